This design comes from an exercise in tuning for small area and a short achievable clock period on the open sky130 flow, not from production work. In this exercise RTL edits were held to simulation tests only and were not proved equivalent to the original. Runs are listed by start time; runs that overlapped did not see each other's results, and the first one shown may already differ from the original design. Not every run is shown, and edits may drop behaviour that the tests do not exercise. In runs 19 to 30 the design's own scripts or RTL, not TritonCTS, make the clock network. The flow treats the clock pin as an ideal source. Dropping or thinning the clock tree relies on that and would not hold on a real chip.

==> flow/config.mk <==
export PLATFORM = sky130hd
export DESIGN_NAME = top_module
export DESIGN_NICKNAME = top_module
export VERILOG_FILES = /design/flow/design.v
export SDC_FILE = /design/flow/constraint.sdc
export NUM_CORES = 4
export LEC_CHECK = 0
export CAP_MARGIN = 20
export CORE_MARGIN = 2
export CORE_UTILIZATION = 40
export SLEW_MARGIN = 20
==> flow/run.sh <==
#!/bin/bash
# synth_recipe.tcl (not shown) runs the flow's synth.tcl, then flattens the netlist and writes it again
# the make line also repeats each setting of config.mk as NAME=value (left out here)
make -C /OpenROAD-flow-scripts/flow DESIGN_CONFIG=/design/flow/config.mk WORK_HOME=/design/flow/orfs CLKGATE_MAP_FILE= SYNTH_SCRIPT=/design/flow/synth_recipe.tcl finish
==> flow/design.v <==
module top_module(
    input clk,
    input load,
    input [255:0] data,
    output reg [255:0] q ); 
    integer i, j, x, y, w, h;
    reg [15:0] next_q [15:0];
    reg [3:0] counter [0:15][0:15];
    always@(*) begin
        for(i=0; i<16; i=i+1) begin
            next_q[i] = q[i*16 +: 16];
            for(j=0; j<16; j=j+1) begin
                counter[i][j] = 0;
            end
        end
        for(i=0; i<16; i=i+1) begin
            for(j=0; j<16; j=j+1) begin
                x = (16+(i-1))%16;
                y = (16+(j-1))%16;
                w = (16+(i+1))%16;
                h = (16+(j+1))%16;
                counter[i][j] = 
                	next_q[x][y] + next_q[x][j] + next_q[x][h] + 
                    next_q[i][y] +                next_q[i][h] + 
                    next_q[w][y] + next_q[w][j] + next_q[w][h];
            end
        end
        for(i=0; i<16; i=i+1) begin
            for(j=0; j<16; j=j+1) begin
                if(counter[i][j] <= 4'd1)
                    next_q[i][j] = 0;
                else if(counter[i][j] == 4'd3)
                    next_q[i][j] = 1;
                else if(counter[i][j] >= 4'd4)
                    next_q[i][j] = 0;
            end
        end
    end
    always@(posedge clk) begin
        if(load)
            q <= data;
        else begin
            for(i=0; i<16; i=i+1) begin
                for(j=0; j<16; j=j+1) begin
                    q[i*16 + j] <= next_q[i][j]; 
                end
            end
        end
    end
endmodule
==> flow/constraint.sdc <==
create_clock -name core_clock -period 5.0 [get_ports {clk}]
set_input_delay 1.0000 -clock core_clock [delete_from_list [all_inputs] [get_ports {clk}]]
set_output_delay 1.0000 -clock core_clock [all_outputs]
set_load 0.01 [all_outputs]
==> impl_metrics.csv, run 1 <==
group,metric,value,unit
setup_path,r2r_slack,0.98,ns
placed_design,port-buffer-count,513,
clock_network,ctsResizeCount,0,
drt,num_vias,39640,
drt,drc,0,
worst_hold_path,hold_depth,2,
status,outcome,"complete, no violations",
synth,ys_types,22,
die,initial_utilization,0.4014,
setup_path,endpoint_kind,"flop",
timing,slew_violations,0,
timing,finalHoldViolations,0,
timing,tns,0,ns
clock_network,cts_root_buf,"clkbuf_16",
finish,final_cell_mix,"1335 x inv_1, 1023 x fa_1, 768 x ha_1",
drt,first_iter_violations,2039,
finish,layout_commonest_cell,"inv_1",
grt,grt_pass1_vias,41580,
finish,area_growth,14.96,%
setup_path,r2r_start,"q[156]",
run,maxCapViolCount,0,
clock_network,cts_tree,"built",
clock_network,cts-hold-fix-buffers,0,
clock_network,clk_pin_slew,0.06,ns
timing,setup_viol,0,
die,die_w,374.8,µm
timing,max_freq,248.7,MHz
drt,drt-met1-wl,67760,µm
clock_network,max-clock-path-buffers,3,
setup_path,cp_common_cell,"fa_1",
clock_network,cts_buffers,45,
clock_network,clock_latency,0.64,ns
grt,overflow,0,
clock_network,cts.sinks,256,
die,ios,514,
grt,grt_max_degree,115,
drt,viasPerCell,5.076,
synth,synth_nets,7546,
grt,antenna_found_initial,5,
setup_path,ff2ff_path_depth,11,
synth,syn-instance-count,5497,
clock_network,h-tree-depth,2,
drt,wl_met2,71910,µm
setup_path,slowest_delay,0.52,ns
synth,ys_seq_area_frac,0.1398,
die,rows,136,
timing,finClkSkew,0.02324,ns
placed_design,gp_congestion,0.8808,
drt,postRouteWirelength,153300,µm
synth,ys_ff_latch,256,
setup_path,critical_path_peak_fanout,6,
drt,drtPass1Iterations,5,
timing,maxSlewHeadroom,0.4367,
finish,largest_reg_flops,256,
synth,synth_top_area_frac,0.3725,
timing,fin_crit_sh,0.8041,
die,dieArea,140400,µm²
setup_path,critPathRequiredTime,5.37,ns
timing,period_minus_slack,4.020,ns
finish,drive_gt1_frac,0.01380,
setup_path,rr_endpoint,"q[172]",
timing,rsz0062_at_grt,"false",
setup_path,cp_cell_sequence,"inv_1 > fa_1 > fa_1 > fa_1 > inv_1 > ha_1 > inv_1 > fa_1 > nor3b_1 > a21oi_1 > or4_1",
drt,top_layer_used,"met5",
drt,routed-wl-met3,8847,µm
setup_path,critPathLaunchType,"flop",
setup_path,crit_type,"reg2reg",
setup_path,critical-path-slowest-cell,"fa_1",
die,die_y,374.8,µm
synth,avgSynthCellArea,10.00,µm²
placed_design,dpl.hpwl,129700,µm
synth,netlist_area,54980,µm²
worst_hold_path,hold_path_end,"q[147]",
finish,nets,8035,
timing,tightestPinTransition,0.8450,ns
worst_hold_path,hp-class,"reg2reg",
grt,grt_pass1_wl,240600,µm
clock_network,postCtsSetupRepairBufs,0,
synth,yosysTopAreaCell,"fa_1",
grt,grt_use_total,0.2242,
synth,synth_area_leaders,"fa_1 37%, ha_1 17%, edfxtp_1 14%, inv_1 9.1%, a21oi_1 4.2%",
synth,ys_warn_count,3,
drt,ant_nets,0,
finish,reg_top3,"q (256)",
finish,largest-register,"q",
drt,wl_per_cell,19.63,µm
die,core_area,137000,µm²
worst_hold_path,hp-start,"q[132]",
setup_path,crit_arrival,4.39,ns
## Yosys cell counts, drive strengths merged
master / number
a21oi: 457
inv: 1335
nand2: 516
mux2i: 5
edfxtp: 256
nor2b: 23
nor2: 260
o21ai: 11
nor3b: 1
o41ai: 18
fa: 1023
and2: 228
or4: 28
a211oi: 5
o31ai: 227
buf: 85
nand3b: 1
a31oi: 22
or4b: 228
ha: 768
## critical path: cells and delay by family (launching register included)
kind / cells / cell delay, ns
AND/OR/NAND/NOR: 2 / 0.66
adder cells (fa/ha/maj): 5 / 1.98
AO/OA/AOI/OAI: 1 / 0.12
flip-flops: 1 / 0.47
buffers and inverters: 3 / 0.53
## per-layer routing
| layer | vias up | global-route usage |
|---|---|---|
| met1 | 19810 | 0.3032 |
| li1 | 18770 | - |
| met3 | 193 | 0.04040 |
| met4 | 6 | 0.06216 |
| met5 | - | 0 |
| met2 | 851 | 0.3687 |
## worst max path at each step
stage	from	slack [ns]	end
after floorplan	q[144]	1.29	q[145]
after global placement	q[165]	1.07	q[166]
after detailed placement	q[219]	1.03	q[220]
after CTS	q[219]	1.02	q[220]
after global routing	q[156]	0.74	q[172]
final	q[156]	0.98	q[172]
## kinds of logic (layout without fill, tap and decap cells)
family | Yosys count | in the layout | synth area share
AOI/OAI and AO/OA | 740 | 740 | 0.08210
adders and majority gates | 1791 | 1791 | 0.5472
buffers and inverters | 1420 | 1937 | 0.1028
DFF | 256 | 256 | 0.1398
muxes | 5 | 5 | 0.0009103
other | 0 | 1 | 0
and+or+nand+nor | 1285 | 1285 | 0.1271
## stage by stage
step / util / worst slack [ns] / instances / hold slack, ns / cell area [µm²]
finish: 0.4615 / 0.9797 / 7809 / 0.8313 / 63210
global route: 0.4614 / 0.7416 / 7808 / 0.8874 / 63210
CTS: 0.4614 / 1.019 / 7808 / 0.8380 / 63210
detailed placement: 0.4518 / 1.028 / 7733 / 0.8200 / 61890
global placement: 0.4518 / 1.072 / 7733 / 0.8186 / 61890
floorplan: - / 1.288 / 5497 / 0.8135 / 54980
## layout make-up
cell class	instances	area [µm²]
fill	12820	73770
clock buffer	61	1229
timing repair buffer	527	5308
sequential	256	7687
inverter	1335	5011
tap	1794	2245
multi-input combinational	3821	41640
clock inverter	14	85.08
antenna	1	2.502
Power of run 1 is left out: the tool's default activity adds up to more than one toggle a clock period on the data nets, which glitch-free logic cannot reach.
==> inputs of run 2 (changes only) <==
==> flow/design.v (replaced) <==
module lf_fa(input a, input b, input c, output s, output co);
    assign s  = a ^ b ^ c;
    assign co = (a & b) | (a & c) | (b & c);
endmodule
module lf_next(input z0, input z1, input x0, input d, input self,
               input load, input data, output n);
    wire c0 = x0 ^ d;
    wire y  = x0 & d;
    assign n = load ? data : (~z1 & (z0 ^ y) & (c0 | self));
endmodule
module top_module(
    input clk,
    input load,
    input [255:0] data,
    output reg [255:0] q );
    wire [255:0] v0, v1, nxt;
    genvar i, j;
    generate
        for (i = 0; i < 16; i = i + 1) begin : row
            for (j = 0; j < 16; j = j + 1) begin : col
                lf_fa uv (.a(q[((i+15)%16)*16+j]), .b(q[i*16+j]), .c(q[((i+1)%16)*16+j]),
                          .s(v0[i*16+j]), .co(v1[i*16+j]));
            end
            for (j = 0; j < 16; j = j + 1) begin : cl
                localparam M = i*16+j;
                localparam L = i*16+((j+15)%16);
                localparam R = i*16+((j+1)%16);
                wire x0, x1, z0, z1;
                lf_fa ux (.a(v0[L]), .b(v0[R]), .c(q[((i+15)%16)*16+j]), .s(x0), .co(x1));
                lf_fa uz (.a(v1[L]), .b(v1[R]), .c(x1), .s(z0), .co(z1));
                lf_next un (.z0(z0), .z1(z1), .x0(x0), .d(q[((i+1)%16)*16+j]), .self(q[M]),
                            .load(load), .data(data[M]), .n(nxt[M]));
            end
        end
    endgenerate
    always @(posedge clk)
        q <= nxt;
endmodule
==> run 2 against run 1 <==
  * Area after synthesis is 37% lower
  * Wire length decreased by 32%
  * Core utilization up 0.53 points
  * Worst setup slack better by 0.99 ns
  * Non-clock buffer count decreased by 7
  * Count of clock-buffer cells in the layout did not move
==> impl_metrics.csv, run 2 <==
group,metric,value,unit
die,die_y,298.5,µm
placed_design,gp_congestion,0.8705,
synth,synth_most_common_cell,"fa_1",
die,ios,514,
placed_design,placed_area,38980,µm²
timing,period_minus_slack,3.030,ns
timing,maxSlewHeadroom,0.4585,
synth,synth_flop_cell,"dfxtp_1",
timing,max_freq,330.0,MHz
clock_network,cts-hold-fix-buffers,0,
finish,final_cell_mix,"768 x fa_1, 584 x inv_1, 512 x clkdlybuf4s50_1",
synth,synth_nets,4483,
finish,stdcell_area,40300,µm²
synth,ys_types,16,
worst_hold_path,hp-class,"reg2reg",
die,die_w,298.5,µm
drt,viasPerCell,4.916,
timing,holdWs,0.6824,ns
synth,netlist_area,34700,µm²
timing,slew_violations,0,
drt,ant_nets,0,
drt,num_vias,22780,
finish,n_fill_cell,7994,
grt,grt_use_total,0.2395,
die,rows,108,
setup_path,crit_arrival,2.03,ns
die,initial_utilization,0.4018,
setup_path,cp_cell_sequence,"clkdlybuf4s50_1",
finish,fin_util,0.4668,
setup_path,critical-path-slowest-cell,"clkdlybuf4s50_1",
die,dieArea,89120,µm²
finish,nets,4731,
synth,syn-instance-count,3201,
setup_path,slowest_delay,0.83,ns
synth,synth_area_leaders,"fa_1 44%, dfxtp_1 15%, ha_1 9.2%, inv_1 6.3%, xor2_1 6.2%",
clock_network,cts_tree,"built",
timing,tightestPinTransition,0.8123,ns
timing,finalHoldViolations,0,
setup_path,crit_type,"reg2out",
synth,async_reset_ff_frac,0,
run,maxCapViolCount,0,
setup_path,critPathRequiredTime,4.00,ns
synth,synthTopCellsByCount,"768 x fa_1, 584 x inv_1",
setup_path,critPathLaunchType,"flop",
synth,yosysTopAreaCell,"fa_1",
clock_network,max-clock-path-buffers,3,
finish,layout_commonest_cell,"fa_1",
clock_network,postCtsSetupRepairBufs,0,
timing,setup_viol,0,
status,outcome,"complete, no violations",
drt,drtPass1Iterations,7,
setup_path,crit_buf_inv,1,
grt,overflow,0,
timing,fin_crit_sh,0.6061,
clock_network,cts.sinks,256,
drt,drc,0,
finish,ff_latch_area,5125,µm²
setup_path,crit_family,"buffers and inverters",
timing,rsz0062_at_grt,"false",
setup_path,endpoint_kind,"output pin",
finish,reg_top3,"q (256)",
clock_network,ctsResizeCount,0,
clock_network,h-tree-depth,2,
finish,multi_input_area,24980,µm²
drt,postRouteWirelength,103900,µm
grt,antenna_found_initial,3,
synth,synth_top_area_frac,0.4431,
placed_design,port-buffer-count,513,
synth,ys_warn_count,1,
clock_network,clk_pin_slew,0.06,ns
timing,finClkSkew,0.02967,ns
synth,avgSynthCellArea,10.84,µm²
grt,grt_pass1_wl,159500,µm
clock_network,clock_latency,0.57,ns
drt,wl_per_cell,22.43,µm
finish,largest-register,"q",
drt,first_iter_violations,1167,
clock_network,cts_root_buf,"clkbuf_16",
synth,synth_edf_count,0,
grt,grt_max_degree,115,
timing,tns,0,ns
grt,grt_pass1_vias,24470,
setup_path,critical_path_peak_fanout,7,
die,core_area,86350,µm²
finish,area_growth,16.16,%
placed_design,dpl.hpwl,88150,µm
finish,drive_gt1_frac,0.01842,
clock_network,cts_buffers,39,
finish,largest_reg_flops,256,
synth,ys_ff_latch,256,
synth,ys_seq_area_frac,0.1477,
## run 2: changes by cell type in the layout (fill, tap and decap cells not counted), moves of 228 or more
cell / before / now
o21ai_0: 11 / 244
fa_1: 1023 / 768
and2_1: 228 / 0
xor2_1: 0 / 244
a21oi_1: 457 / 0
nand2_1: 516 / 256
edfxtp_1: 256 / 0
ha_1: 768 / 256
or4b_1: 228 / 0
inv_1: 1335 / 584
dfxtp_1: 0 / 256
nor2_1: 260 / 12
## run 2: layer usage
metal  part of all wire  track usage
met1               0.43       0.3212
met3              0.059      0.04311
met5            0.00013            0
met2               0.49       0.4006
met4              0.028      0.06281
## run 2: final cells by class
cell class / count / area share
diodes: 3 / 0.0001863
clock buffers: 61 / 0.02955
clock inverters: 6 / 0.003229
inverters: 584 / 0.05439
multi-input cells: 2048 / 0.6199
flip-flops and latches: 256 / 0.1272
well taps: 1155 / 0.03586
repair buffers: 520 / 0.1298
## run 2: worst paths after layout
check	start	endpoint	slack (ns)	cells after the start
worst min-delay path	q[153]	q[153]	0.68	2
worst min register to register	q[153]	q[153]	0.68	2
worst max-delay path	q[200]	q[200]	1.97	1
worst max register to register	q[5]	q[246]	2.20	7
## run 2: kinds of logic (layout without fill, tap and decap cells)
family	count (synthesis)	count (layout)	share of synthesized area
fa+ha+maj	1024	1024	0.5354
buf+inv	897	1171	0.1323
compound gates	500	500	0.09101
simple gates	268	268	0.02899
xor+xnor	256	256	0.06462
flops	256	256	0.1477
other cells	0	3	0
## run 2: through the flow
step	instances	setup WS [ns]
after detailed placement	4563	2.209
after global placement	4563	2.279
after CTS	4630	1.886
after floorplan	3201	2.459
after global routing	4632	1.811
final	4633	1.970
Power of run 2 is left out for the same reason.
==> inputs of run 3 (changes only) <==
--- a/flow/config.mk
+++ b/flow/config.mk
@@ -11 +11,3 @@
 export SLEW_MARGIN = 20
+export SYNTH_HIERARCHICAL = 1
+export SYNTH_MINIMUM_KEEP_SIZE = 0
==> run 3 against run 2 <==
  * Still clean
  * Via count shrank 5.9%
  * Synthesized cell count shrank 28%
  * Worst hold slack gained 0.042 ns
  * Final cell count shrank 15%
==> impl_metrics.csv, run 3 <==
group,metric,value,unit
status,outcome,"complete, no violations",
die,core_area,79130,µm²
clock_network,cts-hold-fix-buffers,0,
finish,nets,4150,
synth,avgSynthCellArea,13.90,µm²
clock_network,cts_buffers,39,
clock_network,ctsResizeCount,0,
die,initial_utilization,0.4048,
setup_path,crit_arrival,1.97,ns
synth,ys_seq_area_frac,0.1600,
timing,slew_violations,0,
clock_network,cts_root_buf,"clkbuf_16",
placed_design,gp_congestion,0.9226,
placed_design,port-buffer-count,513,
finish,final_cell_mix,"768 x fa_1, 512 x clkdlybuf4s50_1",
timing,rsz0062_at_grt,"false",
timing,fin_crit_sh,0.5940,
grt,antenna_found_initial,2,
setup_path,critPathRequiredTime,4.00,ns
drt,drtPass1Iterations,4,
drt,postRouteWirelength,103100,µm
die,ios,514,
timing,setup_viol,0,
synth,synth_nets,3586,
clock_network,clock_latency,0.57,ns
clock_network,clk_pin_slew,0.06,ns
clock_network,h-tree-depth,2,
drt,wl_per_cell,26.16,µm
timing,maxSlewHeadroom,0.3934,
die,die_w,287.0,µm
clock_network,cts_tree,"built",
timing,period_minus_slack,2.970,ns
die,die_y,287.0,µm
die,rows,103,
grt,grt_max_degree,95,
timing,finalHoldViolations,0,
clock_network,postCtsSetupRepairBufs,0,
synth,synth_edf_count,0,
finish,largest-register,"q",
setup_path,slowest_delay,0.71,ns
grt,grt_pass1_wl,158700,µm
grt,grt_use_total,0.2588,
finish,layout_commonest_cell,"fa_1",
synth,async_reset_ff_frac,0,
finish,reg_top3,"q (256)",
setup_path,cp_cell_sequence,"clkdlybuf4s50_1",
setup_path,endpoint_kind,"output pin",
finish,largest_reg_flops,256,
synth,synth_flop_cell,"dfxtp_1",
die,dieArea,82360,µm²
worst_hold_path,hp-class,"reg2reg",
drt,num_vias,21440,
synth,syn-instance-count,2304,
timing,max_freq,336.7,MHz
synth,yosysTopAreaCell,"fa_1",
setup_path,crit_family,"buffers and inverters",
synth,synth_most_common_cell,"fa_1",
drt,viasPerCell,5.439,
setup_path,critPathLaunchType,"flop",
finish,area_growth,24.17,%
grt,overflow,0,
drt,drc,0,
synth,netlist_area,32030,µm²
timing,tightestPinTransition,0.9099,ns
setup_path,crit_type,"reg2out",
synth,synth_area_leaders,"fa_1 48%, dfxtp_1 16%, o41ai_2 13%, ha_1 10%, xnor2_1 7.0%",
setup_path,crit_buf_inv,1,
synth,ys_ff_latch,256,
clock_network,cts.sinks,256,
synth,ys_warn_count,7,
drt,first_iter_violations,928,
grt,grt_pass1_vias,25200,
finish,drive_gt1_frac,0.1097,
run,maxCapViolCount,0,
placed_design,dpl.hpwl,87600,µm
setup_path,critical-path-slowest-cell,"clkdlybuf4s50_1",
synth,synth_top_area_frac,0.4800,
timing,finClkSkew,0.01339,ns
synth,ys_types,7,
clock_network,max-clock-path-buffers,3,
drt,ant_nets,0,
setup_path,critical_path_peak_fanout,7,
timing,tns,0,ns
## run 3: worst paths after layout
path              startpoint      to  slack (ns)  cells after the start
setup / recovery      q[188]  q[188]        2.03                      1
hold / removal          q[6]    q[6]        0.72                      2
setup reg to reg       q[42]   q[27]        2.21                      5
hold reg to reg         q[6]    q[6]        0.72                      2
## run 3: stage by stage
stage | std cells | setup slack [ns] | area, µm² | util | hold WS [ns]
after CTS | 3941 | 2.007 | 39770 | 0.5026 | 0.7313
after global routing | 3942 | 1.974 | 39770 | 0.5026 | 0.7586
after detailed placement | 3877 | 2.262 | 38620 | 0.4881 | 0.7185
after floorplan | 2304 | 2.580 | 32030 | - | 0.6652
after global placement | 3877 | 2.307 | 38620 | 0.4881 | 0.6954
final | 3942 | 2.030 | 39770 | 0.5026 | 0.7247
## run 3: logic make-up (layout without fill, tap and decap cells)
kind of cell / after synthesis / in the layout / synth area share
compound gates: 256 / 256 / 0.1300
buf+inv: 0 / 587 / 0
fa+ha+maj: 1024 / 1024 / 0.5800
simple gates: 512 / 512 / 0.06000
flops: 256 / 256 / 0.1600
other cells: 0 / 1 / 0
xor+xnor: 256 / 256 / 0.07000
## run 3: per-module statistics from Yosys (local to each module, per instance)
module | cells | flops+latches | cell area [µm²]
lf_fa | 1 | 0 | 20.02
lf_next | 5 | 0 | 45.04
top_module | 256 | 256 | 5125
## run 3: per-layer routing
metal / global-route usage / routed length [µm] / vias to the layer above
met4: 0.09180 / 3939 / 2
li1: - / - / 9224
met5: 0 / 10 / -
met1: 0.3345 / 42530 / 11450
met2: 0.4361 / 51340 / 599
met3: 0.04714 / 5286 / 166
## run 3: layout make-up
class | instances | area [µm²]
flip-flops and latches | 256 | 5125
fillers | 6918 | 39360
diodes | 1 | 2.502
repair buffers | 523 | 5278
multi-input cells | 2048 | 26910
clock inverters | 5 | 36.28
clock buffers | 59 | 1111
well taps | 1050 | 1314
Power of run 3 is left out for the same reason.
==> inputs of run 4 (changes only) <==
==> flow/flow/run.sh (new file) <==
#!/bin/bash
# Layout flow: the standard ORFS flow (standard.sh), with
#  - port buffers made from $PORT_BUF instead of the default delay buffer,
#  - after floorplan, cells resized by flow/resize.tcl (flip-flops to a
#    stronger drive, oversized logic gates back to size 1).
# Each tool's output goes to the logs under orfs/logs and to standard.log here.
set -euo pipefail
here=$(pwd)
source "$here/flow/opts.sh"
{
  echo "export BUFFER_PORTS_ARGS = -buffer_cell $PORT_BUF"
  echo "export POST_FLOORPLAN_TCL = $here/flow/resize.tcl"
  echo "export FF_CELL = $FF_CELL"
} >> "$FLOW_CONFIG"
bash standard.sh > standard.log 2>&1
==> flow/flow/opts.sh (new file) <==
PORT_BUF=sky130_fd_sc_hd__buf_1
FF_CELL=sky130_fd_sc_hd__dfxtp_2
==> flow/flow/resize.tcl (new file) <==
# Resize cells after floorplan: flip-flops to $FF_CELL, and the
# "_2" sizes that synthesis picked for single logic gates back to "_1".
set ff [get_lib_cell $::env(FF_CELL)]
set n_ff 0
set n_dn 0
foreach inst [get_cells *] {
  set m [get_property [get_property $inst lib_cell] name]
  if {$m eq "sky130_fd_sc_hd__dfxtp_1" && $m ne $::env(FF_CELL)} {
    replace_cell $inst $ff
    incr n_ff
  } elseif {[regexp {^(sky130_fd_sc_hd__(o41ai|o31ai|a31oi|nor4bb|o21ai|a21oi|nand2|nor2|xnor2|xor2))_2$} $m -> base]} {
    replace_cell $inst [get_lib_cell ${base}_1]
    incr n_dn
  }
}
puts "resize.tcl: $n_ff flip-flops to $::env(FF_CELL), $n_dn gates to size 1"
==> flow/standard.sh (new file) <==
#!/bin/bash
# synth_recipe.tcl (not shown) runs the flow's synth.tcl, then flattens the netlist and writes it again
# the make line also repeats each setting of config.mk as NAME=value (left out here)
make -C /OpenROAD-flow-scripts/flow DESIGN_CONFIG=/design/flow/config.mk WORK_HOME=/design/flow/orfs CLKGATE_MAP_FILE= SYNTH_SCRIPT=/design/flow/synth_recipe.tcl "${@:-finish}"
--- a/flow/config.mk
+++ b/flow/config.mk
@@ -13 +13,4 @@
 export SYNTH_MINIMUM_KEEP_SIZE = 0
+export BUFFER_PORTS_ARGS = -buffer_cell sky130_fd_sc_hd__buf_1
+export POST_FLOORPLAN_TCL = /design/flow/flow/resize.tcl
+export FF_CELL = sky130_fd_sc_hd__dfxtp_2
removed: flow/run.sh
==> run 4 against run 3 <==
  * Synthesized cell count unchanged
  * The run now fails in floorplan
  * Area after synthesis unchanged
==> impl_metrics.csv, run 4 <==
group,metric,value,unit
synth,async_reset_ff_frac,0,
status,tool.error,"Error: floorplan.tcl, 161 instance objects do not have a lib_cell property.",
synth,synth_top_area_frac,0.4800,
synth,avgSynthCellArea,13.90,µm²
synth,yosysTopAreaCell,"fa_1",
die,initial_utilization,0.4048,
synth,synth_area_leaders,"fa_1 48%, dfxtp_1 16%, o41ai_2 13%, ha_1 10%, xnor2_1 7.0%",
die,die_w,287.0,µm
die,rows,103,
synth,ys_warn_count,7,
synth,ys_types,7,
synth,syn-instance-count,2304,
synth,synth_edf_count,0,
die,die_y,287.0,µm
synth,netlist_area,32030,µm²
synth,synth_most_common_cell,"fa_1",
synth,synth_flop_cell,"dfxtp_1",
status,outcome,"did not finish",
synth,synth_nets,3586,
synth,ys_seq_area_frac,0.1600,
status,last-stage-reached,"floorplan",
synth,ys_ff_latch,256,
## run 4: cell families after synthesis
| group | share of synthesized area |
|---|---|
| AOI/OAI and AO/OA | 0.1300 |
| xor gates and xnor gates | 0.07000 |
| DFF | 0.1600 |
| and+or+nand+nor | 0.06000 |
| adders and majority gates | 0.5800 |
## run 4: per-module statistics from Yosys, one instance, submodules excluded
module	flops+latches	area (µm²)	times used
lf_fa	0	20.02	768
top_module	256	5125	1
lf_next	0	45.04	256
==> inputs of run 5 (changes only) <==
==> flow/flow/opts.sh (replaced) <==
PORT_BUF=sky130_fd_sc_hd__buf_1
FF_CELL=sky130_fd_sc_hd__dfxtp_4
--- a/flow/config.mk
+++ b/flow/config.mk
@@ -10,2 +10,3 @@
 export CORE_UTILIZATION = 40
+export CTS_CLUSTER_SIZE = 32
 export SLEW_MARGIN = 20
@@ -15,2 +16,2 @@
 export POST_FLOORPLAN_TCL = /design/flow/flow/resize.tcl
-export FF_CELL = sky130_fd_sc_hd__dfxtp_2
+export FF_CELL = sky130_fd_sc_hd__dfxtp_4
==> run 5 against run 4 <==
  * The flow again stops in floorplan
  * Area after synthesis stayed put
  * Synthesized cell count stayed put
==> impl_metrics.csv, run 5 <==
group,metric,value,unit
status,outcome,"did not finish",
status,last-stage-reached,"floorplan",
status,tool.error,"Error: floorplan.tcl, 161 instance objects do not have a lib_cell property.",
synth,async_reset_ff_frac,0,
synth,ys_warn_count,7,
synth,synth_flop_cell,"dfxtp_1",
synth,synth_compound_area_frac,0.1300,
die,rows,103,
synth,ys_seq_area_frac,0.1600,
synth,synth_most_common_cell,"fa_1",
die,die_w,287.0,µm
die,initial_utilization,0.4048,
synth,ys_types,7,
synth,synth_area_leaders,"fa_1 48%, dfxtp_1 16%, o41ai_2 13%, ha_1 10%, xnor2_1 7.0%",
synth,synthSimpleGateAreaFrac,0.06000,
synth,synth_top_area_frac,0.4800,
synth,synthMuxAreaShare,0,
synth,synth_adder_area_share,0.5800,
synth,netlist_area,32030,µm²
synth,yosysTopAreaCell,"fa_1",
synth,synth-xor-area-share,0.07000,
synth,avgSynthCellArea,13.90,µm²
synth,synth_nets,3586,
synth,synth_edf_count,0,
synth,synth_top_family_by_area,"adder cells",
synth,syn-instance-count,2304,
die,die_y,287.0,µm
synth,ys_ff_latch,256,
run 5: cell families after synthesis:
logic type               after synthesis
adder cells (fa/ha/maj)             1024
AND/OR/NAND/NOR                      512
AO/OA/AOI/OAI                        256
XOR/XNOR                             256
flip-flops                           256
run 5: Yosys stat by module, one instance, submodules excluded:
module,flops+latches,cells,copies in the design
top_module,256,256,1
lf_next,0,5,256
lf_fa,0,1,768
==> inputs of run 6 (changes only) <==
==> flow/flow/resize.tcl (replaced) <==
# Resize cells after floorplan: flip-flops to $FF_CELL, and the
# "_2" sizes that synthesis picked for single logic gates back to "_1".
set n_ff 0
set n_dn 0
foreach inst [[ord::get_db_block] getInsts] {
  set m [[$inst getMaster] getName]
  set name [$inst getName]
  if {$m eq "sky130_fd_sc_hd__dfxtp_1" && $m ne $::env(FF_CELL)} {
    replace_cell [get_cells $name] [get_lib_cells $::env(FF_CELL)]
    incr n_ff
  } elseif {[regexp {^(sky130_fd_sc_hd__(o41ai|o31ai|a31oi|nor4bb|o21ai|a21oi|nand2|nor2|xnor2|xor2))_2$} $m -> base]} {
    replace_cell [get_cells $name] [get_lib_cells ${base}_1]
    incr n_dn
  }
}
puts "resize.tcl: $n_ff flip-flops to $::env(FF_CELL), $n_dn gates to size 1"
==> run 6 against run 5 <==
  * Area after synthesis unchanged
  * Synthesized cell count unchanged
  * The run now finishes clean
==> impl_metrics.csv, run 6 <==
group,metric,value,unit
timing,max_freq,392.4,MHz
timing,period_minus_slack,2.548,ns
synth,synth-xor-area-share,0.07000,
timing,finClkSkew,0.01112,ns
grt,grt_use_total,0.2504,
timing,setup_viol,0,
timing,tightestPinTransition,0.9554,ns
grt,grt_max_degree,138,
finish,area_growth,10.98,%
finish,final_cell_mix,"768 x fa_1, 512 x buf_1",
run,maxCapViolCount,0,
grt,overflow,0,
synth,synth_edf_count,0,
drt,drc,0,
drt,ant_nets,0,
synth,synth_area_leaders,"fa_1 48%, dfxtp_1 16%, o41ai_2 13%, ha_1 10%, xnor2_1 7.0%",
synth,netlist_area,32030,µm²
finish,nets,4149,
synth,ys_ff_latch,256,
timing,maxSlewHeadroom,0.3631,
synth,synth_compound_area_frac,0.1300,
clock_network,cts_root_buf,"clkbuf_16",
drt,wl_per_cell,25.45,µm
placed_design,gp_congestion,0.9036,
drt,postRouteWirelength,100600,µm
timing,slew_violations,0,
finish,drive_gt1_frac,0.1087,
synth,synth_top_area_frac,0.4800,
drt,num_vias,21540,
setup_path,critPathLaunchType,"flop",
synth,async_reset_ff_frac,0,
die,die_w,287.0,µm
die,ios,514,
synth,synth_adder_area_share,0.5800,
timing,fin_crit_sh,0.5096,
synth,synth_nets,3586,
timing,setup_ws,2.452,ns
grt,grt_pass1_vias,25290,
finish,largest_reg_flops,256,
drt,first_iter_violations,1033,
die,rows,103,
synth,ys_warn_count,7,
status,outcome,"complete, no violations",
synth,avgSynthCellArea,13.90,µm²
placed_design,dpl.hpwl,84960,µm
clock_network,cts_tree,"built",
clock_network,h-tree-depth,2,
timing,holdWs,0.5839,ns
die,initial_utilization,0.4048,
worst_hold_path,hp-class,"reg2reg",
clock_network,ctsResizeCount,0,
synth,ys_seq_area_frac,0.1600,
setup_path,crit_arrival,2.97,ns
synth,syn-instance-count,2304,
clock_network,clock_latency,0.56,ns
synth,ys_types,7,
placed_design,dp_slack,2.186,ns
clock_network,cts.sinks,256,
timing,tns,0,ns
clock_network,cts_buffers,39,
synth,synthMuxAreaShare,0,
placed_design,port-buffer-count,513,
finish,layout_commonest_cell,"fa_1",
clock_network,postCtsSetupRepairBufs,0,
setup_path,critPathRequiredTime,5.42,ns
drt,viasPerCell,5.453,
grt,antenna_found_initial,17,
drt,drtPass1Iterations,5,
die,core_area,79130,µm²
finish,fin_util,0.4493,
synth,synthSimpleGateAreaFrac,0.06000,
clock_network,max-clock-path-buffers,3,
setup_path,endpoint_kind,"flop",
synth,yosysTopAreaCell,"fa_1",
timing,finalHoldViolations,0,
setup_path,critical_path_peak_fanout,7,
clock_network,cts-hold-fix-buffers,0,
setup_path,crit_type,"reg2reg",
clock_network,clk_pin_slew,0.06,ns
grt,grt_pass1_wl,154200,µm
synth,synth_top_family_by_area,"adder cells",
finish,reg_top3,"q (256)",
synth,synth_flop_cell,"dfxtp_1",
die,dieArea,82360,µm²
timing,rsz0062_at_grt,"false",
synth,synth_most_common_cell,"fa_1",
die,die_y,287.0,µm
finish,largest-register,"q",
-- run 6: area by class of cell --
cell class / instances / area, µm²
clock buffers: 48 / 1010
multi-input cells: 2048 / 24980
clock inverters: 15 / 103.9
diodes: 12 / 30.03
fillers: 7312 / 43580
repair buffers: 522 / 2022
flip-flops and latches: 256 / 6086
well taps: 1050 / 1314
-- run 6: per-layer routing --
metal  GRT usage  up-vias  routed length, µm
met3     0.06706      223               7514
li1            -     9275                  -
met1      0.3079    11300              39250
met2      0.4178      732              49480
met4      0.1020       12               4229
met5           0        -                 71
-- run 6: critical path, cell delays in order, from the launching register on --
cell and delay, ns:
dfxtp_4 0.39, fa_1 0.56, fa_1 0.47, fa_1 0.46
xnor2_1 0.14, o41ai_1 0.39
-- run 6: cell families (layout without fill, tap and decap cells) --
family / Yosys count / after routing
other: 0 / 12
buffers and inverters: 0 / 585
DFF: 256 / 256
adders and majority gates: 1024 / 1024
and+or+nand+nor: 512 / 512
AOI/OAI and AO/OA: 256 / 256
xor gates and xnor gates: 256 / 256
-- run 6: per-module statistics from Yosys (local to each module, per instance) --
module	cells	area, µm²	times used	flops+latches
top_module	256	5125	1	256
lf_next	5	45.04	256	0
lf_fa	1	20.02	768	0
-- run 6: path summary, 6_finish.rpt --
kind / to / slack [ns] / start / cells past startpoint
worst max register to register: q[220] / 2.45 / q[203] / 5
worst min register to register: q[32] / 0.58 / q[32] / 2
worst max-delay path: q[220] / 2.45 / q[203] / 5
worst min-delay path: q[32] / 0.58 / q[32] / 2
-- run 6: per-stage QoR --
stage / cells / area, µm²
after floorplan: 2304 / 32030
after global placement: 3876 / 34410
after detailed placement: 3876 / 34410
after CTS: 3939 / 35520
after global routing: 3950 / 35550
final: 3951 / 35550
Power of run 6 is left out for the same reason.
==> inputs of run 7 (changes only) <==
==> flow/flow/opts.sh (replaced) <==
PORT_BUF=sky130_fd_sc_hd__buf_1
FF_CELL=sky130_fd_sc_hd__dfxtp_2
--- a/flow/config.mk
+++ b/flow/config.mk
@@ -10,3 +10,2 @@
 export CORE_UTILIZATION = 40
-export CTS_CLUSTER_SIZE = 32
 export SLEW_MARGIN = 20
@@ -16,2 +15,2 @@
 export POST_FLOORPLAN_TCL = /design/flow/flow/resize.tcl
-export FF_CELL = sky130_fd_sc_hd__dfxtp_4
+export FF_CELL = sky130_fd_sc_hd__dfxtp_2
==> run 7 against run 6 <==
  * Critical path depth unchanged
  * First-iteration DRC count increased by 0.87%
  * Count of clock-buffer cells in the layout increased by 8
  * Flip-flop and latch count unchanged
  * Die area unchanged
  * Global-route usage decreased by 1.5 points
  * Core utilization decreased by 0.67 points
  * Area after synthesis unchanged
  * Highest routed layer unchanged
==> impl_metrics.csv, run 7 <==
group,metric,value,unit
setup_path,critPathLaunchType,"flop",
clock_network,cts_buffers,38,
drt,drtPass1Iterations,5,
setup_path,critical_path_peak_fanout,7,
grt,overflow,0,
finish,n_fill_cell,7566,
timing,max_freq,384.4,MHz
drt,viasPerCell,5.251,
die,ios,514,
synth,synth_edf_count,0,
worst_hold_path,hold_path_end,"q[170]",
drt,drc,0,
setup_path,critPathRequiredTime,5.44,ns
grt,antenna_found_initial,6,
setup_path,r2r_start,"q[115]",
setup_path,r2r_slack,2.40,ns
finish,fin_util,0.4425,
setup_path,cp_common_cell,"fa_1",
synth,synth_top_area_frac,0.4800,
synth,ys_seq_area_frac,0.1600,
synth,ys_ff_latch,256,
drt,ant_nets,0,
clock_network,cts-hold-fix-buffers,0,
setup_path,crit_buf_inv,0,
setup_path,slowest_delay,0.56,ns
clock_network,postCtsSetupRepairBufs,0,
worst_hold_path,hp-start,"q[170]",
placed_design,port-buffer-count,513,
synth,syn-instance-count,2304,
drt,first_iter_violations,1042,
drt,postRouteWirelength,93730,µm
grt,grt_use_total,0.2357,
die,core_area,79130,µm²
synth,synth_area_leaders,"fa_1 48%, dfxtp_1 16%, o41ai_2 13%, ha_1 10%, xnor2_1 7.0%",
placed_design,gp_congestion,0.8530,
placed_design,dpl.hpwl,79580,µm
clock_network,clock_latency,0.56,ns
grt,grt_pass1_vias,23260,
clock_network,cts_root_buf,"clkbuf_16",
timing,period_minus_slack,2.601,ns
setup_path,endpoint_kind,"flop",
timing,tns,0,ns
die,dieArea,82360,µm²
synth,ys_warn_count,7,
finish,largest-register,"q",
timing,tightestPinTransition,0.9615,ns
timing,fin_crit_sh,0.5203,
timing,finalHoldViolations,0,
timing,rsz0062_at_grt,"false",
drt,wl_per_cell,23.75,µm
synth,synth_most_common_cell,"fa_1",
clock_network,cts.sinks,256,
setup_path,crit_arrival,3.04,ns
synth,netlist_area,32030,µm²
synth,synth_nets,3586,
grt,grt_max_degree,149,
finish,reg_top3,"q (256)",
setup_path,crit_family,"adder cells",
setup_path,cp_cell_sequence,"fa_1 > fa_1 > fa_1 > xnor2_1 > o41ai_1",
finish,drive_gt1_frac,0.1113,
finish,layout_commonest_cell,"fa_1",
clock_network,cts_tree,"built",
die,die_w,287.0,µm
finish,multi_input_area,24980,µm²
timing,slew_violations,0,
finish,ff_latch_area,5445,µm²
finish,largest_reg_flops,256,
setup_path,crit_type,"reg2reg",
die,die_y,287.0,µm
status,outcome,"complete, no violations",
setup_path,ff2ff_path_depth,5,
timing,holdWs,0.5903,ns
timing,finClkSkew,0.02212,ns
finish,nets,4148,
die,rows,103,
synth,ys_types,7,
synth,synth_flop_cell,"dfxtp_1",
timing,setup_viol,0,
synth,avgSynthCellArea,13.90,µm²
synth,async_reset_ff_frac,0,
clock_network,clk_pin_slew,0.06,ns
synth,yosysTopAreaCell,"fa_1",
run,maxCapViolCount,0,
finish,final_cell_mix,"768 x fa_1, 512 x buf_1",
worst_hold_path,hp-class,"reg2reg",
grt,grt_pass1_wl,144200,µm
worst_hold_path,hold_depth,2,
setup_path,rr_endpoint,"q[116]",
timing,maxSlewHeadroom,0.3590,
clock_network,h-tree-depth,2,
clock_network,ctsResizeCount,0,
finish,area_growth,9.324,%
clock_network,max-clock-path-buffers,3,
setup_path,critical-path-slowest-cell,"fa_1",
drt,num_vias,20720,
die,initial_utilization,0.4048,
-- run 7: changes by cell type in the layout (fill, tap and decap cells not counted) --
cell       before  now
clkbuf_8        0    7
clkinv_1        6    0
dfxtp_2         0  256
inv_6           3    2
bufinv_16       1    3
dfxtp_4       256    0
clkbuf_1        9   10
diode_2        12    4
-- run 7: cells by family after synthesis --
logic type	Yosys count	synth area share
compound gates	256	0.1300
fa+ha+maj	1024	0.5800
xor+xnor	256	0.07000
flops	256	0.1600
simple gates	512	0.06000
-- run 7: worst max path at each step --
stage                 from  cells past startpoint      to  slack [ns]
floorplan            q[31]                      5    q[0]        2.58
global placement      load                      3   q[42]        2.29
finish              q[115]                      5  q[116]        2.40
global route        q[131]                      5  q[116]        2.29
CTS                 q[131]                      5  q[116]        2.41
detailed placement    load                      4   q[33]        2.23
-- run 7: layout make-up --
class,count,share of cell area
Multi-Input combinational cell,2048,0.7135
Sequential cell,256,0.1555
Timing Repair Buffer,522,0.05774
Tap cell,1050,0.03752
Clock buffer,56,0.03169
Clock inverter,10,0.003787
Antenna cell,4,0.0002858
-- run 7: worst min-delay path, cell delays in order, from the launching register on --
cell and delay [ns]:
dfxtp_2 0.38, nor2_1 0.11, o41ai_1 0.06
-- run 7: Yosys stat by module, one instance, submodules excluded --
module      cells inside  flops+latches
top_module           256            256
lf_next                5              0
lf_fa                  1              0
-- run 7: per-layer routing --
| metal | vias up | wire, µm | global-route usage |
|---|---|---|---|
| li1 | 9212 | - | - |
| met1 | 10660 | 39690 | 0.3151 |
| met2 | 655 | 43900 | 0.3774 |
| met3 | 186 | 5897 | 0.04468 |
| met4 | 4 | 4232 | 0.09727 |
| met5 | - | 23 | 0 |
-- run 7: metrics by stage --
step | area [µm²] | worst slack (ns) | cells
6_report | 35020 | 2.399 | 3946
5_1_grt | 35020 | 2.291 | 3946
4_1_cts | 35010 | 2.412 | 3942
3_5_place_dp | 33760 | 2.230 | 3876
3_3_place_gp | 33760 | 2.289 | 3876
2_1_floorplan | 32030 | 2.580 | 2304
Power of run 7 is left out for the same reason.
==> inputs of run 8 (changes only) <==
==> flow/flow/opts.sh (replaced) <==
PORT_BUF=sky130_fd_sc_hd__buf_1
FF_CELL=sky130_fd_sc_hd__dfxtp_4
--- a/flow/config.mk
+++ b/flow/config.mk
@@ -9,3 +9,6 @@
 export CORE_MARGIN = 2
-export CORE_UTILIZATION = 40
+export CORE_UTILIZATION = 60
+export CTS_BUF_LIST = sky130_fd_sc_hd__clkbuf_8
+export CTS_CLUSTER_DIAMETER = 60
+export CTS_CLUSTER_SIZE = 30
 export SLEW_MARGIN = 20
@@ -15,2 +18,2 @@
 export POST_FLOORPLAN_TCL = /design/flow/flow/resize.tcl
-export FF_CELL = sky130_fd_sc_hd__dfxtp_2
+export FF_CELL = sky130_fd_sc_hd__dfxtp_4
==> run 8 against run 7 <==
  * First-iteration DRC count increased by 14%
  * Largest cell class unchanged
  * Count of clock-buffer cells in the layout is 15 lower
  * Global-route usage grew 11 points
  * Sequential share of layout area grew 2.0 points
  * Via count rose by 3.3%
==> impl_metrics.csv, run 8 <==
group,metric,value,unit
status,outcome,"complete, no violations",
clock_network,cts-hold-fix-buffers,0,
clock_network,clock_latency,0.63,ns
die,dieArea,55250,µm²
die,rows,84,
setup_path,critPathLaunchType,"flop",
clock_network,cts.sinks,256,
timing,period_minus_slack,2.532,ns
setup_path,endpoint_kind,"flop",
finish,area_growth,8.508,%
synth,synth_most_common_cell,"fa_1",
timing,finClkSkew,0.02307,ns
drt,drc,0,
synth,async_reset_ff_frac,0,
clock_network,cts_buffers,40,
finish,layout_commonest_cell,"fa_1",
placed_design,dpl.hpwl,78280,µm
clock_network,max-clock-path-buffers,3,
worst_hold_path,hp-class,"in2reg",
die,core_area,52660,µm²
drt,wl_per_cell,25.74,µm
setup_path,crit_type,"reg2reg",
synth,ys_seq_area_frac,0.1600,
setup_path,crit_arrival,3.03,ns
timing,rsz0062_at_grt,"false",
synth,synth_edf_count,0,
timing,max_freq,394.9,MHz
placed_design,port-buffer-count,513,
setup_path,r2r_slack,2.47,ns
timing,tns,0,ns
synth,syn-instance-count,2304,
grt,grt_use_total,0.3496,
grt,grt_max_degree,145,
synth,avgSynthCellArea,13.90,µm²
synth,ys_warn_count,7,
run,maxCapViolCount,0,
finish,largest_reg_flops,256,
timing,fin_crit_sh,0.5065,
finish,nets,4148,
die,die_y,235.1,µm
finish,largest-register,"q",
grt,antenna_found_initial,24,
die,ios,514,
clock_network,ctsResizeCount,0,
clock_network,postCtsSetupRepairBufs,0,
timing,maxSlewHeadroom,0.4520,
synth,ys_ff_latch,256,
clock_network,h-tree-depth,2,
die,initial_utilization,0.6083,
die,die_w,235.1,µm
grt,grt_pass1_wl,144600,µm
grt,overflow,0,
setup_path,critical_path_peak_fanout,7,
drt,first_iter_violations,1186,
drt,postRouteWirelength,92480,µm
grt,grt_pass1_vias,23670,
drt,viasPerCell,5.959,
setup_path,critPathRequiredTime,5.50,ns
timing,tightestPinTransition,0.8220,ns
finish,final_cell_mix,"768 x fa_1, 512 x buf_1",
synth,netlist_area,32030,µm²
placed_design,gp_congestion,0.9330,
finish,drive_gt1_frac,0.1096,
clock_network,cts_tree,"built",
synth,synth_flop_cell,"dfxtp_1",
timing,slew_violations,0,
clock_network,clk_pin_slew,0.07,ns
drt,num_vias,21410,
timing,finalHoldViolations,0,
clock_network,cts_root_buf,"clkbuf_8",
synth,ys_types,7,
drt,ant_nets,0,
synth,synth_area_leaders,"fa_1 48%, dfxtp_1 16%, o41ai_2 13%, ha_1 10%, xnor2_1 7.0%",
drt,drtPass1Iterations,5,
finish,reg_top3,"q (256)",
synth,yosysTopAreaCell,"fa_1",
synth,synth_top_area_frac,0.4800,
synth,synth_nets,3586,
timing,setup_viol,0,
run 8: cell counts after synthesis:
No cell type changed its count.
run 8: Yosys stat by module, one instance, submodules excluded:
module / cells inside / cell area (µm²) / flops+latches
top_module: 256 / 5125 / 256
lf_fa: 1 / 20.02 / 0
lf_next: 5 / 45.04 / 0
run 8: logic make-up (layout without fill, tap and decap cells):
group	after synthesis	count (layout)	synth area share
XOR/XNOR	256	256	0.07000
AO/OA/AOI/OAI	256	256	0.1300
buffers and inverters	0	588	0
adder cells (fa/ha/maj)	1024	1024	0.5800
AND/OR/NAND/NOR	512	512	0.06000
other	0	13	0
flip-flops	256	256	0.1600
run 8: worst paths after layout:
path	startpoint	to	cells past startpoint
max reg2reg	q[119]	q[136]	5
max	q[119]	q[136]	5
min reg2reg	q[29]	q[29]	2
min	data[48]	q[48]	3
run 8: critical path, stage by stage (launching register included):
cell and delay, ns:
dfxtp_4 0.40, fa_1 0.59, fa_1 0.47, fa_1 0.46
xnor2_1 0.14, o41ai_1 0.35
run 8: stage by stage:
step,worst slack [ns],cell area (µm²),hold WS (ns),utilization,cells
global placement,2.415,33940,0.5545,0.6445,3512
detailed placement,2.312,33940,0.5699,0.6445,3512
CTS,2.460,34720,0.4976,0.6594,3580
floorplan,2.580,32030,0.6652,-,2304
finish,2.468,34760,0.5472,0.6601,3593
global route,2.323,34750,0.5224,0.6600,3592
run 8: final cells by class:
cell class / count / area, µm²
antenna: 13 / 32.53
clock buffer: 41 / 564.3
clock inverter: 27 / 221.5
fill: 4115 / 17900
multi-input combinational: 2048 / 24980
sequential: 256 / 6086
tap: 688 / 860.8
timing repair buffer: 520 / 2007
run 8: metal layers:
| layer | global-route usage | share of wire | wire [µm] | vias to the layer above |
|---|---|---|---|---|
| li1 | - | - | - | 9248 |
| met1 | 0.4751 | 0.41 | 37850 | 11230 |
| met2 | 0.5527 | 0.48 | 44040 | 720 |
| met3 | 0.07695 | 0.072 | 6622 | 195 |
| met4 | 0.1373 | 0.042 | 3849 | 22 |
| met5 | 0 | 0.0012 | 114 | - |
Power of run 8 is left out for the same reason.
==> inputs of run 9 (changes only) <==
--- a/flow/config.mk
+++ b/flow/config.mk
@@ -9,6 +9,4 @@
 export CORE_MARGIN = 2
-export CORE_UTILIZATION = 60
-export CTS_BUF_LIST = sky130_fd_sc_hd__clkbuf_8
-export CTS_CLUSTER_DIAMETER = 60
-export CTS_CLUSTER_SIZE = 30
+export CORE_UTILIZATION = 70
+export CTS_BUF_LIST = sky130_fd_sc_hd__clkbuf_4 sky130_fd_sc_hd__clkbuf_8
 export SLEW_MARGIN = 20
==> run 9 against run 8 <==
  * Area after synthesis did not move
  * Global-route usage rose by 5.6 points
  * Cell area barely moved
  * Register-to-register slack got worse by 0.05 ns
  * Synthesized cell count did not move
  * Still clean on timing, DRC and antenna
  * Critical endpoint is now q[219]
  * Fmax fell by 1.8%
==> impl_metrics.csv, run 9 <==
group,metric,value,unit
drt,ant_nets,0,
clock_network,cts_buffers,52,
drt,postRouteWirelength,91520,µm
drt,first_iter_violations,1666,
synth,ys_seq_area_frac,0.1600,
grt,grt_max_degree,139,
setup_path,crit_type,"reg2reg",
setup_path,critical_path_peak_fanout,7,
setup_path,critical_path.startpoint,"q[202]",
die,die_y,217.9,µm
synth,avgSynthCellArea,13.90,µm²
timing,finClkSkew,0.02744,ns
finish,stdcell_area,34780,µm²
drt,num_vias,22150,
clock_network,clk_pin_slew,0.07,ns
grt,grt_pass1_wl,142700,µm
die,core_area,45280,µm²
clock_network,clock_latency,0.66,ns
placed_design,dpl.hpwl,76910,µm
setup_path,critPathRequiredTime,5.51,ns
synth,ys_warn_count,7,
finish,drive_gt1_frac,0.1157,
die,initial_utilization,0.7073,
setup_path,critPathLaunchType,"flop",
worst_hold_path,hp-start,"data[47]",
synth,synth_flop_cell,"dfxtp_1",
timing,finalHoldViolations,0,
clock_network,cts.sinks,256,
timing,holdWs,0.5338,ns
timing,tightestPinTransition,1.010,ns
synth,yosysTopAreaCell,"fa_1",
status,outcome,"complete, no violations",
synth,synth_most_common_cell,"fa_1",
setup_path,endpoint_kind,"flop",
finish,nets,4159,
run,maxCapViolCount,0,
grt,antenna_found_initial,21,
finish,final_cell_mix,"768 x fa_1, 512 x buf_1",
clock_network,max-clock-path-buffers,3,
timing,fin_crit_sh,0.5157,
timing,max_freq,387.8,MHz
synth,synth_edf_count,0,
finish,ff_latch_area,6086,µm²
grt,overflow,0,
clock_network,ctsResizeCount,0,
placed_design,placed_area,33830,µm²
finish,area_growth,8.598,%
synth,synth_top_area_frac,0.4800,
placed_design,port-buffer-count,513,
clock_network,cts-hold-fix-buffers,0,
synth,synth_area_leaders,"fa_1 48%, dfxtp_1 16%, o41ai_2 13%, ha_1 10%, xnor2_1 7.0%",
synth,syn-instance-count,2304,
clock_network,postCtsSetupRepairBufs,0,
finish,multi_input_area,24980,µm²
synth,async_reset_ff_frac,0,
synth,synth_nets,3586,
drt,drtPass1Iterations,5,
grt,grt_use_total,0.4060,
timing,rsz0062_at_grt,"false",
grt,grt_pass1_vias,24790,
timing,maxSlewHeadroom,0.3269,
setup_path,r2r_start,"q[202]",
finish,n_fill_cell,3069,
synth,ys_ff_latch,256,
finish,largest-register,"q",
die,ios,514,
synth,netlist_area,32030,µm²
finish,layout_commonest_cell,"fa_1",
worst_hold_path,hp-class,"in2reg",
timing,tns,0,ns
clock_network,h-tree-depth,2,
setup_path,crit_arrival,3.09,ns
clock_network,cts_tree,"built",
placed_design,gp_congestion,0.9525,
drt,wl_per_cell,25.98,µm
timing,slew_violations,0,
clock_network,cts_root_buf,"clkbuf_8",
die,rows,78,
synth,ys_types,7,
finish,largest_reg_flops,256,
timing,setup_viol,0,
drt,drc,0,
finish,reg_top3,"q (256)",
die,dieArea,47480,µm²
timing,period_minus_slack,2.578,ns
drt,viasPerCell,6.289,
die,die_w,217.9,µm
==> run 9: cell counts after synthesis <==
No cell type changed its count.
==> run 9: path summary, 6_finish.rpt <==
kind	endpoint	slack [ns]	cells after the start
worst max-delay path	q[219]	2.42	5
worst min-delay path	q[47]	0.53	3
worst min register to register	q[247]	0.58	2
worst max register to register	q[219]	2.42	5
==> run 9: cell families after synthesis <==
| kind of cell | share of synthesized area |
|---|---|
| xor+xnor | 0.07000 |
| simple gates | 0.06000 |
| compound gates | 0.1300 |
| fa+ha+maj | 0.5800 |
| flops | 0.1600 |
==> run 9: metal layers <==
layer  track usage  up-vias  share of wire
li1              -     9277              -
met1        0.5305    11610           0.38
met2        0.6553     1017           0.48
met3       0.08954      240          0.083
met4        0.1862       10          0.050
met5             0        -        0.00060
==> run 9: cell type report <==
type                       count  area share
clock inverter                 9    0.001007
tap                          600     0.02158
antenna                       18    0.001295
timing repair buffer         519     0.05784
clock buffer                  72     0.02507
multi-input combinational   2048      0.7182
sequential                   256      0.1750
==> run 9: modules after synthesis, one instance, submodules excluded <==
module	cells inside	times used
lf_fa	1	768
top_module	256	1
lf_next	5	256
==> run 9: per-stage QoR <==
stage,utilization,setup WS [ns],instances
2_1_floorplan,-,2.580,2304
3_3_place_gp,0.7471,2.281,3423
3_5_place_dp,0.7471,2.187,3423
4_1_cts,0.7672,2.429,3504
5_1_grt,0.7679,2.347,3517
6_report,0.7682,2.422,3522
==> run 9: worst max-delay path, cell delays in order (launching register included) <==
cell and delay, ns:
dfxtp_4 0.39, fa_1 0.57, fa_1 0.47, fa_1 0.48
xnor2_1 0.15, o41ai_1 0.38
Power of run 9 is left out for the same reason.
==> inputs of run 10 (changes only) <==
--- a/flow/design.v
+++ b/flow/design.v
@@ -4,7 +4,31 @@
 endmodule
-module lf_next(input z0, input z1, input x0, input d, input self,
-               input load, input data, output n);
-    wire c0 = x0 ^ d;
-    wire y  = x0 & d;
-    assign n = load ? data : (~z1 & (z0 ^ y) & (c0 | self));
+module lf_inv(input a, output y);
+    assign y = ~a;
+endmodule
+module lf_o21ai(input a1, input a2, input b1, output y);
+    assign y = ~((a1 | a2) & b1);
+endmodule
+module lf_a21oi(input a1, input a2, input b1, output y);
+    assign y = ~((a1 & a2) | b1);
+endmodule
+module lf_a31oi(input a1, input a2, input a3, input b1, output y);
+    assign y = ~((a1 & a2 & a3) | b1);
+endmodule
+module lf_a21o(input a1, input a2, input b1, output y);
+    assign y = (a1 & a2) | b1;
+endmodule
+module lf_nand2(input a, input b, output y);
+    assign y = ~(a & b);
+endmodule
+module lf_dec(input s0, input k, input t0, input t1, input self,
+              input load, input data, output n);
+    wire sn, a, b, c, e, h, dl;
+    lf_inv    g1 (.a(s0), .y(sn));
+    lf_o21ai  g2 (.a1(k), .a2(t0), .b1(t1), .y(a));            
+    lf_a21oi  g3 (.a1(k), .a2(t0), .b1(t1), .y(b));            
+    lf_a31oi  g4 (.a1(self), .a2(sn), .a3(a), .b1(b), .y(c));   
+    lf_o21ai  g5 (.a1(k), .a2(t0), .b1(s0), .y(e));            
+    lf_a21o   g6 (.a1(b), .a2(e), .b1(load), .y(h));           
+    lf_nand2  g7 (.a(data), .b(load), .y(dl));
+    lf_o21ai  g8 (.a1(c), .a2(h), .b1(dl), .y(n));
 endmodule
@@ -27,7 +51,7 @@
                 localparam R = i*16+((j+1)%16);
-                wire x0, x1, z0, z1;
-                lf_fa ux (.a(v0[L]), .b(v0[R]), .c(q[((i+15)%16)*16+j]), .s(x0), .co(x1));
-                lf_fa uz (.a(v1[L]), .b(v1[R]), .c(x1), .s(z0), .co(z1));
-                lf_next un (.z0(z0), .z1(z1), .x0(x0), .d(q[((i+1)%16)*16+j]), .self(q[M]),
-                            .load(load), .data(data[M]), .n(nxt[M]));
+                wire s0, k, t0, t1;
+                lf_fa ul (.a(v0[L]), .b(v0[M]), .c(v0[R]), .s(s0), .co(k));
+                lf_fa uh (.a(v1[L]), .b(v1[M]), .c(v1[R]), .s(t0), .co(t1));
+                lf_dec ud (.s0(s0), .k(k), .t0(t0), .t1(t1), .self(q[M]),
+                           .load(load), .data(data[M]), .n(nxt[M]));
             end
--- a/flow/config.mk
+++ b/flow/config.mk
@@ -9,4 +9,3 @@
 export CORE_MARGIN = 2
-export CORE_UTILIZATION = 70
-export CTS_BUF_LIST = sky130_fd_sc_hd__clkbuf_4 sky130_fd_sc_hd__clkbuf_8
+export CORE_UTILIZATION = 40
 export SLEW_MARGIN = 20
==> run 10 against run 9 <==
  * Worst setup slack better by 0.33 ns
  * Core utilization down 31 points
  * Synthesized cell count grew 33%
  * First-iteration DRC count grew 15%
  * Wire length rose by 10%
==> impl_metrics.csv, run 10 <==
group,metric,value,unit
finish,drive_gt1_frac,0.08518,
timing,tightestPinTransition,0.8529,ns
drt,wl_per_cell,21.34,µm
drt,num_vias,26120,
setup_path,endpoint_kind,"output pin",
setup_path,crit_path_end,"q[20]",
drt,ant_nets,0,
finish,n_fill_cell,7595,
setup_path,crit_arrival,1.25,ns
synth,yosysTopAreaCell,"fa_1",
clock_network,cts_buffers,39,
finish,largest_reg_flops,256,
setup_path,cp_num_cells,1,
drt,postRouteWirelength,100700,µm
clock_network,h-tree-depth,2,
setup_path,rr_endpoint,"q[152]",
die,initial_utilization,0.4048,
clock_network,clk_pin_slew,0.06,ns
timing,maxSlewHeadroom,0.4314,
grt,grt_max_degree,153,
setup_path,critPathLaunchType,"flop",
die,rows,103,
timing,rsz0062_at_grt,"false",
setup_path,critPathRequiredTime,4.00,ns
clock_network,clock_latency,0.58,ns
timing,max_freq,444.6,MHz
finish,largest-register,"q",
die,dieArea,82360,µm²
worst_hold_path,hp-class,"in2reg",
drt,first_iter_violations,1921,
synth,synth_top_area_frac,0.4800,
setup_path,crit_family,"flip-flops",
synth,async_reset_ff_frac,0,
finish,reg_top3,"q (256)",
clock_network,max-clock-path-buffers,3,
status,outcome,"complete, no violations",
die,die_y,287.0,µm
die,core_area,79130,µm²
timing,fin_crit_sh,0.4498,
timing,period_minus_slack,2.249,ns
drt,drtPass1Iterations,5,
setup_path,r2r_slack,2.94,ns
synth,synth_nets,4098,
timing,setup_ws,2.751,ns
clock_network,cts.sinks,256,
finish,fin_cells,4717,
drt,drc,0,
setup_path,ff2ff_path_depth,5,
setup_path,slowest_delay,0.41,ns
die,ios,514,
synth,ys_ff_latch,256,
synth,synth_flop_cell,"dfxtp_1",
setup_path,crit_buf_inv,1,
clock_network,cts_root_buf,"clkbuf_16",
placed_design,port-buffer-count,513,
finish,area_growth,14.16,%
drt,viasPerCell,5.537,
synth,syn-instance-count,3072,
finish,ff_latch_area,6086,µm²
placed_design,dp_slack,2.438,ns
setup_path,r2r_start,"q[135]",
finish,multi_input_area,24980,µm²
synth,ys_types,8,
synth,netlist_area,32030,µm²
setup_path,cp_cell_sequence,"buf_1",
placed_design,placed_cells,4641,
finish,final_cell_mix,"768 x o21ai_1, 768 x fa_1, 512 x buf_1",
setup_path,crit_type,"reg2out",
clock_network,ctsResizeCount,0,
synth,avgSynthCellArea,10.43,µm²
timing,setup_viol,0,
clock_network,cts_tree,"built",
run,maxCapViolCount,0,
timing,slew_violations,0,
grt,grt_pass1_wl,154800,µm
grt,overflow,0,
setup_path,critical_path.startpoint,"q[20]",
clock_network,postCtsSetupRepairBufs,0,
synth,synthTopCellsByCount,"768 x fa_1, 768 x o21ai_1",
timing,finClkSkew,0.02536,ns
placed_design,dpl.hpwl,84520,µm
synth,ys_warn_count,7,
clock_network,cts-hold-fix-buffers,0,
grt,antenna_found_initial,6,
placed_design,gp_congestion,0.8966,
timing,finalHoldViolations,0,
grt,grt_pass1_vias,26150,
finish,nets,4658,
setup_path,critical_path_peak_fanout,5,
setup_path,critical-path-slowest-cell,"dfxtp_4",
die,die_w,287.0,µm
timing,tns,0,ns
synth,ys_seq_area_frac,0.1600,
synth,synth_edf_count,0,
timing,holdWs,0.6162,ns
synth,synth_area_leaders,"fa_1 48%, dfxtp_1 16%, o21ai_1 12%, a21oi_2 7.0%, a21o_1 6.0%",
grt,grt_use_total,0.2473,
[run 10: Yosys stat by module (local to each module, per instance), a selection]
module / copies in the design / flops+latches
lf_a21oi: 256 / 0
lf_fa: 768 / 0
lf_inv: 256 / 0
lf_a31oi: 256 / 0
top_module: 1 / 256
lf_o21ai: 768 / 0
lf_a21o: 256 / 0
lf_nand2: 256 / 0
[run 10: stage by stage]
stage,instance area (µm²),util
after detailed placement,35360,0.4468
after global placement,35360,0.4468
after CTS,36560,0.4620
after floorplan,32030,-
after global routing,36560,0.4620
final,36570,0.4621
[run 10: how the worst min path moves through the flow]
| stage | start | end | slack [ns] | cells past startpoint |
|---|---|---|---|---|
| CTS | data[47] | q[47] | 0.58 | 3 |
| detailed placement | q[172] | q[172] | 0.61 | 2 |
| global placement | q[156] | q[156] | 0.61 | 2 |
| finish | data[29] | q[29] | 0.62 | 3 |
| global route | data[14] | q[14] | 0.60 | 3 |
| floorplan | q[0] | q[0] | 0.67 | 2 |
[run 10: cell families after synthesis]
| group | after synthesis | share of synthesized area |
|---|---|---|
| compound gates | 1536 | 0.3000 |
| fa+ha+maj | 768 | 0.4800 |
| buf+inv | 256 | 0.03000 |
| flops | 256 | 0.1600 |
| simple gates | 256 | 0.03000 |
[run 10: worst min-delay path, cell delays in order]
cell and delay, ns:
buf_1 0.07, nand2_1 0.05, o21ai_1 0.05
[run 10: routing by layer]
metal | vias to the layer above | GRT usage | wire length, µm
met5 | - | 0 | 22
met3 | 140 | 0.05143 | 7786
met2 | 952 | 0.4022 | 47880
met1 | 12860 | 0.3343 | 42220
li1 | 12160 | - | -
met4 | 4 | 0.07214 | 2747
[run 10: final cells by class]
class,instances,area share
Multi-Input combinational cell,2560,0.6833
Sequential cell,256,0.1664
Timing Repair Buffer,519,0.05502
Tap cell,1050,0.03593
Clock buffer,51,0.02792
Inverter,256,0.02628
Clock inverter,21,0.004859
Antenna cell,4,0.0002737
Power of run 10 is left out for the same reason.
==> inputs of run 11 (changes only) <==
--- a/flow/flow/run.sh
+++ b/flow/flow/run.sh
@@ -4,4 +4,9 @@
 #  - after floorplan, cells resized by flow/resize.tcl (flip-flops to a
-#    stronger drive, oversized logic gates back to size 1).
-# Each tool's output goes to the logs under orfs/logs and to standard.log here.
+#    stronger drive, oversized logic gates back to size 1),
+#  - after global placement, output port buffers resized to $OUT_BUF
+#    by flow/post_gp.tcl,
+#  - optionally, clock tree synthesis arguments of our own ($CTS_ARGS),
+#  - optionally, timing repair limited to the moves in $MOVES.
+# Settings are in flow/opts.sh. Each tool's output goes to its log under
+# orfs/logs, and make's output to standard.log here.
 set -euo pipefail
@@ -12,3 +17,11 @@
   echo "export POST_FLOORPLAN_TCL = $here/flow/resize.tcl"
+  echo "export POST_GLOBAL_PLACE_TCL = $here/flow/post_gp.tcl"
   echo "export FF_CELL = $FF_CELL"
+  echo "export OUT_BUF = $OUT_BUF"
+  if [[ -n "${CTS_ARGS:-}" ]]; then echo "export CTS_ARGS = $CTS_ARGS"; fi
+  if [[ -n "${MOVES:-}" ]]; then
+    echo "export SETUP_MOVE_SEQUENCE = $MOVES"
+    echo "export SKIP_GATE_CLONING = 1"
+    echo "export SKIP_LAST_GASP = 1"
+  fi
 } >> "$FLOW_CONFIG"
==> flow/flow/opts.sh (replaced) <==
PORT_BUF=sky130_fd_sc_hd__buf_1
FF_CELL=sky130_fd_sc_hd__dfxtp_4
OUT_BUF=sky130_fd_sc_hd__buf_2
CTS_ARGS="-sink_clustering_enable -repair_clock_nets -sink_buffer_max_cap_derate 0.05"
==> flow/flow/post_gp.tcl (new file) <==
# After global placement: output port buffers to $OUT_BUF.
set n 0
foreach inst [[ord::get_db_block] getInsts] {
  set m [[$inst getMaster] getName]
  if {$m eq "sky130_fd_sc_hd__buf_1" && [regexp {^output[0-9]+$} [$inst getName]]} {
    replace_cell [get_cells [$inst getName]] [get_lib_cells $::env(OUT_BUF)]
    incr n
  }
}
puts "post_gp.tcl: $n output buffers to $::env(OUT_BUF)"
--- a/flow/config.mk
+++ b/flow/config.mk
@@ -9,3 +9,3 @@
 export CORE_MARGIN = 2
-export CORE_UTILIZATION = 40
+export CORE_UTILIZATION = 60
 export SLEW_MARGIN = 20
@@ -15,2 +15,5 @@
 export POST_FLOORPLAN_TCL = /design/flow/flow/resize.tcl
+export POST_GLOBAL_PLACE_TCL = /design/flow/flow/post_gp.tcl
 export FF_CELL = sky130_fd_sc_hd__dfxtp_4
+export OUT_BUF = sky130_fd_sc_hd__buf_2
+export CTS_ARGS = -sink_clustering_enable -repair_clock_nets -sink_buffer_max_cap_derate 0.05
==> run 11 against run 10 <==
  * First-iteration DRC count grew 16%
  * Critical path depth did not move
  * Worst hold slack got worse by 0.30 ns
  * Synthesized cell count stayed put
==> impl_metrics.csv, run 11 <==
group,metric,value,unit
synth,ys_warn_count,7,
setup_path,r2r_start,"q[104]",
setup_path,slowest_delay,0.43,ns
setup_path,critical_path_peak_fanout,5,
clock_network,postCtsSetupRepairBufs,0,
synth,synth_nets,4098,
synth,synth_edf_count,0,
clock_network,h-tree-depth,2,
drt,num_vias,27680,
drt,ant_nets,0,
synth,synth_area_leaders,"fa_1 48%, dfxtp_1 16%, o21ai_1 12%, a21oi_2 7.0%, a21o_1 6.0%",
synth,synth_flop_cell,"dfxtp_1",
finish,final_cell_mix,"768 x o21ai_1, 768 x fa_1",
die,die_w,235.1,µm
setup_path,endpoint_kind,"output pin",
synth,netlist_area,32030,µm²
setup_path,critPathLaunchType,"flop",
setup_path,crit_arrival,1.50,ns
synth,yosysTopAreaCell,"fa_1",
synth,ys_seq_area_frac,0.1600,
setup_path,cp_num_cells,1,
timing,finalHoldViolations,0,
setup_path,critical-path-slowest-cell,"dfxtp_4",
timing,slew_violations,0,
drt,viasPerCell,6.322,
setup_path,r2r_slack,2.88,ns
synth,ys_types,8,
placed_design,port-buffer-count,513,
synth,synthTopCellsByCount,"768 x fa_1, 768 x o21ai_1",
grt,grt_max_degree,120,
timing,maxSlewHeadroom,0.4997,
die,die_y,235.1,µm
timing,setup_viol,0,
clock_network,cts.sinks,256,
timing,max_freq,399.6,MHz
setup_path,crit_path_end,"q[44]",
clock_network,cts_tree,"built",
clock_network,cts_root_buf,"clkbuf_4",
grt,antenna_found_initial,17,
setup_path,crit_family,"flip-flops",
worst_hold_path,hp-class,"in2reg",
placed_design,dpl.hpwl,84700,µm
grt,overflow,0,
setup_path,rr_endpoint,"q[121]",
finish,multi_input_area,24980,µm²
drt,postRouteWirelength,101400,µm
clock_network,cts_buffers,54,
setup_path,crit_type,"reg2out",
die,dieArea,55250,µm²
clock_network,cts-hold-fix-buffers,0,
clock_network,clock_latency,0.89,ns
grt,grt_pass1_wl,159100,µm
timing,tns,0,ns
setup_path,ff2ff_path_depth,5,
die,ios,514,
finish,nets,4672,
grt,grt_use_total,0.3719,
synth,syn-instance-count,3072,
synth,synth_top_area_frac,0.4800,
synth,async_reset_ff_frac,0,
timing,rsz0062_at_grt,"false",
timing,fin_crit_sh,0.5005,
synth,avgSynthCellArea,10.43,µm²
timing,finClkSkew,0.02429,ns
finish,ff_latch_area,6086,µm²
setup_path,cp_cell_sequence,"buf_2",
setup_path,critPathRequiredTime,4.00,ns
finish,largest-register,"q",
die,core_area,52660,µm²
finish,n_fill_cell,4039,
die,initial_utilization,0.6083,
setup_path,crit_buf_inv,1,
synth,ys_ff_latch,256,
finish,largest_reg_flops,256,
die,rows,84,
clock_network,ctsResizeCount,0,
run,maxCapViolCount,0,
drt,drc,0,
timing,period_minus_slack,2.502,ns
clock_network,clk_pin_slew,0.06,ns
grt,grt_pass1_vias,29220,
finish,drive_gt1_frac,0.1561,
drt,drtPass1Iterations,6,
finish,reg_top3,"q (256)",
status,outcome,"complete, no violations",
timing,tightestPinTransition,0.7505,ns
drt,first_iter_violations,2221,
drt,wl_per_cell,23.16,µm
finish,area_growth,12.81,%
setup_path,critical_path.startpoint,"q[44]",
clock_network,max-clock-path-buffers,3,
-- run 11: routing by layer --
metal  up-vias  GRT usage  wire (µm)
li1      12190          -          -
met1     13870     0.4738      38610
met2      1292     0.5986      47900
met3       296    0.09316       9264
met4        20     0.1791       5509
met5         -          0        114
-- run 11: area by class of cell --
type | count | share of cell area
Antenna cell | 7 | 0.0004848
Clock buffer | 79 | 0.02313
Clock inverter | 14 | 0.001454
Inverter | 256 | 0.02659
Multi-Input combinational cell | 2560 | 0.6914
Sequential cell | 256 | 0.1684
Tap cell | 688 | 0.02382
Timing Repair Buffer | 518 | 0.06468
-- run 11: cells by family after synthesis --
kind of cell,synth area share
AND/OR/NAND/NOR,0.03000
flip-flops,0.1600
AO/OA/AOI/OAI,0.3000
buffers and inverters,0.03000
adder cells (fa/ha/maj),0.4800
-- run 11: worst min-delay path by stage --
stage | slack, ns | startpoint | depth (start not counted) | to
after floorplan | 0.67 | q[0] | 2 | q[0]
after global placement | 0.60 | q[78] | 2 | q[78]
after detailed placement | 0.61 | q[116] | 2 | q[116]
after CTS | 0.24 | data[226] | 3 | q[226]
after global routing | 0.28 | data[194] | 3 | q[194]
final | 0.32 | data[226] | 3 | q[226]
-- run 11: per-module statistics from Yosys, one instance, submodules excluded, a selection --
module	copies in the design	cell area, µm²	cells	flip-flops and latches
lf_nand2	256	3.754	1	0
lf_a21oi	256	8.758	1	0
lf_a31oi	256	6.256	1	0
lf_inv	256	3.754	1	0
lf_o21ai	768	5.005	1	0
top_module	1	5125	256	256
-- run 11: through the flow --
stage / std cells / util / cell area, µm² / worst slack (ns) / hold WS, ns
4_1_cts: 4371 / 0.6859 / 36120 / 2.421 / 0.2391
3_3_place_gp: 4278 / 0.6630 / 34910 / 2.510 / 0.5952
2_1_floorplan: 3072 / - / 32030 / 3.044 / 0.6712
6_report: 4378 / 0.6862 / 36130 / 2.498 / 0.3164
3_5_place_dp: 4278 / 0.6690 / 35230 / 2.466 / 0.6095
5_1_grt: 4376 / 0.6862 / 36130 / 2.422 / 0.2781
Power of run 11 is left out for the same reason.
==> inputs of run 12 (changes only) <==
==> flow/flow/opts.sh (replaced) <==
PORT_BUF=sky130_fd_sc_hd__buf_1
FF_CELL=sky130_fd_sc_hd__dfxtp_4
OUT_BUF=sky130_fd_sc_hd__buf_2
MOVES=sizeup,swap
--- a/flow/config.mk
+++ b/flow/config.mk
@@ -10,2 +10,3 @@
 export CORE_UTILIZATION = 60
+export SETUP_SLACK_MARGIN = 3.0
 export SLEW_MARGIN = 20
@@ -18,2 +19,4 @@
 export OUT_BUF = sky130_fd_sc_hd__buf_2
-export CTS_ARGS = -sink_clustering_enable -repair_clock_nets -sink_buffer_max_cap_derate 0.05
+export SETUP_MOVE_SEQUENCE = sizeup,swap
+export SKIP_GATE_CLONING = 1
+export SKIP_LAST_GASP = 1
==> run 12 against run 11 <==
  * Worst hold slack gained 0.32 ns
  * Final cell count decreased by 0.71%
  * Die area stayed put
  * Worst setup slack improved by 0.35 ns
  * Wire length is 6.7% higher
  * Cell area rose by 9.8%
  * Critical path type unchanged
  * Critical endpoint is now q[41]
==> impl_metrics.csv, run 12 <==
group,metric,value,unit
setup_path,critical-path-slowest-cell,"dfxtp_4",
clock_network,cts_tree,"built",
grt,grt_max_degree,120,
clock_network,h-tree-depth,2,
setup_path,critical_path_peak_fanout,5,
clock_network,clk_pin_slew,0.06,ns
timing,fin_crit_sh,0.4311,
synth,ys_types,8,
finish,final_cell_mix,"740 x o21ai_1, 441 x fa_1, 327 x fa_2",
die,die_y,235.1,µm
grt,use_met1,0.4828,
drt,viasPerCell,6.530,
timing,tns,0,ns
setup_path,critPathLaunchType,"flop",
finish,n_fill_cell,3526,
run,maxCapViolCount,0,
finish,largest_reg_flops,256,
setup_path,crit_type,"reg2out",
timing,finClkSkew,0.01057,ns
synth,netlist_area,32030,µm²
synth,async_reset_ff_frac,0,
setup_path,endpoint_kind,"output pin",
die,ios,514,
setup_path,slowest_delay,0.45,ns
finish,reg_top3,"q (256)",
drt,num_vias,28390,
timing,period_minus_slack,2.155,ns
clock_network,postCtsSetupRepairBufs,0,
drt,drtPass1Iterations,5,
grt,met2_usage,0.6167,
grt,antenna_found_initial,15,
synth,avgSynthCellArea,10.43,µm²
clock_network,clock_latency,0.56,ns
synth,ys_warn_count,7,
finish,drive_gt1_frac,0.3131,
setup_path,cp_cell_sequence,"buf_6",
synth,synth_nets,4098,
timing,rsz0062_at_grt,"true",
die,rows,84,
finish,layout_commonest_cell,"o21ai_1",
setup_path,critPathRequiredTime,4.00,ns
drt,postRouteWirelength,108200,µm
grt,overflow,0,
finish,fin_util,0.7538,
setup_path,crit_family,"flip-flops",
grt,grt-busiest-layer,"met2",
die,core_area,52660,µm²
placed_design,dpl.hpwl,84700,µm
die,die_w,235.1,µm
clock_network,cts-hold-fix-buffers,0,
synth,ys_ff_latch,256,
synth,synth_edf_count,0,
finish,stdcell_area,39690,µm²
finish,nets,4655,
die,dieArea,55250,µm²
timing,max_freq,464.0,MHz
setup_path,crit_arrival,1.16,ns
status,outcome,"complete, no violations",
clock_network,cts_buffers,37,
synth,ys_seq_area_frac,0.1600,
drt,drc,0,
timing,finalHoldViolations,0,
synth,syn-instance-count,3072,
timing,setup_viol,0,
finish,largest-register,"q",
clock_network,max-clock-path-buffers,3,
timing,slew_violations,0,
grt,grt_use_total,0.3828,
grt,grt_pass1_vias,29840,
drt,first_iter_violations,2304,
placed_design,port-buffer-count,513,
synth,synthTopCellsByCount,"768 x fa_1, 768 x o21ai_1",
synth,yosysTopAreaCell,"fa_1",
setup_path,crit_buf_inv,1,
finish,area_growth,23.91,%
synth,synth_area_leaders,"fa_1 48%, dfxtp_1 16%, o21ai_1 12%, a21oi_2 7.0%, a21o_1 6.0%",
timing,tightestPinTransition,0.7025,ns
placed_design,placed_area,35230,µm²
grt,grt_pass1_wl,163600,µm
drt,ant_nets,0,
clock_network,cts_root_buf,"clkbuf_16",
grt,grt_use_met3,0.09164,
timing,maxSlewHeadroom,0.5317,
synth,synth_flop_cell,"dfxtp_1",
synth,synth_top_area_frac,0.4800,
drt,wl_per_cell,24.89,µm
die,initial_utilization,0.6083,
clock_network,cts.sinks,256,
worst_hold_path,hp-class,"reg2reg",
-- run 12: cell counts after synthesis --
No cell type changed its count.
-- run 12: worst paths after layout --
| path | from | endpoint | slack, ns | cells past startpoint |
|---|---|---|---|---|
| setup / recovery | q[41] | q[41] | 2.84 | 1 |
| setup reg to reg | q[164] | q[181] | 2.89 | 5 |
| hold reg to reg | q[134] | q[134] | 0.63 | 2 |
| hold / removal | q[134] | q[134] | 0.63 | 2 |
-- run 12: per-stage QoR --
step / setup slack [ns] / hold slack, ns / std cells
after detailed placement: 2.466 / 0.6095 / 4278
after global routing: 2.827 / 0.6360 / 4344
after floorplan: 3.044 / 0.6712 / 3072
after CTS: 2.832 / 0.6131 / 4339
final: 2.845 / 0.6333 / 4347
after global placement: 2.510 / 0.5952 / 4278
-- run 12: kinds of logic (layout without fill, tap and decap cells) --
family,Yosys count,count (layout),share of synthesized area
simple gates,256,256,0.03000
other cells,0,8,0
buf+inv,256,835,0.03000
compound gates,1536,1536,0.3000
flops,256,256,0.1600
fa+ha+maj,768,768,0.4800
-- run 12: what timing repair did --
action | in CTS | in global routing
endpoints found under the hold margin | 0 | 0
pin swaps | 2 | 441
cloned | 0 | 0
setup endpoints to repair | 448 | 509
resized for setup | 556 | 383
-- run 12: layout make-up --
type	instances	area, µm²	share of cell area
well taps	688	860.8	0.02169
multi-input cells	2560	26800	0.6753
clock buffers	49	970.9	0.02446
clock inverters	12	50.05	0.001261
diodes	8	20.02	0.0005044
repair buffers	518	3939	0.09924
inverters	256	960.9	0.02421
flip-flops and latches	256	6086	0.1533
-- run 12: per-layer routing --
layer / vias to the layer above / part of all wire
li1: 12140 / -
met1: 14500 / 0.37
met4: 18 / 0.060
met3: 347 / 0.087
met5: - / 0.00091
met2: 1385 / 0.48
-- run 12: modules after synthesis (local to each module, per instance), excerpt --
module | cells inside | flip-flops and latches | copies in the design
lf_a31oi | 1 | 0 | 256
top_module | 256 | 256 | 1
lf_o21ai | 1 | 0 | 768
lf_a21oi | 1 | 0 | 256
lf_a21o | 1 | 0 | 256
lf_inv | 1 | 0 | 256
lf_nand2 | 1 | 0 | 256
lf_fa | 1 | 0 | 768
-- run 12: worst register-to-register path, stage by stage (launching register included) --
cell and delay [ns]:
dfxtp_4 0.41, fa_1 0.61, fa_1 0.51, a21oi_1 0.25, a21o_1 0.15, o21ai_1 0.07
Power of run 12 is left out for the same reason.
==> inputs of run 13 (changes only) <==
==> flow/flow/opts.sh (replaced) <==
PORT_BUF=sky130_fd_sc_hd__buf_1
FF_CELL=sky130_fd_sc_hd__dfxtp_4
OUT_BUF=sky130_fd_sc_hd__buf_2
CTS_ARGS="-sink_clustering_enable -repair_clock_nets -sink_clustering_size 20 -sink_clustering_max_diameter 100 -buf_list sky130_fd_sc_hd__clkbuf_16 -root_buf sky130_fd_sc_hd__clkbuf_16"
--- a/flow/config.mk
+++ b/flow/config.mk
@@ -10,3 +10,2 @@
 export CORE_UTILIZATION = 60
-export SETUP_SLACK_MARGIN = 3.0
 export SLEW_MARGIN = 20
@@ -19,4 +18,2 @@
 export OUT_BUF = sky130_fd_sc_hd__buf_2
-export SETUP_MOVE_SEQUENCE = sizeup,swap
-export SKIP_GATE_CLONING = 1
-export SKIP_LAST_GASP = 1
+export CTS_ARGS = -sink_clustering_enable -repair_clock_nets -sink_clustering_size 20 -sink_clustering_max_diameter 100 -buf_list sky130_fd_sc_hd__clkbuf_16 -root_buf sky130_fd_sc_hd__clkbuf_16
==> run 13 against run 12 <==
  * Area after synthesis is the same
  * Highest routed layer unchanged
  * Wire length shrank 6.6%
  * Final cell count shrank 0.62%
  * Via count shrank 2.7%
  * Non-clock buffer count is the same
  * Count of clock-buffer cells in the layout shrank 28
  * Critical endpoint is now q[164]
  * Sequential share of layout area grew 1.6 points
  * Core utilization shrank 7.2 points
  * Die area is the same
==> impl_metrics.csv, run 13 <==
group,metric,value,unit
finish,nets,4638,
clock_network,postCtsSetupRepairBufs,0,
setup_path,critical_path_peak_fanout,5,
finish,final_cell_mix,"768 x o21ai_1, 768 x fa_1, 257 x inv_1",
clock_network,cts_root_buf,"clkbuf_16",
die,core_area,52660,µm²
clock_network,cts-hold-fix-buffers,0,
timing,setup_ws,2.803,ns
die,dieArea,55250,µm²
placed_design,dpl.hpwl,84700,µm
finish,stdcell_area,35920,µm²
synth,ys_types,8,
setup_path,endpoint_kind,"output pin",
timing,maxSlewHeadroom,0.5018,
finish,largest-register,"q",
clock_network,cts_buffers,20,
finish,area_growth,12.14,%
finish,drive_gt1_frac,0.1518,
die,initial_utilization,0.6083,
drt,postRouteWirelength,101100,µm
setup_path,rr_endpoint,"q[141]",
synth,netlist_area,32030,µm²
grt,overflow,0,
synth,synthTopCellsByCount,"768 x fa_1, 768 x o21ai_1",
setup_path,critical_path.startpoint,"q[164]",
grt,antenna_found_initial,13,
synth,ys_ff_latch,256,
synth,ys_warn_count,7,
clock_network,cts.sinks,256,
synth,syn-instance-count,3072,
timing,tightestPinTransition,0.7472,ns
grt,grt_pass1_wl,158300,µm
run,maxCapViolCount,0,
setup_path,crit_type,"reg2out",
setup_path,cp_cell_sequence,"buf_2",
drt,drc,0,
setup_path,crit_buf_inv,1,
setup_path,crit_family,"flip-flops",
worst_hold_path,hp-class,"reg2reg",
setup_path,cp_num_cells,1,
finish,reg_top3,"q (256)",
clock_network,clk_pin_slew,0.08,ns
setup_path,crit_path_end,"q[164]",
timing,setup_viol,0,
synth,synth_flop_cell,"dfxtp_1",
drt,ant_nets,0,
placed_design,placed_area,35230,µm²
synth,ys_seq_area_frac,0.1600,
die,die_y,235.1,µm
drt,wl_per_cell,23.40,µm
grt,grt_use_total,0.3690,
timing,slew_violations,0,
clock_network,ctsResizeCount,0,
drt,viasPerCell,6.396,
setup_path,slowest_delay,0.45,ns
drt,first_iter_violations,2364,
synth,synth_top_area_frac,0.4800,
timing,rsz0062_at_grt,"false",
placed_design,port-buffer-count,513,
synth,synth_edf_count,0,
setup_path,r2r_start,"q[125]",
setup_path,r2r_slack,2.84,ns
timing,finClkSkew,0.02357,ns
die,die_w,235.1,µm
clock_network,max-clock-path-buffers,3,
clock_network,cts_tree,"built",
synth,yosysTopAreaCell,"fa_1",
synth,synth_area_leaders,"fa_1 48%, dfxtp_1 16%, o21ai_1 12%, a21oi_2 7.0%, a21o_1 6.0%",
grt,grt_pass1_vias,28940,
finish,fin_cells,4320,
setup_path,crit_arrival,1.20,ns
synth,synth_nets,4098,
clock_network,h-tree-depth,1,
drt,drtPass1Iterations,6,
grt,grt_max_degree,120,
setup_path,ff2ff_path_depth,5,
timing,max_freq,455.2,MHz
die,ios,514,
timing,period_minus_slack,2.197,ns
setup_path,critical-path-slowest-cell,"dfxtp_4",
finish,n_fill_cell,4032,
timing,finalHoldViolations,0,
timing,tns,0,ns
clock_network,clock_latency,0.57,ns
die,rows,84,
placed_design,placed_cells,4278,
setup_path,critPathRequiredTime,4.00,ns
setup_path,critPathLaunchType,"flop",
timing,fin_crit_sh,0.4394,
placed_design,dp_slack,2.466,ns
status,outcome,"complete, no violations",
synth,avgSynthCellArea,10.43,µm²
finish,largest_reg_flops,256,
synth,async_reset_ff_frac,0,
drt,num_vias,27630,
==> run 13: cell counts after synthesis <==
No cell type changed its count.
==> run 13: final cells by class <==
class	count	area, µm²	share of cell area
sequential	256	6086	0.1694
tap	688	860.8	0.02397
antenna	8	20.02	0.0005574
clock buffer	21	525.5	0.01463
clock inverter	13	143.9	0.004006
multi-input combinational	2560	24980	0.6956
timing repair buffer	518	2337	0.06507
inverter	256	960.9	0.02675
==> run 13: worst min-delay path by stage <==
stage | start | to | slack [ns] | depth (start not counted)
2_1_floorplan | q[0] | q[0] | 0.67 | 2
3_3_place_gp | q[78] | q[78] | 0.60 | 2
3_5_place_dp | q[116] | q[116] | 0.61 | 2
4_1_cts | data[120] | q[120] | 0.60 | 3
5_1_grt | data[194] | q[194] | 0.63 | 3
6_report | q[63] | q[63] | 0.63 | 2
==> run 13: tightest hold or removal path, stage by stage, from the launching register on <==
cell	delay [ns]
dfxtp_4	0.40
a31oi_1	0.09
o21ai_1	0.10
==> run 13: cells by family after synthesis <==
family	share of synthesized area
AO/OA/AOI/OAI	0.3000
adder cells (fa/ha/maj)	0.4800
buffers and inverters	0.03000
flip-flops	0.1600
AND/OR/NAND/NOR	0.03000
==> run 13: metal layers <==
layer / global-route usage / wire length, µm
met1: 0.4807 / 38840
met2: 0.5999 / 47910
met3: 0.07307 / 8896
met4: 0.1715 / 5363
met5: 0 / 64
==> run 13: Yosys stat by module (local to each module, per instance), a selection <==
module | area, µm² | cells inside | flip-flops and latches | times used
lf_nand2 | 3.754 | 1 | 0 | 256
lf_inv | 3.754 | 1 | 0 | 256
lf_o21ai | 5.005 | 1 | 0 | 768
lf_a21oi | 8.758 | 1 | 0 | 256
lf_fa | 20.02 | 1 | 0 | 768
lf_a21o | 7.507 | 1 | 0 | 256
top_module | 5125 | 256 | 256 | 1
lf_a31oi | 6.256 | 1 | 0 | 256
==> run 13: metrics by stage <==
step	hold WS (ns)	utilization
after floorplan	0.6712	-
after global placement	0.5952	0.6630
after detailed placement	0.6095	0.6690
after CTS	0.6048	0.6818
after global routing	0.6303	0.6819
final	0.6253	0.6821
Power of run 13 is left out for the same reason.
==> inputs of run 14 (changes only) <==
--- a/flow/flow/run.sh
+++ b/flow/flow/run.sh
@@ -7,4 +7,3 @@
 #    by flow/post_gp.tcl,
-#  - optionally, clock tree synthesis arguments of our own ($CTS_ARGS),
-#  - optionally, timing repair limited to the moves in $MOVES.
+#  - optionally, clock tree synthesis arguments of our own ($CTS_ARGS).
 # Settings are in flow/opts.sh. Each tool's output goes to its log under
@@ -21,7 +20,2 @@
   if [[ -n "${CTS_ARGS:-}" ]]; then echo "export CTS_ARGS = $CTS_ARGS"; fi
-  if [[ -n "${MOVES:-}" ]]; then
-    echo "export SETUP_MOVE_SEQUENCE = $MOVES"
-    echo "export SKIP_GATE_CLONING = 1"
-    echo "export SKIP_LAST_GASP = 1"
-  fi
 } >> "$FLOW_CONFIG"
==> flow/flow/opts.sh (replaced) <==
PORT_BUF=sky130_fd_sc_hd__buf_1
FF_CELL=sky130_fd_sc_hd__dfxtp_4
OUT_BUF=sky130_fd_sc_hd__buf_2
--- a/flow/config.mk
+++ b/flow/config.mk
@@ -18,2 +18 @@
 export OUT_BUF = sky130_fd_sc_hd__buf_2
-export CTS_ARGS = -sink_clustering_enable -repair_clock_nets -sink_clustering_size 20 -sink_clustering_max_diameter 100 -buf_list sky130_fd_sc_hd__clkbuf_16 -root_buf sky130_fd_sc_hd__clkbuf_16
==> run 14 against run 13 <==
  * Critical path type unchanged
  * Synthesized cell count unchanged
  * Count of clock-buffer cells in the layout up 28
  * Final cell count up 0.63%
  * Still clean on timing, DRC and antenna
  * Fmax up 0.79%
  * Highest routed layer unchanged
  * Largest cell class unchanged
  * Sequential share of layout area down 0.16 points
  * Core utilization up 0.67 points
==> impl_metrics.csv, run 14 <==
group,metric,value,unit
status,outcome,"complete, no violations",
timing,maxSlewHeadroom,0.4971,
clock_network,cts_buffers,37,
die,die_w,235.1,µm
grt,grt_max_degree,120,
grt,antenna_found_initial,17,
finish,nets,4655,
placed_design,dpl.hpwl,84700,µm
setup_path,critPathRequiredTime,4.00,ns
setup_path,slowest_delay,0.44,ns
synth,yosysTopAreaCell,"fa_1",
synth,ys_warn_count,7,
clock_network,postCtsSetupRepairBufs,0,
synth,syn-instance-count,3072,
synth,ys_types,8,
clock_network,ctsResizeCount,0,
clock_network,cts-hold-fix-buffers,0,
synth,ys_ff_latch,256,
synth,netlist_area,32030,µm²
run,maxCapViolCount,0,
timing,max_freq,458.8,MHz
finish,area_growth,13.23,%
setup_path,crit_arrival,1.18,ns
drt,wl_per_cell,23.43,µm
clock_network,cts.sinks,256,
clock_network,clk_pin_slew,0.06,ns
synth,synth_area_leaders,"fa_1 48%, dfxtp_1 16%, o21ai_1 12%, a21oi_2 7.0%, a21o_1 6.0%",
setup_path,crit_buf_inv,1,
timing,tns,0,ns
timing,period_minus_slack,2.180,ns
synth,synth_edf_count,0,
grt,grt_pass1_vias,29150,
drt,drtPass1Iterations,6,
synth,ys_seq_area_frac,0.1600,
synth,synthTopCellsByCount,"768 x fa_1, 768 x o21ai_1",
synth,synth_nets,4098,
die,core_area,52660,µm²
synth,avgSynthCellArea,10.43,µm²
drt,viasPerCell,6.363,
clock_network,cts_tree,"built",
clock_network,h-tree-depth,2,
finish,largest_reg_flops,256,
setup_path,cp_cell_sequence,"buf_2",
placed_design,port-buffer-count,513,
timing,rsz0062_at_grt,"false",
grt,grt_pass1_wl,159600,µm
die,initial_utilization,0.6083,
setup_path,critPathLaunchType,"flop",
die,rows,84,
grt,grt_use_total,0.3736,
setup_path,critical_path_peak_fanout,5,
setup_path,endpoint_kind,"output pin",
setup_path,crit_family,"flip-flops",
finish,final_cell_mix,"768 x o21ai_1, 768 x fa_1",
clock_network,clock_latency,0.56,ns
clock_network,cts_root_buf,"clkbuf_16",
die,die_y,235.1,µm
drt,drc,0,
timing,tightestPinTransition,0.7544,ns
setup_path,crit_type,"reg2out",
clock_network,max-clock-path-buffers,3,
worst_hold_path,hp-class,"reg2reg",
finish,drive_gt1_frac,0.1531,
setup_path,critical-path-slowest-cell,"dfxtp_4",
timing,finalHoldViolations,0,
synth,synth_top_area_frac,0.4800,
grt,overflow,0,
synth,synth_flop_cell,"dfxtp_1",
finish,largest-register,"q",
die,ios,514,
drt,postRouteWirelength,101900,µm
timing,finClkSkew,0.01196,ns
finish,reg_top3,"q (256)",
drt,first_iter_violations,2416,
synth,async_reset_ff_frac,0,
timing,setup_viol,0,
drt,num_vias,27660,
die,dieArea,55250,µm²
drt,ant_nets,0,
timing,slew_violations,0,
finish,n_fill_cell,3986,
timing,fin_crit_sh,0.4359,
[run 14: cell counts after synthesis]
Identical to the previous run, type by type.
[run 14: per-layer routing]
metal  global-route usage  wire length, µm
met5                    0               99
met4               0.1866             5587
met3              0.09070             9267
met2               0.6013            48180
met1               0.4753            38730
[run 14: worst register-to-register path, stage by stage, from the launching register on]
cell and delay (ns):
dfxtp_4 0.40, fa_1 0.60, fa_1 0.50, a21oi_1 0.27
a21o_1 0.19, o21ai_1 0.07
[run 14: final timing paths]
| path | cells after the start | start | slack (ns) | end |
|---|---|---|---|---|
| min | 2 | q[63] | 0.62 | q[63] |
| max reg2reg | 5 | q[176] | 2.87 | q[193] |
| min reg2reg | 2 | q[63] | 0.62 | q[63] |
| max | 1 | q[164] | 2.82 | q[164] |
[run 14: area by class of cell]
type,count,area [µm²],share of cell area
multi-input cells,2560,24980,0.6888
clock inverters,12,50.05,0.001380
well taps,688,860.8,0.02373
clock buffers,49,970.9,0.02677
flip-flops and latches,256,6086,0.1678
repair buffers,518,2337,0.06444
diodes,8,20.02,0.0005520
inverters,256,960.9,0.02649
[run 14: cell families (layout without fill, tap and decap cells)]
kind of cell | after synthesis | after routing | synth area share
AOI/OAI and AO/OA | 1536 | 1536 | 0.3000
DFF | 256 | 256 | 0.1600
and+or+nand+nor | 256 | 256 | 0.03000
buffers and inverters | 256 | 835 | 0.03000
other | 0 | 8 | 0
adders and majority gates | 768 | 768 | 0.4800
[run 14: stage by stage]
stage	worst slack (ns)	util	hold slack [ns]	cell area [µm²]	std cells
2_1_floorplan	3.044	-	0.6712	32030	3072
3_3_place_gp	2.510	0.6630	0.5952	34910	4278
3_5_place_dp	2.466	0.6690	0.6095	35230	4278
4_1_cts	2.798	0.6884	0.6131	36250	4339
5_1_grt	2.776	0.6887	0.6358	36260	4344
6_report	2.820	0.6888	0.6220	36270	4347
[run 14: Yosys stat by module (local to each module, per instance), excerpt]
module,cells inside,flip-flops and latches,times used,cell area [µm²]
lf_nand2,1,0,256,3.754
top_module,256,256,1,5125
lf_a21oi,1,0,256,8.758
lf_fa,1,0,768,20.02
lf_o21ai,1,0,768,5.005
lf_a21o,1,0,256,7.507
lf_a31oi,1,0,256,6.256
lf_inv,1,0,256,3.754
Power of run 14 is left out for the same reason.
==> inputs of run 15 (changes only) <==
--- a/flow/flow/run.sh
+++ b/flow/flow/run.sh
@@ -7,3 +7,4 @@
 #    by flow/post_gp.tcl,
-#  - optionally, clock tree synthesis arguments of our own ($CTS_ARGS).
+#  - optionally, clock tree synthesis arguments of our own ($CTS_ARGS),
+#  - optionally, timing repair limited to the moves in $MOVES.
 # Settings are in flow/opts.sh. Each tool's output goes to its log under
@@ -20,2 +21,7 @@
   if [[ -n "${CTS_ARGS:-}" ]]; then echo "export CTS_ARGS = $CTS_ARGS"; fi
+  if [[ -n "${MOVES:-}" ]]; then
+    echo "export SETUP_MOVE_SEQUENCE = $MOVES"
+    echo "export SKIP_GATE_CLONING = 1"
+    echo "export SKIP_LAST_GASP = 1"
+  fi
 } >> "$FLOW_CONFIG"
--- a/flow/config.mk
+++ b/flow/config.mk
@@ -9,3 +9,3 @@
 export CORE_MARGIN = 2
-export CORE_UTILIZATION = 60
+export CORE_UTILIZATION = 75
 export SLEW_MARGIN = 20
==> run 15 against run 14 <==
  * Non-clock buffer count shrank 2
  * Sequential share of layout area is 0.097 points higher
  * Die area decreased by 20%
  * Register-to-register slack worse by 0.10 ns
  * Clock skew is 0.0017 ns lower
  * Critical path type is now reg2reg
  * Critical endpoint is now q[216]
==> impl_metrics.csv, run 15 <==
group,metric,value,unit
synth,syn-instance-count,3072,
placed_design,port-buffer-count,513,
synth,synth_top_area_frac,0.4800,
die,core_area,42040,µm²
grt,grt_pass1_vias,31580,
grt,grt_pass1_wl,167000,µm
finish,largest-register,"q",
status,outcome,"complete, no violations",
drt,num_vias,30200,
grt,grt_use_total,0.4963,
drt,ant_nets,0,
finish,final_cell_mix,"768 x o21ai_1, 768 x fa_1",
finish,drive_gt1_frac,0.1535,
drt,first_iter_violations,4096,
clock_network,h-tree-depth,2,
synth,avgSynthCellArea,10.43,µm²
timing,slew_violations,0,
worst_hold_path,hp-class,"in2reg",
die,ios,514,
finish,stdcell_area,36060,µm²
drt,drtPass1Iterations,6,
clock_network,cts_root_buf,"clkbuf_16",
synth,synth_edf_count,0,
timing,rsz0062_at_grt,"false",
setup_path,cp_cell_sequence,"fa_1 > fa_1 > a21oi_1 > a21o_1 > o21ai_1",
synth,ys_seq_area_frac,0.1600,
setup_path,critical-path-slowest-cell,"fa_1",
drt,drc,0,
placed_design,dpl.hpwl,85980,µm
timing,max_freq,447.7,MHz
setup_path,crit_family,"adder cells",
setup_path,critPathRequiredTime,5.45,ns
grt,grt_max_degree,189,
finish,fin_cells,4197,
grt,antenna_found_initial,13,
setup_path,cp_common_cell,"fa_1",
placed_design,placed_cells,4127,
finish,nets,4652,
synth,synth_top_family_by_area,"adder cells",
timing,finClkSkew,0.01026,ns
setup_path,crit_buf_inv,0,
finish,reg_top3,"q (256)",
synth,yosysTopAreaCell,"fa_1",
timing,maxSlewHeadroom,0.3117,
drt,viasPerCell,7.197,
timing,tightestPinTransition,1.033,ns
timing,fin_crit_sh,0.4467,
synth,ys_warn_count,7,
synth,synth_nets,4098,
clock_network,cts-hold-fix-buffers,0,
finish,largest_reg_flops,256,
synth,ys_ff_latch,256,
grt,overflow,0,
setup_path,slowest_delay,0.58,ns
placed_design,placed_area,35010,µm²
clock_network,cts.sinks,256,
synth,synth_compound_area_frac,0.3000,
clock_network,clock_latency,0.57,ns
timing,setup_viol,0,
die,initial_utilization,0.7619,
setup_path,crit_arrival,2.68,ns
die,dieArea,44380,µm²
die,die_w,210.7,µm
clock_network,clk_pin_slew,0.06,ns
timing,period_minus_slack,2.233,ns
synth,ys_types,8,
setup_path,endpoint_kind,"flop",
die,die_y,210.7,µm
synth,async_reset_ff_frac,0,
finish,area_growth,12.58,%
clock_network,postCtsSetupRepairBufs,0,
synth,synth-xor-area-share,0,
clock_network,cts_tree,"built",
synth,synth_flop_cell,"dfxtp_1",
timing,tns,0,ns
clock_network,max-clock-path-buffers,3,
synth,synth_area_leaders,"fa_1 48%, dfxtp_1 16%, o21ai_1 12%, a21oi_2 7.0%, a21o_1 6.0%",
synth,synthTopCellsByCount,"768 x fa_1, 768 x o21ai_1",
drt,postRouteWirelength,108100,µm
setup_path,critical_path_peak_fanout,5,
setup_path,critPathLaunchType,"flop",
run,maxCapViolCount,0,
drt,wl_per_cell,25.76,µm
synth,netlist_area,32030,µm²
synth,synthMuxAreaShare,0,
timing,finalHoldViolations,0,
synth,synth_adder_area_share,0.4800,
die,rows,75,
setup_path,crit_type,"reg2reg",
clock_network,ctsResizeCount,0,
synth,synthSimpleGateAreaFrac,0.03000,
clock_network,cts_buffers,36,
==> run 15: path summary, 6_finish.rpt <==
| path | from | endpoint | slack [ns] | cells after the start |
|---|---|---|---|---|
| max | q[199] | q[216] | 2.77 | 5 |
| min reg2reg | q[96] | q[96] | 0.63 | 2 |
| min | data[1] | q[1] | 0.63 | 3 |
| max reg2reg | q[199] | q[216] | 2.77 | 5 |
==> run 15: cells by family after synthesis <==
group | count (synthesis)
flops | 256
buf+inv | 256
fa+ha+maj | 768
simple gates | 256
compound gates | 1536
==> run 15: modules after synthesis, one instance, submodules excluded, a selection <==
module	cell area, µm²	copies in the design	cells inside	flops+latches
lf_a21oi	8.758	256	1	0
lf_a31oi	6.256	256	1	0
lf_fa	20.02	768	1	0
lf_inv	3.754	256	1	0
lf_nand2	3.754	256	1	0
lf_o21ai	5.005	768	1	0
top_module	5125	1	256	256
==> run 15: final cells by class <==
| type | count | area, µm² |
|---|---|---|
| antenna | 10 | 25.02 |
| tap | 539 | 674.4 |
| fill | 2199 | 5979 |
| timing repair buffer | 516 | 2310 |
| multi-input combinational | 2560 | 24980 |
| sequential | 256 | 6086 |
| inverter | 256 | 960.9 |
| clock inverter | 15 | 65.06 |
| clock buffer | 45 | 955.9 |
==> run 15: per-stage QoR <==
step / worst slack, ns / util / hold WS (ns)
after global placement: 2.826 / 0.8253 / 0.5927
after detailed placement: 2.771 / 0.8329 / 0.6098
final: 2.767 / 0.8578 / 0.6262
after CTS: 2.804 / 0.8572 / 0.6239
after floorplan: 3.044 / - / 0.6712
after global routing: 2.736 / 0.8575 / 0.6448
==> run 15: worst register-to-register path, cell delays in order, from the launching register on <==
cell,delay (ns)
dfxtp_4,0.38
fa_1,0.57
fa_1,0.58
a21oi_1,0.31
a21o_1,0.20
o21ai_1,0.08
==> run 15: routing by layer <==
metal	part of all wire	global-route usage	vias to the layer above
met4	0.094	0.3745	8
met2	0.46	0.7690	2792
met5	0.00044	0	-
met3	0.13	0.1459	806
met1	0.32	0.5933	14480
li1	-	-	12120
Power of run 15 is left out for the same reason.
==> inputs of run 16 (changes only) <==
==> flow/flow/opts.sh (replaced) <==
PORT_BUF=sky130_fd_sc_hd__buf_1
FF_CELL=sky130_fd_sc_hd__dfxtp_2
OUT_BUF=sky130_fd_sc_hd__buf_2
--- a/flow/config.mk
+++ b/flow/config.mk
@@ -9,3 +9,3 @@
 export CORE_MARGIN = 2
-export CORE_UTILIZATION = 75
+export CORE_UTILIZATION = 60
 export SLEW_MARGIN = 20
@@ -16,3 +16,3 @@
 export POST_GLOBAL_PLACE_TCL = /design/flow/flow/post_gp.tcl
-export FF_CELL = sky130_fd_sc_hd__dfxtp_4
+export FF_CELL = sky130_fd_sc_hd__dfxtp_2
 export OUT_BUF = sky130_fd_sc_hd__buf_2
==> run 16 against run 15 <==
  * Die area increased by 24%
  * First-iteration DRC count decreased by 43%
  * Synthesized cell count unchanged
  * Count of clock-buffer cells in the layout is 19 higher
  * Worst setup slack worse by 0.048 ns
  * Sequential share of layout area down 1.7 points
  * Area after synthesis stayed put
  * Critical endpoint is now q[108]
  * Flip-flop and latch count unchanged
  * Wire length down 5.5%
  * Critical path depth down 4
  * Via count fell by 8.4%
  * Register-to-register slack better by 0.06 ns
==> impl_metrics.csv, run 16 <==
group,metric,value,unit
timing,tightestPinTransition,0.8769,ns
drt,drc,0,
timing,slew_violations,0,
timing,finalHoldViolations,0,
drt,postRouteWirelength,102200,µm
synth,synthTopCellsByCount,"768 x fa_1, 768 x o21ai_1",
die,die_y,235.1,µm
clock_network,cts-hold-fix-buffers,0,
placed_design,dpl.hpwl,84970,µm
finish,largest_reg_flops,256,
finish,drive_gt1_frac,0.1592,
setup_path,critPathLaunchType,"flop",
clock_network,cts_buffers,38,
finish,final_cell_mix,"768 x o21ai_1, 768 x fa_1",
timing,maxSlewHeadroom,0.4154,
timing,setup_viol,0,
die,rows,84,
finish,largest-register,"q",
synth,synth_top_area_frac,0.4800,
die,core_area,52660,µm²
setup_path,critical_path_peak_fanout,5,
finish,n_fill_cell,4142,
drt,drtPass1Iterations,6,
setup_path,critPathRequiredTime,4.00,ns
grt,overflow,0,
die,initial_utilization,0.6083,
clock_network,cts_tree,"built",
timing,max_freq,438.2,MHz
grt,grt_pass1_vias,28630,
clock_network,ctsResizeCount,0,
timing,period_minus_slack,2.282,ns
clock_network,max-clock-path-buffers,3,
die,die_w,235.1,µm
synth,syn-instance-count,3072,
setup_path,crit_buf_inv,1,
setup_path,crit_type,"reg2out",
setup_path,slowest_delay,0.50,ns
clock_network,clk_pin_slew,0.06,ns
synth,ys_ff_latch,256,
synth,async_reset_ff_frac,0,
timing,fin_crit_sh,0.4564,
placed_design,port-buffer-count,513,
grt,grt_use_total,0.3713,
drt,first_iter_violations,2331,
setup_path,endpoint_kind,"output pin",
timing,rsz0062_at_grt,"false",
clock_network,postCtsSetupRepairBufs,0,
clock_network,h-tree-depth,2,
synth,netlist_area,32030,µm²
clock_network,clock_latency,0.59,ns
setup_path,critical-path-slowest-cell,"dfxtp_2",
synth,yosysTopAreaCell,"fa_1",
synth,ys_warn_count,7,
run,maxCapViolCount,0,
die,ios,514,
timing,finClkSkew,0.02553,ns
synth,synth_flop_cell,"dfxtp_1",
setup_path,cp_cell_sequence,"buf_2",
grt,grt_max_degree,112,
synth,ys_types,8,
timing,tns,0,ns
finish,reg_top3,"q (256)",
clock_network,cts.sinks,256,
drt,ant_nets,0,
setup_path,crit_family,"flip-flops",
status,outcome,"complete, no violations",
drt,num_vias,27670,
drt,wl_per_cell,23.43,µm
synth,synth_nets,4098,
grt,antenna_found_initial,16,
die,dieArea,55250,µm²
synth,avgSynthCellArea,10.43,µm²
drt,viasPerCell,6.343,
synth,synth_edf_count,0,
clock_network,cts_root_buf,"clkbuf_16",
grt,grt_pass1_wl,158500,µm
finish,area_growth,12.16,%
worst_hold_path,hp-class,"in2reg",
synth,synth_area_leaders,"fa_1 48%, dfxtp_1 16%, o21ai_1 12%, a21oi_2 7.0%, a21o_1 6.0%",
synth,ys_seq_area_frac,0.1600,
setup_path,crit_arrival,1.28,ns
finish,nets,4661,
[run 16: cell counts after synthesis]
No cell type changed its count.
[run 16: logic make-up after synthesis]
group,after synthesis,share of synthesized area
flip-flops,256,0.1600
AND/OR/NAND/NOR,256,0.03000
AO/OA/AOI/OAI,1536,0.3000
buffers and inverters,256,0.03000
adder cells (fa/ha/maj),768,0.4800
[run 16: per-stage QoR]
step	setup WS [ns]	cells	util	hold slack (ns)	cell area (µm²)
floorplan	3.044	3072	-	0.6712	32030
global placement	2.506	4283	0.6513	0.6213	34290
detailed placement	2.415	4283	0.6574	0.6258	34610
CTS	2.702	4351	0.6817	0.5887	35900
global route	2.703	4362	0.6822	0.6218	35920
finish	2.718	4363	0.6823	0.6040	35930
[run 16: final cells by class]
| type | instances | area, µm² | share of cell area |
|---|---|---|---|
| antenna | 12 | 30.03 | 0.0008359 |
| clock buffer | 64 | 1262 | 0.03514 |
| clock inverter | 4 | 20.02 | 0.0005572 |
| inverter | 256 | 960.9 | 0.02675 |
| multi-input combinational | 2560 | 24980 | 0.6954 |
| sequential | 256 | 5445 | 0.1516 |
| tap | 688 | 860.8 | 0.02396 |
| timing repair buffer | 523 | 2362 | 0.06575 |
[run 16: final timing paths]
| path | start | endpoint | slack, ns | cells after the start |
|---|---|---|---|---|
| setup / recovery | q[108] | q[108] | 2.72 | 1 |
| hold / removal | data[160] | q[160] | 0.60 | 3 |
| setup reg to reg | q[108] | q[93] | 2.83 | 5 |
| hold reg to reg | q[128] | q[128] | 0.63 | 2 |
[run 16: routing by layer]
layer	wire, µm	GRT usage
met3	9281	0.08435
met2	48940	0.5929
met4	5027	0.1824
met5	58	0
met1	38900	0.4820
[run 16: per-module statistics from Yosys, one instance, submodules excluded, excerpt]
module | cell area, µm² | copies in the design | cells inside
lf_a31oi | 6.256 | 256 | 1
lf_inv | 3.754 | 256 | 1
lf_o21ai | 5.005 | 768 | 1
lf_a21oi | 8.758 | 256 | 1
lf_fa | 20.02 | 768 | 1
lf_nand2 | 3.754 | 256 | 1
top_module | 5125 | 1 | 256
lf_a21o | 7.507 | 256 | 1
Power of run 16 is left out for the same reason.
==> inputs of run 17 (changes only) <==
==> flow/flow/opts.sh (replaced) <==
PORT_BUF=sky130_fd_sc_hd__buf_1
FF_CELL=sky130_fd_sc_hd__dfxtp_4
OUT_BUF=sky130_fd_sc_hd__buf_2
CTS_ARGS="-sink_clustering_enable -repair_clock_nets -sink_clustering_size 20 -sink_clustering_max_diameter 100 -buf_list sky130_fd_sc_hd__clkbuf_16 -root_buf sky130_fd_sc_hd__clkbuf_16 -dont_use_dummy_load"
--- a/flow/config.mk
+++ b/flow/config.mk
@@ -16,3 +16,4 @@
 export POST_GLOBAL_PLACE_TCL = /design/flow/flow/post_gp.tcl
-export FF_CELL = sky130_fd_sc_hd__dfxtp_2
+export FF_CELL = sky130_fd_sc_hd__dfxtp_4
 export OUT_BUF = sky130_fd_sc_hd__buf_2
+export CTS_ARGS = -sink_clustering_enable -repair_clock_nets -sink_clustering_size 20 -sink_clustering_max_diameter 100 -buf_list sky130_fd_sc_hd__clkbuf_16 -root_buf sky130_fd_sc_hd__clkbuf_16 -dont_use_dummy_load
==> run 17 against run 16 <==
  * Flip-flop and latch count unchanged
  * Global-route usage fell by 0.33 points
  * Critical path depth did not move
  * Fmax up 4.6%
  * First-iteration DRC count hardly changed
  * Synthesized cell count is the same
==> impl_metrics.csv, run 17 <==
group,metric,value,unit
status,outcome,"complete, no violations",
finish,drive_gt1_frac,0.1490,
grt,use_met1,0.4749,
synth,ys_warn_count,7,
grt,met2_usage,0.6006,
setup_path,rr_endpoint,"q[167]",
placed_design,dpl.hpwl,84700,µm
clock_network,cts-hold-fix-buffers,0,
synth,ys_ff_latch,256,
setup_path,critPathRequiredTime,4.00,ns
setup_path,r2r_slack,2.87,ns
grt,antenna_found_initial,17,
setup_path,cp_cell_sequence,"buf_2",
clock_network,cts_buffers,20,
die,die_w,235.1,µm
finish,n_fill_cell,4047,
setup_path,crit_buf_inv,1,
synth,synth_nets,4098,
finish,multi_input_area,24980,µm²
worst_hold_path,hold_depth,2,
grt,grt_use_met3,0.07895,
grt,grt-busiest-layer,"met2",
grt,grt_pass1_wl,158000,µm
timing,tightestPinTransition,0.7477,ns
timing,slew_violations,0,
synth,synth_edf_count,0,
timing,setup_viol,0,
setup_path,critPathLaunchType,"flop",
setup_path,crit_type,"reg2out",
drt,ant_nets,0,
die,core_area,52660,µm²
grt,grt_use_total,0.3680,
die,die_y,235.1,µm
finish,area_growth,11.60,%
drt,viasPerCell,6.400,
finish,ff_latch_area,6086,µm²
synth,synth_area_leaders,"fa_1 48%, dfxtp_1 16%, o21ai_1 12%, a21oi_2 7.0%, a21o_1 6.0%",
timing,finalHoldViolations,0,
clock_network,clock_latency,0.55,ns
timing,finClkSkew,0.03629,ns
synth,synth_flop_cell,"dfxtp_1",
finish,final_cell_mix,"768 x o21ai_1, 768 x fa_1",
setup_path,crit_arrival,1.18,ns
setup_path,slowest_delay,0.45,ns
clock_network,ctsResizeCount,0,
clock_network,postCtsSetupRepairBufs,0,
setup_path,crit_family,"flip-flops",
timing,fin_crit_sh,0.4363,
clock_network,cts.sinks,256,
timing,tns,0,ns
drt,num_vias,27550,
clock_network,cts_root_buf,"clkbuf_16",
clock_network,h-tree-depth,1,
finish,largest_reg_flops,256,
synth,avgSynthCellArea,10.43,µm²
drt,drtPass1Iterations,5,
placed_design,port-buffer-count,513,
setup_path,critical-path-slowest-cell,"dfxtp_4",
setup_path,critical_path_peak_fanout,5,
drt,postRouteWirelength,100700,µm
grt,grt_max_degree,120,
setup_path,r2r_start,"q[150]",
clock_network,max-clock-path-buffers,3,
die,rows,84,
synth,ys_types,8,
drt,wl_per_cell,23.40,µm
finish,largest-register,"q",
timing,max_freq,458.4,MHz
synth,syn-instance-count,3072,
grt,grt_pass1_vias,28860,
worst_hold_path,hold_path_end,"q[63]",
die,initial_utilization,0.6083,
timing,maxSlewHeadroom,0.5015,
synth,synth_top_area_frac,0.4800,
timing,rsz0062_at_grt,"false",
synth,synthTopCellsByCount,"768 x fa_1, 768 x o21ai_1",
synth,yosysTopAreaCell,"fa_1",
timing,period_minus_slack,2.182,ns
drt,drc,0,
synth,ys_seq_area_frac,0.1600,
finish,reg_top3,"q (256)",
synth,netlist_area,32030,µm²
die,ios,514,
grt,overflow,0,
clock_network,clk_pin_slew,0.07,ns
die,dieArea,55250,µm²
synth,async_reset_ff_frac,0,
run,maxCapViolCount,0,
worst_hold_path,hp-class,"reg2reg",
setup_path,endpoint_kind,"output pin",
clock_network,cts_tree,"built",
drt,first_iter_violations,2329,
setup_path,ff2ff_path_depth,5,
worst_hold_path,hp-start,"q[63]",
finish,nets,4638,
## run 17: cell counts after synthesis
No cell type changed its count.
## run 17: final cells by class
type / count / share of cell area
tap: 688 / 0.02408
timing repair buffer: 518 / 0.06538
multi-input combinational: 2560 / 0.6989
antenna: 7 / 0.0004900
clock buffer: 20 / 0.01400
sequential: 256 / 0.1702
inverter: 256 / 0.02688
## run 17: modules after synthesis, one instance, submodules excluded, excerpt
module / cells / cell area, µm² / flip-flops and latches / copies in the design
lf_a21o: 1 / 7.507 / 0 / 256
lf_a31oi: 1 / 6.256 / 0 / 256
lf_fa: 1 / 20.02 / 0 / 768
lf_inv: 1 / 3.754 / 0 / 256
lf_nand2: 1 / 3.754 / 0 / 256
lf_o21ai: 1 / 5.005 / 0 / 768
top_module: 256 / 5125 / 256 / 1
## run 17: through the flow
stage	hold slack (ns)	std cells	area, µm²	util	setup slack, ns
detailed placement	0.6095	4278	35230	0.6690	2.466
finish	0.6262	4305	35750	0.6789	2.818
floorplan	0.6712	3072	32030	-	3.044
CTS	0.6116	4298	35730	0.6785	2.796
global route	0.6470	4302	35740	0.6787	2.794
global placement	0.5952	4278	34910	0.6630	2.510
## run 17: cells by family (layout without fill, tap and decap cells)
logic type,Yosys count,count (layout),share of synthesized area
AND/OR/NAND/NOR,256,256,0.03000
flip-flops,256,256,0.1600
adder cells (fa/ha/maj),768,768,0.4800
buffers and inverters,256,794,0.03000
other,0,7,0
AO/OA/AOI/OAI,1536,1536,0.3000
## run 17: worst max-delay path by stage
stage | start | endpoint | depth (start not counted)
after floorplan | q[31] | q[0] | 5
after global placement | load | q[154] | 4
after detailed placement | load | q[121] | 4
after CTS | q[43] | q[43] | 1
after global routing | q[164] | q[164] | 1
final | q[164] | q[164] | 1
## run 17: worst register-to-register path: cells and delay by family, from the launching register on
family          cells  cell delay [ns]
compound gates      3             0.49
fa+ha+maj           2             1.11
flops               1             0.40
## run 17: routing by layer
| layer | share of wire | vias to the layer above |
|---|---|---|
| li1 | - | 12090 |
| met1 | 0.38 | 13900 |
| met2 | 0.48 | 1284 |
| met3 | 0.090 | 252 |
| met4 | 0.050 | 20 |
| met5 | 0.0011 | - |
Power of run 17 is left out for the same reason.
==> inputs of run 18 (changes only) <==
--- a/flow/flow/run.sh
+++ b/flow/flow/run.sh
@@ -20,2 +20,3 @@
   echo "export OUT_BUF = $OUT_BUF"
+  if [[ -n "${V_FA:-}" ]]; then echo "export V_FA = $V_FA"; fi
   if [[ -n "${CTS_ARGS:-}" ]]; then echo "export CTS_ARGS = $CTS_ARGS"; fi
--- a/flow/flow/opts.sh
+++ b/flow/flow/opts.sh
@@ -4 +4,2 @@
 CTS_ARGS="-sink_clustering_enable -repair_clock_nets -sink_clustering_size 20 -sink_clustering_max_diameter 100 -buf_list sky130_fd_sc_hd__clkbuf_16 -root_buf sky130_fd_sc_hd__clkbuf_16 -dont_use_dummy_load"
+V_FA=sky130_fd_sc_hd__fa_2
--- a/flow/flow/resize.tcl
+++ b/flow/flow/resize.tcl
@@ -1,5 +1,17 @@
-# Resize cells after floorplan: flip-flops to $FF_CELL, and the
-# "_2" sizes that synthesis picked for single logic gates back to "_1".
+# Resize cells after floorplan: flip-flops to $FF_CELL, the "_2" sizes that
+# synthesis picked for single logic gates back to "_1", and (if $V_FA is
+# set) the full adders fed straight from the flip-flops to $V_FA.
 set n_ff 0
 set n_dn 0
+set n_fa 0
+proc driver_master {iterm} {
+  set net [$iterm getNet]
+  if {$net eq "NULL"} { return "" }
+  foreach it [$net getITerms] {
+    if {[$it isOutputSignal]} { return [[[$it getInst] getMaster] getName] }
+  }
+  return ""
+}
+set vfa ""
+if {[info exists ::env(V_FA)]} { set vfa $::env(V_FA) }
 foreach inst [[ord::get_db_block] getInsts] {
@@ -13,4 +25,9 @@
     incr n_dn
+  } elseif {$m eq "sky130_fd_sc_hd__fa_1" && $vfa ne ""} {
+    if {[string match "sky130_fd_sc_hd__dfxtp*" [driver_master [$inst findITerm A]]]} {
+      replace_cell [get_cells $name] [get_lib_cells $vfa]
+      incr n_fa
+    }
   }
 }
-puts "resize.tcl: $n_ff flip-flops to $::env(FF_CELL), $n_dn gates to size 1"
+puts "resize.tcl: $n_ff flip-flops to $::env(FF_CELL), $n_dn gates to size 1, $n_fa adders to $vfa"
--- a/flow/config.mk
+++ b/flow/config.mk
@@ -18,2 +18,3 @@
 export OUT_BUF = sky130_fd_sc_hd__buf_2
+export V_FA = sky130_fd_sc_hd__fa_2
 export CTS_ARGS = -sink_clustering_enable -repair_clock_nets -sink_clustering_size 20 -sink_clustering_max_diameter 100 -buf_list sky130_fd_sc_hd__clkbuf_16 -root_buf sky130_fd_sc_hd__clkbuf_16 -dont_use_dummy_load
==> run 18 against run 17 <==
  * Critical path depth unchanged
  * Non-clock buffer count up 4
  * Synthesized cell count unchanged
  * Sequential share of layout area down 0.32 points
  * Via count up 0.24%
  * Still clean
  * Worst setup slack worse by 0.0077 ns
  * Clock skew up 0.0039 ns
  * Die area unchanged
  * Area after synthesis unchanged
  * Global-route usage up 0.80 points
  * Flip-flop and latch count unchanged
  * Register-to-register slack better by 0.06 ns
==> impl_metrics.csv, run 18 <==
group,metric,value,unit
status,outcome,"complete, no violations",
grt,grt_max_degree,151,
synth,netlist_area,32030,µm²
clock_network,clock_latency,0.57,ns
setup_path,crit_family,"flip-flops",
clock_network,cts-hold-fix-buffers,0,
synth,ys_ff_latch,256,
drt,first_iter_violations,2372,
setup_path,critPathLaunchType,"flop",
finish,final_cell_mix,"768 x o21ai_1, 512 x fa_1",
run,maxCapViolCount,0,
finish,layout_commonest_cell,"o21ai_1",
timing,tightestPinTransition,0.7417,ns
grt,antenna_found_initial,13,
setup_path,crit_arrival,1.19,ns
finish,multi_input_area,25620,µm²
finish,reg_top3,"q (256)",
placed_design,port-buffer-count,513,
setup_path,slowest_delay,0.43,ns
synth,ys_types,8,
setup_path,endpoint_kind,"output pin",
synth,ys_warn_count,7,
die,ios,514,
grt,grt_use_total,0.3760,
synth,yosysTopAreaCell,"fa_1",
timing,setup_viol,0,
clock_network,cts_tree,"built",
drt,ant_nets,0,
die,initial_utilization,0.6083,
setup_path,critPathRequiredTime,4.00,ns
drt,num_vias,27620,
clock_network,postCtsSetupRepairBufs,0,
synth,async_reset_ff_frac,0,
setup_path,critical-path-slowest-cell,"dfxtp_4",
finish,largest-register,"q",
clock_network,h-tree-depth,1,
worst_hold_path,hp-class,"in2reg",
die,rows,84,
timing,finalHoldViolations,0,
die,core_area,52660,µm²
finish,n_fill_cell,4034,
finish,fin_util,0.6920,
clock_network,cts_root_buf,"clkbuf_16",
drt,drtPass1Iterations,6,
clock_network,clk_pin_slew,0.10,ns
drt,viasPerCell,6.405,
timing,tns,0,ns
synth,synth_edf_count,0,
timing,holdWs,0.6310,ns
synth,avgSynthCellArea,10.43,µm²
timing,finClkSkew,0.04020,ns
synth,syn-instance-count,3072,
timing,slew_violations,0,
die,dieArea,55250,µm²
drt,postRouteWirelength,103300,µm
timing,max_freq,456.8,MHz
clock_network,cts_buffers,20,
clock_network,ctsResizeCount,0,
synth,synth_top_area_frac,0.4800,
finish,area_growth,13.76,%
timing,fin_crit_sh,0.4379,
setup_path,critical_path_peak_fanout,5,
die,die_y,235.1,µm
grt,grt_pass1_vias,28970,
drt,drc,0,
finish,ff_latch_area,6086,µm²
finish,fin_cells,4312,
setup_path,crit_type,"reg2out",
finish,drive_gt1_frac,0.2208,
placed_design,placed_cells,4282,
clock_network,cts.sinks,256,
synth,synthTopCellsByCount,"768 x fa_1, 768 x o21ai_1",
synth,synth_nets,4098,
drt,wl_per_cell,23.96,µm
die,die_w,235.1,µm
grt,grt_pass1_wl,161000,µm
finish,largest_reg_flops,256,
placed_design,dpl.hpwl,87270,µm
timing,rsz0062_at_grt,"false",
setup_path,crit_buf_inv,1,
grt,overflow,0,
finish,nets,4642,
timing,maxSlewHeadroom,0.5055,
synth,synth_area_leaders,"fa_1 48%, dfxtp_1 16%, o21ai_1 12%, a21oi_2 7.0%, a21o_1 6.0%",
synth,ys_seq_area_frac,0.1600,
timing,period_minus_slack,2.189,ns
setup_path,cp_cell_sequence,"buf_2",
clock_network,max-clock-path-buffers,3,
synth,synth_flop_cell,"dfxtp_1",
-- run 18: cell counts after synthesis --
No cell type changed its count.
-- run 18: cells by family (layout without fill, tap and decap cells) --
family | after synthesis | in the layout | synth area share
adder cells (fa/ha/maj) | 768 | 768 | 0.4800
buffers and inverters | 256 | 798 | 0.03000
AO/OA/AOI/OAI | 1536 | 1536 | 0.3000
flip-flops | 256 | 256 | 0.1600
AND/OR/NAND/NOR | 256 | 256 | 0.03000
other | 0 | 10 | 0
-- run 18: path summary, 6_finish.rpt --
kind             start  endpoint  slack, ns  depth (start not counted)
max             q[111]    q[111]       2.81                          1
min          data[172]    q[172]       0.63                          3
max reg2reg     q[150]    q[151]       2.93                          5
min reg2reg      q[19]     q[19]       0.63                          2
-- run 18: layer usage --
metal / wire length (µm) / global-route usage / vias to the layer above
li1: - / - / 12100
met1: 40790 / 0.5009 / 13960
met2: 50190 / 0.6157 / 1303
met3: 7758 / 0.05992 / 251
met4: 4530 / 0.1630 / 6
met5: 32 / 0 / -
-- run 18: layout make-up --
type / count / share of cell area
Antenna cell: 10 / 0.0006868
Clock buffer: 20 / 0.01374
Inverter: 256 / 0.02637
Multi-Input combinational cell: 2560 / 0.7032
Sequential cell: 256 / 0.1670
Timing Repair Buffer: 522 / 0.06531
Tap cell: 688 / 0.02362
-- run 18: through the flow --
stage,worst slack (ns),instance area (µm²)
2_1_floorplan,3.044,32030
3_3_place_gp,2.396,35590
3_5_place_dp,2.369,35910
4_1_cts,2.795,36410
5_1_grt,2.778,36430
6_report,2.811,36440
-- run 18: worst register-to-register path, stage by stage, from the launching register on --
cell	delay [ns]
dfxtp_4	0.45
fa_2	0.53
fa_1	0.50
a21oi_1	0.24
a21o_1	0.16
o21ai_1	0.08
-- run 18: Yosys stat by module, one instance, submodules excluded, a selection --
module	cell area, µm²	copies in the design	flip-flops and latches	cells inside
lf_a21oi	8.758	256	0	1
lf_o21ai	5.005	768	0	1
lf_inv	3.754	256	0	1
lf_a21o	7.507	256	0	1
lf_a31oi	6.256	256	0	1
lf_nand2	3.754	256	0	1
lf_fa	20.02	768	0	1
top_module	5125	1	256	256
Power of run 18 is left out for the same reason.
==> inputs of run 19 (changes only) <==
--- a/flow/flow/run.sh
+++ b/flow/flow/run.sh
@@ -8,3 +8,6 @@
 #  - optionally, clock tree synthesis arguments of our own ($CTS_ARGS),
-#  - optionally, timing repair limited to the moves in $MOVES.
+#  - optionally, timing repair limited to the moves in $MOVES,
+#  - optionally, a two-level clock tree of our own (flow/cts_tree.tcl)
+#    in place of TritonCTS ($CTS_GRID),
+#  - optionally, a buffer tree of our own for the load input ($LOAD_GRID).
 # Settings are in flow/opts.sh. Each tool's output goes to its log under
@@ -22,2 +25,13 @@
   if [[ -n "${CTS_ARGS:-}" ]]; then echo "export CTS_ARGS = $CTS_ARGS"; fi
+  if [[ -n "${CTS_GRID:-}" ]]; then
+    echo "export PRE_CTS_TCL = $here/flow/cts_tree.tcl"
+    echo "export CTS_GRID = $CTS_GRID"
+    echo "export CTS_LEAF = $CTS_LEAF"
+    echo "export CTS_ROOT = $CTS_ROOT"
+  fi
+  if [[ -n "${LOAD_GRID:-}" ]]; then
+    echo "export LOAD_GRID = $LOAD_GRID"
+    echo "export LOAD_LEAF = $LOAD_LEAF"
+    echo "export LOAD_ROOT = $LOAD_ROOT"
+  fi
   if [[ -n "${MOVES:-}" ]]; then
==> flow/flow/cts_tree.tcl (new file) <==
# PRE_CTS hook: clock_tree_synthesis replaced by a two-level tree of our
# own. One root buffer ($CTS_ROOT) on the clock port drives $CTS_GRID^2 leaf
# buffers ($CTS_LEAF), each at the centroid of an equal-size group of
# flip-flops formed by position (flow/tree.tcl). Every flip-flop sees the
# same two buffers.
source [file join [file dirname [info script]] tree.tcl]
rename clock_tree_synthesis orfs_clock_tree_synthesis
proc clock_tree_synthesis {args} {
  set block [ord::get_db_block]
  set clk [$block findNet clk]
  $clk setSigType CLOCK
  set root_net [insert_root $clk $::env(CTS_ROOT) clkbuf_root]
  split_net $root_net $::env(CTS_GRID) $::env(CTS_LEAF) clkbuf_leaf
}
==> flow/flow/opts.sh (replaced) <==
PORT_BUF=sky130_fd_sc_hd__buf_1
FF_CELL=sky130_fd_sc_hd__dfxtp_4
OUT_BUF=sky130_fd_sc_hd__buf_2
CTS_GRID=4
CTS_LEAF=sky130_fd_sc_hd__clkbuf_16
CTS_ROOT=sky130_fd_sc_hd__clkbuf_16
LOAD_GRID=4
LOAD_LEAF=sky130_fd_sc_hd__buf_4
LOAD_ROOT=sky130_fd_sc_hd__buf_8
--- a/flow/flow/post_gp.tcl
+++ b/flow/flow/post_gp.tcl
@@ -1,2 +1,3 @@
-# After global placement: output port buffers to $OUT_BUF.
+# After global placement: output port buffers to $OUT_BUF and, if
+# $LOAD_GRID is set, a buffer tree of our own for the load input.
 set n 0
@@ -10 +11,13 @@
 puts "post_gp.tcl: $n output buffers to $::env(OUT_BUF)"
+if {[info exists ::env(LOAD_GRID)]} {
+  source [file join [file dirname [info script]] tree.tcl]
+  set block [ord::get_db_block]
+  set pnet [[$block findBTerm load] getNet]
+  # the port buffer that buffer_ports put on load
+  foreach it [$pnet getITerms] {
+    if {[$it getIoType] eq "INPUT"} { set ibuf [$it getInst] }
+  }
+  replace_cell [get_cells [$ibuf getName]] [get_lib_cells $::env(LOAD_ROOT)]
+  set lnet [[$ibuf findITerm X] getNet]
+  split_net $lnet $::env(LOAD_GRID) $::env(LOAD_LEAF) loadbuf
+}
==> flow/flow/tree.tcl (new file) <==
# Buffer trees of our own for the two nets with a large fanout.
#   split_net NET GRID MASTER PREFIX: the sinks of NET are split by position
#   into GRID x GRID groups of equal size; each group is driven by one new
#   buffer of type MASTER at its centroid, whose input is on NET.
proc tree_sinks {net} {
  set sinks {}
  foreach it [$net getITerms] {
    if {[$it getIoType] eq "INPUT"} {
      set bb [[$it getInst] getBBox]
      lappend sinks [list $it [expr {([$bb xMin] + [$bb xMax]) / 2}] [expr {([$bb yMin] + [$bb yMax]) / 2}]]
    }
  }
  return $sinks
}

proc split_net {net g mname prefix} {
  set block [ord::get_db_block]
  set master [[ord::get_db] findMaster $mname]
  set sinks [tree_sinks $net]
  set n [llength $sinks]
  set bycol [lsort -integer -index 1 $sinks]
  set per_col [expr {int(ceil(double($n) / $g))}]
  set k 0
  for {set c 0} {$c < $g} {incr c} {
    set col [lsort -integer -index 2 [lrange $bycol [expr {$c * $per_col}] [expr {($c + 1) * $per_col - 1}]]]
    set per_row [expr {int(ceil(double([llength $col]) / $g))}]
    for {set r 0} {$r < $g} {incr r} {
      set grp [lrange $col [expr {$r * $per_row}] [expr {($r + 1) * $per_row - 1}]]
      if {[llength $grp] == 0} { continue }
      set sx 0
      set sy 0
      foreach s $grp { set sx [expr {$sx + [lindex $s 1]}]; set sy [expr {$sy + [lindex $s 2]}] }
      set cx [expr {$sx / [llength $grp]}]
      set cy [expr {$sy / [llength $grp]}]
      set buf [odb::dbInst_create $block $master ${prefix}_$k]
      $buf setLocation [expr {$cx - [$master getWidth] / 2}] [expr {$cy - [$master getHeight] / 2}]
      $buf setPlacementStatus PLACED
      set out [odb::dbNet_create $block ${prefix}_net_$k]
      $out setSigType [$net getSigType]
      [$buf findITerm X] connect $out
      foreach s $grp {
        set it [lindex $s 0]
        $it disconnect
        $it connect $out
      }
      [$buf findITerm A] connect $net
      incr k
    }
  }
  puts "tree.tcl: net [$net getName]: $n sinks split over $k $mname buffers"
}

# Insert one buffer of type MASTER between NET's driver and all its sinks;
# returns the new net.
proc insert_root {net mname name} {
  set block [ord::get_db_block]
  set master [[ord::get_db] findMaster $mname]
  set sinks [tree_sinks $net]
  set sx 0
  set sy 0
  foreach s $sinks { set sx [expr {$sx + [lindex $s 1]}]; set sy [expr {$sy + [lindex $s 2]}] }
  set n [llength $sinks]
  set buf [odb::dbInst_create $block $master $name]
  $buf setLocation [expr {$sx / $n - [$master getWidth] / 2}] [expr {$sy / $n - [$master getHeight] / 2}]
  $buf setPlacementStatus PLACED
  set out [odb::dbNet_create $block ${name}_net]
  $out setSigType [$net getSigType]
  foreach s $sinks {
    set it [lindex $s 0]
    $it disconnect
    $it connect $out
  }
  [$buf findITerm X] connect $out
  [$buf findITerm A] connect $net
  return $out
}
--- a/flow/config.mk
+++ b/flow/config.mk
@@ -18,3 +18,8 @@
 export OUT_BUF = sky130_fd_sc_hd__buf_2
-export V_FA = sky130_fd_sc_hd__fa_2
-export CTS_ARGS = -sink_clustering_enable -repair_clock_nets -sink_clustering_size 20 -sink_clustering_max_diameter 100 -buf_list sky130_fd_sc_hd__clkbuf_16 -root_buf sky130_fd_sc_hd__clkbuf_16 -dont_use_dummy_load
+export PRE_CTS_TCL = /design/flow/flow/cts_tree.tcl
+export CTS_GRID = 4
+export CTS_LEAF = sky130_fd_sc_hd__clkbuf_16
+export CTS_ROOT = sky130_fd_sc_hd__clkbuf_16
+export LOAD_GRID = 4
+export LOAD_LEAF = sky130_fd_sc_hd__buf_4
+export LOAD_ROOT = sky130_fd_sc_hd__buf_8
==> run 19 against run 18 <==
  * Wire length fell by 2.7%
  * Sequential share of layout area increased by 0.30 points
  * Cell area is 1.7% lower
  * Die area unchanged
  * Critical path depth stayed put
  * Synthesized cell count did not move
  * Register-to-register slack got worse by 0.05 ns
  * First-iteration DRC count is 7.8% lower
  * Area after synthesis unchanged
  * Critical path type unchanged
  * Critical endpoint is now q[165]
==> impl_metrics.csv, run 19 <==
group,metric,value,unit
status,outcome,"complete, no violations",
setup_path,critPathLaunchType,"flop",
drt,wl_per_cell,23.28,µm
finish,final_cell_mix,"768 x o21ai_1, 768 x fa_1",
finish,largest-register,"q",
drt,postRouteWirelength,100600,µm
finish,drive_gt1_frac,0.1521,
placed_design,port-buffer-count,513,
synth,syn-instance-count,3072,
die,ios,514,
setup_path,endpoint_kind,"output pin",
timing,period_minus_slack,2.168,ns
worst_hold_path,hold_depth,2,
synth,async_reset_ff_frac,0,
grt,grt-busiest-layer,"met2",
timing,setup_viol,0,
setup_path,rr_endpoint,"q[130]",
timing,finalHoldViolations,0,
drt,ant_nets,0,
grt,antenna_found_initial,16,
setup_path,critPathRequiredTime,4.00,ns
setup_path,crit_buf_inv,1,
synth,ys_warn_count,7,
worst_hold_path,hold_path_end,"q[64]",
timing,tightestPinTransition,0.5826,ns
timing,max_freq,461.3,MHz
clock_network,ctsResizeCount,0,
drt,num_vias,27560,
worst_hold_path,hp-class,"reg2reg",
die,die_y,235.1,µm
grt,grt_use_total,0.3667,
timing,holdWs,0.6299,ns
grt,grt_pass1_vias,29190,
clock_network,clock_latency,0.54,ns
die,die_w,235.1,µm
timing,fin_crit_sh,0.4336,
grt,grt_pass1_wl,158900,µm
grt,overflow,0,
die,initial_utilization,0.6083,
clock_network,clk_pin_slew,0.09,ns
synth,ys_seq_area_frac,0.1600,
grt,met2_usage,0.5998,
synth,synth_flop_cell,"dfxtp_1",
setup_path,crit_family,"flip-flops",
grt,grt_use_met3,0.06720,
finish,reg_top3,"q (256)",
timing,finClkSkew,0.01021,ns
synth,synthTopCellsByCount,"768 x fa_1, 768 x o21ai_1",
synth,synth_top_area_frac,0.4800,
setup_path,cp_cell_sequence,"buf_2",
setup_path,slowest_delay,0.45,ns
synth,netlist_area,32030,µm²
synth,synth_area_leaders,"fa_1 48%, dfxtp_1 16%, o21ai_1 12%, a21oi_2 7.0%, a21o_1 6.0%",
synth,ys_ff_latch,256,
clock_network,cts-hold-fix-buffers,0,
finish,area_growth,11.78,%
grt,grt_max_degree,120,
setup_path,r2r_slack,2.88,ns
drt,first_iter_violations,2187,
setup_path,critical_path_peak_fanout,5,
grt,use_met1,0.4782,
timing,tns,0,ns
timing,rsz0062_at_grt,"false",
synth,yosysTopAreaCell,"fa_1",
setup_path,crit_arrival,1.17,ns
finish,n_fill_cell,4075,
drt,viasPerCell,6.381,
run,maxCapViolCount,0,
drt,drc,0,
finish,largest_reg_flops,256,
setup_path,r2r_start,"q[113]",
setup_path,ff2ff_path_depth,5,
clock_network,postCtsSetupRepairBufs,0,
setup_path,critical-path-slowest-cell,"dfxtp_4",
die,dieArea,55250,µm²
synth,synth_nets,4098,
placed_design,dpl.hpwl,85250,µm
synth,ys_types,8,
worst_hold_path,hp-start,"q[64]",
timing,slew_violations,0,
synth,avgSynthCellArea,10.43,µm²
finish,nets,4651,
timing,maxSlewHeadroom,0.6116,
synth,synth_edf_count,0,
die,core_area,52660,µm²
setup_path,crit_type,"reg2out",
drt,drtPass1Iterations,6,
die,rows,84,
## run 19: cell families after synthesis
group	count (synthesis)	share of synthesized area
adders and majority gates	768	0.4800
buffers and inverters	256	0.03000
AOI/OAI and AO/OA	1536	0.3000
DFF	256	0.1600
and+or+nand+nor	256	0.03000
## run 19: how the worst max path moves through the flow
| stage | start | slack, ns | endpoint | cells after the start |
|---|---|---|---|---|
| global route | q[189] | 2.79 | q[206] | 5 |
| floorplan | q[31] | 3.04 | q[0] | 5 |
| detailed placement | load | 2.81 | q[119] | 5 |
| CTS | load | 2.82 | q[119] | 5 |
| finish | q[165] | 2.83 | q[165] | 1 |
| global placement | load | 2.51 | q[154] | 4 |
## run 19: metrics by stage
step	util	cells	cell area [µm²]	worst slack (ns)
global placement	0.6630	4278	34910	2.510
floorplan	-	3072	32030	3.044
global route	0.6798	4316	35790	2.790
finish	0.6800	4320	35800	2.832
CTS	0.6795	4311	35780	2.817
detailed placement	0.6715	4294	35360	2.807
## run 19: Yosys stat by module (local to each module, per instance), excerpt
| module | area [µm²] | copies in the design | cells inside | flops+latches |
|---|---|---|---|---|
| lf_o21ai | 5.005 | 768 | 1 | 0 |
| top_module | 5125 | 1 | 256 | 256 |
| lf_a31oi | 6.256 | 256 | 1 | 0 |
| lf_fa | 20.02 | 768 | 1 | 0 |
| lf_a21oi | 8.758 | 256 | 1 | 0 |
| lf_a21o | 7.507 | 256 | 1 | 0 |
| lf_inv | 3.754 | 256 | 1 | 0 |
| lf_nand2 | 3.754 | 256 | 1 | 0 |
## run 19: area by class of cell
| type | count | area [µm²] | share of cell area |
|---|---|---|---|
| Buffer | 33 | 545.5 | 0.01524 |
| Antenna cell | 9 | 22.52 | 0.0006290 |
| Inverter | 256 | 960.9 | 0.02684 |
| Timing Repair Buffer | 518 | 2345 | 0.06549 |
| Tap cell | 688 | 860.8 | 0.02404 |
| Sequential cell | 256 | 6086 | 0.1700 |
| Multi-Input combinational cell | 2560 | 24980 | 0.6978 |
## run 19: metal layers
layer / part of all wire / up-vias
li1: - / 12140
met1: 0.38 / 13820
met2: 0.48 / 1343
met3: 0.085 / 251
met4: 0.055 / 16
met5: 0.00087 / -
Power of run 19 is left out for the same reason.
==> inputs of run 20 (changes only) <==
--- a/flow/flow/post_gp.tcl
+++ b/flow/flow/post_gp.tcl
@@ -21,2 +21,3 @@
   set lnet [[$ibuf findITerm X] getNet]
+  unbuffer_net $lnet
   split_net $lnet $::env(LOAD_GRID) $::env(LOAD_LEAF) loadbuf
--- a/flow/flow/tree.tcl
+++ b/flow/flow/tree.tcl
@@ -76 +76,36 @@
 }
+
+# Remove the buffers between NET and its final sinks, so that NET drives
+# them all directly again.
+proc unbuffer_net {net} {
+  set block [ord::get_db_block]
+  set removed 0
+  set again 1
+  while {$again} {
+    set again 0
+    foreach it [$net getITerms] {
+      if {[$it getIoType] ne "INPUT"} { continue }
+      set inst [$it getInst]
+      if {![regexp {__(buf|clkbuf)_[0-9]+$} [[$inst getMaster] getName]]} { continue }
+      set out [[$inst findITerm X] getNet]
+      set moved {}
+      if {$out ne "NULL"} {
+        foreach s [$out getITerms] {
+          if {[$s getIoType] eq "INPUT"} { lappend moved $s }
+        }
+        if {[llength [$out getBTerms]] > 0} { continue }
+      }
+      foreach s $moved { $s disconnect; $s connect $net }
+      odb::dbInst_destroy $inst
+      if {$out ne "NULL"} { odb::dbNet_destroy $out }
+      incr removed
+      set again 1
+      break
+    }
+  }
+  set kinds {}
+  foreach it [$net getITerms] {
+    if {[$it getIoType] eq "INPUT"} { dict incr kinds [[[$it getInst] getMaster] getName] }
+  }
+  puts "tree.tcl: net [$net getName]: $removed buffers removed; sinks now: $kinds"
+}
==> run 20 against run 19 <==
  * Area after synthesis unchanged
  * Still clean
  * Die area unchanged
  * First-iteration DRC count up 1.8%
  * Critical endpoint is now q[166]
==> impl_metrics.csv, run 20 <==
group,metric,value,unit
timing,finalHoldViolations,0,
timing,max_freq,460.6,MHz
timing,slew_violations,0,
drt,num_vias,27460,
synth,synth_nets,4098,
setup_path,rr_endpoint,"q[141]",
clock_network,clock_latency,0.54,ns
finish,multi_input_area,24980,µm²
worst_hold_path,hold_path_end,"q[50]",
finish,largest-register,"q",
synth,synth_area_leaders,"fa_1 48%, dfxtp_1 16%, o21ai_1 12%, a21oi_2 7.0%, a21o_1 6.0%",
run,maxCapViolCount,0,
grt,grt_pass1_vias,28670,
die,initial_utilization,0.6083,
worst_hold_path,hp-class,"reg2reg",
placed_design,dpl.hpwl,85750,µm
die,ios,514,
synth,avgSynthCellArea,10.43,µm²
die,core_area,52660,µm²
setup_path,crit_arrival,1.17,ns
timing,finClkSkew,0.009430,ns
drt,drtPass1Iterations,8,
setup_path,critPathRequiredTime,4.00,ns
die,rows,84,
finish,nets,4646,
synth,synth_edf_count,0,
finish,ff_latch_area,6086,µm²
drt,first_iter_violations,2226,
grt,grt_pass1_wl,158600,µm
finish,stdcell_area,35720,µm²
synth,ys_seq_area_frac,0.1600,
synth,yosysTopAreaCell,"fa_1",
synth,synth_top_area_frac,0.4800,
status,outcome,"complete, no violations",
synth,ys_warn_count,7,
grt,grt_max_degree,33,
synth,synth_flop_cell,"dfxtp_1",
finish,n_fill_cell,4095,
timing,maxSlewHeadroom,0.7567,
timing,setup_viol,0,
drt,wl_per_cell,23.57,µm
drt,viasPerCell,6.365,
drt,drc,0,
die,die_w,235.1,µm
placed_design,port-buffer-count,513,
drt,postRouteWirelength,101700,µm
setup_path,crit_family,"flip-flops",
setup_path,crit_buf_inv,1,
grt,grt_use_total,0.3680,
synth,async_reset_ff_frac,0,
worst_hold_path,hold_depth,2,
setup_path,endpoint_kind,"output pin",
synth,syn-instance-count,3072,
setup_path,cp_cell_sequence,"buf_2",
clock_network,clk_pin_slew,0.09,ns
clock_network,postCtsSetupRepairBufs,0,
placed_design,placed_area,35270,µm²
setup_path,critPathLaunchType,"flop",
synth,ys_types,8,
setup_path,slowest_delay,0.44,ns
timing,tns,0,ns
synth,netlist_area,32030,µm²
grt,antenna_found_initial,16,
finish,area_growth,11.51,%
timing,fin_crit_sh,0.4342,
die,dieArea,55250,µm²
clock_network,ctsResizeCount,0,
finish,drive_gt1_frac,0.1509,
setup_path,r2r_start,"q[125]",
clock_network,cts-hold-fix-buffers,0,
timing,tightestPinTransition,0.3649,ns
setup_path,critical_path_peak_fanout,5,
drt,ant_nets,0,
setup_path,r2r_slack,2.85,ns
finish,reg_top3,"q (256)",
worst_hold_path,hp-start,"q[50]",
timing,rsz0062_at_grt,"false",
setup_path,crit_type,"reg2out",
setup_path,critical-path-slowest-cell,"dfxtp_4",
finish,final_cell_mix,"768 x o21ai_1, 768 x fa_1",
finish,largest_reg_flops,256,
setup_path,ff2ff_path_depth,5,
synth,synthTopCellsByCount,"768 x fa_1, 768 x o21ai_1",
timing,period_minus_slack,2.171,ns
die,die_y,235.1,µm
grt,overflow,0,
synth,ys_ff_latch,256,
==> run 20: cell counts after synthesis <==
No cell type changed its count.
==> run 20: area by class of cell <==
cell class	instances	share of cell area
Multi-Input combinational cell	2560	0.6995
Sequential cell	256	0.1704
Timing Repair Buffer	513	0.06320
Inverter	256	0.02690
Tap cell	688	0.02410
Buffer	33	0.01527
Antenna cell	9	0.0006306
==> run 20: worst max-delay path by stage <==
stage | endpoint | start | cells past startpoint | slack (ns)
5_1_grt | q[178] | q[161] | 5 | 2.78
3_5_place_dp | q[178] | q[161] | 5 | 2.89
2_1_floorplan | q[0] | q[31] | 5 | 3.04
3_3_place_gp | q[154] | load | 4 | 2.51
4_1_cts | q[178] | q[161] | 5 | 2.89
6_report | q[166] | q[166] | 1 | 2.83
==> run 20: logic make-up (layout without fill, tap and decap cells) <==
kind of cell / count (synthesis) / after routing / synth area share
buffers and inverters: 256 / 802 / 0.03000
and+or+nand+nor: 256 / 256 / 0.03000
DFF: 256 / 256 / 0.1600
AOI/OAI and AO/OA: 1536 / 1536 / 0.3000
other: 0 / 9 / 0
adders and majority gates: 768 / 768 / 0.4800
==> run 20: metal layers <==
layer | routed length [µm] | GRT usage | vias to the layer above
li1 | - | - | 12120
met1 | 39120 | 0.4796 | 13820
met2 | 48690 | 0.6062 | 1292
met3 | 8616 | 0.07072 | 222
met4 | 5194 | 0.1565 | 16
met5 | 92 | 0 | -
==> run 20: Yosys stat by module, one instance, submodules excluded, a selection <==
module / cell area (µm²) / times used
lf_a21o: 7.507 / 256
lf_o21ai: 5.005 / 768
lf_nand2: 3.754 / 256
lf_inv: 3.754 / 256
lf_a21oi: 8.758 / 256
lf_a31oi: 6.256 / 256
lf_fa: 20.02 / 768
top_module: 5125 / 1
==> run 20: through the flow <==
step | hold WS, ns | setup slack (ns) | std cells | utilization
2_1_floorplan | 0.6712 | 3.044 | 3072 | -
5_1_grt | 0.6541 | 2.782 | 4311 | 0.6781
4_1_cts | 0.6100 | 2.887 | 4306 | 0.6779
3_5_place_dp | 0.6059 | 2.895 | 4289 | 0.6698
3_3_place_gp | 0.5952 | 2.510 | 4278 | 0.6630
6_report | 0.6253 | 2.829 | 4315 | 0.6783
Power of run 20 is left out for the same reason.
==> inputs of run 21 (changes only) <==
--- a/flow/flow/run.sh
+++ b/flow/flow/run.sh
@@ -30,2 +30,3 @@
     echo "export CTS_ROOT = $CTS_ROOT"
+    echo "export CTS_ROOT_GRID = ${CTS_ROOT_GRID:-1}"
   fi
==> flow/flow/cts_tree.tcl (replaced) <==
# PRE_CTS hook: clock_tree_synthesis replaced by a two-level tree of our
# own (flow/tree.tcl). The flip-flops are split by position into
# $CTS_ROOT_GRID^2 equal groups, each driven by a root buffer ($CTS_ROOT) on
# the clock port; each group is split again into $CTS_GRID^2 equal groups,
# each driven by a leaf buffer ($CTS_LEAF) at its centroid. Every
# flip-flop sees one root and one leaf buffer.
source [file join [file dirname [info script]] tree.tcl]
rename clock_tree_synthesis orfs_clock_tree_synthesis
proc clock_tree_synthesis {args} {
  set block [ord::get_db_block]
  set clk [$block findNet clk]
  $clk setSigType CLOCK
  if {$::env(CTS_ROOT_GRID) == 1} {
    set roots [list [insert_root $clk $::env(CTS_ROOT) clkbuf_root]]
  } else {
    set roots [split_net $clk $::env(CTS_ROOT_GRID) $::env(CTS_ROOT) clkbuf_root]
  }
  set k 0
  foreach net $roots {
    split_net $net $::env(CTS_GRID) $::env(CTS_LEAF) clkbuf_leaf_$k
    incr k
  }
}
--- a/flow/flow/opts.sh
+++ b/flow/flow/opts.sh
@@ -3,3 +3,4 @@
 OUT_BUF=sky130_fd_sc_hd__buf_2
-CTS_GRID=4
+CTS_ROOT_GRID=2
+CTS_GRID=2
 CTS_LEAF=sky130_fd_sc_hd__clkbuf_16
--- a/flow/flow/tree.tcl
+++ b/flow/flow/tree.tcl
@@ -23,2 +23,3 @@
   set k 0
+  set outs {}
   for {set c 0} {$c < $g} {incr c} {
@@ -46,2 +47,3 @@
       [$buf findITerm A] connect $net
+      lappend outs $out
       incr k
@@ -50,2 +52,3 @@
   puts "tree.tcl: net [$net getName]: $n sinks split over $k $mname buffers"
+  return $outs
 }
--- a/flow/config.mk
+++ b/flow/config.mk
@@ -19,5 +19,6 @@
 export PRE_CTS_TCL = /design/flow/flow/cts_tree.tcl
-export CTS_GRID = 4
+export CTS_GRID = 2
 export CTS_LEAF = sky130_fd_sc_hd__clkbuf_16
 export CTS_ROOT = sky130_fd_sc_hd__clkbuf_16
+export CTS_ROOT_GRID = 2
 export LOAD_GRID = 4
==> run 21 against run 20 <==
  * Still clean
  * Core utilization rose by 0.13 points
  * Flip-flop and latch count did not move
  * Worst setup slack got worse by 0.011 ns
  * Cell area rose by 0.20%
  * Register-to-register slack got worse by 0.03 ns
  * Worst hold slack improved by 0.0013 ns
  * Clock skew rose by 0.0081 ns
  * Critical path depth rose by 4
==> impl_metrics.csv, run 21 <==
group,metric,value,unit
finish,n_fill_cell,4087,
die,die_y,235.1,µm
timing,slew_violations,0,
timing,setup_viol,0,
synth,syn-instance-count,3072,
grt,grt_pass1_wl,158600,µm
synth,netlist_area,32030,µm²
grt,grt_pass1_vias,28640,
finish,reg_top3,"q (256)",
run,maxCapViolCount,0,
setup_path,r2r_start,"q[124]",
die,initial_utilization,0.6083,
finish,final_cell_mix,"768 x o21ai_1, 768 x fa_1",
setup_path,rr_endpoint,"q[141]",
timing,tns,0,ns
finish,stdcell_area,35790,µm²
drt,viasPerCell,6.393,
setup_path,ff2ff_path_depth,5,
die,dieArea,55250,µm²
die,rows,84,
grt,grt_use_total,0.3678,
setup_path,slowest_delay,0.61,ns
drt,wl_per_cell,23.65,µm
drt,postRouteWirelength,102100,µm
timing,period_minus_slack,2.182,ns
setup_path,critPathLaunchType,"flop",
synth,synth_flop_cell,"dfxtp_1",
status,outcome,"complete, no violations",
setup_path,crit_arrival,2.40,ns
worst_hold_path,hold_depth,2,
setup_path,crit_type,"reg2reg",
grt,antenna_found_initial,16,
clock_network,cts-hold-fix-buffers,0,
placed_design,placed_area,35270,µm²
setup_path,critPathRequiredTime,5.21,ns
finish,drive_gt1_frac,0.1516,
worst_hold_path,hp-class,"reg2reg",
setup_path,cp_cell_sequence,"fa_1 > fa_1 > a21oi_1 > a21o_1 > o21ai_1",
setup_path,r2r_slack,2.82,ns
finish,area_growth,11.73,%
clock_network,clock_latency,0.33,ns
synth,synth_edf_count,0,
synth,synth_nets,4098,
synth,synth_top_area_frac,0.4800,
setup_path,cp_common_cell,"fa_1",
timing,max_freq,458.2,MHz
synth,avgSynthCellArea,10.43,µm²
setup_path,crit_buf_inv,0,
timing,finClkSkew,0.01752,ns
worst_hold_path,hold_path_end,"q[50]",
synth,synthTopCellsByCount,"768 x fa_1, 768 x o21ai_1",
clock_network,postCtsSetupRepairBufs,0,
clock_network,ctsResizeCount,0,
timing,maxSlewHeadroom,0.7553,
drt,ant_nets,0,
die,ios,514,
drt,drc,0,
timing,rsz0062_at_grt,"false",
placed_design,port-buffer-count,513,
drt,drtPass1Iterations,7,
synth,yosysTopAreaCell,"fa_1",
die,core_area,52660,µm²
synth,async_reset_ff_frac,0,
timing,tightestPinTransition,0.3670,ns
worst_hold_path,hp-start,"q[50]",
clock_network,clk_pin_slew,0.08,ns
timing,finalHoldViolations,0,
synth,ys_types,8,
setup_path,critical_path.startpoint,"q[124]",
finish,largest-register,"q",
setup_path,crit_family,"adder cells",
placed_design,dpl.hpwl,85750,µm
drt,first_iter_violations,2154,
timing,holdWs,0.6265,ns
synth,ys_seq_area_frac,0.1600,
timing,fin_crit_sh,0.4365,
setup_path,endpoint_kind,"flop",
finish,largest_reg_flops,256,
synth,ys_warn_count,7,
grt,overflow,0,
finish,nets,4649,
synth,synth_area_leaders,"fa_1 48%, dfxtp_1 16%, o21ai_1 12%, a21oi_2 7.0%, a21o_1 6.0%",
drt,num_vias,27590,
synth,ys_ff_latch,256,
die,die_w,235.1,µm
setup_path,critical-path-slowest-cell,"fa_1",
grt,grt_max_degree,33,
setup_path,critical_path_peak_fanout,5,
==> run 21: how the worst max path moves through the flow <==
stage	end	slack [ns]	cells after the start
6_report	q[141]	2.82	5
5_1_grt	q[178]	2.78	5
4_1_cts	q[178]	2.89	5
3_5_place_dp	q[178]	2.89	5
3_3_place_gp	q[154]	2.51	4
2_1_floorplan	q[0]	3.04	5
==> run 21: layout make-up <==
cell class,count,area (µm²),area share
Inverter,256,960.9,0.02685
Antenna cell,7,17.52,0.0004895
Multi-Input combinational cell,2560,24980,0.6981
Tap cell,688,860.8,0.02405
Timing Repair Buffer,513,2257,0.06307
Sequential cell,256,6086,0.1701
Buffer,36,620.6,0.01734
==> run 21: logic make-up after synthesis <==
logic type | count (synthesis) | synth area share
adder cells (fa/ha/maj) | 768 | 0.4800
AO/OA/AOI/OAI | 1536 | 0.3000
AND/OR/NAND/NOR | 256 | 0.03000
flip-flops | 256 | 0.1600
buffers and inverters | 256 | 0.03000
==> run 21: Yosys stat by module, one instance, submodules excluded, a selection <==
module / cell area [µm²] / times used / flops+latches / cells inside
lf_a21oi: 8.758 / 256 / 0 / 1
lf_a31oi: 6.256 / 256 / 0 / 1
top_module: 5125 / 1 / 256 / 256
lf_a21o: 7.507 / 256 / 0 / 1
lf_nand2: 3.754 / 256 / 0 / 1
lf_o21ai: 5.005 / 768 / 0 / 1
lf_fa: 20.02 / 768 / 0 / 1
lf_inv: 3.754 / 256 / 0 / 1
==> run 21: worst min-delay path, cell delays in order (launching register included) <==
cell     delay [ns]
dfxtp_4        0.40
a31oi_1        0.09
o21ai_1        0.10
==> run 21: routing by layer <==
| metal | GRT usage | vias to the layer above | wire length, µm |
|---|---|---|---|
| met5 | 0 | - | 108 |
| met4 | 0.1504 | 18 | 5070 |
| met3 | 0.07072 | 248 | 8755 |
| met2 | 0.6070 | 1296 | 48790 |
| met1 | 0.4808 | 13920 | 39350 |
| li1 | - | 12110 | - |
==> run 21: metrics by stage <==
stage,util,std cells,setup WS (ns)
global route,0.6795,4314,2.778
CTS,0.6793,4309,2.887
finish,0.6796,4316,2.818
detailed placement,0.6698,4289,2.895
floorplan,-,3072,3.044
global placement,0.6630,4278,2.510
Power of run 21 is left out for the same reason.
==> inputs of run 22 (changes only) <==
--- a/flow/flow/opts.sh
+++ b/flow/flow/opts.sh
@@ -10 +10,2 @@
 LOAD_ROOT=sky130_fd_sc_hd__buf_8
+V_FA=sky130_fd_sc_hd__fa_2
--- a/flow/config.mk
+++ b/flow/config.mk
@@ -18,2 +18,3 @@
 export OUT_BUF = sky130_fd_sc_hd__buf_2
+export V_FA = sky130_fd_sc_hd__fa_2
 export PRE_CTS_TCL = /design/flow/flow/cts_tree.tcl
==> run 22 against run 21 <==
  * Still clean
  * Critical endpoint is now q[249]
  * Via count is 0.99% higher
  * Critical path depth did not move
  * First-iteration DRC count rose by 17%
==> impl_metrics.csv, run 22 <==
group,metric,value,unit
synth,synthTopCellsByCount,"768 x fa_1, 768 x o21ai_1",
worst_hold_path,hp-class,"reg2reg",
synth,netlist_area,32030,µm²
drt,viasPerCell,6.449,
drt,drc,0,
drt,postRouteWirelength,103900,µm
finish,nets,4649,
grt,grt_pass1_wl,162000,µm
synth,ys_ff_latch,256,
synth,synth_flop_cell,"dfxtp_1",
drt,ant_nets,0,
timing,period_minus_slack,2.050,ns
drt,drtPass1Iterations,6,
synth,synth_nets,4098,
drt,num_vias,27870,
die,initial_utilization,0.6083,
timing,tightestPinTransition,0.3800,ns
status,outcome,"complete, no violations",
synth,synth_edf_count,0,
finish,reg_top3,"q (256)",
synth,synth_compound_area_frac,0.3000,
synth,async_reset_ff_frac,0,
finish,layout_commonest_cell,"o21ai_1",
synth,ys_warn_count,7,
timing,finalHoldViolations,0,
worst_hold_path,hold_path_end,"q[19]",
synth,synthMuxAreaShare,0,
die,core_area,52660,µm²
die,rows,84,
placed_design,dpl.hpwl,87750,µm
setup_path,critical-path-slowest-cell,"fa_2",
die,die_y,235.1,µm
synth,ys_seq_area_frac,0.1600,
worst_hold_path,hp-start,"q[19]",
clock_network,clk_pin_slew,0.08,ns
grt,grt_max_degree,33,
timing,rsz0062_at_grt,"false",
timing,finClkSkew,0.009328,ns
worst_hold_path,hold_depth,2,
finish,drive_gt1_frac,0.2223,
setup_path,r2r_start,"q[248]",
setup_path,critPathRequiredTime,5.22,ns
finish,area_growth,13.77,%
finish,largest-register,"q",
setup_path,rr_endpoint,"q[249]",
setup_path,crit_buf_inv,0,
grt,antenna_found_initial,13,
grt,overflow,0,
drt,wl_per_cell,24.04,µm
synth,syn-instance-count,3072,
synth,synth-xor-area-share,0,
placed_design,port-buffer-count,513,
synth,synth_adder_area_share,0.4800,
finish,final_cell_mix,"768 x o21ai_1, 512 x fa_1",
timing,fin_crit_sh,0.4100,
timing,setup_viol,0,
setup_path,critPathLaunchType,"flop",
setup_path,crit_arrival,2.27,ns
setup_path,ff2ff_path_depth,5,
setup_path,cp_cell_sequence,"fa_2 > fa_1 > a21oi_1 > a21o_1 > o21ai_1",
die,die_w,235.1,µm
setup_path,critical_path_peak_fanout,5,
die,ios,514,
finish,n_fill_cell,4039,
setup_path,endpoint_kind,"flop",
timing,tns,0,ns
clock_network,ctsResizeCount,0,
setup_path,slowest_delay,0.51,ns
clock_network,clock_latency,0.33,ns
synth,synthSimpleGateAreaFrac,0.03000,
synth,synth_area_leaders,"fa_1 48%, dfxtp_1 16%, o21ai_1 12%, a21oi_2 7.0%, a21o_1 6.0%",
setup_path,crit_type,"reg2reg",
synth,yosysTopAreaCell,"fa_1",
timing,max_freq,487.8,MHz
clock_network,cts-hold-fix-buffers,0,
synth,avgSynthCellArea,10.43,µm²
setup_path,crit_family,"adder cells",
synth,ys_types,8,
timing,slew_violations,0,
drt,first_iter_violations,2527,
synth,synth_top_area_frac,0.4800,
grt,grt_pass1_vias,29110,
grt,grt_use_total,0.3760,
run,maxCapViolCount,0,
synth,synth_top_family_by_area,"adder cells",
setup_path,r2r_slack,2.95,ns
die,dieArea,55250,µm²
clock_network,postCtsSetupRepairBufs,0,
timing,maxSlewHeadroom,0.7467,
finish,largest_reg_flops,256,
-- run 22: changes by cell type in the layout (fill, tap and decap cells not counted) --
cell and delta:
fa_1 -256, fa_2 +256, diode_2 +5
-- run 22: Yosys stat by module, one instance, submodules excluded, a selection --
module / flip-flops and latches / area [µm²] / cells
lf_fa: 0 / 20.02 / 1
lf_a21oi: 0 / 8.758 / 1
lf_inv: 0 / 3.754 / 1
lf_o21ai: 0 / 5.005 / 1
top_module: 256 / 5125 / 256
lf_nand2: 0 / 3.754 / 1
lf_a31oi: 0 / 6.256 / 1
-- run 22: cell families after synthesis --
| kind of cell | Yosys count |
|---|---|
| compound gates | 1536 |
| fa+ha+maj | 768 |
| buf+inv | 256 |
| simple gates | 256 |
| flops | 256 |
-- run 22: stage by stage --
stage | util | hold WS [ns] | setup slack [ns] | std cells | cell area (µm²)
3_3_place_gp | 0.6759 | 0.6037 | 2.396 | 4282 | 35590
6_report | 0.6920 | 0.6335 | 2.950 | 4321 | 36440
5_1_grt | 0.6920 | 0.6537 | 2.877 | 4320 | 36440
2_1_floorplan | - | 0.6712 | 3.044 | 3072 | 32030
4_1_cts | 0.6915 | 0.6142 | 2.912 | 4309 | 36410
3_5_place_dp | 0.6820 | 0.6140 | 2.929 | 4289 | 35910
-- run 22: how the worst max path moves through the flow --
stage,from,to,depth (start not counted)
after floorplan,q[31],q[0],5
after global placement,load,q[196],5
after detailed placement,load,q[112],4
after CTS,load,q[112],4
after global routing,q[166],q[167],5
final,q[248],q[249],5
-- run 22: final cells by class --
cell class / instances / area, µm² / area share
flip-flops and latches: 256 / 6086 / 0.1670
plain buffers: 36 / 620.6 / 0.01703
well taps: 688 / 860.8 / 0.02362
multi-input cells: 2560 / 25620 / 0.7032
inverters: 256 / 960.9 / 0.02637
repair buffers: 513 / 2257 / 0.06194
diodes: 12 / 30.03 / 0.0008241
-- run 22: tightest hold or removal path: cells and delay by family, from the launching register on --
family | cells | cell delay, ns
compound gates | 2 | 0.19
flops | 1 | 0.41
-- run 22: routing by layer --
metal / wire, µm / global-route usage / vias up
li1: - / - / 12100
met1: 40290 / 0.5023 / 14050
met2: 50020 / 0.6178 / 1414
met3: 8029 / 0.05016 / 294
met4: 5528 / 0.1711 / 2
met5: 11 / 0 / -
Power of run 22 is left out for the same reason.
==> inputs of run 23 (changes only) <==
--- a/flow/flow/opts.sh
+++ b/flow/flow/opts.sh
@@ -11 +11,2 @@
 V_FA=sky130_fd_sc_hd__fa_2
+MOVES=sizeup,swap
--- a/flow/config.mk
+++ b/flow/config.mk
@@ -10,2 +10,3 @@
 export CORE_UTILIZATION = 60
+export SETUP_SLACK_MARGIN = 3.0
 export SLEW_MARGIN = 20
@@ -27 +28,4 @@
 export LOAD_ROOT = sky130_fd_sc_hd__buf_8
+export SETUP_MOVE_SEQUENCE = sizeup,swap
+export SKIP_GATE_CLONING = 1
+export SKIP_LAST_GASP = 1
==> run 23 against run 22 <==
  * Area after synthesis unchanged
  * Flip-flop and latch count unchanged
  * Still clean
  * Final cell count is essentially flat
  * Clock skew rose by 0.0027 ns
  * Worst hold slack worse by 0.0054 ns
  * Via count rose by 1.1%
  * First-iteration DRC count decreased by 9.9%
  * Critical path depth is the same
  * Die area stayed put
  * Global-route usage stayed put
  * Synthesized cell count unchanged
==> impl_metrics.csv, run 23 <==
group,metric,value,unit
clock_network,postCtsSetupRepairBufs,0,
clock_network,cts-hold-fix-buffers,0,
timing,finalHoldViolations,0,
synth,avgSynthCellArea,10.43,µm²
drt,drc,0,
setup_path,critical-path-slowest-cell,"fa_1",
timing,max_freq,494.6,MHz
finish,reg_top3,"q (256)",
setup_path,cp_cell_sequence,"fa_2 > fa_1 > o21ai_1 > a21o_1 > o21ai_1",
die,core_area,52660,µm²
drt,wl_met2,52200,µm
setup_path,slowest_delay,0.59,ns
synth,ys_warn_count,7,
drt,first_iter_violations,2277,
setup_path,r2r_slack,2.98,ns
finish,nets,4649,
timing,setup_viol,0,
timing,finClkSkew,0.01207,ns
clock_network,clk_pin_slew,0.09,ns
drt,wl_per_cell,24.72,µm
drt,viasPerCell,6.522,
setup_path,critical_path_peak_fanout,5,
setup_path,cp_common_cell,"o21ai_1",
setup_path,crit_type,"reg2reg",
setup_path,r2r_start,"q[95]",
placed_design,dpl.hpwl,87750,µm
worst_hold_path,hp-start,"q[200]",
timing,tns,0,ns
timing,rsz0062_at_grt,"true",
setup_path,rr_endpoint,"q[95]",
finish,n_fill_cell,3908,
synth,netlist_area,32030,µm²
clock_network,clock_latency,0.33,ns
synth,async_reset_ff_frac,0,
finish,largest-register,"q",
synth,synth_nets,4098,
finish,drive_gt1_frac,0.3035,
synth,synth_flop_cell,"dfxtp_1",
timing,tightestPinTransition,0.3810,ns
finish,layout_commonest_cell,"o21ai_1",
synth,synth_area_leaders,"fa_1 48%, dfxtp_1 16%, o21ai_1 12%, a21oi_2 7.0%, a21o_1 6.0%",
timing,period_minus_slack,2.022,ns
finish,largest_reg_flops,256,
worst_hold_path,hp-class,"reg2reg",
grt,grt_pass1_wl,162000,µm
finish,area_growth,17.01,%
setup_path,endpoint_kind,"flop",
drt,ant_nets,0,
status,outcome,"complete, no violations",
grt,grt_pass1_vias,29110,
drt,drt-met1-wl,41310,µm
synth,synth_edf_count,0,
synth,synthTopCellsByCount,"768 x fa_1, 768 x o21ai_1",
drt,postRouteWirelength,106800,µm
die,rows,84,
synth,yosysTopAreaCell,"fa_1",
synth,ys_seq_area_frac,0.1600,
grt,antenna_found_initial,13,
drt,drtPass1Iterations,7,
worst_hold_path,hold_path_end,"q[200]",
synth,ys_types,8,
setup_path,crit_arrival,2.27,ns
grt,overflow,0,
run,maxCapViolCount,0,
timing,fin_crit_sh,0.4044,
drt,top_layer_used,"met5",
synth,ys_ff_latch,256,
drt,num_vias,28180,
synth,synth_top_area_frac,0.4800,
setup_path,critPathRequiredTime,5.24,ns
grt,grt_max_degree,33,
drt,routed-wl-met3,7866,µm
placed_design,port-buffer-count,513,
die,die_w,235.1,µm
die,ios,514,
setup_path,ff2ff_path_depth,5,
finish,final_cell_mix,"749 x o21ai_1, 452 x fa_1, 316 x fa_2",
die,initial_utilization,0.6083,
timing,slew_violations,0,
worst_hold_path,hold_depth,2,
die,die_y,235.1,µm
synth,syn-instance-count,3072,
timing,maxSlewHeadroom,0.7460,
die,dieArea,55250,µm²
grt,grt_use_total,0.3760,
setup_path,critPathLaunchType,"flop",
## run 23: how the worst max path moves through the flow
stage / start / end / slack (ns) / cells past startpoint
CTS: load / q[21] / 2.96 / 4
finish: q[95] / q[95] / 2.98 / 5
global placement: load / q[196] / 2.40 / 5
detailed placement: load / q[112] / 2.93 / 4
global route: q[31] / q[31] / 2.89 / 5
floorplan: q[31] / q[0] / 3.04 / 5
## run 23: cell type report
type | instances | area [µm²] | area share
Inverter | 256 | 960.9 | 0.02564
Multi-Input combinational cell | 2560 | 26660 | 0.7113
Sequential cell | 256 | 6086 | 0.1624
Antenna cell | 11 | 27.53 | 0.0007344
Tap cell | 688 | 860.8 | 0.02297
Buffer | 36 | 628.1 | 0.01676
Timing Repair Buffer | 513 | 2257 | 0.06022
## run 23: cell families (layout without fill, tap and decap cells)
| kind of cell | count (synthesis) | count (layout) | synth area share |
|---|---|---|---|
| other cells | 0 | 11 | 0 |
| compound gates | 1536 | 1536 | 0.3000 |
| buf+inv | 256 | 805 | 0.03000 |
| simple gates | 256 | 256 | 0.03000 |
| fa+ha+maj | 768 | 768 | 0.4800 |
| flops | 256 | 256 | 0.1600 |
## run 23: what timing repair did
item | CTS | global route
pin swaps | 0 | 474
setup endpoints to repair | 98 | 241
resized for setup | 3 | 293
## run 23: modules after synthesis (local to each module, per instance), excerpt
module      area, µm²  times used  cells inside  flops+latches
lf_inv          3.754         256             1              0
lf_a31oi        6.256         256             1              0
lf_nand2        3.754         256             1              0
lf_a21oi        8.758         256             1              0
lf_a21o         7.507         256             1              0
lf_fa           20.02         768             1              0
top_module       5125           1           256            256
lf_o21ai        5.005         768             1              0
## run 23: critical path: cells and delay by family (launching register included)
kind / cells / cell delay, ns
compound gates: 3 / 0.39
flops: 1 / 0.44
fa+ha+maj: 2 / 1.11
## run 23: stage by stage
stage	area (µm²)	worst slack [ns]	hold WS (ns)	instances	util
4_1_cts	36420	2.961	0.6142	4309	0.6917
3_5_place_dp	35910	2.929	0.6140	4289	0.6820
5_1_grt	37480	2.893	0.6457	4320	0.7118
3_3_place_gp	35590	2.396	0.6037	4282	0.6759
6_report	37480	2.978	0.6281	4320	0.7118
2_1_floorplan	32030	3.044	0.6712	3072	-
## run 23: layer usage
metal / GRT usage / vias to the layer above
met5: 0 / -
met4: 0.1711 / 2
met3: 0.05016 / 279
met2: 0.6177 / 1394
met1: 0.5024 / 14420
li1: - / 12080
Power of run 23 is left out for the same reason.
==> inputs of run 24 (changes only) <==
--- a/flow/flow/opts.sh
+++ b/flow/flow/opts.sh
@@ -2,3 +2,3 @@
 FF_CELL=sky130_fd_sc_hd__dfxtp_4
-OUT_BUF=sky130_fd_sc_hd__buf_2
+OUT_BUF=sky130_fd_sc_hd__buf_1
 CTS_ROOT_GRID=2
@@ -11,2 +11 @@
 V_FA=sky130_fd_sc_hd__fa_2
-MOVES=sizeup,swap
--- a/flow/config.mk
+++ b/flow/config.mk
@@ -10,3 +10,2 @@
 export CORE_UTILIZATION = 60
-export SETUP_SLACK_MARGIN = 3.0
 export SLEW_MARGIN = 20
@@ -18,3 +17,3 @@
 export FF_CELL = sky130_fd_sc_hd__dfxtp_4
-export OUT_BUF = sky130_fd_sc_hd__buf_2
+export OUT_BUF = sky130_fd_sc_hd__buf_1
 export V_FA = sky130_fd_sc_hd__fa_2
@@ -28,4 +27 @@
 export LOAD_ROOT = sky130_fd_sc_hd__buf_8
-export SETUP_MOVE_SEQUENCE = sizeup,swap
-export SKIP_GATE_CLONING = 1
-export SKIP_LAST_GASP = 1
==> run 24 against run 23 <==
  * Clock skew grew 0.0052 ns
  * Largest cell class unchanged
  * Critical path type unchanged
  * Still clean
  * Final cell count is essentially flat
  * Worst hold slack improved by 0.0043 ns
  * Critical endpoint is now q[151]
==> impl_metrics.csv, run 24 <==
group,metric,value,unit
status,outcome,"complete, no violations",
grt,grt_pass1_wl,161800,µm
timing,setup_ws,2.914,ns
clock_network,postCtsSetupRepairBufs,0,
setup_path,critical_path.startpoint,"q[150]",
setup_path,crit_arrival,2.31,ns
finish,largest_reg_flops,256,
synth,ys_types,8,
die,ios,514,
timing,maxSlewHeadroom,0.7427,
setup_path,r2r_start,"q[150]",
die,dieArea,55250,µm²
die,core_area,52660,µm²
synth,netlist_area,32030,µm²
placed_design,port-buffer-count,513,
synth,async_reset_ff_frac,0,
synth,yosysTopAreaCell,"fa_1",
timing,tightestPinTransition,0.3860,ns
synth,synth_edf_count,0,
drt,ant_nets,0,
setup_path,crit_path_end,"q[151]",
finish,fin_cells,4321,
finish,area_growth,12.77,%
drt,drc,0,
finish,drive_gt1_frac,0.1516,
placed_design,placed_cells,4289,
die,initial_utilization,0.6083,
timing,fin_crit_sh,0.4171,
timing,max_freq,479.5,MHz
setup_path,critPathRequiredTime,5.23,ns
drt,postRouteWirelength,103900,µm
finish,n_fill_cell,4061,
setup_path,cp_cell_sequence,"fa_2 > fa_1 > a21oi_1 > a21o_1 > o21ai_1",
synth,ys_seq_area_frac,0.1600,
timing,period_minus_slack,2.086,ns
setup_path,critPathLaunchType,"flop",
setup_path,slowest_delay,0.54,ns
setup_path,cp_num_cells,5,
grt,grt_max_degree,33,
timing,finClkSkew,0.01722,ns
synth,ys_ff_latch,256,
die,die_w,235.1,µm
finish,largest-register,"q",
synth,synth_nets,4098,
grt,overflow,0,
placed_design,dp_slack,2.903,ns
timing,slew_violations,0,
synth,avgSynthCellArea,10.43,µm²
timing,finalHoldViolations,0,
drt,drtPass1Iterations,6,
setup_path,ff2ff_path_depth,5,
drt,first_iter_violations,2360,
run,maxCapViolCount,0,
synth,synth_flop_cell,"dfxtp_1",
timing,setup_viol,0,
finish,final_cell_mix,"768 x o21ai_1, 512 x fa_1, 512 x buf_1",
timing,tns,0,ns
grt,antenna_found_initial,15,
timing,rsz0062_at_grt,"false",
synth,synth_top_area_frac,0.4800,
setup_path,crit_buf_inv,0,
drt,viasPerCell,6.389,
finish,nets,4649,
clock_network,clk_pin_slew,0.09,ns
synth,synthTopCellsByCount,"768 x fa_1, 768 x o21ai_1",
clock_network,ctsResizeCount,0,
synth,synth_area_leaders,"fa_1 48%, dfxtp_1 16%, o21ai_1 12%, a21oi_2 7.0%, a21o_1 6.0%",
synth,ys_warn_count,7,
setup_path,r2r_slack,2.91,ns
die,die_y,235.1,µm
setup_path,crit_family,"adder cells",
setup_path,critical-path-slowest-cell,"fa_2",
synth,syn-instance-count,3072,
setup_path,critical_path_peak_fanout,5,
finish,reg_top3,"q (256)",
grt,grt_pass1_vias,28910,
clock_network,cts-hold-fix-buffers,0,
finish,layout_commonest_cell,"o21ai_1",
worst_hold_path,hp-class,"reg2reg",
setup_path,rr_endpoint,"q[151]",
grt,grt_use_total,0.3763,
die,rows,84,
finish,multi_input_area,25620,µm²
setup_path,crit_type,"reg2reg",
finish,ff_latch_area,6086,µm²
setup_path,endpoint_kind,"flop",
placed_design,dpl.hpwl,87640,µm
worst_hold_path,hp-start,"q[212]",
drt,num_vias,27610,
timing,holdWs,0.6325,ns
drt,wl_per_cell,24.05,µm
clock_network,clock_latency,0.33,ns
-- run 24: cell counts after synthesis --
No cell type changed its count.
-- run 24: worst min-delay path by stage --
stage,end,cells after the start
after floorplan,q[0],2
after global placement,q[12],2
after detailed placement,q[212],2
after CTS,q[212],2
after global routing,q[8],2
final,q[212],2
-- run 24: per-layer routing --
layer | vias to the layer above | share of wire | GRT usage
met4 | 6 | 0.053 | 0.1805
met5 | - | 0.00033 | 0
met2 | 1290 | 0.48 | 0.6087
met1 | 13950 | 0.39 | 0.5050
li1 | 12090 | - | -
met3 | 271 | 0.075 | 0.05416
-- run 24: tightest hold or removal path: stages, from the launching register on --
cell and delay, ns:
dfxtp_4 0.41, a31oi_1 0.09, o21ai_1 0.10
-- run 24: layout make-up --
class                      instances  area share
multi-input combinational       2560      0.7094
sequential                       256      0.1685
timing repair buffer             513     0.05362
inverter                         256     0.02660
tap                              688     0.02383
buffer                            36     0.01718
antenna                           12   0.0008314
-- run 24: through the flow --
stage / instance area [µm²] / util
3_3_place_gp: 35590 / 0.6759
3_5_place_dp: 35590 / 0.6759
5_1_grt: 36120 / 0.6859
6_report: 36120 / 0.6860
4_1_cts: 36090 / 0.6854
2_1_floorplan: 32030 / -
-- run 24: logic make-up after synthesis --
family                     count (synthesis)  synth area share
AOI/OAI and AO/OA                       1536            0.3000
and+or+nand+nor                          256           0.03000
DFF                                      256            0.1600
buffers and inverters                    256           0.03000
adders and majority gates                768            0.4800
-- run 24: modules after synthesis (local to each module, per instance), a selection --
module / cells inside / flops+latches / times used
top_module: 256 / 256 / 1
lf_fa: 1 / 0 / 768
lf_a21oi: 1 / 0 / 256
lf_a21o: 1 / 0 / 256
lf_a31oi: 1 / 0 / 256
lf_o21ai: 1 / 0 / 768
lf_inv: 1 / 0 / 256
lf_nand2: 1 / 0 / 256
Power of run 24 is left out for the same reason.
==> inputs of run 25 (changes only) <==
--- a/flow/flow/run.sh
+++ b/flow/flow/run.sh
@@ -6,3 +6,3 @@
 #  - after global placement, output port buffers resized to $OUT_BUF
-#    by flow/post_gp.tcl,
+#    by flow/post_gp.tcl (and, with $OUT_NEAR, moved toward their flip-flops),
 #  - optionally, clock tree synthesis arguments of our own ($CTS_ARGS),
@@ -24,2 +24,3 @@
   if [[ -n "${V_FA:-}" ]]; then echo "export V_FA = $V_FA"; fi
+  if [[ -n "${OUT_NEAR:-}" ]]; then echo "export OUT_NEAR = $OUT_NEAR"; fi
   if [[ -n "${CTS_ARGS:-}" ]]; then echo "export CTS_ARGS = $CTS_ARGS"; fi
--- a/flow/flow/opts.sh
+++ b/flow/flow/opts.sh
@@ -2,3 +2,3 @@
 FF_CELL=sky130_fd_sc_hd__dfxtp_4
-OUT_BUF=sky130_fd_sc_hd__buf_1
+OUT_BUF=sky130_fd_sc_hd__buf_2
 CTS_ROOT_GRID=2
@@ -11 +11,2 @@
 V_FA=sky130_fd_sc_hd__fa_2
+OUT_NEAR=0.5
--- a/flow/flow/post_gp.tcl
+++ b/flow/flow/post_gp.tcl
@@ -11,2 +11,25 @@
 puts "post_gp.tcl: $n output buffers to $::env(OUT_BUF)"
+# If $OUT_NEAR is set, move each output port buffer from the pin to a point
+# $OUT_NEAR of the way from its flip-flop to the pin (detailed placement
+# legalizes it later), so that the flip-flop does not drive the long wire.
+if {[info exists ::env(OUT_NEAR)]} {
+  set moved 0
+  foreach inst [[ord::get_db_block] getInsts] {
+    if {![regexp {^output[0-9]+$} [$inst getName]]} { continue }
+    set a [[$inst findITerm A] getNet]
+    set drv ""
+    foreach it [$a getITerms] {
+      if {[$it isOutputSignal]} { set drv [$it getInst] }
+    }
+    if {$drv eq ""} { continue }
+    set ob [$inst getBBox]
+    set db [$drv getBBox]
+    set f $::env(OUT_NEAR)
+    set x [expr {int([$db xMin] + $f * ([$ob xMin] - [$db xMin]))}]
+    set y [expr {int([$db yMin] + $f * ([$ob yMin] - [$db yMin]))}]
+    $inst setLocation $x $y
+    incr moved
+  }
+  puts "post_gp.tcl: $moved output buffers moved $::env(OUT_NEAR) of the way from their flip-flops"
+}
 if {[info exists ::env(LOAD_GRID)]} {
--- a/flow/config.mk
+++ b/flow/config.mk
@@ -17,4 +17,5 @@
 export FF_CELL = sky130_fd_sc_hd__dfxtp_4
-export OUT_BUF = sky130_fd_sc_hd__buf_1
+export OUT_BUF = sky130_fd_sc_hd__buf_2
 export V_FA = sky130_fd_sc_hd__fa_2
+export OUT_NEAR = 0.5
 export PRE_CTS_TCL = /design/flow/flow/cts_tree.tcl
==> run 25 against run 24 <==
  * Still clean
  * Sequential share of layout area down 0.15 points
  * Flip-flop and latch count unchanged
  * Fmax grew 1.4%
  * Worst setup slack improved by 0.029 ns
  * Area after synthesis is the same
  * Core utilization increased by 0.61 points
  * Register-to-register slack gained 0.03 ns
  * Final cell count stayed put
  * Critical endpoint is now q[64]
==> impl_metrics.csv, run 25 <==
group,metric,value,unit
die,rows,84,
synth,synthTopCellsByCount,"768 x fa_1, 768 x o21ai_1",
timing,fin_crit_sh,0.4114,
clock_network,postCtsSetupRepairBufs,0,
synth,ys_seq_area_frac,0.1600,
grt,antenna_found_initial,17,
timing,tightestPinTransition,0.3784,ns
grt,grt_max_degree,33,
clock_network,ctsResizeCount,0,
finish,multi_input_area,25620,µm²
drt,num_vias,27800,
setup_path,rr_endpoint,"q[64]",
setup_path,critPathRequiredTime,5.22,ns
setup_path,r2r_slack,2.94,ns
clock_network,clock_latency,0.34,ns
drt,drtPass1Iterations,6,
run,maxCapViolCount,0,
timing,maxSlewHeadroom,0.7477,
synth,netlist_area,32030,µm²
placed_design,placed_cells,4289,
finish,layout_commonest_cell,"o21ai_1",
worst_hold_path,hp-class,"reg2reg",
timing,period_minus_slack,2.057,ns
worst_hold_path,hp-start,"q[212]",
synth,async_reset_ff_frac,0,
finish,fin_cells,4321,
finish,final_cell_mix,"768 x o21ai_1, 512 x fa_1",
finish,area_growth,13.77,%
grt,overflow,0,
placed_design,dpl.hpwl,89530,µm
status,outcome,"complete, no violations",
finish,drive_gt1_frac,0.2223,
timing,tns,0,ns
timing,setup_viol,0,
synth,ys_warn_count,7,
setup_path,slowest_delay,0.51,ns
clock_network,clk_pin_slew,0.09,ns
setup_path,cp_cell_sequence,"fa_2 > fa_1 > a21oi_1 > a21o_1 > o21ai_1",
setup_path,critical-path-slowest-cell,"fa_2",
setup_path,ff2ff_path_depth,5,
timing,max_freq,486.1,MHz
finish,largest-register,"q",
grt,grt_pass1_vias,29040,
worst_hold_path,hold_path_end,"q[212]",
finish,largest_reg_flops,256,
drt,wl_per_cell,24.49,µm
drt,postRouteWirelength,105800,µm
timing,rsz0062_at_grt,"false",
synth,synth_area_leaders,"fa_1 48%, dfxtp_1 16%, o21ai_1 12%, a21oi_2 7.0%, a21o_1 6.0%",
die,core_area,52660,µm²
placed_design,port-buffer-count,513,
timing,slew_violations,0,
synth,ys_types,8,
setup_path,critPathLaunchType,"flop",
die,die_y,235.1,µm
synth,synth_flop_cell,"dfxtp_1",
timing,finClkSkew,0.01513,ns
grt,grt_use_total,0.3839,
die,dieArea,55250,µm²
setup_path,endpoint_kind,"flop",
setup_path,r2r_start,"q[95]",
setup_path,critical_path_peak_fanout,5,
timing,finalHoldViolations,0,
setup_path,crit_arrival,2.28,ns
die,initial_utilization,0.6083,
grt,grt_pass1_wl,164900,µm
die,die_w,235.1,µm
synth,yosysTopAreaCell,"fa_1",
synth,synth_edf_count,0,
clock_network,cts-hold-fix-buffers,0,
finish,n_fill_cell,4059,
drt,first_iter_violations,2597,
setup_path,crit_type,"reg2reg",
worst_hold_path,hold_depth,2,
synth,ys_ff_latch,256,
synth,synth_top_area_frac,0.4800,
die,ios,514,
finish,reg_top3,"q (256)",
drt,drc,0,
synth,avgSynthCellArea,10.43,µm²
synth,syn-instance-count,3072,
finish,nets,4649,
finish,ff_latch_area,6086,µm²
synth,synth_nets,4098,
drt,viasPerCell,6.433,
drt,ant_nets,0,
run 25: cell counts after synthesis:
Identical to the previous run, type by type.
run 25: layout make-up:
| type | instances | share of cell area |
|---|---|---|
| Antenna cell | 12 | 0.0008241 |
| Sequential cell | 256 | 0.1670 |
| Multi-Input combinational cell | 2560 | 0.7032 |
| Timing Repair Buffer | 513 | 0.06194 |
| Buffer | 36 | 0.01703 |
| Tap cell | 688 | 0.02362 |
| Inverter | 256 | 0.02637 |
run 25: per-module statistics from Yosys (local to each module, per instance), excerpt:
module,flip-flops and latches,area (µm²)
lf_a21o,0,7.507
lf_a21oi,0,8.758
lf_a31oi,0,6.256
lf_fa,0,20.02
lf_inv,0,3.754
lf_nand2,0,3.754
lf_o21ai,0,5.005
top_module,256,5125
run 25: kinds of logic after synthesis:
family,share of synthesized area
buf+inv,0.03000
simple gates,0.03000
flops,0.1600
fa+ha+maj,0.4800
compound gates,0.3000
run 25: per-layer routing:
metal | track usage | vias up | routed length [µm] | part of all wire
li1 | - | 12070 | - | -
met1 | 0.5027 | 14050 | 40330 | 0.38
met2 | 0.6197 | 1361 | 50570 | 0.48
met3 | 0.07472 | 306 | 8939 | 0.084
met4 | 0.1841 | 12 | 5937 | 0.056
met5 | 0 | - | 63 | 0.00060
run 25: how the worst max path moves through the flow:
| stage | startpoint | to | slack (ns) | depth (start not counted) |
|---|---|---|---|---|
| 6_report | q[95] | q[64] | 2.94 | 5 |
| 5_1_grt | q[231] | q[216] | 2.88 | 5 |
| 4_1_cts | load | q[112] | 2.88 | 4 |
| 3_5_place_dp | load | q[112] | 2.88 | 4 |
| 3_3_place_gp | load | q[196] | 2.40 | 5 |
| 2_1_floorplan | q[31] | q[0] | 3.04 | 5 |
run 25: worst max-delay path, delay by kind of cell, from the launching register on:
| family | cells | cell delay (ns) |
|---|---|---|
| adders and majority gates | 2 | 0.98 |
| AOI/OAI and AO/OA | 3 | 0.53 |
| DFF | 1 | 0.43 |
run 25: stage by stage:
| stage | util | setup WS [ns] | instance area [µm²] | hold slack [ns] |
|---|---|---|---|---|
| 2_1_floorplan | - | 3.044 | 32030 | 0.6712 |
| 3_3_place_gp | 0.6759 | 2.396 | 35590 | 0.6037 |
| 3_5_place_dp | 0.6820 | 2.881 | 35910 | 0.6062 |
| 4_1_cts | 0.6915 | 2.882 | 36410 | 0.6066 |
| 5_1_grt | 0.6919 | 2.884 | 36430 | 0.6607 |
| 6_report | 0.6920 | 2.943 | 36440 | 0.6272 |
Power of run 25 is left out for the same reason.
==> inputs of run 26 (changes only) <==
--- a/flow/flow/opts.sh
+++ b/flow/flow/opts.sh
@@ -11,2 +11,2 @@
 V_FA=sky130_fd_sc_hd__fa_2
-OUT_NEAR=0.5
+OUT_NEAR=0.1
--- a/flow/config.mk
+++ b/flow/config.mk
@@ -19,3 +19,3 @@
 export V_FA = sky130_fd_sc_hd__fa_2
-export OUT_NEAR = 0.5
+export OUT_NEAR = 0.1
 export PRE_CTS_TCL = /design/flow/flow/cts_tree.tcl
==> run 26 against run 25 <==
  * Still clean
  * Critical path type unchanged
  * First-iteration DRC count up 6.6%
  * Synthesized cell count unchanged
  * Via count up 0.40%
  * Flip-flop and latch count unchanged
  * Global-route usage up 1.3 points
==> impl_metrics.csv, run 26 <==
group,metric,value,unit
timing,finalHoldViolations,0,
setup_path,endpoint_kind,"flop",
die,rows,84,
synth,synthSimpleGateAreaFrac,0.03000,
timing,max_freq,481.4,MHz
timing,tightestPinTransition,0.3758,ns
finish,n_fill_cell,4022,
die,initial_utilization,0.6083,
status,outcome,"complete, no violations",
setup_path,r2r_slack,2.92,ns
drt,postRouteWirelength,109800,µm
synth,synth_flop_cell,"dfxtp_1",
timing,fin_crit_sh,0.4155,
die,dieArea,55250,µm²
setup_path,critPathLaunchType,"flop",
grt,grt_use_met3,0.06685,
grt,met2_usage,0.6533,
synth,synth_nets,4098,
synth,ys_ff_latch,256,
drt,ant_nets,0,
drt,wl_per_cell,25.44,µm
synth,yosysTopAreaCell,"fa_1",
timing,finClkSkew,0.01284,ns
die,ios,514,
synth,avgSynthCellArea,10.43,µm²
setup_path,crit_arrival,2.30,ns
clock_network,clock_latency,0.33,ns
grt,grt_pass1_vias,28940,
synth,async_reset_ff_frac,0,
finish,drive_gt1_frac,0.2223,
synth,ys_seq_area_frac,0.1600,
synth,synth_adder_area_share,0.4800,
drt,num_vias,27910,
synth,ys_warn_count,7,
synth,synthMuxAreaShare,0,
drt,drtPass1Iterations,6,
die,die_w,235.1,µm
grt,antenna_found_initial,9,
synth,synth_edf_count,0,
finish,layout_commonest_cell,"o21ai_1",
timing,slew_violations,0,
synth,netlist_area,32030,µm²
setup_path,critical-path-slowest-cell,"fa_2",
synth,synthTopCellsByCount,"768 x fa_1, 768 x o21ai_1",
grt,grt_use_total,0.3973,
finish,largest-register,"q",
setup_path,crit_type,"reg2reg",
drt,first_iter_violations,2768,
timing,maxSlewHeadroom,0.7495,
timing,period_minus_slack,2.077,ns
placed_design,port-buffer-count,513,
synth,synth_top_area_frac,0.4800,
grt,overflow,0,
setup_path,crit_buf_inv,0,
clock_network,clk_pin_slew,0.09,ns
timing,setup_viol,0,
synth,synth_top_family_by_area,"adder cells",
run,maxCapViolCount,0,
finish,nets,4649,
worst_hold_path,hp-class,"reg2reg",
setup_path,slowest_delay,0.53,ns
clock_network,cts-hold-fix-buffers,0,
setup_path,cp_cell_sequence,"fa_2 > fa_1 > a21oi_1 > a21o_1 > o21ai_1",
grt,use_met1,0.5250,
synth,syn-instance-count,3072,
grt,grt-busiest-layer,"met2",
synth,synth_compound_area_frac,0.3000,
grt,grt_pass1_wl,168600,µm
timing,tns,0,ns
grt,grt_max_degree,33,
finish,reg_top3,"q (256)",
setup_path,critical_path_peak_fanout,5,
drt,drc,0,
placed_design,dpl.hpwl,93820,µm
die,die_y,235.1,µm
finish,largest_reg_flops,256,
setup_path,crit_family,"adder cells",
synth,synth_area_leaders,"fa_1 48%, dfxtp_1 16%, o21ai_1 12%, a21oi_2 7.0%, a21o_1 6.0%",
finish,area_growth,13.73,%
clock_network,postCtsSetupRepairBufs,0,
clock_network,ctsResizeCount,0,
timing,rsz0062_at_grt,"false",
finish,final_cell_mix,"768 x o21ai_1, 512 x fa_1",
synth,synth-xor-area-share,0,
setup_path,critPathRequiredTime,5.22,ns
die,core_area,52660,µm²
synth,ys_types,8,
drt,viasPerCell,6.465,
==> run 26: cell count changes in the layout (fill, tap and decap cells not counted) <==
cell	change
diode_2	-4
==> run 26: area by class of cell <==
cell class                 count  area (µm²)  area share
sequential                   256        6086      0.1671
multi-input combinational   2560       25620      0.7034
buffer                        36       620.6     0.01704
antenna                        8       20.02   0.0005495
inverter                     256       960.9     0.02638
timing repair buffer         513        2257     0.06196
tap                          688       860.8     0.02363
==> run 26: metrics by stage <==
| stage | std cells | utilization | instance area (µm²) | worst slack [ns] | hold slack [ns] |
|---|---|---|---|---|---|
| after floorplan | 3072 | - | 32030 | 3.044 | 0.6712 |
| after global placement | 4282 | 0.6759 | 35590 | 2.396 | 0.6037 |
| after detailed placement | 4289 | 0.6820 | 35910 | 2.908 | 0.6075 |
| after CTS | 4309 | 0.6915 | 36410 | 2.905 | 0.6080 |
| after global routing | 4316 | 0.6918 | 36430 | 2.869 | 0.6534 |
| final | 4317 | 0.6919 | 36430 | 2.923 | 0.6294 |
==> run 26: path summary, 6_finish.rpt <==
path | from | end | cells after the start
worst max-delay path | q[196] | q[197] | 5
worst min-delay path | q[182] | q[182] | 2
worst max register to register | q[196] | q[197] | 5
worst min register to register | q[182] | q[182] | 2
==> run 26: layer usage <==
metal | wire (µm) | part of all wire
met5 | 9 | 0.000082
met1 | 41620 | 0.38
met2 | 53220 | 0.48
met3 | 9311 | 0.085
met4 | 5665 | 0.052
==> run 26: cell families (layout without fill, tap and decap cells) <==
family	count (synthesis)	after routing
other	0	8
adders and majority gates	768	768
and+or+nand+nor	256	256
AOI/OAI and AO/OA	1536	1536
DFF	256	256
buffers and inverters	256	805
==> run 26: worst min-delay path, stage by stage, from the launching register on <==
cell	delay [ns]
dfxtp_4	0.40
a31oi_1	0.09
o21ai_1	0.10
==> run 26: per-module statistics from Yosys, one instance, submodules excluded, excerpt <==
module | area (µm²) | times used | cells inside
lf_fa | 20.02 | 768 | 1
lf_nand2 | 3.754 | 256 | 1
lf_a21oi | 8.758 | 256 | 1
lf_inv | 3.754 | 256 | 1
top_module | 5125 | 1 | 256
lf_o21ai | 5.005 | 768 | 1
lf_a31oi | 6.256 | 256 | 1
lf_a21o | 7.507 | 256 | 1
Power of run 26 is left out for the same reason.
==> inputs of run 27 (changes only) <==
--- a/flow/flow/run.sh
+++ b/flow/flow/run.sh
@@ -6,3 +6,3 @@
 #  - after global placement, output port buffers resized to $OUT_BUF
-#    by flow/post_gp.tcl (and, with $OUT_NEAR, moved toward their flip-flops),
+#    by flow/post_gp.tcl,
 #  - optionally, clock tree synthesis arguments of our own ($CTS_ARGS),
@@ -24,3 +24,2 @@
   if [[ -n "${V_FA:-}" ]]; then echo "export V_FA = $V_FA"; fi
-  if [[ -n "${OUT_NEAR:-}" ]]; then echo "export OUT_NEAR = $OUT_NEAR"; fi
   if [[ -n "${CTS_ARGS:-}" ]]; then echo "export CTS_ARGS = $CTS_ARGS"; fi
--- a/flow/flow/opts.sh
+++ b/flow/flow/opts.sh
@@ -11,2 +11 @@
 V_FA=sky130_fd_sc_hd__fa_2
-OUT_NEAR=0.1
==> flow/flow/post_gp.tcl (replaced) <==
# After global placement: output port buffers to $OUT_BUF and, if
# $LOAD_GRID is set, a buffer tree of our own for the load input.
set n 0
foreach inst [[ord::get_db_block] getInsts] {
  set m [[$inst getMaster] getName]
  if {$m eq "sky130_fd_sc_hd__buf_1" && [regexp {^output[0-9]+$} [$inst getName]]} {
    replace_cell [get_cells [$inst getName]] [get_lib_cells $::env(OUT_BUF)]
    incr n
  }
}
puts "post_gp.tcl: $n output buffers to $::env(OUT_BUF)"
if {[info exists ::env(LOAD_GRID)]} {
  source [file join [file dirname [info script]] tree.tcl]
  set block [ord::get_db_block]
  set pnet [[$block findBTerm load] getNet]
  # the port buffer that buffer_ports put on load
  foreach it [$pnet getITerms] {
    if {[$it getIoType] eq "INPUT"} { set ibuf [$it getInst] }
  }
  replace_cell [get_cells [$ibuf getName]] [get_lib_cells $::env(LOAD_ROOT)]
  set lnet [[$ibuf findITerm X] getNet]
  unbuffer_net $lnet
  split_net $lnet $::env(LOAD_GRID) $::env(LOAD_LEAF) loadbuf
}
--- a/flow/config.mk
+++ b/flow/config.mk
@@ -9,3 +9,3 @@
 export CORE_MARGIN = 2
-export CORE_UTILIZATION = 60
+export CORE_UTILIZATION = 50
 export SLEW_MARGIN = 20
@@ -19,3 +19,2 @@
 export V_FA = sky130_fd_sc_hd__fa_2
-export OUT_NEAR = 0.1
 export PRE_CTS_TCL = /design/flow/flow/cts_tree.tcl
==> run 27 against run 26 <==
  * Critical path depth unchanged
  * Core utilization decreased by 11 points
  * Critical path type unchanged
  * Die area increased by 20%
  * First-iteration DRC count decreased by 28%
  * Largest cell class unchanged
  * Via count decreased by 3.6%
  * Synthesized cell count unchanged
  * Wire length decreased by 5.8%
  * Area after synthesis unchanged
  * Global-route usage decreased by 8.1 points
  * Flip-flop and latch count unchanged
  * Worst setup slack improved by 0.035 ns
  * Register-to-register slack improved by 0.03 ns
==> impl_metrics.csv, run 27 <==
group,metric,value,unit
setup_path,ff2ff_path_depth,5,
die,initial_utilization,0.5069,
die,ios,514,
finish,largest-register,"q",
die,die_w,257.1,µm
die,die_y,257.1,µm
finish,fin_cells,4478,
synth,ys_types,8,
timing,holdWs,0.6259,ns
finish,nets,4649,
grt,grt_pass1_wl,162200,µm
setup_path,critical_path.startpoint,"q[128]",
timing,rsz0062_at_grt,"false",
drt,viasPerCell,6.008,
setup_path,crit_arrival,2.26,ns
synth,synth_top_area_frac,0.4800,
setup_path,critical-path-slowest-cell,"fa_2",
synth,async_reset_ff_frac,0,
setup_path,endpoint_kind,"flop",
synth,synthTopCellsByCount,"768 x fa_1, 768 x o21ai_1",
timing,max_freq,489.5,MHz
timing,slew_violations,0,
worst_hold_path,hold_path_end,"q[32]",
setup_path,critPathLaunchType,"flop",
timing,maxSlewHeadroom,0.7476,
drt,first_iter_violations,2001,
synth,avgSynthCellArea,10.43,µm²
setup_path,r2r_slack,2.96,ns
synth,synth_flop_cell,"dfxtp_1",
finish,drive_gt1_frac,0.2223,
drt,ant_nets,0,
placed_design,dpl.hpwl,88450,µm
synth,synth_nets,4098,
grt,grt_max_degree,33,
drt,num_vias,26900,
die,dieArea,66100,µm²
drt,drc,0,
clock_network,clk_pin_slew,0.09,ns
status,outcome,"complete, no violations",
timing,finalHoldViolations,0,
placed_design,placed_cells,4447,
clock_network,ctsResizeCount,0,
drt,postRouteWirelength,103500,µm
timing,period_minus_slack,2.043,ns
timing,tns,0,ns
run,maxCapViolCount,0,
clock_network,clock_latency,0.34,ns
drt,wl_per_cell,23.10,µm
synth,synth_edf_count,0,
clock_network,cts-hold-fix-buffers,0,
setup_path,r2r_start,"q[128]",
finish,area_growth,14.37,%
worst_hold_path,hp-class,"reg2reg",
setup_path,critPathRequiredTime,5.21,ns
synth,synth_area_leaders,"fa_1 48%, dfxtp_1 16%, o21ai_1 12%, a21oi_2 7.0%, a21o_1 6.0%",
timing,finClkSkew,0.01949,ns
setup_path,crit_type,"reg2reg",
synth,ys_seq_area_frac,0.1600,
synth,syn-instance-count,3072,
die,core_area,63200,µm²
timing,setup_viol,0,
finish,fin_util,0.5797,
worst_hold_path,hp-start,"q[32]",
placed_design,port-buffer-count,513,
setup_path,slowest_delay,0.51,ns
finish,reg_top3,"q (256)",
worst_hold_path,hold_depth,2,
grt,overflow,0,
grt,grt_pass1_vias,28230,
finish,largest_reg_flops,256,
setup_path,cp_cell_sequence,"fa_2 > fa_1 > a21oi_1 > a21o_1 > o21ai_1",
finish,n_fill_cell,5412,
synth,ys_ff_latch,256,
drt,drtPass1Iterations,6,
finish,layout_commonest_cell,"o21ai_1",
timing,tightestPinTransition,0.3787,ns
setup_path,rr_endpoint,"q[113]",
die,rows,92,
grt,grt_use_total,0.3160,
timing,fin_crit_sh,0.4086,
clock_network,postCtsSetupRepairBufs,0,
setup_path,critical_path_peak_fanout,5,
finish,final_cell_mix,"768 x o21ai_1, 512 x fa_1",
grt,antenna_found_initial,15,
synth,yosysTopAreaCell,"fa_1",
setup_path,crit_buf_inv,0,
synth,ys_warn_count,7,
synth,netlist_area,32030,µm²
setup_path,crit_family,"adder cells",
run 27: worst max-delay path by stage:
stage          slack [ns]  cells after the start      to
2_1_floorplan        3.04                      5    q[0]
6_report             2.96                      5  q[113]
3_5_place_dp         2.89                      4  q[202]
5_1_grt              2.89                      5  q[254]
3_3_place_gp         2.47                      4  q[145]
4_1_cts              2.89                      4  q[242]
run 27: stage by stage:
stage	worst slack, ns	instance area, µm²
after global placement	2.470	35780
after global routing	2.890	36630
after floorplan	3.044	32030
after CTS	2.891	36610
after detailed placement	2.894	36110
final	2.957	36640
run 27: Yosys stat by module, one instance, submodules excluded, a selection:
| module | cells inside | cell area [µm²] | flops+latches | copies in the design |
|---|---|---|---|---|
| top_module | 256 | 5125 | 256 | 1 |
| lf_fa | 1 | 20.02 | 0 | 768 |
| lf_a21oi | 1 | 8.758 | 0 | 256 |
| lf_a21o | 1 | 7.507 | 0 | 256 |
| lf_a31oi | 1 | 6.256 | 0 | 256 |
| lf_o21ai | 1 | 5.005 | 0 | 768 |
| lf_inv | 1 | 3.754 | 0 | 256 |
| lf_nand2 | 1 | 3.754 | 0 | 256 |
run 27: per-layer routing:
layer | vias up | track usage | share of wire
met2 | 975 | 0.5251 | 0.48
met1 | 13650 | 0.4267 | 0.41
met4 | 10 | 0.1090 | 0.040
li1 | 12080 | - | -
met3 | 191 | 0.04472 | 0.068
met5 | - | 0 | 0.00067
run 27: worst reg2reg max path: stages, from the launching register on:
cell     delay (ns)
dfxtp_4        0.43
fa_2           0.51
fa_1           0.49
a21oi_1        0.26
a21o_1         0.16
o21ai_1        0.07
run 27: area by class of cell:
| cell class | count | area, µm² | area share |
|---|---|---|---|
| Timing Repair Buffer | 513 | 2257 | 0.06161 |
| Buffer | 36 | 620.6 | 0.01694 |
| Multi-Input combinational cell | 2560 | 25620 | 0.6995 |
| Antenna cell | 11 | 27.53 | 0.0007514 |
| Sequential cell | 256 | 6086 | 0.1661 |
| Inverter | 256 | 960.9 | 0.02623 |
| Tap cell | 846 | 1059 | 0.02889 |
run 27: cells by family after synthesis:
family,synth area share
and+or+nand+nor,0.03000
adders and majority gates,0.4800
AOI/OAI and AO/OA,0.3000
buffers and inverters,0.03000
DFF,0.1600
Power of run 27 is left out for the same reason.
==> inputs of run 28 (changes only) <==
--- a/flow/flow/opts.sh
+++ b/flow/flow/opts.sh
@@ -1,3 +1,3 @@
 PORT_BUF=sky130_fd_sc_hd__buf_1
-FF_CELL=sky130_fd_sc_hd__dfxtp_4
+FF_CELL=sky130_fd_sc_hd__dfxtp_2
 OUT_BUF=sky130_fd_sc_hd__buf_2
--- a/flow/config.mk
+++ b/flow/config.mk
@@ -9,3 +9,3 @@
 export CORE_MARGIN = 2
-export CORE_UTILIZATION = 50
+export CORE_UTILIZATION = 60
 export SLEW_MARGIN = 20
@@ -16,3 +16,3 @@
 export POST_GLOBAL_PLACE_TCL = /design/flow/flow/post_gp.tcl
-export FF_CELL = sky130_fd_sc_hd__dfxtp_4
+export FF_CELL = sky130_fd_sc_hd__dfxtp_2
 export OUT_BUF = sky130_fd_sc_hd__buf_2
==> run 28 against run 27 <==
  * Still clean
  * Final cell count shrank 3.5%
  * Die area down 16%
  * Global-route usage increased by 5.7 points
  * Clock skew decreased by 0.0077 ns
  * Critical path type unchanged
==> impl_metrics.csv, run 28 <==
group,metric,value,unit
placed_design,dpl.hpwl,87580,µm
synth,ys_seq_area_frac,0.1600,
setup_path,crit_arrival,2.40,ns
clock_network,clock_latency,0.33,ns
die,die_w,235.1,µm
finish,nets,4649,
finish,final_cell_mix,"768 x o21ai_1, 512 x fa_1",
synth,synth_top_area_frac,0.4800,
die,initial_utilization,0.6083,
setup_path,critical_path_peak_fanout,5,
timing,fin_crit_sh,0.4365,
die,die_y,235.1,µm
synth,synth_area_leaders,"fa_1 48%, dfxtp_1 16%, o21ai_1 12%, a21oi_2 7.0%, a21o_1 6.0%",
clock_network,postCtsSetupRepairBufs,0,
grt,grt_use_total,0.3732,
drt,drc,0,
drt,postRouteWirelength,103600,µm
synth,ys_ff_latch,256,
placed_design,placed_area,35270,µm²
timing,max_freq,458.2,MHz
timing,maxSlewHeadroom,0.7521,
setup_path,slowest_delay,0.57,ns
clock_network,ctsResizeCount,0,
timing,period_minus_slack,2.183,ns
setup_path,endpoint_kind,"flop",
synth,synth_nets,4098,
synth,yosysTopAreaCell,"fa_1",
clock_network,cts-hold-fix-buffers,0,
synth,synth_flop_cell,"dfxtp_1",
timing,rsz0062_at_grt,"false",
synth,ys_warn_count,7,
setup_path,crit_family,"adder cells",
synth,avgSynthCellArea,10.43,µm²
grt,grt_max_degree,33,
worst_hold_path,hp-class,"reg2reg",
grt,overflow,0,
run,maxCapViolCount,0,
grt,grt_pass1_wl,160900,µm
die,core_area,52660,µm²
setup_path,critical-path-slowest-cell,"fa_2",
drt,wl_per_cell,23.98,µm
timing,tightestPinTransition,0.3718,ns
die,rows,84,
finish,area_growth,11.76,%
worst_hold_path,hold_depth,2,
setup_path,crit_type,"reg2reg",
setup_path,critPathRequiredTime,5.22,ns
setup_path,cp_num_cells,5,
finish,layout_commonest_cell,"o21ai_1",
grt,grt_pass1_vias,28840,
timing,finalHoldViolations,0,
finish,largest_reg_flops,256,
synth,syn-instance-count,3072,
finish,drive_gt1_frac,0.2223,
setup_path,critPathLaunchType,"flop",
timing,slew_violations,0,
placed_design,port-buffer-count,513,
drt,first_iter_violations,2466,
drt,ant_nets,0,
synth,netlist_area,32030,µm²
setup_path,ff2ff_path_depth,5,
finish,stdcell_area,35800,µm²
die,dieArea,55250,µm²
die,ios,514,
setup_path,cp_cell_sequence,"fa_2 > fa_1 > a21oi_1 > a21o_1 > o21ai_1",
clock_network,clk_pin_slew,0.08,ns
status,outcome,"complete, no violations",
synth,synthTopCellsByCount,"768 x fa_1, 768 x o21ai_1",
drt,viasPerCell,6.434,
setup_path,crit_buf_inv,0,
finish,reg_top3,"q (256)",
timing,setup_viol,0,
timing,tns,0,ns
synth,async_reset_ff_frac,0,
drt,drtPass1Iterations,5,
synth,ys_types,8,
drt,num_vias,27790,
synth,synth_edf_count,0,
timing,finClkSkew,0.01177,ns
finish,largest-register,"q",
grt,antenna_found_initial,21,
## run 28: cell counts after synthesis
Identical to the previous run, type by type.
## run 28: worst reg2reg max path: stages (launching register included)
cell,delay [ns]
dfxtp_2,0.52
fa_2,0.57
fa_1,0.47
a21oi_1,0.28
a21o_1,0.17
o21ai_1,0.07
## run 28: Yosys stat by module, one instance, submodules excluded, a selection
module      cells inside  flip-flops and latches  area [µm²]
top_module           256                     256        5125
lf_fa                  1                       0       20.02
lf_a21oi               1                       0       8.758
lf_a21o                1                       0       7.507
lf_a31oi               1                       0       6.256
lf_o21ai               1                       0       5.005
lf_inv                 1                       0       3.754
lf_nand2               1                       0       3.754
## run 28: metal layers
layer / GRT usage / routed length (µm)
met5: 0 / 122
met4: 0.1674 / 5510
met1: 0.4938 / 39820
met3: 0.07366 / 9160
met2: 0.6016 / 48990
## run 28: cells by family after synthesis
kind of cell | count (synthesis) | synth area share
compound gates | 1536 | 0.3000
fa+ha+maj | 768 | 0.4800
buf+inv | 256 | 0.03000
simple gates | 256 | 0.03000
flops | 256 | 0.1600
## run 28: stage by stage
step / std cells / hold WS [ns] / setup WS, ns / util
4_1_cts: 4309 / 0.6364 / 2.888 / 0.6793
3_5_place_dp: 4289 / 0.6360 / 2.892 / 0.6698
2_1_floorplan: 3072 / 0.6712 / 3.044 / -
3_3_place_gp: 4280 / 0.6245 / 2.395 / 0.6632
5_1_grt: 4316 / 0.6789 / 2.744 / 0.6796
6_report: 4320 / 0.6472 / 2.817 / 0.6798
## run 28: final timing paths
kind | slack, ns | to | from
worst min-delay path | 0.65 | q[104] | q[104]
worst max register to register | 2.82 | q[135] | q[151]
worst max-delay path | 2.82 | q[135] | q[151]
worst min register to register | 0.65 | q[104] | q[104]
## run 28: area by class of cell
cell class	instances	area, µm²
sequential	256	5445
timing repair buffer	513	2257
fill	4142	16860
multi-input combinational	2560	25620
antenna	11	27.53
tap	688	860.8
buffer	36	620.6
inverter	256	960.9
Power of run 28 is left out for the same reason.
==> inputs of run 29 (changes only) <==
--- a/flow/flow/opts.sh
+++ b/flow/flow/opts.sh
@@ -1,3 +1,3 @@
 PORT_BUF=sky130_fd_sc_hd__buf_1
-FF_CELL=sky130_fd_sc_hd__dfxtp_2
+FF_CELL=sky130_fd_sc_hd__dfxtp_4
 OUT_BUF=sky130_fd_sc_hd__buf_2
--- a/flow/config.mk
+++ b/flow/config.mk
@@ -9,3 +9,5 @@
 export CORE_MARGIN = 2
-export CORE_UTILIZATION = 60
+export CORE_UTILIZATION = 50
+export GPL_ROUTABILITY_DRIVEN = 0
+export PLACE_DENSITY = 0.9
 export SLEW_MARGIN = 20
@@ -16,3 +18,3 @@
 export POST_GLOBAL_PLACE_TCL = /design/flow/flow/post_gp.tcl
-export FF_CELL = sky130_fd_sc_hd__dfxtp_2
+export FF_CELL = sky130_fd_sc_hd__dfxtp_4
 export OUT_BUF = sky130_fd_sc_hd__buf_2
==> run 29 against run 28 <==
  * First-iteration DRC count increased by 10%
  * Die area is 20% higher
  * Global-route usage decreased by 6.4 points
  * Final cell count is 3.5% higher
  * Cell area grew 2.3%
  * Wire length down 0.80%
  * Sequential share of layout area is 1.4 points higher
  * Clock skew grew 0.0075 ns
  * Worst setup slack improved by 0.11 ns
  * Fmax rose by 5.4%
  * Via count rose by 2.2%
==> impl_metrics.csv, run 29 <==
group,metric,value,unit
synth,ys_types,8,
setup_path,critPathLaunchType,"flop",
setup_path,crit_type,"reg2reg",
synth,synth_nets,4098,
drt,drc,0,
grt,grt_use_total,0.3094,
synth,synthTopCellsByCount,"768 x fa_1, 768 x o21ai_1",
synth,avgSynthCellArea,10.43,µm²
finish,n_fill_cell,4930,
finish,reg_top3,"q (256)",
grt,grt_pass1_vias,29790,
clock_network,postCtsSetupRepairBufs,0,
setup_path,slowest_delay,0.52,ns
run,maxCapViolCount,0,
die,rows,92,
clock_network,ctsResizeCount,0,
setup_path,crit_arrival,2.29,ns
finish,area_growth,14.34,%
setup_path,critPathRequiredTime,5.22,ns
timing,finalHoldViolations,0,
worst_hold_path,hp-class,"reg2reg",
timing,rsz0062_at_grt,"false",
drt,num_vias,28410,
clock_network,cts-hold-fix-buffers,0,
drt,postRouteWirelength,102800,µm
clock_network,clock_latency,0.34,ns
synth,syn-instance-count,3072,
grt,grt_pass1_wl,160900,µm
timing,max_freq,482.7,MHz
clock_network,clk_pin_slew,0.08,ns
timing,tightestPinTransition,0.3940,ns
setup_path,critical_path_peak_fanout,5,
synth,synth_flop_cell,"dfxtp_1",
timing,maxSlewHeadroom,0.7373,
synth,ys_warn_count,7,
placed_design,dpl.hpwl,85740,µm
drt,ant_nets,0,
drt,drtPass1Iterations,9,
die,die_w,257.1,µm
finish,largest_reg_flops,256,
timing,fin_crit_sh,0.4143,
status,outcome,"complete, no violations",
grt,overflow,0,
grt,antenna_found_initial,7,
timing,tns,0,ns
die,die_y,257.1,µm
synth,synth_edf_count,0,
timing,setup_viol,0,
finish,largest-register,"q",
setup_path,endpoint_kind,"flop",
timing,period_minus_slack,2.072,ns
finish,layout_commonest_cell,"o21ai_1",
die,dieArea,66100,µm²
finish,final_cell_mix,"768 x o21ai_1, 512 x fa_1",
finish,nets,4649,
drt,wl_per_cell,22.98,µm
synth,async_reset_ff_frac,0,
setup_path,critical-path-slowest-cell,"fa_2",
synth,ys_seq_area_frac,0.1600,
setup_path,cp_cell_sequence,"fa_2 > fa_1 > a21oi_1 > a21o_1 > o21ai_1",
placed_design,port-buffer-count,513,
drt,first_iter_violations,2714,
grt,grt_max_degree,33,
timing,slew_violations,0,
synth,synth_top_area_frac,0.4800,
synth,synth_area_leaders,"fa_1 48%, dfxtp_1 16%, o21ai_1 12%, a21oi_2 7.0%, a21o_1 6.0%",
die,core_area,63200,µm²
drt,viasPerCell,6.351,
finish,drive_gt1_frac,0.2223,
die,ios,514,
synth,yosysTopAreaCell,"fa_1",
synth,ys_ff_latch,256,
die,initial_utilization,0.5069,
timing,finClkSkew,0.01927,ns
synth,netlist_area,32030,µm²
run 29: cell types whose count changed in the layout (fill, tap and decap cells not counted):
| cell | previous run | this run |
|---|---|---|
| dfxtp_4 | 0 | 256 |
| dfxtp_2 | 256 | 0 |
| diode_2 | 11 | 6 |
run 29: routing by layer:
metal,vias up,routed length (µm),global-route usage
li1,12100,-,-
met1,13890,36540,0.3797
met2,1943,47570,0.4902
met3,479,10280,0.06491
met4,0,8387,0.2175
met5,-,0,0
run 29: worst paths after layout:
kind,slack [ns],endpoint,from,cells after the start
setup reg to reg,2.93,q[48],q[63],5
setup / recovery,2.93,q[48],q[63],5
hold / removal,0.64,q[226],q[226],2
hold reg to reg,0.64,q[226],q[226],2
run 29: through the flow:
step | cell area (µm²) | instances | hold slack, ns | worst slack, ns | util
finish | 36620 | 4473 | 0.6398 | 2.928 | 0.5795
global placement | 35750 | 4438 | 0.6117 | 2.411 | 0.5657
detailed placement | 36110 | 4447 | 0.6209 | 2.901 | 0.5714
global route | 36620 | 4473 | 0.6627 | 2.859 | 0.5795
CTS | 36610 | 4467 | 0.6226 | 2.895 | 0.5793
floorplan | 32030 | 3072 | 0.6712 | 3.044 | -
run 29: final cells by class:
class / instances / area, µm² / area share
Timing Repair Buffer: 513 / 2257 / 0.06163
Multi-Input combinational cell: 2560 / 25620 / 0.6997
Tap cell: 846 / 1059 / 0.02890
Antenna cell: 6 / 15.01 / 0.0004100
Buffer: 36 / 620.6 / 0.01695
Inverter: 256 / 960.9 / 0.02624
Sequential cell: 256 / 6086 / 0.1662
run 29: worst max-delay path: cells and delay by family (launching register included):
| kind | cells | cell delay (ns) |
|---|---|---|
| adder cells (fa/ha/maj) | 2 | 1.01 |
| AO/OA/AOI/OAI | 3 | 0.51 |
| flip-flops | 1 | 0.44 |
run 29: cells by family after synthesis:
family	count (synthesis)	share of synthesized area
AO/OA/AOI/OAI	1536	0.3000
adder cells (fa/ha/maj)	768	0.4800
buffers and inverters	256	0.03000
flip-flops	256	0.1600
AND/OR/NAND/NOR	256	0.03000
run 29: Yosys stat by module, one instance, submodules excluded, a selection:
module / cells / area [µm²] / times used
top_module: 256 / 5125 / 1
lf_fa: 1 / 20.02 / 768
lf_a21oi: 1 / 8.758 / 256
lf_a21o: 1 / 7.507 / 256
lf_a31oi: 1 / 6.256 / 256
lf_o21ai: 1 / 5.005 / 768
lf_inv: 1 / 3.754 / 256
lf_nand2: 1 / 3.754 / 256
Power of run 29 is left out for the same reason.
==> inputs of run 30 (changes only) <==
--- a/flow/config.mk
+++ b/flow/config.mk
@@ -9,5 +9,4 @@
 export CORE_MARGIN = 2
-export CORE_UTILIZATION = 50
-export GPL_ROUTABILITY_DRIVEN = 0
-export PLACE_DENSITY = 0.9
+export CORE_UTILIZATION = 60
+export PLACE_DENSITY = 0.8
 export SLEW_MARGIN = 20
==> run 30 against run 29 <==
  * Core utilization up 11 points
  * Cell area down 0.49%
  * Die area down 16%
==> impl_metrics.csv, run 30 <==
group,metric,value,unit
status,outcome,"complete, no violations",
synth,syn-instance-count,3072,
finish,layout_commonest_cell,"o21ai_1",
synth,synth_flop_cell,"dfxtp_1",
drt,wl_per_cell,22.06,µm
worst_hold_path,hp-start,"q[184]",
clock_network,clk_pin_slew,0.08,ns
timing,finClkSkew,0.01187,ns
finish,n_fill_cell,3901,
synth,synth_top_area_frac,0.4800,
timing,setup_viol,0,
synth,synthTopCellsByCount,"768 x fa_1, 768 x o21ai_1",
drt,num_vias,26840,
clock_network,postCtsSetupRepairBufs,0,
setup_path,crit_arrival,2.31,ns
clock_network,ctsResizeCount,0,
synth,avgSynthCellArea,10.43,µm²
finish,reg_top3,"q (256)",
die,initial_utilization,0.6083,
setup_path,crit_type,"reg2reg",
grt,grt_use_total,0.3471,
placed_design,placed_area,35910,µm²
grt,grt_pass1_wl,150100,µm
timing,maxSlewHeadroom,0.7499,
drt,drtPass1Iterations,5,
synth,ys_warn_count,7,
setup_path,critPathLaunchType,"flop",
setup_path,endpoint_kind,"flop",
drt,postRouteWirelength,95320,µm
synth,netlist_area,32030,µm²
setup_path,r2r_start,"q[239]",
synth,synth_area_leaders,"fa_1 48%, dfxtp_1 16%, o21ai_1 12%, a21oi_2 7.0%, a21o_1 6.0%",
finish,nets,4649,
placed_design,dpl.hpwl,79730,µm
setup_path,critical_path_peak_fanout,5,
timing,slew_violations,0,
die,rows,84,
die,core_area,52660,µm²
die,die_y,235.1,µm
timing,max_freq,478.6,MHz
synth,yosysTopAreaCell,"fa_1",
drt,viasPerCell,6.210,
timing,fin_crit_sh,0.4179,
timing,tns,0,ns
grt,grt_max_degree,33,
finish,area_growth,13.77,%
synth,ys_ff_latch,256,
run,maxCapViolCount,0,
setup_path,critical_path.startpoint,"q[239]",
finish,final_cell_mix,"768 x o21ai_1, 512 x fa_1",
grt,overflow,0,
timing,finalHoldViolations,0,
drt,ant_nets,0,
finish,largest_reg_flops,256,
drt,drc,0,
synth,synth_edf_count,0,
die,die_w,235.1,µm
die,ios,514,
grt,antenna_found_initial,14,
die,dieArea,55250,µm²
finish,multi_input_area,25620,µm²
finish,stdcell_area,36440,µm²
synth,synth_nets,4098,
grt,grt_pass1_vias,26890,
setup_path,critPathRequiredTime,5.22,ns
finish,drive_gt1_frac,0.2223,
timing,period_minus_slack,2.089,ns
finish,ff_latch_area,6086,µm²
placed_design,port-buffer-count,513,
clock_network,cts-hold-fix-buffers,0,
timing,tightestPinTransition,0.3751,ns
drt,first_iter_violations,2322,
clock_network,clock_latency,0.33,ns
synth,ys_types,8,
synth,ys_seq_area_frac,0.1600,
synth,async_reset_ff_frac,0,
timing,rsz0062_at_grt,"false",
finish,largest-register,"q",
worst_hold_path,hp-class,"reg2reg",
[run 30: cell count changes in the layout (fill, tap and decap cells not counted)]
cell and change:
diode_2 +7
[run 30: cells by family (layout without fill, tap and decap cells)]
| logic type | Yosys count | count (layout) | share of synthesized area |
|---|---|---|---|
| DFF | 256 | 256 | 0.1600 |
| AOI/OAI and AO/OA | 1536 | 1536 | 0.3000 |
| adders and majority gates | 768 | 768 | 0.4800 |
| other | 0 | 13 | 0 |
| buffers and inverters | 256 | 805 | 0.03000 |
| and+or+nand+nor | 256 | 256 | 0.03000 |
[run 30: per-module statistics from Yosys, one instance, submodules excluded, excerpt]
module / cell area [µm²] / copies in the design
top_module: 5125 / 1
lf_fa: 20.02 / 768
lf_a21oi: 8.758 / 256
lf_a21o: 7.507 / 256
lf_a31oi: 6.256 / 256
lf_o21ai: 5.005 / 768
lf_inv: 3.754 / 256
lf_nand2: 3.754 / 256
[run 30: path summary, 6_finish.rpt]
check,endpoint,slack [ns],cells after the start
max,q[224],2.91,5
min,q[184],0.62,2
min reg2reg,q[184],0.62,2
max reg2reg,q[224],2.91,5
[run 30: critical path, cell delays in order, from the launching register on]
cell     delay, ns
dfxtp_4       0.45
fa_2          0.52
fa_1          0.49
a21oi_1       0.30
a21o_1        0.17
o21ai_1       0.06
[run 30: per-layer routing]
layer  vias to the layer above  share of wire  track usage
met5                         -        0.00039            0
met4                         4          0.051       0.1525
met3                       265          0.092      0.07437
met2                      1295           0.46       0.5411
met1                     13150           0.40       0.4731
li1                      12120              -            -
[run 30: cell type report]
cell class	count	area share
well taps	688	0.02362
inverters	256	0.02637
multi-input cells	2560	0.7032
flip-flops and latches	256	0.1670
plain buffers	36	0.01703
repair buffers	513	0.06194
diodes	13	0.0008927
[run 30: per-stage QoR]
stage | hold slack [ns] | worst slack, ns | instances | util
6_report | 0.6238 | 2.911 | 4322 | 0.6921
5_1_grt | 0.6571 | 2.867 | 4322 | 0.6921
4_1_cts | 0.6157 | 2.960 | 4309 | 0.6915
3_5_place_dp | 0.6163 | 2.960 | 4289 | 0.6820
3_3_place_gp | 0.6105 | 2.428 | 4281 | 0.6756
2_1_floorplan | 0.6712 | 3.044 | 3072 | -
Power of run 30 is left out for the same reason.

## port drivers added, routing unchanged
The flow's constraints put no driver on any port. The routed layouts listed below were extracted and timed again, unchanged, in two steps. Step 1 (the two cells are an assumption about what drives the block):
set clk [get_ports {clk}]
set_driving_cell -lib_cell sky130_fd_sc_hd__clkbuf_16 $clk
set_driving_cell -lib_cell sky130_fd_sc_hd__buf_2 [delete_from_list [all_inputs] $clk]
Step 2, shift: input delay + t, output delay - t, t = (earliest + latest rising clock arrival at the registers) / 2. This alone moves slack from input paths to output paths. a / b / c = ideal / step 1 / step 2; a / b = the first two.
run	t (ns)	setup WS [ns]	clock arrival spread, ns	pins driven straight from the clock port
run 1	0.701	0.980 / 0.980 / 0.980	0.024 / 0.024	1
run 2	0.621	1.970 / 1.905 / 2.201	0.033 / 0.033	1
run 3	0.625	2.030 / 1.964 / 2.213	0.015 / 0.014	1
run 6	0.612	2.452 / 2.452 / 2.154	0.015 / 0.016	1
run 7	0.618	2.399 / 2.399 / 2.135	0.028 / 0.028	1
run 8	0.685	2.468 / 2.468 / 2.231	0.024 / 0.024	1
run 9	0.698	2.422 / 2.422 / 2.136	0.034 / 0.034	1
run 10	0.633	2.751 / 2.686 / 2.371	0.034 / 0.034	1
run 11	0.933	2.498 / 2.438 / 2.403	0.025 / 0.024	1
run 12	0.619	2.845 / 2.784 / 2.442	0.012 / 0.011	1
run 13	0.617	2.803 / 2.742 / 2.389	0.025 / 0.025	1
run 14	0.625	2.820 / 2.755 / 2.397	0.014 / 0.015	1
run 15	0.624	2.767 / 2.727 / 2.645	0.017 / 0.016	1
run 16	0.637	2.718 / 2.655 / 2.360	0.036 / 0.037	1
run 17	0.603	2.818 / 2.756 / 2.419	0.054 / 0.054	1
run 18	0.614	2.811 / 2.746 / 2.306	0.047 / 0.046	1
run 19	0.601	2.832 / 2.767 / 2.739	0.012 / 0.012	1
run 20	0.600	2.829 / 2.766 / 2.848	0.011 / 0.012	1
run 21	0.454	2.818 / 2.818 / 2.818	0.021 / 0.022	4
run 22	0.459	2.950 / 2.903 / 2.845	0.012 / 0.013	4
run 23	0.455	2.978 / 2.905 / 2.877	0.014 / 0.014	4
run 24	0.467	2.914 / 2.826 / 2.840	0.020 / 0.020	4
run 25	0.465	2.943 / 2.887 / 2.780	0.020 / 0.020	4
run 26	0.463	2.923 / 2.863 / 2.798	0.015 / 0.015	4
run 27	0.464	2.957 / 2.901 / 2.834	0.022 / 0.022	4
run 28	0.469	2.817 / 2.803 / 2.817	0.013 / 0.013	4
run 29	0.475	2.928 / 2.880 / 2.820	0.022 / 0.022	4
run 30	0.466	2.911 / 2.905 / 2.898	0.013 / 0.013	4
After both steps every run listed still meets setup and hold. The setup slack of run 18, which loses most, moves by -0.065 ns with the drivers and by -0.505 ns with both steps.
